This design comes from an exercise in tuning for small area on the open sky130 flow, not from production work. In this exercise RTL edits were held to simulation tests only and were not proved equivalent to the original. Order is by start time. A run may have started before the one above it ended, and the first run may already hold edits. Not every run is shown, and edits may drop behaviour that the tests do not exercise. The flow treats the clock pin as an ideal source, which a real chip does not have. No activity file was given, so power comes from the tool's default toggle rates.

### flow/config.mk
export PLATFORM = sky130hd
export DESIGN_NAME = sc_axi_slave
export DESIGN_NICKNAME = sc_axi_slave
export VERILOG_FILES = /design/flow/design.v
export SDC_FILE = /design/flow/constraint.sdc
export NUM_CORES = 4
export LEC_CHECK = 0
export CAP_MARGIN = 20
export CORE_MARGIN = 2
export CORE_UTILIZATION = 40
export SLEW_MARGIN = 20
### flow/constraint.sdc
create_clock -name core_clock -period 5.0 [get_ports {S_AXI_ACLK}]
set_input_delay 1.0000 -clock core_clock [delete_from_list [all_inputs] [get_ports {S_AXI_ACLK}]]
set_output_delay 1.0000 -clock core_clock [all_outputs]
set_load 0.01 [all_outputs]
### flow/design.v
module sc_axi_slave # (
  parameter P_AD_W = 32,
  parameter P_DT_W = 32,
  parameter P_ID_W = 8
) (
  input S_AXI_ACLK,
  input S_AXI_ARESETN,
  input [P_ID_W-1:0] S_AXI_AWID,
  input [P_AD_W-1:0] S_AXI_AWADDR,
  input [7:0] S_AXI_AWLEN,
  input [2:0] S_AXI_AWSIZE,
  input [1:0] S_AXI_AWBURST,
  input S_AXI_AWLOCK,
  input [3:0] S_AXI_AWCACHE,
  input [2:0] S_AXI_AWPROT,
  input S_AXI_AWVALID,
  output reg S_AXI_AWREADY,
  input [P_DT_W-1:0] S_AXI_WDATA,
  input [P_DT_W/8-1:0] S_AXI_WSTRB,
  input S_AXI_WLAST,
  input S_AXI_WVALID,
  output reg S_AXI_WREADY,
  output reg [P_ID_W-1:0] S_AXI_BID,
  output reg [1:0] S_AXI_BRESP,
  output reg S_AXI_BVALID,
  input S_AXI_BREADY,
  input [P_ID_W-1:0] S_AXI_ARID,
  input [P_AD_W-1:0] S_AXI_ARADDR,
  input [7:0] S_AXI_ARLEN,
  input [2:0] S_AXI_ARSIZE,
  input [1:0] S_AXI_ARBURST,
  input S_AXI_ARLOCK,
  input [3:0] S_AXI_ARCACHE,
  input [2:0] S_AXI_ARPROT,
  input S_AXI_ARVALID,
  output reg S_AXI_ARREADY,
  output reg [P_ID_W-1:0] S_AXI_RID,
  output reg [P_DT_W-1:0] S_AXI_RDATA,
  output reg [1:0] S_AXI_RRESP,
  output reg S_AXI_RLAST,
  output reg S_AXI_RVALID,
  input S_AXI_RREADY,
  output reg REG_WEN,
  output reg [P_AD_W-1:0] REG_WADDR,
  output reg [P_DT_W/8-1:0] REG_WBTEN,
  output reg [P_DT_W-1:0] REG_WDATA,
  output reg REG_REN,
  output reg [P_AD_W-1:0] REG_RADDR,
  input [P_DT_W-1:0] REG_RDATA,
  input REG_WACCERR,
  input REG_RACCERR,
  input REG_RWAIT
);
parameter [2:0] p_bank_width = (P_DT_W == (2 << 4)) ? 3'h2 :
                               (P_DT_W == (2 << 5)) ? 3'h3 :
                               (P_DT_W == (2 << 6)) ? 3'h4 :
                               (P_DT_W == (2 << 7)) ? 3'h5 :
                               (P_DT_W == (2 << 8)) ? 3'h6 :
                               (P_DT_W == (2 << 9)) ? 3'h7 :
                                                      3'h1 ;
reg [2:0] r_rstn_retim;
reg r_rstn_pedge;
wire w_axi_awen;
wire w_axi_wen;
wire w_axi_ben;
reg [1:0] r_wch_status;
reg r_aw_lat_wflg;
reg [P_ID_W-1:0] r_awid_lat [0:1];
reg [P_AD_W-1:0] r_awaddr_lat [0:1];
reg [7:0] r_awlen_lat [0:1];
reg [2:0] r_awsize_lat [0:1];
reg [1:0] r_awburst_lat [0:1];
reg r_aw_lat_full;
reg [P_DT_W-1:0] r_wdata_lat;
reg [P_DT_W/8-1:0] r_wstrb_lat;
reg r_aw_lat_rflg;
reg r_wstate;
reg [P_ID_W-1:0] r_wid;
reg [1:0] r_wburst;
reg [7:0] r_wlen;
wire w_axi_aren;
wire w_axi_ren;
reg [P_ID_W-1:0] r_arid_lat;
reg [P_DT_W/8-1:0] r_reg_rbten;
reg r_rstate;
reg [1:0] r_rburst;
reg [7:0] r_rlen;
reg [7:0] r_rlen_cnt;
reg r_wait_flg;
reg [3:0] r_wait_cnt;
reg [3:0] r_read_extend_cnt;
integer i;
always @ (posedge S_AXI_ACLK or negedge S_AXI_ARESETN) begin
  if (!S_AXI_ARESETN) begin
    r_rstn_retim <= 0;
    r_rstn_pedge <= 0;
  end else begin
    r_rstn_retim <= {r_rstn_retim[1:0], 1'b1};
    r_rstn_pedge <= r_rstn_retim[1] & ~r_rstn_retim[2];
  end
end
assign w_axi_awen = S_AXI_AWVALID & S_AXI_AWREADY;
assign w_axi_wen  = S_AXI_WVALID  & S_AXI_WREADY;
assign w_axi_ben  = S_AXI_BVALID  & S_AXI_BREADY;
always @ (posedge S_AXI_ACLK or negedge S_AXI_ARESETN) begin
  if (!S_AXI_ARESETN) begin
    r_wch_status <= 2'b01;
  end else if (w_axi_awen & (w_axi_wen & S_AXI_WLAST)) begin
    r_wch_status <= r_wch_status;
  end else if (w_axi_awen) begin
    r_wch_status <= r_wch_status + 2'b01;
  end else if (w_axi_wen & S_AXI_WLAST) begin
    r_wch_status <= r_wch_status - 2'b01;
  end
end
always @ (posedge S_AXI_ACLK or negedge S_AXI_ARESETN) begin
  if (!S_AXI_ARESETN) begin
    S_AXI_AWREADY <= 0;
  end else if (r_rstn_pedge) begin
    S_AXI_AWREADY <= 1;
  end else if (w_axi_wen & S_AXI_WLAST) begin
    S_AXI_AWREADY <= 1;
  end else if (r_wch_status >= 2'b10 & w_axi_awen) begin
    S_AXI_AWREADY <= 0;
  end
end
always @ (posedge S_AXI_ACLK or negedge S_AXI_ARESETN) begin
  if (!S_AXI_ARESETN) begin
    S_AXI_WREADY <= 0;
  end else if (r_rstn_pedge) begin
    S_AXI_WREADY <= 1;
  end else if (w_axi_awen) begin
    S_AXI_WREADY <= 1;
  end else if (r_wch_status <= 2'b01 & w_axi_wen) begin
    S_AXI_WREADY <= 0;
  end
end
always @ (posedge S_AXI_ACLK or negedge S_AXI_ARESETN) begin
  if (!S_AXI_ARESETN) begin
    S_AXI_BVALID <= 0;
    S_AXI_BRESP  <= 0;
    S_AXI_BID    <= 0;
  end else if (((w_axi_awen | r_wch_status >= 2'b10) & (w_axi_wen & S_AXI_WLAST)) |
                (w_axi_awen & r_wch_status == 2'b00)) begin
    S_AXI_BVALID <= 1;
    S_AXI_BRESP  <= {REG_WACCERR, 1'b0};
    if (r_wch_status >= 2'b10) begin
      if (r_wstate)
        S_AXI_BID <= r_wid;
      else
        S_AXI_BID <= r_awid_lat[r_aw_lat_rflg];
    end else begin
      S_AXI_BID <= S_AXI_AWID;
    end
  end else if (S_AXI_BREADY) begin
    S_AXI_BVALID <= 0;
    S_AXI_BRESP  <= 0;
    S_AXI_BID    <= 0;
  end
end
always @ (posedge S_AXI_ACLK or negedge S_AXI_ARESETN) begin
  if (!S_AXI_ARESETN) begin
    r_aw_lat_wflg    <= 0;
    r_awid_lat[0]    <= 0;
    r_awid_lat[1]    <= 0;
    r_awaddr_lat[0]  <= 0;
    r_awaddr_lat[1]  <= 0;
    r_awlen_lat[0]   <= 0;
    r_awlen_lat[1]   <= 0;
    r_awsize_lat[0]  <= 0;
    r_awsize_lat[1]  <= 0;
    r_awburst_lat[0] <= 0;
    r_awburst_lat[1] <= 0;
  end else if (w_axi_awen & (r_wch_status >= 2'b10 |
                            (r_wch_status == 2'b01 & ~S_AXI_WVALID))) begin
    r_aw_lat_wflg                <= ~r_aw_lat_wflg;
    r_awid_lat[r_aw_lat_wflg]    <= S_AXI_AWID;
    r_awaddr_lat[r_aw_lat_wflg]  <= S_AXI_AWADDR;
    r_awlen_lat[r_aw_lat_wflg]   <= S_AXI_AWLEN;
    r_awsize_lat[r_aw_lat_wflg]  <= S_AXI_AWSIZE;
    r_awburst_lat[r_aw_lat_wflg] <= S_AXI_AWBURST;
  end
end
always @ (posedge S_AXI_ACLK or negedge S_AXI_ARESETN) begin
  if (!S_AXI_ARESETN) begin
    r_aw_lat_full <= 0;
  end else if (r_aw_lat_wflg != r_aw_lat_rflg & w_axi_awen & ~S_AXI_WVALID) begin
    r_aw_lat_full <= 1;
  end else if (S_AXI_WVALID & ~w_axi_awen) begin
    r_aw_lat_full <= 0;
  end
end
always @ (posedge S_AXI_ACLK or negedge S_AXI_ARESETN) begin
  if (!S_AXI_ARESETN) begin
    r_wdata_lat <= 0;
    r_wstrb_lat <= 0;
  end else if (w_axi_wen) begin
    r_wdata_lat <= S_AXI_WDATA;
    r_wstrb_lat <= S_AXI_WSTRB;
  end
end
always @ (posedge S_AXI_ACLK or negedge S_AXI_ARESETN) begin
  if (!S_AXI_ARESETN) begin
    r_aw_lat_rflg <= 0;
    r_wstate      <= 0;
    r_wid         <= 0;
    r_wburst      <= 0;
    r_wlen        <= 0;
    REG_WEN       <= 0;
    REG_WADDR     <= 0;
    REG_WBTEN     <= 0;
    REG_WDATA     <= 0;
  end else if (~r_wstate) begin
    if (w_axi_wen) begin
      if (r_aw_lat_wflg != r_aw_lat_rflg | r_aw_lat_full) begin
        r_aw_lat_rflg <= ~r_aw_lat_rflg;
        r_wstate      <= 1;
        r_wid         <= r_awid_lat[r_aw_lat_rflg];
        r_wburst      <= r_awburst_lat[r_aw_lat_rflg];
        r_wlen        <= r_awlen_lat[r_aw_lat_rflg];
        REG_WEN       <= 1;
        REG_WADDR     <= r_awaddr_lat[r_aw_lat_rflg];
        if ((1 << r_awsize_lat[r_aw_lat_rflg]) > (P_DT_W/8)) begin
          REG_WBTEN     <= {(P_DT_W/8){1'b1}};
        end else begin
          case (r_awsize_lat[r_aw_lat_rflg])
            0:       REG_WBTEN <= (  {1{1'b1}} << r_awaddr_lat[r_aw_lat_rflg][p_bank_width-1:0]) & S_AXI_WSTRB;
            1:       REG_WBTEN <= (  {2{1'b1}} << r_awaddr_lat[r_aw_lat_rflg][p_bank_width-1:0]) & S_AXI_WSTRB;
            2:       REG_WBTEN <= (  {4{1'b1}} << r_awaddr_lat[r_aw_lat_rflg][p_bank_width-1:0]) & S_AXI_WSTRB;
            3:       REG_WBTEN <= (  {8{1'b1}} << r_awaddr_lat[r_aw_lat_rflg][p_bank_width-1:0]) & S_AXI_WSTRB;
            4:       REG_WBTEN <= ( {16{1'b1}} << r_awaddr_lat[r_aw_lat_rflg][p_bank_width-1:0]) & S_AXI_WSTRB;
            5:       REG_WBTEN <= ( {32{1'b1}} << r_awaddr_lat[r_aw_lat_rflg][p_bank_width-1:0]) & S_AXI_WSTRB;
            6:       REG_WBTEN <= ( {64{1'b1}} << r_awaddr_lat[r_aw_lat_rflg][p_bank_width-1:0]) & S_AXI_WSTRB;
            default: REG_WBTEN <= ({128{1'b1}} << r_awaddr_lat[r_aw_lat_rflg][p_bank_width-1:0]) & S_AXI_WSTRB;
          endcase
        end
        REG_WDATA     <= S_AXI_WDATA;
      end else if (w_axi_awen) begin
        r_wstate      <= 1;
        r_wid         <= S_AXI_AWID;
        r_wburst      <= S_AXI_AWBURST;
        r_wlen        <= S_AXI_AWLEN;
        REG_WEN       <= 1;
        REG_WADDR     <= S_AXI_AWADDR;
        if ((1 << S_AXI_AWSIZE) > (P_DT_W/8)) begin
          REG_WBTEN     <= {(P_DT_W/8){1'b1}};
        end else begin
          case (S_AXI_AWSIZE)
            0:       REG_WBTEN <= (  {1{1'b1}} << S_AXI_AWADDR[p_bank_width-1:0]) & S_AXI_WSTRB;
            1:       REG_WBTEN <= (  {2{1'b1}} << S_AXI_AWADDR[p_bank_width-1:0]) & S_AXI_WSTRB;
            2:       REG_WBTEN <= (  {4{1'b1}} << S_AXI_AWADDR[p_bank_width-1:0]) & S_AXI_WSTRB;
            3:       REG_WBTEN <= (  {8{1'b1}} << S_AXI_AWADDR[p_bank_width-1:0]) & S_AXI_WSTRB;
            4:       REG_WBTEN <= ( {16{1'b1}} << S_AXI_AWADDR[p_bank_width-1:0]) & S_AXI_WSTRB;
            5:       REG_WBTEN <= ( {32{1'b1}} << S_AXI_AWADDR[p_bank_width-1:0]) & S_AXI_WSTRB;
            6:       REG_WBTEN <= ( {64{1'b1}} << S_AXI_AWADDR[p_bank_width-1:0]) & S_AXI_WSTRB;
            default: REG_WBTEN <= ({128{1'b1}} << S_AXI_AWADDR[p_bank_width-1:0]) & S_AXI_WSTRB;
          endcase
        end
        REG_WDATA     <= S_AXI_WDATA;
      end
    end else if (w_axi_awen & ~S_AXI_WREADY) begin
      r_wstate      <= 1;
      r_wid         <= S_AXI_AWID;
      r_wburst      <= S_AXI_AWBURST;
      r_wlen        <= S_AXI_AWLEN;
      REG_WEN       <= 1;
      REG_WADDR     <= S_AXI_AWADDR;
      if ((1 << S_AXI_AWSIZE) > (P_DT_W/8)) begin
        REG_WBTEN     <= {(P_DT_W/8){1'b1}};
      end else begin
        case (S_AXI_AWSIZE)
          0:       REG_WBTEN <= (  {1{1'b1}} << S_AXI_AWADDR[p_bank_width-1:0]) & r_wstrb_lat;
          1:       REG_WBTEN <= (  {2{1'b1}} << S_AXI_AWADDR[p_bank_width-1:0]) & r_wstrb_lat;
          2:       REG_WBTEN <= (  {4{1'b1}} << S_AXI_AWADDR[p_bank_width-1:0]) & r_wstrb_lat;
          3:       REG_WBTEN <= (  {8{1'b1}} << S_AXI_AWADDR[p_bank_width-1:0]) & r_wstrb_lat;
          4:       REG_WBTEN <= ( {16{1'b1}} << S_AXI_AWADDR[p_bank_width-1:0]) & r_wstrb_lat;
          5:       REG_WBTEN <= ( {32{1'b1}} << S_AXI_AWADDR[p_bank_width-1:0]) & r_wstrb_lat;
          6:       REG_WBTEN <= ( {64{1'b1}} << S_AXI_AWADDR[p_bank_width-1:0]) & r_wstrb_lat;
          default: REG_WBTEN <= ({128{1'b1}} << S_AXI_AWADDR[p_bank_width-1:0]) & r_wstrb_lat;
        endcase
      end
      REG_WDATA     <= r_wdata_lat;
    end
  end else if (w_axi_ben) begin
    r_wstate      <= 0;
    r_wid         <= 0;
    r_wburst      <= 0;
    r_wlen        <= 0;
    REG_WEN       <= 0;
    REG_WADDR     <= 0;
    REG_WBTEN     <= 0;
    REG_WDATA     <= 0;
  end else if (w_axi_wen) begin
    REG_WEN <= 1;
    if (r_wburst == 2'b10) begin
      if (r_wlen == 8'h01 & REG_WADDR[p_bank_width])
        REG_WADDR <= {REG_WADDR[P_AD_W-1:p_bank_width+1], {p_bank_width+1{1'b0}}};
      else if (r_wlen == 8'h03 & (&REG_WADDR[p_bank_width +: 2]))
        REG_WADDR <= {REG_WADDR[P_AD_W-1:p_bank_width+2], {p_bank_width+2{1'b0}}};
      else if (r_wlen == 8'h07 & (&REG_WADDR[p_bank_width +: 3]))
        REG_WADDR <= {REG_WADDR[P_AD_W-1:p_bank_width+3], {p_bank_width+3{1'b0}}};
      else if (r_wlen == 8'h0F & (&REG_WADDR[p_bank_width +: 4]))
        REG_WADDR <= {REG_WADDR[P_AD_W-1:p_bank_width+4], {p_bank_width+4{1'b0}}};
      else
        REG_WADDR <= REG_WADDR + (1 << p_bank_width);
    end else if (r_wburst == 2'b01) begin
      REG_WADDR <= REG_WADDR + (1 << p_bank_width);
    end
    REG_WDATA <= S_AXI_WDATA;
  end else begin
    REG_WEN       <= 0;
    REG_WADDR     <= 0;
    REG_WBTEN     <= 0;
    REG_WDATA     <= 0;
  end
end
assign w_axi_aren = S_AXI_ARVALID & S_AXI_ARREADY;
assign w_axi_ren  = S_AXI_RVALID  & S_AXI_RREADY;
always @ (posedge S_AXI_ACLK or negedge S_AXI_ARESETN) begin
  if (!S_AXI_ARESETN) begin
    S_AXI_ARREADY <= 0;
  end else if (r_rstn_pedge) begin
    S_AXI_ARREADY <= 1;
  end else if (w_axi_ren & S_AXI_RLAST) begin
    S_AXI_ARREADY <= 1;
  end else if (w_axi_aren) begin
    S_AXI_ARREADY <= 0;
  end
end
always @ (posedge S_AXI_ACLK or negedge S_AXI_ARESETN) begin
  if (!S_AXI_ARESETN) begin
    r_rstate      <= 0;
    r_rburst      <= 0;
    r_rlen        <= 0;
    r_rlen_cnt    <= 0;
    r_arid_lat    <= 0;
    REG_REN       <= 0;
    REG_RADDR     <= 0;
    r_reg_rbten   <= 0;
  end else if (~r_rstate & w_axi_aren) begin
    r_rstate      <= 1;
    r_rburst      <= S_AXI_ARBURST;
    r_rlen        <= S_AXI_ARLEN;
    r_rlen_cnt    <= 0;
    r_arid_lat    <= S_AXI_ARID;
    REG_REN       <= 1;
    REG_RADDR     <= S_AXI_ARADDR;
    if ((1 << S_AXI_ARSIZE) > (P_DT_W/8)) begin
      r_reg_rbten   <= {(P_DT_W/8){1'b1}};
    end else begin
      case (S_AXI_ARSIZE)
        0:       r_reg_rbten <=   {1{1'b1}} << S_AXI_ARADDR[p_bank_width-1:0];
        1:       r_reg_rbten <=   {2{1'b1}} << S_AXI_ARADDR[p_bank_width-1:0];
        2:       r_reg_rbten <=   {4{1'b1}} << S_AXI_ARADDR[p_bank_width-1:0];
        3:       r_reg_rbten <=   {8{1'b1}} << S_AXI_ARADDR[p_bank_width-1:0];
        4:       r_reg_rbten <=  {16{1'b1}} << S_AXI_ARADDR[p_bank_width-1:0];
        5:       r_reg_rbten <=  {32{1'b1}} << S_AXI_ARADDR[p_bank_width-1:0];
        6:       r_reg_rbten <=  {64{1'b1}} << S_AXI_ARADDR[p_bank_width-1:0];
        default: r_reg_rbten <= {128{1'b1}} << S_AXI_ARADDR[p_bank_width-1:0];
      endcase
    end
  end else if (r_rstate) begin
    if (r_rlen_cnt >= r_rlen) begin
      r_rstate      <= 0;
      r_rburst      <= 0;
      r_rlen        <= 0;
      r_rlen_cnt    <= 0;
      REG_REN       <= 0;
      REG_RADDR     <= 0;
    end else begin
      r_rlen_cnt    <= r_rlen_cnt + 8'h1;
      if (r_rburst == 2'b10) begin
        if (r_rlen == 8'h01 & REG_RADDR[p_bank_width])
          REG_RADDR <= {REG_RADDR[P_AD_W-1:p_bank_width+1], {p_bank_width+1{1'b0}}};
        else if (r_rlen == 8'h03 & (&REG_RADDR[p_bank_width +: 2]))
          REG_RADDR <= {REG_RADDR[P_AD_W-1:p_bank_width+2], {p_bank_width+2{1'b0}}};
        else if (r_rlen == 8'h07 & (&REG_RADDR[p_bank_width +: 3]))
          REG_RADDR <= {REG_RADDR[P_AD_W-1:p_bank_width+3], {p_bank_width+3{1'b0}}};
        else if (r_rlen == 8'h0F & (&REG_RADDR[p_bank_width +: 4]))
          REG_RADDR <= {REG_RADDR[P_AD_W-1:p_bank_width+4], {p_bank_width+4{1'b0}}};
        else
          REG_RADDR <= REG_RADDR + (1 << p_bank_width);
      end else if (r_rburst == 2'b01) begin
        REG_RADDR <= REG_RADDR + (1 << p_bank_width);
      end
    end
  end
end
always @ (posedge S_AXI_ACLK or negedge S_AXI_ARESETN) begin
  if (!S_AXI_ARESETN) begin
    r_wait_flg <= 0;
    r_wait_cnt <= 0;
  end else if (REG_RWAIT) begin
    r_wait_flg <= 1;
    r_wait_cnt <= r_wait_cnt + 1;
  end else if (~REG_REN & r_read_extend_cnt >= r_wait_cnt - 1) begin
    r_wait_flg <= 0;
    r_wait_cnt <= 0;
  end
end
always @ (posedge S_AXI_ACLK or negedge S_AXI_ARESETN) begin
  if (!S_AXI_ARESETN) begin
    r_read_extend_cnt <= 0;
  end else if (~REG_REN & r_wait_flg) begin
    if (~REG_RWAIT & r_read_extend_cnt >= r_wait_cnt - 1)
      r_read_extend_cnt <= 0;
    else
      r_read_extend_cnt <= r_read_extend_cnt + 1;
  end else begin
    r_read_extend_cnt <= 0;
  end
end
always @ (posedge S_AXI_ACLK or negedge S_AXI_ARESETN) begin
  if (!S_AXI_ARESETN) begin
    S_AXI_RID    <= 0;
    S_AXI_RDATA  <= 0;
    S_AXI_RVALID <= 0;
    S_AXI_RLAST  <= 0;
    S_AXI_RRESP  <= 0;
  end else begin
    if (S_AXI_RREADY) begin
      if ((REG_REN | r_wait_flg) & ~REG_RWAIT) begin
        S_AXI_RVALID <= 1'b1;
        S_AXI_RID    <= r_arid_lat;
        S_AXI_RRESP  <= {REG_RACCERR, 1'b0};
      end else begin
        S_AXI_RVALID <= 0;
        S_AXI_RID    <= 0;
        S_AXI_RRESP  <= 0;
      end
      for (i=0; i<P_DT_W/8; i=i+1) begin
        S_AXI_RDATA[i*8 +: 8] <= REG_RDATA[i*8 +: 8] & {8{r_reg_rbten[i]}};
      end
      S_AXI_RLAST  <= ~REG_RWAIT &
                      ((~r_wait_flg &  REG_REN & r_rlen_cnt        >= r_rlen) |
                       ( r_wait_flg & ~REG_REN & r_read_extend_cnt >= r_wait_cnt - 1));
    end
  end
end
endmodule
### flow/run.sh
#!/bin/bash
# synth_recipe.tcl (not shown) runs the flow's synth.tcl, then flattens the netlist and writes it again
# the make line also repeats each setting of config.mk as NAME=value (left out here)
make -C /OpenROAD-flow-scripts/flow DESIGN_CONFIG=/design/flow/config.mk WORK_HOME=/design/flow/orfs CLKGATE_MAP_FILE= SYNTH_SCRIPT=/design/flow/synth_recipe.tcl finish
==> run summary, run 1 <==
Static Leak=9.95 nW; Yosys cell types=85; asr flop ratio synth=1.00; most used cell, CP=inv_1; fraction of layout cells with a size suffix above 1=0.131; post-DP HPWL=34.0 mm; Avg WL per Cell=18.6 um; synthesized flop and latch total=368; gr usage total=0.212; WP buf/inv=3; first-pass GRT wire length=81.4 mm; H-tree depth=2; count leader, synth=dfrtp_1; vias in the first global route=14,800; RSZ-0062 raised after global routing=no; CP max stage delay=0.60 ns; die width=218 um; Routed Antenna Nets=0; WHS=0.350 ns; # hold bufs at CTS=0; antenna violations before repair=5; Max Clock Skew=0.0185 ns; Root Buffer=clkbuf_16; top-area cell type share of the netlist area=0.502; period utilization=0.629; crit end category=flop; CP max-delay cell=o21ai_0; area leader, netlist=dfrtp_1; Power, Total=15.0 mW; DRC viols=0; total wire length=50.6 mm; slew of the pin with the lowest slew margin=1.07 ns; Netlist Area Pre-Place=18,300 um2; DR iter-0 viols=1,079; nets=2,312; Syn Area/Cell=10.2 um2; Top Ports=361; EDFF count, synth=0; crit path DAT=3.59 ns; clock-pin slew on the worst setup and hold paths=0.05 ns; Setup CP Type=reg -> reg; Worst setup SP type=flop; first drt pass iteration count=5; Worst EP required=5.44 ns; grt ovf=0; Via-to-Cell Ratio=5.47; pwr dens=634 nW/um2; status=no timing/DRC/antenna violations; Clock Tree Buf Depth=3; Num CTS Buffers=43; Max Cap Viol=0; minimum clock period=3.15 ns; Cells after Synth=1,789; die height=218 um; largest net degree at the start of global routing=123; core area=45,300 um2; # rows=78; # Post-CTS Setup Buffers=0; GP Congestion=0.828; yosys warns=6; Initial Util=0.404; Post-synth top flop=dfrtp_1; I/O Buffers=342; Max VDD drop=0.366 mV; Slew Viols, Final=0; count of final setup violators=0; area delta synth->final=29.4%; CTS tree=yes; Final Hold Viols=0; sequential area share after synthesis=0.503; HP Class=reg -> reg; DR vias=14,900; die area=47,500 um2; critical-path maximum fanout=30; TNS Setup=0 ns; Slew HR=0.288; Post-CTS Resized=0; CP cell instances=inv_1, ha_1, or2_2, o21ai_0, inv_1, nand2_2, buf_4, mux2_2; Synth area leaders=dfrtp_1 (50%), mux2_2 (9.4%), nand2_1 (3.3%); Crit path max-delay family=simple AND/OR/NAND/NOR gates; f_max=318 MHz; commonest cells in the netlist=dfrtp_1 (367), nand2_1 (161), mux2_2 (153); CTS sink count=368; Skew-Pair Late Insertion Delay=0.56 ns
cell type report:
class                   count  area, um2
fillers                  4035      21600
flip-flops and latches    368       9220
multi-input cells        1233       8360
repair buffers            367       3670
clock buffers              68       1320
well taps                 600        751
inverters                  74        278
clock inverters             7       88.8
diodes                      1       2.50
cells in the final DEF (no fill, tap or decap), drive strengths merged, types with 6 or more instances in the layout:
master         Yosys  final
o41ai             23     23
xnor2              8      8
inv               73     74
and3              23     23
mux2             153    153
nor2             139    139
nor3              19     19
and2              12     12
o21ai            120    120
nand2            163    163
nor2b              6      6
o32a               7      7
o211ai            26     26
nand4             22     22
mux2i             52     52
ha                24     24
a21o              11     11
dfrtp            367    367
a211oi            17     17
nor3b              8      8
a31oi             15     15
nand3             73     73
a22o              54     54
buf               48     27
nor4               7      7
clkdlybuf4s50      0    340
o31ai             27     27
a21oi            114    114
clkbuf            67     68
a22oi             33     33
metal layers:
layer	global-route usage	wire length (um)	vias up
li1	-	-	7107
met1	0.284	22800	7286
met2	0.346	23700	386
met3	0.0459	3110	72
met4	0.0592	947	8
met5	0	57	-
power breakdown:
group	switching [mW]	internal, mW
Clock	1.23	1.90
Sequential	0.984	4.24
Combinational	3.54	3.13
cell families (layout without fill, tap and decap cells):
| kind of cell | Yosys count | in the layout | synth area share |
|---|---|---|---|
| xor+xnor | 13 | 13 | 0.00663 |
| buf+inv | 189 | 516 | 0.0440 |
| simple gates | 496 | 496 | 0.126 |
| fa+ha+maj | 25 | 25 | 0.0169 |
| mux | 205 | 205 | 0.123 |
| compound gates | 491 | 491 | 0.180 |
| other cells | 2 | 4 | 0.000410 |
| flops | 368 | 368 | 0.503 |
registers in the layout (all words and copies together) (netlist names), 6 cells and up:
signal / count
REG_RADDR: 32
REG_WADDR: 32
REG_WDATA: 32
S_AXI_BID: 8
S_AXI_RDATA: 32
S_AXI_RID: 8
r_arid_lat: 8
r_awaddr_lat: 64
r_awid_lat: 16
r_awlen_lat: 16
r_awsize_lat: 6
r_rlen: 8
r_rlen_cnt: 8
r_wdata_lat: 32
r_wid: 8
r_wlen: 8
metrics by stage:
stage,instances,setup slack [ns],cell area (um2),utilization
3_5_place_dp,2641,1.15,22300,0.491
3_3_place_gp,2640,1.19,22200,0.491
4_1_cts,2716,1.74,23700,0.523
5_1_grt,2717,1.65,23700,0.523
6_report,2718,1.85,23700,0.523
2_1_floorplan,1790,2.52,18300,-
final timing paths:
check                                            start                               to  slack [ns]  cells after the start
max                        r_wch_status[0]$_DFFE_PN1P_  r_awaddr_lat[1][15]$_DFFE_PN0P_        1.85                      8
min                          r_rstn_retim[0]$_DFF_PN0_        r_rstn_retim[1]$_DFF_PN0_        0.35                      0
max reg2reg                r_wch_status[0]$_DFFE_PN1P_  r_awaddr_lat[1][15]$_DFFE_PN0P_        1.85                      8
min reg2reg                  r_rstn_retim[0]$_DFF_PN0_        r_rstn_retim[1]$_DFF_PN0_        0.35                      0
max in group asynchronous                S_AXI_ARESETN         REG_RADDR[3]$_DFFE_PN0P_        3.40                      2
min in group asynchronous                S_AXI_ARESETN         REG_WDATA[3]$_DFFE_PN0P_        0.51                      1
==> inputs of run 2 (changes only) <==
==> flow/design.v (replaced) <==
module sc_axi_slave # (
  parameter P_AD_W = 32,
  parameter P_DT_W = 32,
  parameter P_ID_W = 8
) (
  input S_AXI_ACLK,
  input S_AXI_ARESETN,
  input [P_ID_W-1:0] S_AXI_AWID,
  input [P_AD_W-1:0] S_AXI_AWADDR,
  input [7:0] S_AXI_AWLEN,
  input [2:0] S_AXI_AWSIZE,
  input [1:0] S_AXI_AWBURST,
  input S_AXI_AWLOCK,
  input [3:0] S_AXI_AWCACHE,
  input [2:0] S_AXI_AWPROT,
  input S_AXI_AWVALID,
  output reg S_AXI_AWREADY,
  input [P_DT_W-1:0] S_AXI_WDATA,
  input [P_DT_W/8-1:0] S_AXI_WSTRB,
  input S_AXI_WLAST,
  input S_AXI_WVALID,
  output reg S_AXI_WREADY,
  output reg [P_ID_W-1:0] S_AXI_BID,
  output [1:0] S_AXI_BRESP,
  output reg S_AXI_BVALID,
  input S_AXI_BREADY,
  input [P_ID_W-1:0] S_AXI_ARID,
  input [P_AD_W-1:0] S_AXI_ARADDR,
  input [7:0] S_AXI_ARLEN,
  input [2:0] S_AXI_ARSIZE,
  input [1:0] S_AXI_ARBURST,
  input S_AXI_ARLOCK,
  input [3:0] S_AXI_ARCACHE,
  input [2:0] S_AXI_ARPROT,
  input S_AXI_ARVALID,
  output reg S_AXI_ARREADY,
  output reg [P_ID_W-1:0] S_AXI_RID,
  output reg [P_DT_W-1:0] S_AXI_RDATA,
  output [1:0] S_AXI_RRESP,
  output reg S_AXI_RLAST,
  output reg S_AXI_RVALID,
  input S_AXI_RREADY,
  output reg REG_WEN,
  output reg [P_AD_W-1:0] REG_WADDR,
  output reg [P_DT_W/8-1:0] REG_WBTEN,
  output [P_DT_W-1:0] REG_WDATA,
  output reg REG_REN,
  output reg [P_AD_W-1:0] REG_RADDR,
  input [P_DT_W-1:0] REG_RDATA,
  input REG_WACCERR,
  input REG_RACCERR,
  input REG_RWAIT
);
localparam [2:0] M_HOLD = 3'd0,   
                 M_W2   = 3'd1,   
                 M_W4   = 3'd2,
                 M_W8   = 3'd3,
                 M_W16  = 3'd4,
                 M_INCR = 3'd5;   
function [2:0] f_mode;
  input [1:0] burst;
  input [7:0] len;
  begin
    if (burst == 2'b01)
      f_mode = M_INCR;
    else if (burst == 2'b10)
      case (len)
        8'h01:   f_mode = M_W2;
        8'h03:   f_mode = M_W4;
        8'h07:   f_mode = M_W8;
        8'h0F:   f_mode = M_W16;
        default: f_mode = M_INCR;
      endcase
    else
      f_mode = M_HOLD;
  end
endfunction
function [1:0] f_size;
  input [2:0] size;
  f_size = size[2] ? 2'd3 : size[1:0];
endfunction
function [3:0] f_bten;
  input [1:0] szc;
  input [1:0] a;
  case (szc)
    2'd0:    f_bten = 4'b0001 << a;
    2'd1:    f_bten = 4'b0011 << a;
    2'd2:    f_bten = 4'b1111 << a;
    default: f_bten = 4'b1111;
  endcase
endfunction
function [P_AD_W-1:0] f_step;
  input [2:0] mode;
  input [P_AD_W-1:0] a;
  reg [P_AD_W-3:0] inc;
  reg [P_AD_W-3:0] lim;
  reg wrap;
  integer k;
  begin
    inc = a[P_AD_W-1:2] + 1'b1;
    case (mode)
      M_W2:    begin lim = 1;  wrap = a[2];      end
      M_W4:    begin lim = 3;  wrap = &a[3:2];   end
      M_W8:    begin lim = 7;  wrap = &a[4:2];   end
      M_W16:   begin lim = 15; wrap = &a[5:2];   end
      M_INCR:  begin lim = {(P_AD_W-2){1'b1}}; wrap = 1'b0; end
      default: begin lim = 0;  wrap = 1'b0;      end
    endcase
    for (k = 0; k < P_AD_W-2; k = k + 1)
      f_step[k+2] = lim[k] ? inc[k] : a[k+2];
    f_step[1:0] = wrap ? 2'b00 : a[1:0];
  end
endfunction
reg [2:0] r_rstn_retim;
reg r_rstn_pedge;
wire w_axi_awen;
wire w_axi_wen;
wire w_axi_ben;
reg [1:0] r_wch_status;
reg r_aw_lat_wflg;
reg [P_ID_W-1:0] r_awid_lat0, r_awid_lat1;
reg [P_AD_W-1:0] r_awaddr_lat0, r_awaddr_lat1;
reg [2:0] r_awmode_lat0, r_awmode_lat1;
reg [1:0] r_awsize_lat0, r_awsize_lat1;
reg r_aw_lat_full;
reg [P_DT_W-1:0] r_wdata_lat;
reg [P_DT_W/8-1:0] r_wstrb_lat;
reg r_aw_lat_rflg;
reg r_wstate;
reg [P_ID_W-1:0] r_wid;
reg [2:0] r_wmode;
reg r_bresp;
wire w_axi_aren;
wire w_axi_ren;
reg [P_ID_W-1:0] r_arid_lat;
reg [P_DT_W/8-1:0] r_reg_rbten;
reg [2:0] r_rmode;
reg [7:0] r_rrem;
reg r_wait_flg;
reg [3:0] r_wait_cnt;
reg [3:0] r_read_extend_cnt;
reg r_rresp;
assign S_AXI_BRESP = {r_bresp, 1'b0};
assign S_AXI_RRESP = {r_rresp, 1'b0};
assign REG_WDATA   = r_wdata_lat;
always @ (posedge S_AXI_ACLK or negedge S_AXI_ARESETN) begin
  if (!S_AXI_ARESETN) begin
    r_rstn_retim <= 0;
    r_rstn_pedge <= 0;
  end else begin
    r_rstn_retim <= {r_rstn_retim[1:0], 1'b1};
    r_rstn_pedge <= r_rstn_retim[1] & ~r_rstn_retim[2];
  end
end
assign w_axi_awen = S_AXI_AWVALID & S_AXI_AWREADY;
assign w_axi_wen  = S_AXI_WVALID  & S_AXI_WREADY;
assign w_axi_ben  = S_AXI_BVALID  & S_AXI_BREADY;
always @ (posedge S_AXI_ACLK or negedge S_AXI_ARESETN) begin
  if (!S_AXI_ARESETN) begin
    r_wch_status <= 2'b01;
  end else if (w_axi_awen & (w_axi_wen & S_AXI_WLAST)) begin
    r_wch_status <= r_wch_status;
  end else if (w_axi_awen) begin
    r_wch_status <= r_wch_status + 2'b01;
  end else if (w_axi_wen & S_AXI_WLAST) begin
    r_wch_status <= r_wch_status - 2'b01;
  end
end
always @ (posedge S_AXI_ACLK or negedge S_AXI_ARESETN) begin
  if (!S_AXI_ARESETN) begin
    S_AXI_AWREADY <= 0;
  end else if (r_rstn_pedge) begin
    S_AXI_AWREADY <= 1;
  end else if (w_axi_wen & S_AXI_WLAST) begin
    S_AXI_AWREADY <= 1;
  end else if (r_wch_status >= 2'b10 & w_axi_awen) begin
    S_AXI_AWREADY <= 0;
  end
end
always @ (posedge S_AXI_ACLK or negedge S_AXI_ARESETN) begin
  if (!S_AXI_ARESETN) begin
    S_AXI_WREADY <= 0;
  end else if (r_rstn_pedge) begin
    S_AXI_WREADY <= 1;
  end else if (w_axi_awen) begin
    S_AXI_WREADY <= 1;
  end else if (r_wch_status <= 2'b01 & w_axi_wen) begin
    S_AXI_WREADY <= 0;
  end
end
wire w_bset = ((w_axi_awen | r_wch_status >= 2'b10) & (w_axi_wen & S_AXI_WLAST)) |
              (w_axi_awen & r_wch_status == 2'b00);
always @ (posedge S_AXI_ACLK or negedge S_AXI_ARESETN) begin
  if (!S_AXI_ARESETN) begin
    S_AXI_BVALID <= 0;
  end else if (w_bset) begin
    S_AXI_BVALID <= 1;
  end else if (S_AXI_BREADY) begin
    S_AXI_BVALID <= 0;
  end
end
wire [P_ID_W-1:0] w_lat_id   = r_aw_lat_rflg ? r_awid_lat1   : r_awid_lat0;
wire [P_AD_W-1:0] w_lat_addr = r_aw_lat_rflg ? r_awaddr_lat1 : r_awaddr_lat0;
wire [2:0]        w_lat_mode = r_aw_lat_rflg ? r_awmode_lat1 : r_awmode_lat0;
wire [1:0]        w_lat_size = r_aw_lat_rflg ? r_awsize_lat1 : r_awsize_lat0;
wire [2:0] w_aw_mode = f_mode(S_AXI_AWBURST, S_AXI_AWLEN);
wire [1:0] w_aw_size = f_size(S_AXI_AWSIZE);
always @ (posedge S_AXI_ACLK) begin
  if (w_bset) begin
    r_bresp <= REG_WACCERR;
    if (r_wch_status >= 2'b10) begin
      if (r_wstate)
        S_AXI_BID <= r_wid;
      else
        S_AXI_BID <= w_lat_id;
    end else begin
      S_AXI_BID <= S_AXI_AWID;
    end
  end
end
wire w_lat_we = w_axi_awen & (r_wch_status >= 2'b10 |
                              (r_wch_status == 2'b01 & ~S_AXI_WVALID));
always @ (posedge S_AXI_ACLK or negedge S_AXI_ARESETN) begin
  if (!S_AXI_ARESETN) begin
    r_aw_lat_wflg <= 0;
    r_awid_lat0   <= 0;
    r_awid_lat1   <= 0;
    r_awaddr_lat0 <= 0;
    r_awaddr_lat1 <= 0;
    r_awmode_lat0 <= M_HOLD;
    r_awmode_lat1 <= M_HOLD;
    r_awsize_lat0 <= 0;
    r_awsize_lat1 <= 0;
  end else if (w_lat_we) begin
    r_aw_lat_wflg <= ~r_aw_lat_wflg;
    if (r_aw_lat_wflg) begin
      r_awid_lat1   <= S_AXI_AWID;
      r_awaddr_lat1 <= S_AXI_AWADDR;
      r_awmode_lat1 <= w_aw_mode;
      r_awsize_lat1 <= w_aw_size;
    end else begin
      r_awid_lat0   <= S_AXI_AWID;
      r_awaddr_lat0 <= S_AXI_AWADDR;
      r_awmode_lat0 <= w_aw_mode;
      r_awsize_lat0 <= w_aw_size;
    end
  end
end
always @ (posedge S_AXI_ACLK or negedge S_AXI_ARESETN) begin
  if (!S_AXI_ARESETN) begin
    r_aw_lat_full <= 0;
  end else if (r_aw_lat_wflg != r_aw_lat_rflg & w_axi_awen & ~S_AXI_WVALID) begin
    r_aw_lat_full <= 1;
  end else if (S_AXI_WVALID & ~w_axi_awen) begin
    r_aw_lat_full <= 0;
  end
end
always @ (posedge S_AXI_ACLK) begin
  if (w_axi_wen) begin
    r_wdata_lat <= S_AXI_WDATA;
    r_wstrb_lat <= S_AXI_WSTRB;
  end
end
wire w_lat_valid = r_aw_lat_wflg != r_aw_lat_rflg | r_aw_lat_full;
wire w_start_lat = w_axi_wen & w_lat_valid;
wire w_wstart    = w_start_lat | (w_axi_wen & w_axi_awen) |
                   (w_axi_awen & ~S_AXI_WREADY);
wire [P_AD_W-1:0] w_src_addr = w_start_lat ? w_lat_addr : S_AXI_AWADDR;
wire [2:0]        w_src_mode = w_start_lat ? w_lat_mode : w_aw_mode;
wire [1:0]        w_src_size = w_start_lat ? w_lat_size : w_aw_size;
wire [P_ID_W-1:0] w_src_id   = w_start_lat ? w_lat_id   : S_AXI_AWID;
wire [3:0]        w_src_strb = w_axi_wen ? S_AXI_WSTRB : r_wstrb_lat;
always @ (posedge S_AXI_ACLK or negedge S_AXI_ARESETN) begin
  if (!S_AXI_ARESETN) begin
    r_aw_lat_rflg <= 0;
    r_wstate      <= 0;
    REG_WEN       <= 0;
  end else if (~r_wstate) begin
    if (w_start_lat)
      r_aw_lat_rflg <= ~r_aw_lat_rflg;
    r_wstate <= w_wstart;
    REG_WEN  <= w_wstart;
  end else if (w_axi_ben) begin
    r_wstate <= 0;
    REG_WEN  <= 0;
  end else begin
    REG_WEN  <= w_axi_wen;
  end
end
always @ (posedge S_AXI_ACLK) begin
  if (~r_wstate) begin
    r_wid     <= w_src_id;
    r_wmode   <= w_src_mode;
    REG_WADDR <= w_src_addr;
    REG_WBTEN <= f_bten(w_src_size, w_src_addr[1:0]) &
                 (w_src_size == 2'd3 ? 4'b1111 : w_src_strb);
  end else begin
    REG_WADDR <= w_axi_wen ? f_step(r_wmode, REG_WADDR) : {P_AD_W{1'b0}};
    REG_WBTEN <= w_axi_wen ? REG_WBTEN : 4'b0000;
  end
end
assign w_axi_aren = S_AXI_ARVALID & S_AXI_ARREADY;
assign w_axi_ren  = S_AXI_RVALID  & S_AXI_RREADY;
always @ (posedge S_AXI_ACLK or negedge S_AXI_ARESETN) begin
  if (!S_AXI_ARESETN) begin
    S_AXI_ARREADY <= 0;
  end else if (r_rstn_pedge) begin
    S_AXI_ARREADY <= 1;
  end else if (w_axi_ren & S_AXI_RLAST) begin
    S_AXI_ARREADY <= 1;
  end else if (w_axi_aren) begin
    S_AXI_ARREADY <= 0;
  end
end
wire w_rlast_beat = r_rrem == 8'h00;
always @ (posedge S_AXI_ACLK or negedge S_AXI_ARESETN) begin
  if (!S_AXI_ARESETN) begin
    REG_REN     <= 0;
    r_arid_lat  <= 0;
    r_reg_rbten <= 0;
  end else if (~REG_REN) begin
    if (w_axi_aren) begin
      REG_REN     <= 1;
      r_arid_lat  <= S_AXI_ARID;
      r_reg_rbten <= f_bten(f_size(S_AXI_ARSIZE), S_AXI_ARADDR[1:0]);
    end
  end else if (w_rlast_beat) begin
    REG_REN <= 0;
  end
end
always @ (posedge S_AXI_ACLK) begin
  if (~REG_REN) begin
    r_rmode   <= f_mode(S_AXI_ARBURST, S_AXI_ARLEN);
    r_rrem    <= S_AXI_ARLEN;
    REG_RADDR <= S_AXI_ARADDR;
  end else begin
    r_rrem    <= r_rrem - 8'h01;
    REG_RADDR <= f_step(r_rmode, REG_RADDR);
  end
end
always @ (posedge S_AXI_ACLK or negedge S_AXI_ARESETN) begin
  if (!S_AXI_ARESETN) begin
    r_wait_flg <= 0;
    r_wait_cnt <= 0;
  end else if (REG_RWAIT) begin
    r_wait_flg <= 1;
    r_wait_cnt <= r_wait_cnt + 1;
  end else if (~REG_REN & r_read_extend_cnt >= r_wait_cnt - 1) begin
    r_wait_flg <= 0;
    r_wait_cnt <= 0;
  end
end
always @ (posedge S_AXI_ACLK or negedge S_AXI_ARESETN) begin
  if (!S_AXI_ARESETN) begin
    r_read_extend_cnt <= 0;
  end else if (~REG_REN & r_wait_flg) begin
    if (~REG_RWAIT & r_read_extend_cnt >= r_wait_cnt - 1)
      r_read_extend_cnt <= 0;
    else
      r_read_extend_cnt <= r_read_extend_cnt + 1;
  end else begin
    r_read_extend_cnt <= 0;
  end
end
always @ (posedge S_AXI_ACLK or negedge S_AXI_ARESETN) begin
  if (!S_AXI_ARESETN) begin
    S_AXI_RVALID <= 0;
  end else if (S_AXI_RREADY) begin
    S_AXI_RVALID <= (REG_REN | r_wait_flg) & ~REG_RWAIT;
  end
end
always @ (posedge S_AXI_ACLK) begin
  if (S_AXI_RREADY) begin
    S_AXI_RID   <= r_arid_lat;
    r_rresp     <= REG_RACCERR;
    S_AXI_RDATA <= REG_RDATA & {{8{r_reg_rbten[3]}}, {8{r_reg_rbten[2]}},
                                {8{r_reg_rbten[1]}}, {8{r_reg_rbten[0]}}};
    S_AXI_RLAST <= ~REG_RWAIT &
                   ((~r_wait_flg &  REG_REN & w_rlast_beat) |
                    ( r_wait_flg & ~REG_REN & r_read_extend_cnt >= r_wait_cnt - 1));
  end
end
endmodule
==> run 2 against run 1 <==
Clock power decreased by 19%. Critical endpoint is now REG_REN. Still clean. Utilization is 2.9 points higher. Non-clock buffer count is 13 lower. Synthesized cell count decreased by 36%. First-iteration DRC count shrank 61%. Global-route usage shrank 3.0 points.
==> run summary, run 2 <==
fillers=2,989 (-26%); largest family of logic cells by synthesized area=multiplexers; die height=192 um (-12%); Avg WL per Cell=17.2 um (-7.6%); Initial Util=0.407 (+0.00304); count of final setup violators=0 (unchanged); Synth area leaders=edfxtp_1 (35%), dfrtp_1 (23%), mux2_2 (9.0%); Via-to-Cell Ratio=5.01 (-8.3%); nets=1,701 (-26%); Slew HR=0.326 (+0.0381); core area=34,600 um2 (-24%); Cells after Synth=1,141 (-36%); r2r endpoint=r_awaddr_lat1[25]$_DFFE_PN0P_; Max Cap Viol=0 (unchanged); antenna violations before repair=0 (-5); period utilization=0.641 (+0.0115); Clock Tree Buf Depth=3 (unchanged); critical-path maximum fanout=85 (+180%); # Post-CTS Setup Buffers=0 (unchanged); Max Clock Skew=0.0159 ns (-0.00261 ns); Netlist Area Pre-Place=14,100 um2 (-23%); commonest cells in the netlist=edfxtp_1 (165), dfrtp_1 (127), nor2_1 (116); highest-count cells in the layout ignoring fill and taps=clkdlybuf4s50_1 (340), edfxtp_1 (165), dfrtp_1 (125); clock-pin slew on the worst setup and hold paths=0.06 ns (about the same); Setup CP Type=reg -> out; DR iter-0 viols=425 (-61%); Post-CTS Resized=0 (unchanged); CTS sink count=305 (-17%); Post-Place Cells=1,895 (-28%); antenna cells=0 (-1); crit end category=primary output; Syn Area/Cell=12.4 um2 (+21%); post-synthesis mux area share=0.124 (+0.00165); Post-synth top flop=edfxtp_1; first-pass GRT wire length=52.8 mm (-35%); post-DP HPWL=23.3 mm (-32%); sink of the worst hold path=r_rstn_retim[1]$_DFF_PN0_; CTS tree=yes; Max VDD drop=0.239 mV (-35%); fraction of layout cells with a size suffix above 1=0.136 (+0.00528); DRC viols=0 (unchanged); asr flop ratio synth=0.420 (-0.580); area of the multi-input gates=5370 um2 (-36%); I/O Buffers=342 (unchanged); Power, Total=10.7 mW (-29%); sequential area share after synthesis=0.595 (+0.0924); simple-gate portion of the synthesized area=0.110 (-0.0167); Slew Viols, Final=0 (unchanged); TNS Setup=0 ns (unchanged); H-tree depth=2 (unchanged); f_max=312 MHz (-1.8%); top-area cell type share of the netlist area=0.351 (-0.150); # rows=68 (-13%); Yosys cell types=61 (-28%); DR vias=9,828 (-34%); commonest non-fill, non-tap cell in the layout=clkdlybuf4s50_1; post-synthesis xor/xnor area fraction=0.0459 (+0.0392); min-delay src=r_rstn_retim[0]$_DFF_PN0_; Skew-Pair Late Insertion Delay=0.51 ns (-0.05 ns); Worst setup SP type=flop; Final Hold Viols=0 (unchanged); Worst EP required=4.00 ns (-1.44 ns); yosys warns=1 (-5); HP Class=reg -> reg; Place WS=1.48 ns (+0.334 ns); Post-Synth Adder-Cell Area=0.0195 (+0.00257); Top Ports=361 (unchanged); Num CTS Buffers=36 (-16%); # hold bufs at CTS=0 (unchanged); FF+latch area=8400 um2 (-8.8%); RSZ-0062 raised after global routing=no; total wire length=33.7 mm (-33%); Post-Layout Cell Count=1,961 (-28%); vias in the first global route=9,757 (-34%); Static Leak=7.34 nW (-26%); area delta synth->final=35.4%; first drt pass iteration count=4 (-1); synthesized flop and latch total=305 (-17%); pwr dens=559 nW/um2 (-12%); area leader, netlist=edfxtp_1; GP Congestion=0.759 (-8.4%); largest net degree at the start of global routing=86 (-30%); R2R Setup Slk=2.02 ns (+0.17 ns); Cells on Worst Hold Path=0 (unchanged); die area=36,800 um2 (-23%); Root Buffer=clkbuf_16; gr usage total=0.182 (-0.0303); Worst Slack Setup Final=1.80 ns (-0.0577 ns); crit path DAT=2.20 ns (-1.39 ns); Reg2Reg Depth=6 (-2); status=no timing/DRC/antenna violations; count leader, synth=edfxtp_1; post-synthesis compound-gate area fraction=0.0794 (-0.101); die width=192 um (-12%); minimum clock period=3.20 ns (+0.0577 ns); slew of the pin with the lowest slew margin=1.01 ns (-0.0546 ns); reg2reg start=r_wch_status[0]$_DFFE_PN1P_; grt ovf=0 (unchanged); Routed Antenna Nets=0 (unchanged); EDFF count, synth=165 (+165)
-- run 2: how the worst max path moves through the flow --
stage | slack [ns] | cells past startpoint | from | to
floorplan | 1.62 | 11 | S_AXI_WVALID | REG_WBTEN[2]$_SDFFCE_PP0P_
global placement | 1.48 | 7 | S_AXI_WVALID | REG_WBTEN[1]$_SDFFCE_PP0P_
detailed placement | 1.48 | 7 | S_AXI_WVALID | REG_WBTEN[1]$_SDFFCE_PP0P_
CTS | 1.76 | 2 | REG_REN$_DFF_PN0_ | REG_REN
global route | 1.69 | 2 | REG_REN$_DFF_PN0_ | REG_REN
finish | 1.80 | 2 | REG_REN$_DFF_PN0_ | REG_REN
-- run 2: cell families after synthesis --
kind of cell	count (synthesis)
adder cells (fa/ha/maj)	22
buffers and inverters	82
other	2
multiplexers	159
AND/OR/NAND/NOR	308
XOR/XNOR	73
flip-flops	305
AO/OA/AOI/OAI	190
-- run 2: per-stage QoR --
step / hold slack [ns] / area, um2 / util
after floorplan: 0.331 / 14100 / -
after global placement: 0.333 / 17900 / 0.518
after detailed placement: 0.347 / 17900 / 0.518
after CTS: 0.360 / 19100 / 0.552
after global routing: 0.371 / 19100 / 0.552
final: 0.355 / 19100 / 0.552
-- run 2: layout make-up --
cell class              count  share of cell area
clock buffers              56              0.0575
clock inverters            10             0.00314
inverters                  26             0.00511
multi-input cells         755               0.281
flip-flops and latches    305               0.440
well taps                 455              0.0298
repair buffers            354               0.184
-- run 2: routing by layer --
layer,GRT usage,part of all wire,vias up
met5,0,0,-
met4,0.0494,0.022,0
met3,0.0471,0.066,59
met2,0.304,0.48,241
met1,0.234,0.43,4703
li1,-,-,4825
-- run 2: power by group --
group | internal, mW | switching, mW | leakage, nW
Combinational | 1.96 | 1.80 | 3.49
Clock | 1.52 | 1.01 | 0.574
Sequential | 3.78 | 0.618 | 3.28
-- run 2: critical path, cell delays in order (launching register included) --
cell,delay (ns)
dfrtp_2,0.34
buf_4,0.65
clkdlybuf4s50_1,0.68
==> inputs of run 3 (changes only) <==
--- a/flow/config.mk
+++ b/flow/config.mk
@@ -7,5 +7,6 @@
 export LEC_CHECK = 0
 export CAP_MARGIN = 20
 export CORE_MARGIN = 2
-export CORE_UTILIZATION = 40
+export CORE_UTILIZATION = 65
+export CTS_BUF_LIST = sky130_fd_sc_hd__clkbuf_4
 export SLEW_MARGIN = 20
==> run 3 against run 2 <==
Still clean on timing, DRC and antenna. Die area down 38%. Maximum frequency decreased by 0.42%. Non-clock buffer count decreased by 2. Clock-buffer cell count grew 70. Sequential share of layout area up 0.81 points. Via count up 9.2%. Total power is 1.5% lower. Critical path type is now reg -> reg. Critical endpoint is now REG_WADDR[15]$_DFFE_PP_.
==> run summary, run 3 <==
R2R Setup Slk=1.78 ns (-0.24 ns); Avg WL per Cell=19.4 um (+13%); WP buf/inv=1 (-1); CP cell instances=xor2_2, o21ai_4, buf_4, mux2i_1, nor2_1, a31o_2; DRC viols=0 (unchanged); met3 usage=0.0840 (+0.0369); top-area cell type share of the netlist area=0.351 (unchanged); TNS Setup=0 ns (unchanged); synthesized flop and latch total=305 (unchanged); slew of the pin with the lowest slew margin=1.00 ns (-0.00949 ns); Max Clock Skew=0.0360 ns (+0.0201 ns); Synth area leaders=edfxtp_1 (35%), dfrtp_1 (23%), mux2_2 (9.0%); Max VDD drop=0.296 mV (+24%); Clock Tree Buf Depth=3 (unchanged); count leader, synth=edfxtp_1; largest net degree at the start of global routing=94 (+9.3%); Clk pwr share=0.211 (-0.026); Static Leak=7.39 nW (+0.71%); # rows=53 (-22%); switching part of the total=0.341 (+0.0203); Skew-Pair Late Insertion Delay=0.69 ns (+0.18 ns); post-DP HPWL=24.3 mm (+4.3%); Routed Antenna Nets=0 (unchanged); first drt pass iteration count=5 (+1); gr usage total=0.318 (+0.136); Setup CP Type=reg -> reg; EDFF count, synth=165 (unchanged); count of final setup violators=0 (unchanged); Worst EP required=5.42 ns (+1.42 ns); Sw Pwr=3.59 mW (+4.7%); logic gate share of total power=0.362 (+0.010); total wire length=36.1 mm (+7.3%); Power, Total=10.5 mW (-1.5%); Post-synth top flop=edfxtp_1; HP Class=reg -> reg; crit path DAT=3.64 ns (+1.44 ns); routing usage on met1=0.372 (+0.138); area leader, netlist=edfxtp_1; fraction of layout cells with a size suffix above 1=0.177 (+0.0408); Yosys cell types=61 (unchanged); RSZ-0062 raised after global routing=no; Syn Area/Cell=12.4 um2 (unchanged); sequential area share after synthesis=0.595 (unchanged); die width=151 um (-21%); core area=21,200 um2 (-39%); Initial Util=0.667 (+0.259); f_max=311 MHz (-0.42%); CP max-delay cell=dfrtp_2; Num CTS Buffers=78 (+120%); H-tree depth=3 (+1); DR vias=10,700 (+9.2%); Max Cap Viol=0 (unchanged); GR peak layer=met2; # hold bufs at CTS=0 (unchanged); Post-CTS Resized=0 (unchanged); Worst setup SP type=flop; yosys warns=1 (unchanged); grt ovf=0 (unchanged); # Post-CTS Setup Buffers=0 (unchanged); period utilization=0.643 (+0.00271); first-pass GRT wire length=55.9 mm (+6.0%); Crit path max-delay family=compound AO/OA/AOI/OAI gates; Reg power frac=0.427 (+0.016); commonest non-fill, non-tap cell in the layout=clkdlybuf4s50_1; crit end category=flop; die area=22,900 um2 (-38%); Cells after Synth=1,141 (unchanged); I/O Buffers=342 (unchanged); GP Congestion=0.856 (+13%); CTS tree=yes; Slew HR=0.332 (+0.00633); antenna violations before repair=1 (+1); critical-path maximum fanout=55 (-35%); DR iter-0 viols=614 (+44%); nets=1,741 (+2.4%); Via-to-Cell Ratio=5.77 (+15%); Top Ports=361 (unchanged); vias in the first global route=11,000 (+13%); GR Util met2=0.555 (+0.251); Internal=6.93 mW (-4.5%); asr flop ratio synth=0.420 (unchanged); commonest cells in the netlist=edfxtp_1 (165), dfrtp_1 (127), nor2_1 (116); status=no timing/DRC/antenna violations; Final Hold Viols=0 (unchanged); Slew Viols, Final=0 (unchanged); die height=151 um (-21%); area delta synth->final=33.0%; minimum clock period=3.22 ns (+0.0135 ns); highest-count cells in the layout ignoring fill and taps=clkdlybuf4s50_1 (340), edfxtp_1 (165), clkbuf_4 (126); Root Buffer=clkbuf_4; WHS=0.371 ns (+0.0164 ns); Netlist Area Pre-Place=14,100 um2 (unchanged); CTS sink count=305 (unchanged); pwr dens=561 nW/um2 (+0.30%); CP max stage delay=0.87 ns (+0.19 ns); clock-pin slew on the worst setup and hold paths=0.07 ns (about the same)
[run 3: cell counts after synthesis]
Identical to the previous run, type by type.
[run 3: worst reg2reg max path, delay by kind of cell, from the launching register on]
family / cells / cell delay [ns]
AO/OA/AOI/OAI: 2 / 0.88
XOR/XNOR: 1 / 0.22
AND/OR/NAND/NOR: 1 / 0.07
flip-flops: 1 / 0.87
buffers and inverters: 1 / 0.64
multiplexers: 1 / 0.29
[run 3: through the flow]
step	std cells	area [um2]	setup WS [ns]	utilization
5_1_grt	1859	18800	1.64	0.887
6_report	1860	18800	1.78	0.887
3_5_place_dp	1713	17700	1.43	0.837
2_1_floorplan	1142	14100	1.62	-
3_3_place_gp	1713	17700	1.50	0.837
4_1_cts	1858	18800	1.81	0.886
[run 3: cell type report]
cell class                 count  area (um2)
antenna                        2        5.00
clock buffer                 126         946
clock inverter                19         100
fill                         942        2390
inverter                      26        97.6
multi-input combinational    755        5370
sequential                   305        8400
tap                          275         344
timing repair buffer         352        3490
[run 3: routing by layer]
metal  wire length, um  vias to the layer above
met5                 0                        -
met4              1220                        0
met3              3040                      106
met2             18600                      499
met1             13300                     5188
li1                  -                     4936
[run 3: kinds of logic (layout without fill, tap and decap cells)]
family                     count (synthesis)  count (layout)  synth area share
AOI/OAI and AO/OA                        190             190            0.0794
xor gates and xnor gates                  73              73            0.0459
adders and majority gates                 22              22            0.0195
buffers and inverters                     82             523            0.0255
DFF                                      305             305             0.595
muxes                                    159             159             0.124
other                                      2               5          0.000532
and+or+nand+nor                          308             308             0.110
[run 3: worst paths after layout]
path                                      startpoint                    endpoint  depth (start not counted)
hold / removal             r_rstn_retim[0]$_DFF_PN0_   r_rstn_retim[1]$_DFF_PN0_                          0
max in group asynchronous              S_AXI_ARESETN   r_aw_lat_rflg$_DFFE_PN0P_                          2
setup / recovery           r_aw_lat_rflg$_DFFE_PN0P_     REG_WADDR[15]$_DFFE_PP_                          6
hold reg to reg            r_rstn_retim[0]$_DFF_PN0_   r_rstn_retim[1]$_DFF_PN0_                          0
min in group asynchronous              S_AXI_ARESETN  r_awid_lat1[5]$_DFFE_PN0P_                          1
setup reg to reg           r_aw_lat_rflg$_DFFE_PN0P_     REG_WADDR[15]$_DFFE_PP_                          6
[run 3: power by group through the flow]
stage	clock [mW]	combinational, mW	sequential [mW]
2_1_floorplan	0	2.29	4.44
3_3_place_gp	0	3.59	4.42
3_5_place_dp	0	3.75	4.50
4_1_cts	2.25	3.81	4.47
5_1_grt	2.40	4.13	4.59
6_report	2.22	3.81	4.49
==> inputs of run 4 (changes only) <==
--- a/flow/design.v
+++ b/flow/design.v
@@ -118,6 +118,7 @@
 wire w_axi_ben;
 reg [1:0] r_wch_status;
 reg r_aw_lat_wflg;
+reg r_aw_lat_vld0, r_aw_lat_vld1;   
 reg [P_ID_W-1:0] r_awid_lat0, r_awid_lat1;
 reg [P_AD_W-1:0] r_awaddr_lat0, r_awaddr_lat1;
 reg [2:0] r_awmode_lat0, r_awmode_lat1;
@@ -199,10 +200,12 @@
     S_AXI_BVALID <= 0;
   end
 end
-wire [P_ID_W-1:0] w_lat_id   = r_aw_lat_rflg ? r_awid_lat1   : r_awid_lat0;
-wire [P_AD_W-1:0] w_lat_addr = r_aw_lat_rflg ? r_awaddr_lat1 : r_awaddr_lat0;
-wire [2:0]        w_lat_mode = r_aw_lat_rflg ? r_awmode_lat1 : r_awmode_lat0;
-wire [1:0]        w_lat_size = r_aw_lat_rflg ? r_awsize_lat1 : r_awsize_lat0;
+wire w_rd0 = ~r_aw_lat_rflg & r_aw_lat_vld0;
+wire w_rd1 =  r_aw_lat_rflg & r_aw_lat_vld1;
+wire [P_ID_W-1:0] w_lat_id   = ({P_ID_W{w_rd1}} & r_awid_lat1)   | ({P_ID_W{w_rd0}} & r_awid_lat0);
+wire [P_AD_W-1:0] w_lat_addr = ({P_AD_W{w_rd1}} & r_awaddr_lat1) | ({P_AD_W{w_rd0}} & r_awaddr_lat0);
+wire [2:0]        w_lat_mode = ({3{w_rd1}} & r_awmode_lat1) | ({3{w_rd0}} & r_awmode_lat0);
+wire [1:0]        w_lat_size = ({2{w_rd1}} & r_awsize_lat1) | ({2{w_rd0}} & r_awsize_lat0);
 wire [2:0] w_aw_mode = f_mode(S_AXI_AWBURST, S_AXI_AWLEN);
 wire [1:0] w_aw_size = f_size(S_AXI_AWSIZE);
 always @ (posedge S_AXI_ACLK) begin
@@ -223,16 +226,18 @@
 always @ (posedge S_AXI_ACLK or negedge S_AXI_ARESETN) begin
   if (!S_AXI_ARESETN) begin
     r_aw_lat_wflg <= 0;
-    r_awid_lat0   <= 0;
-    r_awid_lat1   <= 0;
-    r_awaddr_lat0 <= 0;
-    r_awaddr_lat1 <= 0;
-    r_awmode_lat0 <= M_HOLD;
-    r_awmode_lat1 <= M_HOLD;
-    r_awsize_lat0 <= 0;
-    r_awsize_lat1 <= 0;
+    r_aw_lat_vld0 <= 0;
+    r_aw_lat_vld1 <= 0;
   end else if (w_lat_we) begin
     r_aw_lat_wflg <= ~r_aw_lat_wflg;
+    if (r_aw_lat_wflg)
+      r_aw_lat_vld1 <= 1;
+    else
+      r_aw_lat_vld0 <= 1;
+  end
+end
+always @ (posedge S_AXI_ACLK) begin
+  if (w_lat_we) begin
     if (r_aw_lat_wflg) begin
       r_awid_lat1   <= S_AXI_AWID;
       r_awaddr_lat1 <= S_AXI_AWADDR;
--- a/flow/config.mk
+++ b/flow/config.mk
@@ -7,6 +7,5 @@
 export LEC_CHECK = 0
 export CAP_MARGIN = 20
 export CORE_MARGIN = 2
-export CORE_UTILIZATION = 65
-export CTS_BUF_LIST = sky130_fd_sc_hd__clkbuf_4
+export CORE_UTILIZATION = 40
 export SLEW_MARGIN = 20
==> run 4 against run 3 <==
Combinational power is 13% lower. Clock power is 12% higher. Critical path depth is 4 higher. Clock-buffer cell count is 81 lower. Worst hold slack worse by 0.025 ns. Critical path type is now in -> reg.
==> run summary, run 4 <==
Max Clock Skew=0.0121 ns (-0.0239 ns); HP Class=reg -> reg; Post-Layout Cell Count=1,853 (-0.38%); commonest cells in the netlist=edfxtp_1 (255), nor2_1 (85), nand2_1 (62); Synth area leaders=edfxtp_1 (57%), dfrtp_1 (7.2%), a221o_1 (2.5%); Routed Antenna Nets=0 (unchanged); Post-Place Cells=1,789 (+4.4%); # Post-CTS Setup Buffers=0 (unchanged); TNS Setup=0 ns (unchanged); Worst EP required=5.22 ns (-0.20 ns); CTS sink count=307 (+0.66%); r2r endpoint=REG_WBTEN[3]$_SDFFCE_PP0P_; die area=35,200 um2 (+54%); synthesized flop and latch total=307 (+0.66%); crit path DAT=3.27 ns (-0.37 ns); clock-pin slew on the worst setup and hold paths=0.06 ns (about the same); Final Hold Viols=0 (unchanged); post-DP HPWL=24.0 mm (-1.0%); Clock Tree Buf Depth=3 (unchanged); top-area cell type share of the netlist area=0.568 (+0.217); die width=188 um (+24%); pwr dens=541 nW/um2 (-3.6%); I/O Buffers=342 (unchanged); Via-to-Cell Ratio=5.21 (-9.8%); nets=1,602 (-8.0%); Slew HR=0.291 (-0.0405); DR iter-0 viols=582 (-5.2%); CP cell instances=clkdlybuf4s50_1, nand2_1, inv_2, o21ai_4, a221o_1, o21a_1, ha_1, nor2_1, and3b_1, a211oi_1; RSZ-0062 raised after global routing=no; Worst setup SP type=input port; Post-synth top flop=edfxtp_1; vias in the first global route=9,272 (-16%); Cells after Synth=1,034 (-9.4%); CP max stage delay=0.58 ns (-0.29 ns); Max VDD drop=0.352 mV (+19%); Root Buffer=clkbuf_16; CTS tree=yes; grt ovf=0 (unchanged); sequential area share after synthesis=0.661 (+0.0652); Syn Area/Cell=13.0 um2 (+5.4%); sink of the worst hold path=r_rstn_retim[1]$_DFF_PN0_; Top Ports=361 (unchanged); count leader, synth=edfxtp_1; reg2reg start=r_aw_lat_rflg$_DFFE_PN0P_; Setup CP Type=in -> reg; minimum clock period=3.05 ns (-0.164 ns); area leader, netlist=edfxtp_1; DRC viols=0 (unchanged); Post-CTS Resized=0 (unchanged); core area=33,400 um2 (+58%); EDFF count, synth=255 (+55%); highest-count cells in the layout ignoring fill and taps=clkdlybuf4s50_1 (340), edfxtp_1 (255), nor2_1 (84); Netlist Area Pre-Place=13,500 um2 (-4.5%); status=no timing/DRC/antenna violations; gr usage total=0.194 (-0.123); GP Congestion=0.825 (-3.7%); first-pass GRT wire length=53.6 mm (-4.3%); Reg2Reg Depth=8 (+2); Yosys cell types=59 (-3.3%); # rows=67 (+26%); crit end category=flop; die height=188 um (+24%); DR vias=9,646 (-10%); Avg WL per Cell=18.9 um (-2.9%); fraction of layout cells with a size suffix above 1=0.0805 (-0.0964); total wire length=35.0 mm (-3.2%); critical-path maximum fanout=26 (-53%); slew of the pin with the lowest slew margin=1.06 ns (+0.0608 ns); Static Leak=6.67 nW (-9.8%); asr flop ratio synth=0.130 (-0.289); Cells on Worst Hold Path=0 (unchanged); H-tree depth=2 (-1); min-delay src=r_rstn_retim[0]$_DFF_PN0_; commonest non-fill, non-tap cell in the layout=clkdlybuf4s50_1; R2R Setup Slk=2.30 ns (+0.52 ns); period utilization=0.610 (-0.0328); Slew Viols, Final=0 (unchanged); CP max-delay cell=clkdlybuf4s50_1; # hold bufs at CTS=0 (unchanged); Initial Util=0.404 (-0.263); first drt pass iteration count=5 (unchanged); largest net degree at the start of global routing=83 (-12%); count of final setup violators=0 (unchanged); Num CTS Buffers=36 (-54%); f_max=328 MHz (+5.4%); post-route core utilization=0.554 (-0.332); antenna violations before repair=4 (+3); Max Cap Viol=0 (unchanged); area delta synth->final=37.3%; Skew-Pair Late Insertion Delay=0.51 ns (-0.18 ns); yosys warns=1 (unchanged)
[run 4: how the worst max path moves through the flow]
stage                  startpoint  slack, ns  depth (start not counted)                          to
global route         S_AXI_WVALID       1.74                         10  REG_WBTEN[3]$_SDFFCE_PP0P_
CTS                  S_AXI_WVALID       1.98                         10  REG_WBTEN[3]$_SDFFCE_PP0P_
global placement     S_AXI_WVALID       1.48                          9  REG_WBTEN[2]$_SDFFCE_PP0P_
finish               S_AXI_WVALID       1.95                         10  REG_WBTEN[3]$_SDFFCE_PP0P_
floorplan           S_AXI_AWVALID       0.18                          2  r_awaddr_lat0[0]$_DFFE_PP_
detailed placement   S_AXI_WVALID       1.44                          9  REG_WBTEN[2]$_SDFFCE_PP0P_
[run 4: cell families after synthesis]
family,count (synthesis),share of synthesized area
flip-flops,307,0.661
AND/OR/NAND/NOR,307,0.118
AO/OA/AOI/OAI,221,0.109
buffers and inverters,78,0.0240
XOR/XNOR,68,0.0442
multiplexers,29,0.0230
adder cells (fa/ha/maj),22,0.0204
other,2,0.000557
[run 4: through the flow]
stage / hold WS (ns) / power (mW) / worst slack [ns] / instance area [um2]
floorplan: 0.331 / 6.05 / 0.179 / 13500
global placement: 0.332 / 7.53 / 1.48 / 17400
detailed placement: 0.335 / 7.59 / 1.44 / 17400
CTS: 0.347 / 10.1 / 1.98 / 18500
global route: 0.358 / 10.6 / 1.74 / 18500
finish: 0.346 / 10.0 / 1.95 / 18500
[run 4: layer usage]
layer	wire length, um	vias up	GRT usage
li1	-	4576	-
met2	16300	371	0.313
met5	32	-	0
met3	2950	57	0.0576
met1	14900	4636	0.256
met4	797	6	0.0548
[run 4: worst max-delay path, delay by kind of cell]
kind | cells | cell delay [ns]
compound gates | 4 | 0.74
buf+inv | 2 | 0.69
simple gates | 3 | 0.50
fa+ha+maj | 1 | 0.33
[run 4: final cells by class]
class	count	area, um2
inverters	28	105
repair buffers	356	3520
well taps	448	561
fillers	2840	14900
flip-flops and latches	307	8900
diodes	1	2.50
multi-input cells	650	4300
clock inverters	18	110
clock buffers	45	1010
[run 4: report_power, final]
part | total (mW) | internal [mW] | leakage [nW] | switching (mW)
clock | 2.48 | 1.47 | 0.551 | 1.01
sequential | 4.20 | 3.71 | 3.05 | 0.494
combinational | 3.31 | 1.54 | 3.07 | 1.78
total | 10.0 | 6.72 | 6.67 | 3.28
==> inputs of run 5 (changes only) <==
==> flow/flow/run.sh (new file) <==
#!/bin/bash
# Standard ORFS layout, with the port buffers made of the smallest buffer cell.
set -o pipefail
export BUFFER_PORTS_ARGS="-buffer_cell sky130_fd_sc_hd__buf_1"
bash standard.sh > standard.log 2>&1
==> flow/standard.sh (new file) <==
#!/bin/bash
# synth_recipe.tcl (not shown) runs the flow's synth.tcl, then flattens the netlist and writes it again
# the make line also repeats each setting of config.mk as NAME=value (left out here)
make -C /OpenROAD-flow-scripts/flow DESIGN_CONFIG=/design/flow/config.mk WORK_HOME=/design/flow/orfs CLKGATE_MAP_FILE= SYNTH_SCRIPT=/design/flow/synth_recipe.tcl "${@:-finish}"
removed: flow/run.sh
==> run 5 against run 4 <==
Clock skew increased by 0.0010 ns. Total power decreased by 5.8%. Area after synthesis unchanged. Via count decreased by 1.2%. Cell count decreased by 0.11%. Highest routed layer unchanged.
==> run summary, run 5 <==
# hold bufs at CTS=0 (unchanged); Initial Util=0.404 (unchanged); pwr dens=576 nW/um2 (+6.6%); Post-CTS Resized=0 (unchanged); post-DP HPWL=22.5 mm (-6.3%); Cells after Synth=1,034 (unchanged); core area=33,400 um2 (unchanged); crit end category=flop; commonest non-fill, non-tap cell in the layout=buf_1; Static Leak=5.73 nW (-14%); gr usage total=0.184 (-0.0110); Post-Place Cells=1,788 (-0.056%); area leader, netlist=edfxtp_1; total wire length=33.0 mm (-5.6%); Routed Antenna Nets=0 (unchanged); top-area cell type share of the netlist area=0.568 (unchanged); crit path DAT=3.33 ns (+0.06 ns); EDFF count, synth=255 (unchanged); Clock Tree Buf Depth=3 (unchanged); period utilization=0.602 (-0.00839); Max VDD drop=0.309 mV (-12%); Root Buffer=clkbuf_16; Post-Layout Cell Count=1,851 (-0.11%); Slew HR=0.257 (-0.0343); Avg WL per Cell=17.8 um (-5.5%); first drt pass iteration count=4 (-1); status=no timing/DRC/antenna violations; Yosys cell types=59 (unchanged); commonest cells in the netlist=edfxtp_1 (255), nor2_1 (85), nand2_1 (62); vias in the first global route=9,488 (+2.3%); CTS tree=yes; TNS Setup=0 ns (unchanged); die width=188 um (unchanged); HP Class=reg -> reg; Slew Viols, Final=0 (unchanged); clock-pin slew on the worst setup and hold paths=0.06 ns (about the same); yosys warns=1 (unchanged); Post-synth top flop=edfxtp_1; # rows=67 (unchanged); Num CTS Buffers=35 (-2.8%); Top Ports=361 (unchanged); grt ovf=0 (unchanged); GP Congestion=0.807 (-2.1%); f_max=332 MHz (+1.4%); area delta synth->final=21.3%; first-pass GRT wire length=51.7 mm (-3.5%); Worst setup SP type=input port; minimum clock period=3.01 ns (-0.0419 ns); largest net degree at the start of global routing=79 (-4.8%); count of final setup violators=0 (unchanged); H-tree depth=2 (unchanged); Syn Area/Cell=13.0 um2 (unchanged); slew of the pin with the lowest slew margin=1.11 ns (+0.0515 ns); Max Clock Skew=0.0132 ns (+0.00103 ns); antenna violations before repair=2 (-2); Max Cap Viol=0 (unchanged); DR vias=9,527 (-1.2%); CP max stage delay=0.56 ns (-0.02 ns); Skew-Pair Late Insertion Delay=0.51 ns (about the same); synthesized flop and latch total=307 (unchanged); I/O Buffers=342 (unchanged); Final Hold Viols=0 (unchanged); CP max-delay cell=buf_4; DR iter-0 viols=545 (-6.4%); RSZ-0062 raised after global routing=no; fraction of layout cells with a size suffix above 1=0.0777 (-0.00279); Synth area leaders=edfxtp_1 (57%), dfrtp_1 (7.2%), a221o_1 (2.5%); Worst EP required=5.32 ns (+0.10 ns); asr flop ratio synth=0.130 (unchanged); antenna cells=0 (-1); Via-to-Cell Ratio=5.15 (-1.1%); sequential area share after synthesis=0.661 (unchanged); nets=1,600 (-0.12%); die height=188 um (unchanged); CP cell instances=buf_1, nand2_1, inv_2, buf_4, o21ai_4, buf_4, mux2i_1, and3b_1, a211oi_1; # Post-CTS Setup Buffers=0 (unchanged); CTS sink count=307 (unchanged); most used cell, CP=buf_4; Netlist Area Pre-Place=13,500 um2 (unchanged); die area=35,200 um2 (unchanged); Setup CP Type=in -> reg; DRC viols=0 (unchanged); critical-path maximum fanout=47 (+81%); count leader, synth=edfxtp_1; highest-count cells in the layout ignoring fill and taps=buf_1 (340), edfxtp_1 (255), nor2_1 (84)
-- run 5: cell counts after synthesis --
Identical to the previous run, type by type.
-- run 5: logic make-up (layout without fill, tap and decap cells) --
| family | count (synthesis) | after routing | share of synthesized area |
|---|---|---|---|
| AOI/OAI and AO/OA | 221 | 221 | 0.109 |
| xor gates and xnor gates | 68 | 68 | 0.0442 |
| adders and majority gates | 22 | 22 | 0.0204 |
| buffers and inverters | 78 | 446 | 0.0240 |
| DFF | 307 | 307 | 0.661 |
| muxes | 29 | 29 | 0.0230 |
| other | 2 | 3 | 0.000557 |
| and+or+nand+nor | 307 | 307 | 0.118 |
-- run 5: critical path, delay by kind of cell --
family | cells | cell delay (ns)
compound gates | 2 | 0.40
buf+inv | 4 | 1.03
mux | 1 | 0.45
simple gates | 2 | 0.44
-- run 5: layout make-up --
cell class	count	area [um2]
Fill cell	3023	17000
Inverter	28	105
Timing Repair Buffer	355	1380
Clock buffer	47	983
Sequential cell	307	8900
Clock inverter	16	111
Tap cell	448	561
Multi-Input combinational cell	650	4300
-- run 5: final timing paths --
path	startpoint	end	slack, ns	cells after the start
max	S_AXI_WVALID	REG_WBTEN[3]$_SDFFCE_PP0P_	1.99	9
min reg2reg	r_rstn_retim[0]$_DFF_PN0_	r_rstn_retim[1]$_DFF_PN0_	0.34	0
max reg2reg	r_aw_lat_rflg$_DFFE_PN0P_	REG_WBTEN[3]$_SDFFCE_PP0P_	2.18	7
min	r_rstn_retim[0]$_DFF_PN0_	r_rstn_retim[1]$_DFF_PN0_	0.34	0
min in group asynchronous	S_AXI_ARESETN	r_arid_lat[4]$_DFFE_PN0P_	0.56	2
max in group asynchronous	S_AXI_ARESETN	REG_REN$_DFF_PN0_	4.06	2
-- run 5: stage by stage --
| step | power (mW) | utilization | hold WS, ns | area (um2) | worst slack (ns) |
|---|---|---|---|---|---|
| 2_1_floorplan | 6.05 | - | 0.331 | 13500 | 0.179 |
| 3_3_place_gp | 6.97 | 0.457 | 0.333 | 15200 | 1.53 |
| 3_5_place_dp | 7.06 | 0.457 | 0.336 | 15200 | 1.45 |
| 4_1_cts | 9.53 | 0.490 | 0.344 | 16300 | 1.97 |
| 5_1_grt | 10.0 | 0.490 | 0.344 | 16300 | 1.79 |
| 6_report | 9.42 | 0.490 | 0.341 | 16300 | 1.99 |
-- run 5: per-layer routing --
layer / global-route usage / part of all wire / vias to the layer above
li1: - / - / 4570
met1: 0.245 / 0.43 / 4584
met2: 0.302 / 0.47 / 320
met3: 0.0434 / 0.071 / 49
met4: 0.0469 / 0.020 / 4
met5: 0 / 0.00082 / -
-- run 5: report_power, final --
part / leakage [nW] / internal (mW) / switching [mW]
Sequential: 3.05 / 3.71 / 0.510
Combinational: 2.15 / 1.02 / 1.75
Clock: 0.538 / 1.44 / 0.998
==> inputs of run 6 (changes only) <==
--- a/flow/design.v
+++ b/flow/design.v
@@ -92,12 +92,11 @@
 function [P_AD_W-1:0] f_step;
   input [2:0] mode;
   input [P_AD_W-1:0] a;
-  reg [P_AD_W-3:0] inc;
   reg [P_AD_W-3:0] lim;
+  reg c;
   reg wrap;
   integer k;
   begin
-    inc = a[P_AD_W-1:2] + 1'b1;
     case (mode)
       M_W2:    begin lim = 1;  wrap = a[2];      end
       M_W4:    begin lim = 3;  wrap = &a[3:2];   end
@@ -106,11 +105,26 @@
       M_INCR:  begin lim = {(P_AD_W-2){1'b1}}; wrap = 1'b0; end
       default: begin lim = 0;  wrap = 1'b0;      end
     endcase
-    for (k = 0; k < P_AD_W-2; k = k + 1)
-      f_step[k+2] = lim[k] ? inc[k] : a[k+2];
+    c = 1'b1;
+    for (k = 0; k < P_AD_W-2; k = k + 1) begin
+      f_step[k+2] = a[k+2] ^ (c & lim[k]);
+      c = c & a[k+2];
+    end
     f_step[1:0] = wrap ? 2'b00 : a[1:0];
   end
 endfunction
+function [7:0] f_dec8;
+  input [7:0] v;
+  reg b;
+  integer k;
+  begin
+    b = 1'b1;
+    for (k = 0; k < 8; k = k + 1) begin
+      f_dec8[k] = v[k] ^ b;
+      b = b & ~v[k];
+    end
+  end
+endfunction
 reg [2:0] r_rstn_retim;
 reg r_rstn_pedge;
 wire w_axi_awen;
@@ -147,12 +161,11 @@
 always @ (posedge S_AXI_ACLK or negedge S_AXI_ARESETN) begin
   if (!S_AXI_ARESETN) begin
     r_rstn_retim <= 0;
-    r_rstn_pedge <= 0;
   end else begin
-    r_rstn_retim <= {r_rstn_retim[1:0], 1'b1};
-    r_rstn_pedge <= r_rstn_retim[1] & ~r_rstn_retim[2];
+    r_rstn_retim <= {r_rstn_retim[1], r_rstn_retim[1] | r_rstn_retim[0], ~r_rstn_retim[2]};
   end
 end
+always @* r_rstn_pedge = r_rstn_retim[2] & r_rstn_retim[0];
 assign w_axi_awen = S_AXI_AWVALID & S_AXI_AWREADY;
 assign w_axi_wen  = S_AXI_WVALID  & S_AXI_WREADY;
 assign w_axi_ben  = S_AXI_BVALID  & S_AXI_BREADY;
@@ -339,10 +352,11 @@
     r_rrem    <= S_AXI_ARLEN;
     REG_RADDR <= S_AXI_ARADDR;
   end else begin
-    r_rrem    <= r_rrem - 8'h01;
+    r_rrem    <= f_dec8(r_rrem);
     REG_RADDR <= f_step(r_rmode, REG_RADDR);
   end
 end
+wire w_ext_done = (r_wait_cnt != 4'd0) & (r_read_extend_cnt >= r_wait_cnt - 4'd1);
 always @ (posedge S_AXI_ACLK or negedge S_AXI_ARESETN) begin
   if (!S_AXI_ARESETN) begin
     r_wait_flg <= 0;
@@ -350,7 +364,7 @@
   end else if (REG_RWAIT) begin
     r_wait_flg <= 1;
     r_wait_cnt <= r_wait_cnt + 1;
-  end else if (~REG_REN & r_read_extend_cnt >= r_wait_cnt - 1) begin
+  end else if (~REG_REN & w_ext_done) begin
     r_wait_flg <= 0;
     r_wait_cnt <= 0;
   end
@@ -359,7 +373,7 @@
   if (!S_AXI_ARESETN) begin
     r_read_extend_cnt <= 0;
   end else if (~REG_REN & r_wait_flg) begin
-    if (~REG_RWAIT & r_read_extend_cnt >= r_wait_cnt - 1)
+    if (~REG_RWAIT & w_ext_done)
       r_read_extend_cnt <= 0;
     else
       r_read_extend_cnt <= r_read_extend_cnt + 1;
@@ -382,7 +396,7 @@
                                 {8{r_reg_rbten[1]}}, {8{r_reg_rbten[0]}}};
     S_AXI_RLAST <= ~REG_RWAIT &
                    ((~r_wait_flg &  REG_REN & w_rlast_beat) |
-                    ( r_wait_flg & ~REG_REN & r_read_extend_cnt >= r_wait_cnt - 1));
+                    ( r_wait_flg & ~REG_REN & w_ext_done));
   end
 end
 endmodule
==> flow/flow/run.sh (replaced) <==
#!/bin/bash
# Standard ORFS layout (standard.sh) with two changes:
#  - port buffers use the smallest buffer cell (sky130_fd_sc_hd__buf_1)
#  - clock tree: clkbuf_8 only, sink clusters of 20, no dummy loads
set -o pipefail
export BUFFER_PORTS_ARGS="-buffer_cell sky130_fd_sc_hd__buf_1"
export CTS_ARGS="-sink_clustering_enable -repair_clock_nets -dont_use_dummy_load -buf_list sky130_fd_sc_hd__clkbuf_8 -sink_clustering_size 20 -sink_clustering_max_diameter 50"
bash standard.sh > standard.log 2>&1
--- a/flow/config.mk
+++ b/flow/config.mk
@@ -7,5 +7,5 @@
 export LEC_CHECK = 0
 export CAP_MARGIN = 20
 export CORE_MARGIN = 2
-export CORE_UTILIZATION = 40
+export CORE_UTILIZATION = 70
 export SLEW_MARGIN = 20
==> run 6 against run 5 <==
Wire length fell by 9.7%. Register-to-register slack improved by 0.07 ns. Cell count fell by 14%. Critical path type unchanged.
==> run summary, run 6 <==
DR iter-0 viols=759 (+39%); Max Cap Viol=0 (unchanged); Yosys cell types=61 (+3.4%); first-pass GRT wire length=47.1 mm (-8.9%); period utilization=0.587 (-0.0151); Initial Util=0.713 (+0.309); clock-pin slew on the worst setup and hold paths=0.10 ns (+0.04 ns); Skew-Pair Late Insertion Delay=0.56 ns (+0.05 ns); Power, Total=7.54 mW (-20%); HP Class=reg -> reg; Static Leak=5.24 nW (-8.7%); # rows=49 (-27%); Syn Area/Cell=12.3 um2 (-5.3%); critical-path maximum fanout=38 (-19%); die area=19,300 um2 (-45%); nets=1,585 (-0.94%); Netlist Area Pre-Place=12,800 um2 (-5.3%); CTS sink count=306 (-0.33%); min-delay src=r_rstn_retim[1]$_DFF_PN0_; antenna violations before repair=3 (+1); area delta synth->final=14.3%; CTS tree=yes; Place WS=1.54 ns (+0.0986 ns); Post-CTS Resized=0 (unchanged); I/O Buffers=342 (unchanged); met3 usage=0.0601 (+0.0167); most used cell, CP=o21ai_0; # Post-CTS Setup Buffers=0 (unchanged); Setup CP Type=in -> reg; CP max-delay cell=buf_4; Via-to-Cell Ratio=5.81 (+13%); pwr dens=517 nW/um2 (-10%); highest-count cells in the layout ignoring fill and taps=buf_1 (340), edfxtp_1 (195), nor2_1 (90); first drt pass iteration count=5 (+1); top-area cell type share of the netlist area=0.459 (-0.109); die width=139 um (-26%); fraction of layout cells with a size suffix above 1=0.0603 (-0.0174); Final Hold Viols=0 (unchanged); Max Clock Skew=0.0574 ns (+0.0442 ns); slew of the pin with the lowest slew margin=0.974 ns (-0.140 ns); Cells after Synth=1,034 (unchanged); crit end category=flop; Synth area leaders=edfxtp_1 (46%), dfxtp_1 (11%), dfrtp_1 (7.5%); area leader, netlist=edfxtp_1; Worst setup SP type=input port; die height=139 um (-26%); DRC viols=0 (unchanged); fillers=1,100 (-64%); Top Ports=361 (unchanged); TNS Setup=0 ns (unchanged); Num CTS Buffers=25 (-29%); count of final setup violators=0 (unchanged); Clock Tree Buf Depth=3 (unchanged); yosys warns=1 (unchanged); area of the multi-input gates=4170 um2 (-3.0%); core area=17,900 um2 (-46%); Reg2Reg Depth=9 (+2); sequential area share after synthesis=0.649 (-0.0120); Cells on Worst Hold Path=0 (unchanged); GR peak layer=met2; vias in the first global route=9,204 (-3.0%); synthesized flop and latch total=306 (-0.33%); Slew Viols, Final=0 (unchanged); Max VDD drop=0.362 mV (+17%); reg2reg start=S_AXI_WREADY$_DFFE_PN0P_; post-DP HPWL=20.9 mm (-7.2%); Worst EP required=5.39 ns (+0.07 ns); r2r endpoint=REG_WBTEN[2]$_SDFFCE_PP0P_; commonest cells in the netlist=edfxtp_1 (195), nor2_1 (90), nand2_1 (81); DR vias=9,265 (-2.8%); GR Util met2=0.522 (+0.220); Avg WL per Cell=18.7 um (+4.8%); gr usage total=0.303 (+0.120); asr flop ratio synth=0.127 (-0.00284); largest net degree at the start of global routing=76 (-3.8%); Post-synth top flop=edfxtp_1; crit path DAT=3.32 ns (about the same); CP max stage delay=0.49 ns (-0.07 ns); Worst Slack Setup Final=2.07 ns (+0.0754 ns); count leader, synth=edfxtp_1; H-tree depth=1 (-1); RSZ-0062 raised after global routing=no; sink of the worst hold path=r_rstn_retim[2]$_DFF_PN0_; total wire length=29.8 mm (-9.7%); minimum clock period=2.93 ns (-0.0754 ns); EDFF count, synth=195 (-24%); routing usage on met1=0.386 (+0.141); Root Buffer=clkbuf_8; status=no timing/DRC/antenna violations; CP cell instances=buf_1, and2_2, buf_4, o21ai_4, a221o_1, o21ai_0, ha_1, nor3b_1, o21ai_0, a21oi_1; commonest non-fill, non-tap cell in the layout=buf_1; R2R Setup Slk=2.25 ns (+0.07 ns); Slew HR=0.342 (+0.0851); # hold bufs at CTS=0 (unchanged); Routed Antenna Nets=0 (unchanged); grt ovf=0 (unchanged); GP Congestion=0.893 (+11%); FF+latch area=8280 um2 (-7.0%); f_max=341 MHz (+2.6%)
## run 6: cell types whose count changed after synthesis, sizes merged, moves of 8 or more
| cell | delta |
|---|---|
| a221oi | +13 |
| o22ai | -10 |
| inv | +9 |
| a221o | -13 |
| nand2 | +19 |
| dfxtp | +60 |
| edfxtp | -60 |
| xnor2 | +9 |
| xor2 | -8 |
## run 6: final cells by class
type,instances,share of cell area
sequential,306,0.568
timing repair buffer,351,0.0929
inverter,36,0.00927
clock buffer,25,0.0236
multi-input combinational,642,0.286
antenna,5,0.000858
tap,229,0.0197
## run 6: logic make-up (layout without fill, tap and decap cells)
family,after synthesis,after routing,share of synthesized area
compound gates,205,205,0.107
xor+xnor,69,69,0.0474
fa+ha+maj,22,22,0.0216
buf+inv,87,412,0.0277
flops,306,306,0.649
mux,20,20,0.0171
other cells,1,7,0.000294
simple gates,324,324,0.131
## run 6: layer usage
| metal | wire length [um] | vias to the layer above |
|---|---|---|
| met2 | 15000 | 422 |
| li1 | - | 4399 |
| met5 | 0 | - |
| met4 | 1030 | 0 |
| met1 | 11500 | 4383 |
| met3 | 2310 | 61 |
## run 6: worst max path at each step
stage | end | cells past startpoint | startpoint
3_3_place_gp | REG_WBTEN[2]$_SDFFCE_PP0P_ | 10 | S_AXI_WVALID
4_1_cts | REG_WBTEN[2]$_SDFFCE_PP0P_ | 10 | S_AXI_WVALID
5_1_grt | REG_WBTEN[2]$_SDFFCE_PP0P_ | 10 | S_AXI_WVALID
2_1_floorplan | r_awaddr_lat0[0]$_DFFE_PP_ | 4 | S_AXI_WVALID
3_5_place_dp | REG_WBTEN[2]$_SDFFCE_PP0P_ | 10 | S_AXI_WVALID
6_report | REG_WBTEN[2]$_SDFFCE_PP0P_ | 10 | S_AXI_WVALID
## run 6: report_power, final
group	internal (mW)	switching (mW)
Sequential	3.42	0.506
Combinational	0.924	1.51
Clock	0.447	0.733
## run 6: stage by stage
stage / utilization / area, um2 / std cells / hold WS [ns]
finish: 0.814 / 14600 / 1594 / 0.335
global route: 0.814 / 14600 / 1594 / 0.349
CTS: 0.813 / 14600 / 1589 / 0.345
detailed placement: 0.794 / 14200 / 1564 / 0.358
global placement: 0.794 / 14200 / 1564 / 0.350
floorplan: - / 12800 / 1035 / 0.346
## run 6: worst max-delay path: cells and delay by family
family                   cells  cell delay (ns)
AO/OA/AOI/OAI                5             0.79
buffers and inverters        2             0.70
AND/OR/NAND/NOR              2             0.52
adder cells (fa/ha/maj)      1             0.30
==> inputs of run 7 (changes only) <==
--- a/flow/design.v
+++ b/flow/design.v
@@ -221,17 +221,16 @@
 wire [1:0]        w_lat_size = ({2{w_rd1}} & r_awsize_lat1) | ({2{w_rd0}} & r_awsize_lat0);
 wire [2:0] w_aw_mode = f_mode(S_AXI_AWBURST, S_AXI_AWLEN);
 wire [1:0] w_aw_size = f_size(S_AXI_AWSIZE);
+wire w_st2      = r_wch_status >= 2'b10;
+wire w_bsel_wid = w_st2 & r_wstate;
+wire w_bsel_l1  = w_st2 & ~r_wstate & w_rd1;
+wire w_bsel_l0  = w_st2 & ~r_wstate & w_rd0;
+wire w_bsel_aw  = ~w_st2;
 always @ (posedge S_AXI_ACLK) begin
   if (w_bset) begin
     r_bresp <= REG_WACCERR;
-    if (r_wch_status >= 2'b10) begin
-      if (r_wstate)
-        S_AXI_BID <= r_wid;
-      else
-        S_AXI_BID <= w_lat_id;
-    end else begin
-      S_AXI_BID <= S_AXI_AWID;
-    end
+    S_AXI_BID <= ({P_ID_W{w_bsel_wid}} & r_wid) | ({P_ID_W{w_bsel_l1}} & r_awid_lat1) |
+                 ({P_ID_W{w_bsel_l0}} & r_awid_lat0) | ({P_ID_W{w_bsel_aw}} & S_AXI_AWID);
   end
 end
 wire w_lat_we = w_axi_awen & (r_wch_status >= 2'b10 |
@@ -309,14 +308,20 @@
   if (~r_wstate) begin
     r_wid     <= w_src_id;
     r_wmode   <= w_src_mode;
-    REG_WADDR <= w_src_addr;
     REG_WBTEN <= f_bten(w_src_size, w_src_addr[1:0]) &
                  (w_src_size == 2'd3 ? 4'b1111 : w_src_strb);
   end else begin
-    REG_WADDR <= w_axi_wen ? f_step(r_wmode, REG_WADDR) : {P_AD_W{1'b0}};
     REG_WBTEN <= w_axi_wen ? REG_WBTEN : 4'b0000;
   end
 end
+wire w_sa1 = ~r_wstate & w_start_lat & w_rd1;
+wire w_sa0 = ~r_wstate & w_start_lat & w_rd0;
+wire w_saw = ~r_wstate & ~w_start_lat;
+wire w_sst =  r_wstate & w_axi_wen;
+always @ (posedge S_AXI_ACLK) begin
+  REG_WADDR <= ({P_AD_W{w_sa1}} & r_awaddr_lat1) | ({P_AD_W{w_sa0}} & r_awaddr_lat0) |
+               ({P_AD_W{w_saw}} & S_AXI_AWADDR)  | ({P_AD_W{w_sst}} & f_step(r_wmode, REG_WADDR));
+end
 assign w_axi_aren = S_AXI_ARVALID & S_AXI_ARREADY;
 assign w_axi_ren  = S_AXI_RVALID  & S_AXI_RREADY;
 always @ (posedge S_AXI_ACLK or negedge S_AXI_ARESETN) begin
==> run 7 against run 6 <==
Still clean on timing, DRC and antenna. Total power decreased by 4.4%. Via count fell by 4.5%. Critical path depth is 4 lower. Area after synthesis decreased by 2.5%. Clock skew is 0.0037 ns higher. First-iteration DRC count shrank 6.9%. Global-route usage is 3.5 points lower. Sequential share of layout area increased by 1.0 points. Synthesized cell count down 4.2%. Worst hold slack improved by 0.053 ns. Wire length decreased by 12%. Critical path type is now reg -> reg. Critical endpoint is now REG_WADDR[27]$_DFF_P_. Largest power group unchanged.
==> run summary, run 7 <==
status=no timing/DRC/antenna violations; Slew HR=0.274 (-0.0682); Initial Util=0.717 (+0.00438); Max VDD drop=0.389 mV (+7.4%); Finished Cell Area=14,300 um2 (-2.0%); logic gate share of total power=0.298 (-0.025); Worst setup SP type=flop; Place WS=1.79 ns (+0.250 ns); Top Ports=361 (unchanged); vias in the first global route=8,643 (-6.1%); core area=17,400 um2 (-3.0%); die width=137 um (-1.2%); nets=1,551 (-2.1%); DRC viols=0 (unchanged); grt ovf=0 (unchanged); CTS sink count=306 (unchanged); area leader, netlist=edfxtp_1; top-area cell type share of the netlist area=0.466 (+0.00671); Worst EP required=5.44 ns (+0.05 ns); Worst Slack Setup Final=2.24 ns (+0.174 ns); Root Buffer=clkbuf_8; Netlist Area Pre-Place=12,400 um2 (-2.5%); Reg power frac=0.540 (+0.020); Static Leak=5.12 nW (-2.2%); clock-pin slew on the worst setup and hold paths=0.11 ns (about the same); die area=18,900 um2 (-2.4%); post-DP HPWL=18.5 mm (-11%); total wire length=26.3 mm (-12%); switching part of the total=0.348 (-0.0174); crit end category=flop; fraction of layout cells with a size suffix above 1=0.0528 (-0.00750); f_max=362 MHz (+6.3%); DR vias=8,847 (-4.5%); area delta synth->final=14.7%; Clock Tree Buf Depth=3 (unchanged); Final Hold Viols=0 (unchanged); antenna violations before repair=0 (-3); sequential area share after synthesis=0.663 (+0.0147); Slew Viols, Final=0 (unchanged); Post-Layout Cell Count=1,551 (-2.7%); first-pass GRT wire length=40.1 mm (-15%); Post-synth top flop=edfxtp_1; Setup CP Type=reg -> reg; minimum clock period=2.76 ns (-0.174 ns); CTS tree=yes; # rows=48 (-2.0%); Avg WL per Cell=17.0 um (-9.2%); HP Class=reg -> reg; Routed Antenna Nets=0 (unchanged); gr usage total=0.268 (-0.0346); Cells after Synth=991 (-4.2%); yosys warns=1 (unchanged); asr flop ratio synth=0.127 (unchanged); WHS=0.388 ns (+0.0535 ns); Via-to-Cell Ratio=5.70 (-1.9%); EDFF count, synth=193 (-1.0%); TNS Setup=0 ns (unchanged); Post-CTS Resized=0 (unchanged); crit path DAT=3.20 ns (-0.12 ns); highest-count cells in the layout ignoring fill and taps=buf_1 (340), edfxtp_1 (193), nand2_1 (85); Clk pwr share=0.162 (+0.005); Yosys cell types=57 (-6.6%); die height=137 um (-1.2%); GP Congestion=0.806 (-9.7%); Sw Pwr=2.51 mW (-8.9%); fillers=1,060 (-3.6%); Internal=4.70 mW (-1.7%); first drt pass iteration count=6 (+1); # Post-CTS Setup Buffers=0 (unchanged); antenna cells=0 (-5); post-route core utilization=0.823 (+0.00850); Post-Place Cells=1,526 (-2.4%); pwr dens=505 nW/um2 (-2.4%); DR iter-0 viols=707 (-6.9%); Max Cap Viol=0 (unchanged); period utilization=0.552 (-0.0347); Num CTS Buffers=25 (unchanged); critical-path maximum fanout=30 (-21%); count leader, synth=edfxtp_1; Skew-Pair Late Insertion Delay=0.56 ns (about the same); Synth area leaders=edfxtp_1 (47%), dfxtp_1 (12%), dfrtp_1 (7.6%); largest net degree at the start of global routing=75 (-1.3%); I/O Buffers=342 (unchanged); # hold bufs at CTS=0 (unchanged); Power, Total=7.21 mW (-4.4%); RSZ-0062 raised after global routing=no; Area after DPL=13,900 um2 (-2.0%); commonest cells in the netlist=edfxtp_1 (193), nand2_1 (85), dfxtp_1 (74); Syn Area/Cell=12.6 um2 (+1.8%); synthesized flop and latch total=306 (unchanged); slew of the pin with the lowest slew margin=1.09 ns (+0.115 ns); Max Clock Skew=0.0611 ns (+0.00372 ns); commonest non-fill, non-tap cell in the layout=buf_1; H-tree depth=1 (unchanged); count of final setup violators=0 (unchanged)
run 7: cells by family after synthesis:
family | share of synthesized area
AO/OA/AOI/OAI | 0.0964
XOR/XNOR | 0.0507
adder cells (fa/ha/maj) | 0.0221
buffers and inverters | 0.0236
flip-flops | 0.663
multiplexers | 0.0168
other | 0.000301
AND/OR/NAND/NOR | 0.127
run 7: power by group through the flow:
stage / Combinational (mW) / Sequential, mW / Clock, mW
finish: 2.15 / 3.90 / 1.17
global placement: 2.06 / 3.90 / 0
detailed placement: 2.14 / 3.94 / 0
CTS: 2.16 / 3.89 / 1.19
floorplan: 1.31 / 4.00 / 0
global route: 2.40 / 3.97 / 1.28
run 7: cell type report:
class,count,area (um2),share of cell area
Timing Repair Buffer,351,1350,0.0948
Multi-Input combinational cell,613,3930,0.275
Clock buffer,25,344,0.0241
Sequential cell,306,8260,0.578
Inverter,31,116,0.00815
Tap cell,225,282,0.0197
run 7: path summary, 6_finish.rpt:
check	from	to	slack (ns)	cells past startpoint
worst max-delay path	r_wstate$_DFF_PN0_	REG_WADDR[27]$_DFF_P_	2.24	6
worst min-delay path	r_rstn_retim[2]$_DFF_PN0_	r_rstn_retim[0]$_DFF_PN0_	0.39	1
worst max register to register	r_wstate$_DFF_PN0_	REG_WADDR[27]$_DFF_P_	2.24	6
worst min register to register	r_rstn_retim[2]$_DFF_PN0_	r_rstn_retim[0]$_DFF_PN0_	0.39	1
max in group asynchronous	S_AXI_ARESETN	r_arid_lat[7]$_DFFE_PN0P_	4.08	2
min in group asynchronous	S_AXI_ARESETN	r_wstate$_DFF_PN0_	0.49	2
run 7: critical path, cell delays in order (launching register included):
cell      delay (ns)
dfrtp_1         0.65
clkinv_1        0.82
and2_1          0.41
buf_4           0.25
a22o_1          0.27
a21oi_1         0.14
o21ai_1         0.09
run 7: routing by layer:
metal	vias to the layer above	wire [um]	part of all wire	track usage
met5	-	0	0	0
met4	0	454	0.017	0.0762
met3	36	2150	0.082	0.0563
met2	361	13800	0.52	0.487
met1	4197	9960	0.38	0.324
li1	4253	-	-	-
==> inputs of run 8 (changes only) <==
==> flow/flow/run.sh (replaced) <==
#!/bin/bash
# Layout flow: the standard synthesis and ORFS layout (standard.sh), with
#  - the combinational logic of the synthesized netlist re-mapped by ABC for area
#    (registers untouched; the result is proven equivalent, else the standard
#    netlist is kept)
#  - port buffers made of the smallest buffer cell (sky130_fd_sc_hd__buf_1)
#  - clock tree of clkbuf_8 with sink clusters of 20, no dummy loads
# Each tool's output goes to a log file of its own in this folder.
set -uo pipefail
W=$PWD
F=$W/flow
R=$W/orfs/results/sky130hd/sc_axi_slave/base
LIB=$FLOW_HOME/platforms/sky130hd/lib/sky130_fd_sc_hd__tt_025C_1v80.lib
YOSYS=$FLOW_HOME/../tools/install/yosys/bin/yosys
command -v "$YOSYS" >/dev/null 2>&1 || YOSYS=yosys
DONTUSE=$(grep -A100 "DONT_USE_CELLS" $FLOW_HOME/platforms/sky130hd/config.mk | grep -o "sky130_fd_sc_hd__[a-z0-9_]*" | sed 's/^/-dont_use /' | tr '\n' ' ')

export BUFFER_PORTS_ARGS="-buffer_cell sky130_fd_sc_hd__buf_1"
export CTS_ARGS="-sink_clustering_enable -repair_clock_nets -dont_use_dummy_load -buf_list sky130_fd_sc_hd__clkbuf_8 -sink_clustering_size 20 -sink_clustering_max_diameter 50"

bash standard.sh synth > standard_synth.log 2>&1 || exit 1

cp $R/1_2_yosys.v $W/standard_netlist.v
sed -e "s#LIBFILE#$LIB#g" -e "s#IN_V#$W/standard_netlist.v#" -e "s#OUT_V#$W/reabc_netlist.v#" \
    -e "s#DONTUSE#$DONTUSE#" -e "s#ABCSCRIPT#$F/area.abc#" $F/reabc.ys > $W/reabc.ys
sed -e "s#LIBFILE#$LIB#g" -e "s#IN_V#$W/standard_netlist.v#" -e "s#OUT_V#$W/reabc_netlist.v#" \
    $F/eq.ys > $W/eq.ys
if "$YOSYS" -l $W/reabc.log -q $W/reabc.ys > /dev/null 2>&1 && \
   "$YOSYS" -l $W/eq.log -q $W/eq.ys > /dev/null 2>&1; then
  echo "re-mapped netlist proven equivalent; using it" > $W/reabc_status.log
  cp $W/reabc_netlist.v $R/1_2_yosys.v
  rm -f $R/1_synth.odb $R/1_synth.sdc
else
  echo "re-mapping failed or not proven; keeping the standard netlist" > $W/reabc_status.log
fi

bash standard.sh > standard.log 2>&1
==> flow/flow/area.abc (new file) <==
&get -n
&st
&deepsyn -T 60
&dch
&nf -R 1000 -p
&put
==> flow/flow/eq.ys (new file) <==
# Prove the re-mapped netlist equals the standard one (registers paired by name).
read_liberty -ignore_miss_func LIBFILE
setattr -mod -set keep_hierarchy 1 sky130_fd_sc_hd__df* sky130_fd_sc_hd__edf* sky130_fd_sc_hd__conb*
read_verilog IN_V
rename sc_axi_slave gold
read_verilog OUT_V
rename sc_axi_slave gate
flatten gold gate
equiv_make gold gate eq
hierarchy -top eq
equiv_simple
equiv_status -assert
==> flow/flow/reabc.ys (new file) <==
# Re-map the combinational logic of the standard synthesis netlist for area.
# Registers and tie cells are kept as they are (same instances, names and cells).
read_liberty -ignore_miss_func LIBFILE
read_verilog IN_V
hierarchy -top sc_axi_slave
setattr -mod -set keep_hierarchy 1 sky130_fd_sc_hd__df* sky130_fd_sc_hd__edf* sky130_fd_sc_hd__conb*
flatten
rename -hide w:*.*
opt_clean -purge
abc -liberty LIBFILE DONTUSE -script ABCSCRIPT
opt_clean -purge
hilomap -singleton -hicell sky130_fd_sc_hd__conb_1 HI -locell sky130_fd_sc_hd__conb_1 LO
splitnets
opt_clean -purge
insbuf -buf sky130_fd_sc_hd__buf_4 A X
opt_clean -purge
select sc_axi_slave
write_verilog -noattr -nohex -nodec -selected OUT_V
==> run 8 against run 7 <==
Still clean. Combinational power about the same. Global-route usage up 2.6 points. Wire length up 1.9%.
==> run summary, run 8 <==
Place WS=0.0403 ns (-1.75 ns); Skew-Pair Late Insertion Delay=0.55 ns (about the same); antenna violations before repair=1 (+1); sink of the worst hold path=r_rstn_retim[2]$_DFF_PN0_; grt ovf=0 (unchanged); post-DP HPWL=18.7 mm (+1.0%); Avg WL per Cell=17.9 um (+5.8%); slew of the pin with the lowest slew margin=1.07 ns (-0.0141 ns); Post-Layout Cell Count=1,495 (-3.6%); minimum clock period=4.61 ns (+1.85 ns); I/O Buffers=342 (unchanged); Root Buffer=clkbuf_8; die height=133 um (-2.9%); TNS Setup=0 ns (unchanged); period utilization=0.922 (+0.369); Final Hold Viols=0 (unchanged); clock-pin slew on the worst setup and hold paths=0.12 ns (about the same); die area=17,800 um2 (-5.8%); total wire length=26.8 mm (+1.9%); most used cell, CP=and3_1; Slew Viols, Final=0 (unchanged); Num CTS Buffers=22 (-12%); fillers=966 (-8.9%); vias in the first global route=8,363 (-3.2%); first drt pass iteration count=7 (+1); GP Congestion=0.820 (+1.7%); DR iter-0 viols=611 (-14%); Routed Antenna Nets=0 (unchanged); critical-path maximum fanout=6 (-80%); Worst setup SP type=flop; # rows=47 (-2.1%); Static Leak=4.86 nW (-5.0%); fraction of layout cells with a size suffix above 1=0.0456 (-0.00723); DRC viols=0 (unchanged); H-tree depth=1 (unchanged); Setup CP Type=reg -> reg; Max Clock Skew=0.0408 ns (-0.0203 ns); CP max stage delay=0.47 ns (-0.35 ns); CP startpoint=r_wmode[1]$_DFFE_PN_; R2R Setup Slk=0.39 ns (-1.85 ns); WHS=0.381 ns (-0.00671 ns); Top Ports=361 (unchanged); Worst EP required=5.43 ns (about the same); Worst Slack Setup Final=0.391 ns (-1.85 ns); largest net degree at the start of global routing=53 (-29%); Post-Place Cells=1,466 (-3.9%); min-delay src=r_rstn_retim[1]$_DFF_PN0_; Cells on Worst Hold Path=0 (-1); r2r endpoint=REG_WADDR[31]$_DFF_P_; core area=16,500 um2 (-5.1%); HP Class=reg -> reg; CP max-delay cell=edfxtp_1; Via-to-Cell Ratio=5.74 (+0.67%); first-pass GRT wire length=41.5 mm (+3.5%); CP cell instances=xor2_2, and3_1, nand3_1, nor2_1, and3_1, and3_1, and3_2, and4_1, nand3_1, nor2b_2, and3_1, nand3_1, nor2b_2, and4_2, and4_1, and2_1, and3_1, a21oi_1, o21ai_0, nand3_1; f_max=217 MHz (-40%); DR vias=8,585 (-3.0%); Max VDD drop=0.417 mV (+7.4%); Initial Util=0.711 (-0.00604); Cells after Synth=894 (-9.8%); reg2reg start=r_wmode[1]$_DFFE_PN_; CTS tree=yes; Netlist Area Pre-Place=11,700 um2 (-5.9%); Clock Tree Buf Depth=3 (unchanged); Max Cap Viol=0 (unchanged); pwr dens=534 nW/um2 (+5.8%); count of final setup violators=0 (unchanged); status=no timing/DRC/antenna violations; Crit path max-delay family=simple AND/OR/NAND/NOR gates; yosys warns=1 (unchanged); Slew HR=0.283 (+0.00941); crit end category=flop; FF+latch area=8250 um2 (about the same); gr usage total=0.294 (+0.0260); commonest non-fill, non-tap cell in the layout=buf_1; die width=133 um (-2.9%); area delta synth->final=17.3%; nets=1,476 (-4.8%); area of the multi-input gates=3400 um2 (-13%); CTS sink count=306 (unchanged); Power, Total=7.34 mW (+1.8%); highest-count cells in the layout ignoring fill and taps=buf_1 (340), edfxtp_1 (193), nand2_1 (88); crit path DAT=5.04 ns (+1.84 ns); Syn Area/Cell=13.1 um2 (+4.3%); WP buf/inv=0 (-2); Reg2Reg Depth=20 (+14)
==> run 8: cell type report <==
cell class | instances | area share
well taps | 220 | 0.0200
repair buffers | 361 | 0.104
inverters | 18 | 0.00492
flip-flops and latches | 306 | 0.601
diodes | 2 | 0.000364
multi-input cells | 566 | 0.248
clock buffers | 22 | 0.0220
==> run 8: power breakdown <==
part           internal, mW  switching, mW  leakage [nW]
clock network         0.397          0.714         0.158
registers              3.52          0.526          2.92
logic                 0.827           1.35          1.79
==> run 8: what timing repair did <==
action                                  CTS  global route
pin swaps                                 0             0
hold buffers                              0             0
endpoints found under the setup margin    1            10
setup buffers                             2             3
resized for setup                         0            13
hold endpoints to repair                  0             0
==> run 8: how the worst max path moves through the flow <==
| stage | to | cells past startpoint |
|---|---|---|
| finish | REG_WADDR[31]$_DFF_P_ | 20 |
| global route | REG_RADDR[31]$_DFF_P_ | 24 |
| CTS | REG_RADDR[31]$_DFF_P_ | 24 |
| detailed placement | REG_RADDR[31]$_DFF_P_ | 24 |
| global placement | REG_RADDR[31]$_DFF_P_ | 24 |
| floorplan | REG_WBTEN[3]$_SDFFCE_PP0N_ | 11 |
==> run 8: metrics by stage <==
stage,util,area [um2]
2_1_floorplan,-,11700
3_3_place_gp,0.811,13400
3_5_place_dp,0.811,13400
4_1_cts,0.830,13700
5_1_grt,0.834,13700
6_report,0.834,13700
==> run 8: layer usage <==
| layer | vias up | global-route usage | wire length [um] |
|---|---|---|---|
| met5 | - | 0 | 0 |
| met2 | 379 | 0.516 | 13600 |
| met4 | 0 | 0.0910 | 697 |
| met3 | 47 | 0.0772 | 2500 |
| li1 | 4081 | - | - |
| met1 | 4078 | 0.362 | 10000 |
==> run 8: worst reg2reg max path, cell delays in order, from the launching register on <==
cell and delay (ns):
edfxtp_1 0.47, xor2_2 0.22, and3_1 0.20, nand3_1 0.09, nor2_1 0.18, and3_1 0.27, and3_1 0.25, and3_2 0.26
and4_1 0.30, nand3_1 0.17, nor2b_2 0.20, and3_1 0.26, nand3_1 0.17, nor2b_2 0.20, and4_2 0.31, and4_1 0.26
and2_1 0.20, and3_1 0.22, a21oi_1 0.08, o21ai_0 0.09, nand3_1 0.10
==> inputs of run 9 (changes only) <==
--- a/flow/flow/run.sh
+++ b/flow/flow/run.sh
@@ -4,7 +4,9 @@
 #    (registers untouched; the result is proven equivalent, else the standard
 #    netlist is kept)
 #  - port buffers made of the smallest buffer cell (sky130_fd_sc_hd__buf_1)
-#  - clock tree of clkbuf_8 with sink clusters of 20, no dummy loads
+#  - clock tree of clkbuf_8 with sink clusters of 20, no dummy loads; leaf
+#    buffers whose flip-flop clock pins see a slew over 100 ps are then
+#    upsized to clkbuf_16 (flow/upsize.tcl)
 # Each tool's output goes to a log file of its own in this folder.
 set -uo pipefail
 W=$PWD
@@ -34,4 +36,7 @@
   echo "re-mapping failed or not proven; keeping the standard netlist" > $W/reabc_status.log
 fi
 
+bash standard.sh cts > standard_cts.log 2>&1 || exit 1
+RDIR=$R CLK_SLEW_LIMIT=0.10 openroad -no_init -exit $F/upsize.tcl > $W/upsize.log 2>&1 || exit 1
+
 bash standard.sh > standard.log 2>&1
==> flow/flow/upsize.tcl (new file) <==
# Upsize clock-tree leaf buffers whose flip-flop clock pins see a slow slew.
set R $::env(RDIR)
read_db $R/4_cts.odb
read_liberty $::env(FLOW_HOME)/platforms/sky130hd/lib/sky130_fd_sc_hd__tt_025C_1v80.lib
read_sdc $R/4_cts.sdc
source $::env(FLOW_HOME)/platforms/sky130hd/setRC.tcl
set_propagated_clock [all_clocks]
estimate_parasitics -placement
set lim $::env(CLK_SLEW_LIMIT)
set big [[ord::get_db] findMaster sky130_fd_sc_hd__clkbuf_16]
set done {}
foreach p [get_pins -of_objects [all_registers] -filter "name==CLK"] {
  set s 0
  foreach k {slew_max_rise slew_max_fall} { set v [get_property $p $k]; if {$v > $s} {set s $v} }
  if {$s > $lim} {
    set net [get_nets -of_objects $p]
    foreach d [get_pins -of_objects $net -filter "direction==output"] {
      set inst [get_property $d full_name]
      set iname [get_property [get_cells -of_objects $d] full_name]
      if {[lsearch $done $iname] < 0} {
        set oi [[ord::get_db_block] findInst $iname]
        set m [[$oi getMaster] getName]
        puts "upsize $iname $m (clock pin slew [format %.3f $s])"
        if {[string match sky130_fd_sc_hd__clkbuf_* $m]} { $oi swapMaster $big }
        lappend done $iname
      }
    }
  }
}
puts "upsized [llength $done] buffers"
detailed_placement
check_placement
estimate_parasitics -placement
set worst 0
foreach p [get_pins -of_objects [all_registers] -filter "name==CLK"] {
  foreach k {slew_max_rise slew_max_fall} { set v [get_property $p $k]; if {$v > $worst} {set worst $v} }
}
puts "worst clock pin slew after upsizing: $worst"
write_db $R/4_cts.odb
==> run 9 against run 8 <==
Still clean. Synthesized cell count unchanged. Sequential share of layout area decreased by 0.43 points. Maximum frequency decreased by 0.64%. Clock-buffer cell count unchanged. Clock skew increased by 0.0052 ns.
==> run summary, run 9 <==
Static Leak=4.91 nW (+0.95%); Via-to-Cell Ratio=5.81 (+1.2%); min-delay src=r_rstn_retim[1]$_DFF_PN0_; largest net degree at the start of global routing=53 (unchanged); Slew Viols, Final=0 (unchanged); post-DP HPWL=18.7 mm (unchanged); die width=133 um (unchanged); pwr dens=544 nW/um2 (+1.8%); CP max stage delay=0.45 ns (-0.02 ns); switching part of the total=0.348 (-0.00474); minimum clock period=4.64 ns (+0.0299 ns); DR iter-0 viols=626 (+2.5%); Max Clock Skew=0.0460 ns (+0.00521 ns); die height=133 um (unchanged); core area=16,500 um2 (unchanged); Power, Total=7.52 mW (+2.5%); Finished Cell Area=13,800 um2 (+0.72%); total wire length=27.1 mm (+0.97%); count of final setup violators=0 (unchanged); DR vias=8,684 (+1.2%); die area=17,800 um2 (unchanged); gr usage total=0.296 (+0.00169); grt ovf=0 (unchanged); crit path DAT=5.08 ns (+0.04 ns); Routed Antenna Nets=0 (unchanged); Num CTS Buffers=22 (unchanged); first-pass GRT wire length=41.8 mm (+0.61%); H-tree depth=1 (unchanged); highest-count cells in the layout ignoring fill and taps=buf_1 (340), edfxtp_1 (193), nand2_1 (88); Slew HR=0.263 (-0.0208); Reg2Reg Depth=20 (unchanged); WP buf/inv=0 (unchanged); crit end category=flop; Area after DPL=13,400 um2 (unchanged); CP startpoint=r_wmode[1]$_DFFE_PN_; Crit path max-delay family=simple AND/OR/NAND/NOR gates; Clk pwr share=0.171 (+0.020); nets=1,476 (unchanged); Initial Util=0.711 (unchanged); Cells on Worst Hold Path=0 (unchanged); CTS sink count=306 (unchanged); Skew-Pair Late Insertion Delay=0.57 ns (+0.02 ns); Final Hold Viols=0 (unchanged); Avg WL per Cell=18.1 um (+1.0%); I/O Buffers=342 (unchanged); critical-path maximum fanout=6 (unchanged); area delta synth->final=18.2%; # hold bufs at CTS=0 (unchanged); Worst EP required=5.44 ns (about the same); Clock Tree Buf Depth=3 (unchanged); CP cell instances=xor2_2, and3_1, nand3_1, nor2_1, and3_1, and3_1, and3_2, and4_1, nand3_1, nor2b_2, and3_1, nand3_1, nor2b_2, and4_2, and4_1, and2_1, and3_1, a21oi_1, o21ai_0, nand3_1; CP max-delay cell=edfxtp_1; HP Class=reg -> reg; Max VDD drop=0.423 mV (+1.5%); Cells after Synth=894 (unchanged); DRC viols=0 (unchanged); Worst setup SP type=flop; # rows=47 (unchanged); commonest non-fill, non-tap cell in the layout=buf_1; r2r endpoint=REG_WADDR[31]$_DFF_P_; logic gate share of total power=0.291 (-0.006); Netlist Area Pre-Place=11,700 um2 (unchanged); reg2reg start=r_wmode[1]$_DFFE_PN_; Post-Place Cells=1,466 (unchanged); slew of the pin with the lowest slew margin=1.11 ns (+0.0312 ns); CTS tree=yes; Reg power frac=0.539 (-0.013); Sw Pwr=2.62 mW (+1.2%); Post-Layout Cell Count=1,494 (-0.067%); Max Cap Viol=0 (unchanged); Internal=4.90 mW (+3.3%); Root Buffer=clkbuf_8; f_max=216 MHz (-0.64%); antenna violations before repair=0 (-1); status=no timing/DRC/antenna violations; first drt pass iteration count=8 (+1); Top Ports=361 (unchanged); Syn Area/Cell=13.1 um2 (unchanged); sink of the worst hold path=r_rstn_retim[2]$_DFF_PN0_; most used cell, CP=and3_1; yosys warns=1 (unchanged); vias in the first global route=8,367 (+0.048%); post-route core utilization=0.840 (+0.00600); period utilization=0.928 (+0.00597); GP Congestion=0.820 (unchanged); fraction of layout cells with a size suffix above 1=0.0456 (unchanged); clock-pin slew on the worst setup and hold paths=0.08 ns (-0.04 ns); Setup CP Type=reg -> reg; R2R Setup Slk=0.36 ns (-0.03 ns)
## run 9: worst reg2reg max path: stages (launching register included)
cell and delay [ns]:
edfxtp_1 0.45, xor2_2 0.22, and3_1 0.20, nand3_1 0.09, nor2_1 0.18, and3_1 0.27, and3_1 0.26, and3_2 0.27
and4_1 0.30, nand3_1 0.18, nor2b_2 0.20, and3_1 0.26, nand3_1 0.17, nor2b_2 0.20, and4_2 0.31, and4_1 0.26
and2_1 0.22, and3_1 0.22, a21oi_1 0.08, o21ai_0 0.09, nand3_1 0.10
## run 9: per-stage QoR
stage	worst slack (ns)	hold WS (ns)	setup TNS, ns
floorplan	0.200	0.347	0
global placement	0.202	0.353	0
detailed placement	0.0403	0.365	0
CTS	0.0784	0.384	0
global route	-0.0733	0.391	-0.0733
finish	0.361	0.374	0
## run 9: worst max path at each step
stage / end / slack, ns / depth (start not counted)
detailed placement: REG_RADDR[31]$_DFF_P_ / 0.04 / 24
global placement: REG_RADDR[31]$_DFF_P_ / 0.20 / 24
global route: REG_RADDR[31]$_DFF_P_ / -0.07 / 24
finish: REG_WADDR[31]$_DFF_P_ / 0.36 / 20
floorplan: REG_WBTEN[3]$_SDFFCE_PP0N_ / 0.20 / 11
CTS: REG_RADDR[31]$_DFF_P_ / 0.08 / 24
## run 9: layer usage
layer / vias up / track usage / wire length (um) / part of all wire
li1: 4081 / - / - / -
met3: 45 / 0.0780 / 2660 / 0.098
met4: 0 / 0.0869 / 655 / 0.024
met5: - / 0 / 0 / 0
met1: 4102 / 0.362 / 9990 / 0.37
met2: 456 / 0.522 / 13800 / 0.51
## run 9: layout make-up
type                       count  area [um2]
antenna                        1        2.50
clock buffer                  22         404
fill                         946        2630
inverter                      18        67.6
multi-input combinational    566        3400
sequential                   306        8250
tap                          220         275
timing repair buffer         361        1430
## run 9: power by group through the flow
stage / clock network (mW) / logic, mW / registers, mW
after floorplan: 0 / 1.14 / 4.22
after global placement: 0 / 2.06 / 4.04
after detailed placement: 0 / 2.15 / 4.08
after CTS: 1.12 / 2.17 / 4.03
after global routing: 1.39 / 2.41 / 4.13
final: 1.28 / 2.19 / 4.05
## run 9: timing repair
item / 4_1_cts / 5_1_grt
gates resized for setup: 0 / 13
buffers inserted: 2 / 3
endpoints found under the setup margin: 1 / 9
==> inputs of run 10 (changes only) <==
--- a/flow/config.mk
+++ b/flow/config.mk
@@ -5,7 +5,7 @@
 export SDC_FILE = /design/flow/constraint.sdc
 export NUM_CORES = 4
 export LEC_CHECK = 0
-export CAP_MARGIN = 20
+export CAP_MARGIN = 5
 export CORE_MARGIN = 2
 export CORE_UTILIZATION = 70
-export SLEW_MARGIN = 20
+export SLEW_MARGIN = 5
==> run 10 against run 9 <==
Still clean on timing, DRC and antenna. Worst setup slack about the same. Global-route usage did not move. Synthesized cell count unchanged. Sequential cell count did not move. Largest cell class unchanged.
==> run summary, run 10 <==
status=no timing/DRC/antenna violations; core area=16,500 um2 (unchanged); Initial Util=0.711 (unchanged); Max Clock Skew=0.0460 ns (-0.0000300 ns); TNS Setup=0 ns (unchanged); Routed Antenna Nets=0 (unchanged); commonest non-fill, non-tap cell in the layout=buf_1; reg2reg start=r_wmode[1]$_DFFE_PN_; Avg WL per Cell=18.1 um (about the same); Worst setup SP type=flop; GP Congestion=0.820 (unchanged); Num CTS Buffers=22 (unchanged); DR vias=8,702 (+0.21%); gr usage total=0.296 (unchanged); Setup CP Type=reg -> reg; crit path DAT=5.08 ns (about the same); Cells on Worst Hold Path=0 (unchanged); Slew HR=0.263 (about the same); count of final setup violators=0 (unchanged); highest-count cells in the layout ignoring fill and taps=buf_1 (340), edfxtp_1 (193), nand2_1 (88); R2R Setup Slk=0.36 ns (about the same); Max VDD drop=0.423 mV (about the same); die height=133 um (unchanged); post-route core utilization=0.840 (unchanged); Worst EP required=5.44 ns (about the same); Root Buffer=clkbuf_8; pwr dens=544 nW/um2 (about the same); Cells after Synth=894 (unchanged); Max Cap Viol=0 (unchanged); Reg2Reg Depth=20 (unchanged); f_max=216 MHz (unchanged); Max Used Layer=met4; die width=133 um (unchanged); Final Hold Viols=0 (unchanged); I/O Buffers=342 (unchanged); vias in the first global route=8,367 (unchanged); crit end category=flop; Power, Total=7.52 mW (about the same); first-pass GRT wire length=41.8 mm (unchanged); Syn Area/Cell=13.1 um2 (unchanged); Slew Viols, Final=0 (unchanged); r2r endpoint=REG_WADDR[31]$_DFF_P_; total wire length=27.1 mm (about the same); Met2 Wirelength=13.8 mm (about the same); Via-to-Cell Ratio=5.82 (+0.21%); Netlist Area Pre-Place=11,700 um2 (unchanged); # hold bufs at CTS=0 (unchanged); # rows=47 (unchanged); H-tree depth=1 (unchanged); met3 WL=2.65 mm (-0.23%); Top Ports=361 (unchanged); largest net degree at the start of global routing=53 (unchanged); WHS=0.374 ns (unchanged); antenna violations before repair=0 (unchanged); sink of the worst hold path=r_rstn_retim[2]$_DFF_PN0_; fraction of layout cells with a size suffix above 1=0.0456 (unchanged); DRC viols=0 (unchanged); slew of the pin with the lowest slew margin=1.11 ns (-0.0000253 ns); grt ovf=0 (unchanged); wl on met1=9.97 mm (-0.14%); yosys warns=1 (unchanged); area delta synth->final=18.2% (unchanged); CTS sink count=306 (unchanged); post-DP HPWL=18.7 mm (unchanged); HP Class=reg -> reg; critical-path maximum fanout=6 (unchanged); first drt pass iteration count=8 (unchanged); min-delay src=r_rstn_retim[1]$_DFF_PN0_; die area=17,800 um2 (unchanged); CTS tree=yes; DR iter-0 viols=626 (unchanged); nets=1,476 (unchanged); Skew-Pair Late Insertion Delay=0.57 ns (about the same); minimum clock period=4.64 ns (+0.00000400 ns); clock-pin slew on the worst setup and hold paths=0.08 ns (about the same); Static Leak=4.91 nW (about the same); period utilization=0.928 (about the same); Clock Tree Buf Depth=3 (unchanged)
## run 10: cell types whose count changed in the layout (fill, tap and decap cells not counted), sizes merged
| cell | before | now |
|---|---|---|
| clkbuf | 23 | 24 |
| buf | 360 | 359 |
## run 10: worst max path at each step
stage / start / to / slack (ns) / depth (start not counted)
3_3_place_gp: r_rmode[1]$_SDFFCE_PP0N_ / REG_RADDR[31]$_DFF_P_ / 0.20 / 24
2_1_floorplan: S_AXI_WVALID / REG_WBTEN[3]$_SDFFCE_PP0N_ / 0.20 / 11
3_5_place_dp: r_rmode[1]$_SDFFCE_PP0N_ / REG_RADDR[31]$_DFF_P_ / 0.04 / 24
4_1_cts: r_rmode[2]$_SDFFCE_PN1N_ / REG_RADDR[31]$_DFF_P_ / 0.08 / 24
5_1_grt: r_rmode[2]$_SDFFCE_PN1N_ / REG_RADDR[31]$_DFF_P_ / -0.07 / 24
6_report: r_wmode[1]$_DFFE_PN_ / REG_WADDR[31]$_DFF_P_ / 0.36 / 20
## run 10: stage by stage
| step | area, um2 | setup WS (ns) | std cells |
|---|---|---|---|
| final | 13800 | 0.361 | 1494 |
| after global routing | 13800 | -0.0733 | 1493 |
| after CTS | 13700 | 0.0784 | 1490 |
| after detailed placement | 13400 | 0.0403 | 1466 |
| after global placement | 13400 | 0.202 | 1466 |
| after floorplan | 11700 | 0.200 | 895 |
## run 10: per-layer routing
layer,GRT usage,vias up
li1,-,4081
met1,0.362,4108
met2,0.522,464
met3,0.0780,49
met4,0.0869,0
met5,0,-
## run 10: critical path, cell delays in order, from the launching register on
cell and delay (ns):
edfxtp_1 0.45, xor2_2 0.22, and3_1 0.20, nand3_1 0.09, nor2_1 0.18, and3_1 0.27, and3_1 0.26, and3_2 0.27
and4_1 0.30, nand3_1 0.17, nor2b_2 0.20, and3_1 0.26, nand3_1 0.17, nor2b_2 0.20, and4_2 0.31, and4_1 0.26
and2_1 0.22, and3_1 0.22, a21oi_1 0.08, o21ai_0 0.09, nand3_1 0.10
## run 10: report_power, final
group	total [mW]	leakage (nW)	internal (mW)	switching (mW)
clock network	1.28	0.204	0.550	0.733
logic	2.19	1.79	0.827	1.36
registers	4.05	2.92	3.53	0.528
total	7.52	4.91	4.90	2.62
## run 10: what timing repair did
action,4_1_cts,5_1_grt
pin swaps,0,0
resized for setup,0,13
setup endpoints to repair,1,9
setup buffers,2,3
## run 10: cell type report
type                    count  area (um2)
flip-flops and latches    306        8250
multi-input cells         566        3400
fillers                   946        2630
repair buffers            361        1430
clock buffers              22         404
well taps                 220         275
inverters                  18        67.6
diodes                      1        2.50
==> inputs of run 11 (changes only) <==
--- a/flow/flow/run.sh
+++ b/flow/flow/run.sh
@@ -4,9 +4,9 @@
 #    (registers untouched; the result is proven equivalent, else the standard
 #    netlist is kept)
 #  - port buffers made of the smallest buffer cell (sky130_fd_sc_hd__buf_1)
-#  - clock tree of clkbuf_8 with sink clusters of 20, no dummy loads; leaf
-#    buffers whose flip-flop clock pins see a slew over 100 ps are then
-#    upsized to clkbuf_16 (flow/upsize.tcl)
+#  - clock tree of clkbuf_4 with sink clusters of 16, no dummy loads; buffers
+#    whose flip-flop clock pins see a slew over 100 ps are then upsized
+#    (clkbuf_4 -> 8 -> 16, flow/upsize.tcl)
 # Each tool's output goes to a log file of its own in this folder.
 set -uo pipefail
 W=$PWD
@@ -18,7 +18,7 @@
 DONTUSE=$(grep -A100 "DONT_USE_CELLS" $FLOW_HOME/platforms/sky130hd/config.mk | grep -o "sky130_fd_sc_hd__[a-z0-9_]*" | sed 's/^/-dont_use /' | tr '\n' ' ')
 
 export BUFFER_PORTS_ARGS="-buffer_cell sky130_fd_sc_hd__buf_1"
-export CTS_ARGS="-sink_clustering_enable -repair_clock_nets -dont_use_dummy_load -buf_list sky130_fd_sc_hd__clkbuf_8 -sink_clustering_size 20 -sink_clustering_max_diameter 50"
+export CTS_ARGS="-sink_clustering_enable -repair_clock_nets -dont_use_dummy_load -buf_list sky130_fd_sc_hd__clkbuf_4 -sink_clustering_size 16 -sink_clustering_max_diameter 50"
 
 bash standard.sh synth > standard_synth.log 2>&1 || exit 1
 
==> flow/flow/upsize.tcl (replaced) <==
# Upsize clock-tree buffers that drive flip-flop clock pins with a slow slew:
# clkbuf_4 -> clkbuf_8 -> clkbuf_16, re-timing after each pass.
set R $::env(RDIR)
read_db $R/4_cts.odb
read_liberty $::env(FLOW_HOME)/platforms/sky130hd/lib/sky130_fd_sc_hd__tt_025C_1v80.lib
read_sdc $R/4_cts.sdc
source $::env(FLOW_HOME)/platforms/sky130hd/setRC.tcl
set_propagated_clock [all_clocks]
set lim $::env(CLK_SLEW_LIMIT)
array set next {sky130_fd_sc_hd__clkbuf_2 sky130_fd_sc_hd__clkbuf_4
                sky130_fd_sc_hd__clkbuf_4 sky130_fd_sc_hd__clkbuf_8
                sky130_fd_sc_hd__clkbuf_8 sky130_fd_sc_hd__clkbuf_16}
proc worst_clk_slew {} {
  set worst 0
  foreach p [get_pins -of_objects [all_registers] -filter "name==CLK"] {
    foreach k {slew_max_rise slew_max_fall} { set v [get_property $p $k]; if {$v > $worst} {set worst $v} }
  }
  return $worst
}
set n 0
for {set pass 0} {$pass < 3} {incr pass} {
  estimate_parasitics -placement
  set todo {}
  foreach p [get_pins -of_objects [all_registers] -filter "name==CLK"] {
    set s 0
    foreach k {slew_max_rise slew_max_fall} { set v [get_property $p $k]; if {$v > $s} {set s $v} }
    if {$s > $lim} {
      foreach d [get_pins -of_objects [get_nets -of_objects $p] -filter "direction==output"] {
        set iname [get_property [get_cells -of_objects $d] full_name]
        if {[lsearch $todo $iname] < 0} { lappend todo $iname }
      }
    }
  }
  if {[llength $todo] == 0} break
  foreach iname $todo {
    set oi [[ord::get_db_block] findInst $iname]
    set m [[$oi getMaster] getName]
    if {[info exists next($m)]} {
      puts "pass $pass: upsize $iname $m -> $next($m)"
      $oi swapMaster [[ord::get_db] findMaster $next($m)]
      incr n
    }
  }
}
puts "upsized $n buffers"
detailed_placement
check_placement
estimate_parasitics -placement
puts "worst clock pin slew after upsizing: [worst_clk_slew]"
write_db $R/4_cts.odb
--- a/flow/config.mk
+++ b/flow/config.mk
@@ -5,7 +5,7 @@
 export SDC_FILE = /design/flow/constraint.sdc
 export NUM_CORES = 4
 export LEC_CHECK = 0
-export CAP_MARGIN = 5
+export CAP_MARGIN = 20
 export CORE_MARGIN = 2
 export CORE_UTILIZATION = 70
-export SLEW_MARGIN = 5
+export SLEW_MARGIN = 20
==> run 11 against run 10 <==
Still clean. Worst setup slack gained 0.037 ns. Worst hold slack lost 0.00069 ns. Sequential share of layout area grew 0.33 points. Area after synthesis is the same. Die area is the same. Clock skew grew 0.026 ns. Sequential power is essentially flat. Register-to-register slack gained 0.04 ns. Highest routed layer unchanged.
==> run summary, run 11 <==
I/O Buffers=342 (unchanged); grt ovf=0 (unchanged); DR iter-0 viols=651 (+4.0%); core area=16,500 um2 (unchanged); yosys warns=1 (unchanged); Final Hold Viols=0 (unchanged); commonest non-fill, non-tap cell in the layout=buf_1; post-DP HPWL=18.7 mm (unchanged); Num CTS Buffers=25 (+14%); slew of the pin with the lowest slew margin=1.06 ns (-0.0460 ns); crit end category=flop; Initial Util=0.711 (unchanged); Static Leak=4.88 nW (-0.66%); total wire length=26.3 mm (-2.7%); largest net degree at the start of global routing=53 (unchanged); DR vias=8,571 (-1.5%); Top Ports=361 (unchanged); R2R Setup Slk=0.40 ns (+0.04 ns); f_max=217 MHz (+0.80%); Netlist Area Pre-Place=11,700 um2 (unchanged); count of final setup violators=0 (unchanged); Routed Antenna Nets=0 (unchanged); Clock Tree Buf Depth=3 (unchanged); reg2reg start=r_wmode[1]$_DFFE_PN_; Avg WL per Cell=17.6 um (-3.0%); r2r endpoint=REG_WADDR[31]$_DFF_P_; vias in the first global route=8,284 (-0.99%); sink of the worst hold path=r_rstn_retim[2]$_DFF_PN0_; antenna violations before repair=3 (+3); Slew HR=0.293 (+0.0307); nets=1,479 (+0.20%); status=no timing/DRC/antenna violations; first drt pass iteration count=5 (-3); # rows=47 (unchanged); min-delay src=r_rstn_retim[1]$_DFF_PN0_; Max VDD drop=0.406 mV (-4.2%); Cells on Worst Hold Path=0 (unchanged); H-tree depth=1 (unchanged); die area=17,800 um2 (unchanged); Via-to-Cell Ratio=5.72 (-1.8%); GP Congestion=0.820 (unchanged); Root Buffer=clkbuf_4; Syn Area/Cell=13.1 um2 (unchanged); fillers=969 (+2.4%); Worst setup SP type=flop; CTS sink count=306 (unchanged); pwr dens=534 nW/um2 (-1.8%); fraction of layout cells with a size suffix above 1=0.0478 (+0.00224); Reg2Reg Depth=20 (unchanged); first-pass GRT wire length=40.8 mm (-2.4%); gr usage total=0.289 (-0.00734); Skew-Pair Late Insertion Delay=0.71 ns (+0.14 ns); Area after DPL=13,400 um2 (unchanged); CTS tree=yes; minimum clock period=4.60 ns (-0.0368 ns); Max Cap Viol=0 (unchanged); crit path DAT=5.19 ns (+0.11 ns); # hold bufs at CTS=0 (unchanged); Finished Cell Area=13,800 um2 (-0.54%); area delta synth->final=17.5%; HP Class=reg -> reg; clock-pin slew on the worst setup and hold paths=0.09 ns (about the same); TNS Setup=0 ns (unchanged); WHS=0.373 ns (-0.000688 ns); Worst EP required=5.59 ns (+0.15 ns); DRC viols=0 (unchanged); highest-count cells in the layout ignoring fill and taps=buf_1 (340), edfxtp_1 (193), nand2_1 (88); period utilization=0.920 (-0.00736); critical-path maximum fanout=6 (unchanged); Cells after Synth=894 (unchanged); Slew Viols, Final=0 (unchanged); die width=133 um (unchanged); Max Clock Skew=0.0717 ns (+0.0257 ns); Setup CP Type=reg -> reg; die height=133 um (unchanged)
-- run 11: worst max path at each step --
| stage | start | end | slack (ns) | cells past startpoint |
|---|---|---|---|---|
| 2_1_floorplan | S_AXI_WVALID | REG_WBTEN[3]$_SDFFCE_PP0N_ | 0.20 | 11 |
| 3_3_place_gp | r_rmode[1]$_SDFFCE_PP0N_ | REG_RADDR[31]$_DFF_P_ | 0.20 | 24 |
| 3_5_place_dp | r_rmode[1]$_SDFFCE_PP0N_ | REG_RADDR[31]$_DFF_P_ | 0.04 | 24 |
| 4_1_cts | r_rmode[2]$_SDFFCE_PN1N_ | REG_RADDR[31]$_DFF_P_ | 0.09 | 24 |
| 5_1_grt | r_rmode[2]$_SDFFCE_PN1N_ | REG_RADDR[31]$_DFF_P_ | -0.06 | 24 |
| 6_report | r_wmode[1]$_DFFE_PN_ | REG_WADDR[31]$_DFF_P_ | 0.40 | 20 |
-- run 11: per-layer routing --
layer / part of all wire / GRT usage / routed length [um] / up-vias
met5: 0 / 0 / 0 / -
met4: 0.030 / 0.103 / 800 / 0
met3: 0.091 / 0.0685 / 2400 / 56
met2: 0.51 / 0.506 / 13300 / 399
met1: 0.37 / 0.354 / 9830 / 4025
li1: - / - / - / 4091
-- run 11: area by class of cell --
class / instances / area (um2) / share of cell area
Sequential cell: 306 / 8250 / 0.600
Multi-Input combinational cell: 566 / 3400 / 0.247
Timing Repair Buffer: 361 / 1430 / 0.104
Clock buffer: 25 / 324 / 0.0236
Tap cell: 220 / 275 / 0.0200
Inverter: 18 / 67.6 / 0.00491
Antenna cell: 3 / 7.51 / 0.000546
-- run 11: where the power goes --
group          leakage, nW  total [mW]  internal, mW  switching [mW]
Combinational         1.79        2.17         0.827            1.35
Clock                0.172        1.13         0.416           0.717
Sequential            2.92        4.04          3.52           0.517
Total                 4.88        7.35          4.77            2.58
-- run 11: timing repair --
item | CTS | global route
setup buffers | 2 | 3
setup endpoints to repair | 1 | 10
gates resized for setup | 0 | 13
-- run 11: per-stage QoR --
step	total power, mW	util	setup WS (ns)	cells
2_1_floorplan	5.36	-	0.200	895
3_3_place_gp	6.09	0.811	0.202	1466
3_5_place_dp	6.22	0.811	0.0403	1466
4_1_cts	7.12	0.823	0.0903	1493
5_1_grt	7.77	0.835	-0.0568	1499
6_report	7.35	0.835	0.398	1499
-- run 11: worst max-delay path, cell delays in order, from the launching register on --
cell	delay (ns)
edfxtp_1	0.45
xor2_2	0.22
and3_1	0.20
nand3_1	0.10
nor2_1	0.18
and3_1	0.27
and3_1	0.26
and3_2	0.27
and4_1	0.30
nand3_1	0.17
nor2b_2	0.19
and3_1	0.26
nand3_1	0.17
nor2b_2	0.20
and4_2	0.31
and4_1	0.26
and2_1	0.21
and3_1	0.22
a21oi_1	0.08
o21ai_0	0.09
nand3_1	0.10
==> inputs of run 12 (changes only) <==
--- a/flow/config.mk
+++ b/flow/config.mk
@@ -7,5 +7,5 @@
 export LEC_CHECK = 0
 export CAP_MARGIN = 20
 export CORE_MARGIN = 2
-export CORE_UTILIZATION = 70
+export CORE_UTILIZATION = 85
 export SLEW_MARGIN = 20
==> run 12 against run 11 <==
The flow now stops in global placement. Synthesized cell count is the same. Area after synthesis is the same.
==> run summary, run 12 <==
Cells after Synth=894 (unchanged); Syn Area/Cell=13.1 um2 (unchanged); I/O Buffers=342 (unchanged); die width=121 um (-9.0%); Top Ports=361 (unchanged); die height=121 um (-9.0%); Log Error=[ERROR GPL-0301] Utilization 102.607 % exceeds 100%.; Netlist Area Pre-Place=11,700 um2 (unchanged); yosys warns=1 (unchanged); Halt Stage=global placement; status=stopped before the end; Initial Util=0.877 (+0.166); # rows=42 (-11%)
==> inputs of run 13 (changes only) <==
--- a/flow/config.mk
+++ b/flow/config.mk
@@ -7,5 +7,6 @@
 export LEC_CHECK = 0
 export CAP_MARGIN = 20
 export CORE_MARGIN = 2
-export CORE_UTILIZATION = 85
+export CORE_UTILIZATION = 70
+export PLACE_DENSITY = 0.85
 export SLEW_MARGIN = 20
==> run 13 against run 12 <==
Synthesized cell count stayed put. The run now finishes clean. Area after synthesis stayed put.
==> run summary, run 13 <==
status=no timing/DRC/antenna violations; HP Class=in -> async; crit path DAT=5.23 ns; largest net degree at the start of global routing=47; die height=133 um (+9.9%); core area=16,500 um2; CP max-delay cell=edfxtp_1; count of final setup violators=0; commonest non-fill, non-tap cell in the layout=buf_1; area of the multi-input gates=3400 um2; Max VDD drop=0.428 mV; period utilization=0.938; Internal=4.75 mW; die area=17,800 um2; Routed Antenna Nets=0; post-DP HPWL=19.8 mm; nets=1,479; Worst Slack Setup Final=0.312 ns; H-tree depth=1; Clock Tree Buf Depth=3; yosys warns=1 (unchanged); post-route core utilization=0.836; first-pass GRT wire length=42.4 mm; Place WS=0.0113 ns; Worst EP required=5.54 ns; critical-path maximum fanout=6; FF+latch area=8260 um2; logic gate share of total power=0.297; Top Ports=361 (unchanged); Reg power frac=0.551; CP cell instances=o21ai_0, a21oi_1, nand3_1, nor2_1, and2_0, nand3_1, nor2b_2, nand3_1, nor2b_2, nand3_1, nor2b_2, nand3_1, nor2b_2, nand3_1, nor2b_1, nand3_1, nor2b_2, nand3_1, nor2b_2, nand3_1, nor2b_2, nand3_1, xor2_1, a21oi_1; CP max stage delay=0.43 ns; Via-to-Cell Ratio=5.81; Cells after Synth=894 (unchanged); gr usage total=0.303; Netlist Area Pre-Place=11,700 um2 (unchanged); GP Congestion=0.848; CTS sink count=306; switching part of the total=0.357; pwr dens=537 nW/um2; Root Buffer=clkbuf_4; Static Leak=4.87 nW; vias in the first global route=8,389; I/O Buffers=342 (unchanged); Clk pwr share=0.152; Syn Area/Cell=13.1 um2 (unchanged); total wire length=28.3 mm; Max Clock Skew=0.0833 ns; Final Hold Viols=0; CTS tree=yes; Avg WL per Cell=18.8 um; Setup CP Type=reg -> reg; crit end category=flop; die width=133 um (+9.9%); DR iter-0 viols=776; area delta synth->final=17.6%; Slew Viols, Final=0; # rows=47 (+12%); slew of the pin with the lowest slew margin=1.06 ns; antenna violations before repair=5; Skew-Pair Late Insertion Delay=0.71 ns; DR vias=8,739; f_max=213 MHz; fillers=938; Slew HR=0.291; # hold bufs at CTS=0; Max Cap Viol=0; Worst setup SP type=flop; fraction of layout cells with a size suffix above 1=0.0517; minimum clock period=4.69 ns; Sw Pwr=2.63 mW; grt ovf=0; Num CTS Buffers=25; first drt pass iteration count=5; highest-count cells in the layout ignoring fill and taps=buf_1 (340), edfxtp_1 (193), nand2_1 (88); clock-pin slew on the worst setup and hold paths=0.10 ns; DRC viols=0; Initial Util=0.711 (-0.166); most used cell, CP=nand3_1
-- run 13: final cells by class --
cell class	count	area share
Sequential cell	306	0.600
Multi-Input combinational cell	566	0.247
Timing Repair Buffer	361	0.104
Clock buffer	25	0.0227
Tap cell	220	0.0200
Inverter	18	0.00491
Antenna cell	8	0.00145
-- run 13: critical path: cells and delay by family (launching register included) --
family	cells	cell delay, ns
simple gates	20	3.65
flops	1	0.43
xor+xnor	1	0.16
compound gates	3	0.34
-- run 13: power groups by stage --
stage / clock, mW / combinational (mW) / sequential [mW]
after floorplan: 0 / 1.14 / 4.22
after global placement: 0 / 2.06 / 4.06
after detailed placement: 0 / 2.14 / 4.10
after CTS: 0.937 / 2.15 / 4.04
after global routing: 1.22 / 2.41 / 4.16
final: 1.12 / 2.19 / 4.07
-- run 13: per-stage QoR --
stage	instance area, um2	setup TNS (ns)	std cells	total power [mW]	hold slack, ns
2_1_floorplan	11700	0	895	5.36	0.347
3_3_place_gp	13400	0	1466	6.12	0.351
3_5_place_dp	13400	0	1466	6.24	0.375
4_1_cts	13500	0	1491	7.13	0.404
5_1_grt	13800	-0.200	1504	7.78	0.418
6_report	13800	0	1504	7.39	0.396
-- run 13: what timing repair did --
action / in CTS / in global routing
buffers inserted: 0 / 5
setup endpoints to repair: 0 / 9
gates resized for setup: 0 / 16
-- run 13: per-layer routing --
layer	global-route usage	routed length (um)	vias up	share of wire
met5	0	0	-	0
met4	0.130	1140	0	0.040
met3	0.0635	2260	82	0.080
met2	0.527	14500	422	0.51
met1	0.370	10400	4141	0.37
li1	-	-	4094	-
-- run 13: path summary, 6_finish.rpt --
path	from	end	slack, ns	cells after the start
max	r_rmode[1]$_SDFFCE_PP0N_	REG_RADDR[31]$_DFF_P_	0.31	24
min	S_AXI_ARESETN	r_wstate$_DFF_PN0_	0.40	1
max reg2reg	r_rmode[1]$_SDFFCE_PP0N_	REG_RADDR[31]$_DFF_P_	0.31	24
min reg2reg	r_rstn_retim[1]$_DFF_PN0_	r_rstn_retim[2]$_DFF_PN0_	0.40	0
max in group asynchronous	S_AXI_ARESETN	REG_REN$_DFF_PN0_	3.93	1
min in group core_clock	r_rstn_retim[1]$_DFF_PN0_	r_rstn_retim[2]$_DFF_PN0_	0.40	0

[static timing again, ports no longer ideal]
The results above use ideal ports. As a check the final layouts listed here were re-extracted and re-timed, cells and wires unchanged. Step 1 (the two cells are an assumption about what drives the block):
set clk [get_ports {S_AXI_ACLK}]
set_driving_cell -lib_cell sky130_fd_sc_hd__clkbuf_16 $clk
set_driving_cell -lib_cell sky130_fd_sc_hd__buf_2 [delete_from_list [all_inputs] $clk]
Step 2 adds t to the input delays and takes it off the output delays; t is the mean of the earliest and latest rising clock arrival at the registers after step 1. Input paths then give back, and output paths get back, about the clock's delay inside the block. Three values: ideal, step 1, step 2; two values: the first two.
| run | t (ns) | slack for setup (ns) | worst setup path at the end | clock arrival spread, ns |
|---|---|---|---|---|
| run 1 | 0.609 | 1.855 / 1.855 / 1.309 | input to register | 0.018 / 0.019 |
| run 2 | 0.550 | 1.797 / 1.748 / 1.475 | input to register | 0.016 / 0.017 |
| run 3 | 0.715 | 1.784 / 1.784 / 1.335 | input to register | 0.038 / 0.038 |
| run 4 | 0.552 | 1.948 / 1.948 / 1.396 | input to register | 0.016 / 0.016 |
| run 5 | 0.554 | 1.990 / 2.012 / 1.458 | input to register | 0.021 / 0.022 |
| run 6 | 0.584 | 2.065 / 2.050 / 1.467 | input to register | 0.069 / 0.069 |
| run 7 | 0.575 | 2.239 / 2.239 / 1.726 | input to register | 0.064 / 0.064 |
| run 8 | 0.562 | 0.391 / 0.391 / 0.391 | register to register | 0.063 / 0.063 |
| run 9 | 0.580 | 0.361 / 0.361 / 0.361 | register to register | 0.065 / 0.066 |
| run 10 | 0.581 | 0.361 / 0.361 / 0.361 | register to register | 0.065 / 0.065 |
| run 11 | 0.708 | 0.398 / 0.398 / 0.398 | register to register | 0.075 / 0.075 |
| run 13 | 0.712 | 0.312 / 0.312 / 0.312 | register to register | 0.102 / 0.102 |
After both steps every run listed still meets setup and hold. For run 6, which loses most, drivers alone change the setup slack by -0.015 ns; drivers and shift together by -0.598 ns.
